Background: an optimization exercise with open tools, aiming at small area and a short achievable clock period. Do not read the settings as production practice.
At most, simulation tests tie the RTL to the original design; equivalence was not proved.
Runs are listed by start time; runs that overlapped did not see each other's results, and the first one shown may already differ from the original design.
Some runs may be left out. An edit can pass the tests and still lose a function that they never use.
No functional check of the RTL was part of run 2.
Power figures rest on the tool's default switching activity, not on a simulated workload.

==> design/flow/design.v <==
module ALU #(parameter WIDTH=32)
(		 
output reg 	[WIDTH -1: 0] 	y,
input		[WIDTH -1: 0]	a, b,
input		[2: 0]	select
);
always @ (*)
begin
y= 32'h00000000;
case (select)
3'b000:	y = a + b;
3'b001:	y = a - b;
3'b010:	y = a & b;
3'b011:  y = a | b;
3'b100:	y = a + (~b);
3'b101:	y= 32'h00000000;
3'b110:	y = a ^ b;
3'b111:	y = a & (~b);
default:		y = 32'h00000000;
endcase
end
endmodule
module Mux4to1
#(
	parameter WIDTH = 32
)
(
	input [WIDTH-1:0] data_1, data_3, data_4,
	input [1:0]	selector,
	output [WIDTH-1:0] data_o
);
reg [WIDTH-1:0] data;
localparam [WIDTH-1:0] constant = 32'h1;
always @(*)
begin
case (selector)
	2'b00: begin
	data = data_1;
	end
	2'b01: begin
	data = constant;
	end
	2'b10: begin
	data = data_3;
	end
	2'b11: begin
	data = data_4;
	end
endcase
end
assign data_o = data; 
endmodule
module Reg_Direct(
    input clk, reset,
    input [31:0] data_in,
    output reg [31:0] data_out
);
    always @(posedge clk or negedge reset) 
	 begin 
        if (!reset)
            data_out <= 32'h0;
        else
            data_out <= data_in;
    end
endmodule
module Reg_Enable(
    input clk, reset, enable,
    input [31:0] data_in,
    output reg [31:0] data_out
);
    always @(posedge clk or negedge reset) begin 
        if (!reset)
            data_out <= 32'h0;
        else if (enable) 
				data_out <= data_in;
    end
endmodule
module Reg_Double(
    input clk, reset,
    input  [31:0] data_A_in, data_B_in,
    output [31:0] data_A_out, data_B_out
);
    Reg_Direct RA(.clk(clk), .reset(reset), .data_in(data_A_in), .data_out(data_A_out));
    Reg_Direct RB(.clk(clk), .reset(reset), .data_in(data_B_in), .data_out(data_B_out));
endmodule
module Wrap_Reg_Double(
    input clk, reset,
    input  [31:0] data_A_in, data_B_in,
    output [31:0] data_A_out, data_B_out
);
    Reg_Double RD(.clk(clk), .reset(reset), .data_A_in(data_A_in), .data_A_out(data_A_out), .data_B_in(data_B_in), .data_B_out(data_B_out));   
endmodule
module ff_d(d, clk, reset, enable, q);
input [31:0] d;
input clk, reset, enable;
output reg [31:0] q;
	always @ (posedge clk or negedge reset) begin
		if (!reset) begin
			q <= 0;
		end
		else begin
			if (enable) begin
				q <= d;
			end
		end
	end
endmodule 
module encoder(
input [4:0] a,                                  
input en,                                        
output [31:0] enc );                         
wire [3:0] w;                                 
decoder2x4 x1(w,a[4:3],en);      
decoder3x8 x2(enc[7:0], a[2:0],w[0]);   
decoder3x8 x3(enc[15:8], a[2:0],w[1]);
decoder3x8 x4(enc[23:16], a[2:0],w[2]);
decoder3x8 x5(enc[31:24], a[2:0],w[3]);
endmodule
module decoder2x4(
output reg [3:0] enc,
input [1:0] a,
input en);
always @(a,en)                
if(en)
case(a)
2'b00: enc=4'b0001;     
2'b01: enc=4'b0010;
2'b10: enc=4'b0100;
2'b11: enc=4'b1000;
default: enc=0;
endcase
else enc=0;               
endmodule
module decoder3x8(
output reg [7:0] enc,
input [2:0] a,
input en);
always @(a,en)
if(en)
case(a)                                   
0: enc =8'b00000001;            
1: enc =8'b00000010;            
2: enc =8'b00000100;
3: enc =8'b00001000;
4: enc =8'b00010000;
5: enc =8'b00100000;
6: enc =8'b01000000;
7: enc =8'b10000000;
default: enc=0;
endcase
else enc=0;         
endmodule
module mux_32(I0,I1,I2,I3,I4,I5,I6,I7,I8,I9,I10,I11,I12,I13,I14,I15,I16,I17,I18,I19,I20,I21,I22,I23,I24,
				 I25,I26,I27,I28,I29,I30,I31, Sel, Data);
input [31:0] I0,I1,I2,I3,I4,I5,I6,I7,I8,I9,I10,I11,I12,I13,I14,I15,I16,I17,I18,I19,I20,I21,I22,I23,I24,
				 I25,I26,I27,I28,I29,I30,I31;
input [4:0] Sel;
output [31:0] Data;
reg [31:0] Data_out;
always @(*) begin 
case(Sel)
5'b00000: Data_out = I0;
5'b00001: Data_out = I1;
5'b00010: Data_out = I2;
5'b00011: Data_out = I3;
5'b00100: Data_out = I4;
5'b00101: Data_out = I5;
5'b00110: Data_out = I6;
5'b00111: Data_out = I7;
5'b01000: Data_out = I8;
5'b01001: Data_out = I9;
5'b01010: Data_out = I10;
5'b01011: Data_out = I11;
5'b01100: Data_out = I12;
5'b01101: Data_out = I13;
5'b01110: Data_out = I14;
5'b01111: Data_out = I15;
5'b10000: Data_out = I16;
5'b10001: Data_out = I17;
5'b10010: Data_out = I18;
5'b10011: Data_out = I19;
5'b10100: Data_out = I20;
5'b10101: Data_out = I21;
5'b10110: Data_out = I22;
5'b10111: Data_out = I23;
5'b11000: Data_out = I24;
5'b11001: Data_out = I25;
5'b11010: Data_out = I26;
5'b11011: Data_out = I27;
5'b11100: Data_out = I28;
5'b11101: Data_out = I29;
5'b11110: Data_out = I30;
5'b11111: Data_out = I31;
endcase 
end 
assign Data = Data_out;
endmodule 
module Register_File #(parameter N = 32)(
	input 		clk,
	input 		reset,
	input 		Reg_Write_i,
	input [4:0] Write_Register_i,
	input [4:0] Read_Register_1_i,
	input [4:0] Read_Register_2_i,
	input [N-1:0] Write_Data_i,
	output [N-1:0] Read_Data_1_o,
	output [N-1:0] Read_Data_2_o
	);
	localparam enb = 1'b1;
	wire [N-1:0] enc;
	wire [N-1:0] q0, q1, q2, q3, q4, q5, q6, q7, q8, q9, q10, q11, q12, q13, q14, q15, q16, q17, q18, q19, q20, q21, q22, q23, 
				    q24, q25, q26, q27, q28, q29, q30, q31;
	encoder E0 (.a(Write_Register_i),.en(enb),.enc(enc));
	assign q0 = {N{1'b0}};
	ff_d  R1(.d(Write_Data_i), .clk(clk), .reset(reset), .enable(enc[1]&Reg_Write_i),  .q(q1));
	ff_d  R2(.d(Write_Data_i), .clk(clk), .reset(reset), .enable(enc[2]&Reg_Write_i),  .q(q2));
	ff_d  R3(.d(Write_Data_i), .clk(clk), .reset(reset), .enable(enc[3]&Reg_Write_i),  .q(q3));
	ff_d  R4(.d(Write_Data_i), .clk(clk), .reset(reset), .enable(enc[4]&Reg_Write_i),  .q(q4));
	ff_d  R5(.d(Write_Data_i), .clk(clk), .reset(reset), .enable(enc[5]&Reg_Write_i),  .q(q5));
	ff_d  R6(.d(Write_Data_i), .clk(clk), .reset(reset), .enable(enc[6]&Reg_Write_i),  .q(q6));
	ff_d  R7(.d(Write_Data_i), .clk(clk), .reset(reset), .enable(enc[7]&Reg_Write_i),  .q(q7));
	ff_d  R8(.d(Write_Data_i), .clk(clk), .reset(reset), .enable(enc[8]&Reg_Write_i),  .q(q8));
	ff_d  R9(.d(Write_Data_i), .clk(clk), .reset(reset), .enable(enc[9]&Reg_Write_i),  .q(q9));
	ff_d R10(.d(Write_Data_i), .clk(clk), .reset(reset), .enable(enc[10]&Reg_Write_i), .q(q10));
	ff_d R11(.d(Write_Data_i), .clk(clk), .reset(reset), .enable(enc[11]&Reg_Write_i), .q(q11));
	ff_d R12(.d(Write_Data_i), .clk(clk), .reset(reset), .enable(enc[12]&Reg_Write_i), .q(q12));
	ff_d R13(.d(Write_Data_i), .clk(clk), .reset(reset), .enable(enc[13]&Reg_Write_i), .q(q13));
	ff_d R14(.d(Write_Data_i), .clk(clk), .reset(reset), .enable(enc[14]&Reg_Write_i), .q(q14));
	ff_d R15(.d(Write_Data_i), .clk(clk), .reset(reset), .enable(enc[15]&Reg_Write_i), .q(q15));
	ff_d R16(.d(Write_Data_i), .clk(clk), .reset(reset), .enable(enc[16]&Reg_Write_i), .q(q16));
	ff_d R17(.d(Write_Data_i), .clk(clk), .reset(reset), .enable(enc[17]&Reg_Write_i), .q(q17));
	ff_d R18(.d(Write_Data_i), .clk(clk), .reset(reset), .enable(enc[18]&Reg_Write_i), .q(q18));
	ff_d R19(.d(Write_Data_i), .clk(clk), .reset(reset), .enable(enc[19]&Reg_Write_i), .q(q19));
	ff_d R20(.d(Write_Data_i), .clk(clk), .reset(reset), .enable(enc[20]&Reg_Write_i), .q(q20));
	ff_d R21(.d(Write_Data_i), .clk(clk), .reset(reset), .enable(enc[21]&Reg_Write_i), .q(q21));
	ff_d R22(.d(Write_Data_i), .clk(clk), .reset(reset), .enable(enc[22]&Reg_Write_i), .q(q22));
	ff_d R23(.d(Write_Data_i), .clk(clk), .reset(reset), .enable(enc[23]&Reg_Write_i), .q(q23));
	ff_d R24(.d(Write_Data_i), .clk(clk), .reset(reset), .enable(enc[24]&Reg_Write_i), .q(q24));
	ff_d R25(.d(Write_Data_i), .clk(clk), .reset(reset), .enable(enc[25]&Reg_Write_i), .q(q25));
	ff_d R26(.d(Write_Data_i), .clk(clk), .reset(reset), .enable(enc[26]&Reg_Write_i), .q(q26));
	ff_d R27(.d(Write_Data_i), .clk(clk), .reset(reset), .enable(enc[27]&Reg_Write_i), .q(q27));
	ff_d R28(.d(Write_Data_i), .clk(clk), .reset(reset), .enable(enc[28]&Reg_Write_i), .q(q28));
	ff_d R29(.d(Write_Data_i), .clk(clk), .reset(reset), .enable(enc[29]&Reg_Write_i), .q(q29));
	ff_d R30(.d(Write_Data_i), .clk(clk), .reset(reset), .enable(enc[30]&Reg_Write_i), .q(q30));
	ff_d R31(.d(Write_Data_i), .clk(clk), .reset(reset), .enable(enc[31]&Reg_Write_i), .q(q31));
	mux_32 RD1(.I0(q0), .I1(q1), .I2(q2), .I3(q3), .I4(q4), .I5(q5), .I6(q6), .I7(q7), .I8(q8), .I9(q9), .I10(q10), .I11(q11),
	           .I12(q12), .I13(q13), .I14(q14), .I15(q15), .I16(q16), .I17(q17), .I18(q18), .I19(q19), .I20(q20), .I21(q21),
		   .I22(q22), .I23(q23), .I24(q24), .I25(q25), .I26(q26), .I27(q27), .I28(q28), .I29(q29), .I30(q30), .I31(q31),
		        .Sel(Read_Register_1_i), .Data(Read_Data_1_o));
	mux_32 RD2(.I0(q0), .I1(q1), .I2(q2), .I3(q3), .I4(q4), .I5(q5), .I6(q6), .I7(q7), .I8(q8), .I9(q9), .I10(q10), .I11(q11),
	           .I12(q12), .I13(q13), .I14(q14), .I15(q15), .I16(q16), .I17(q17), .I18(q18), .I19(q19), .I20(q20), .I21(q21),
		   .I22(q22), .I23(q23), .I24(q24), .I25(q25), .I26(q26), .I27(q27), .I28(q28), .I29(q29), .I30(q30), .I31(q31),
		        .Sel(Read_Register_2_i),.Data(Read_Data_2_o));
endmodule
module Wrap_Register_File #(parameter N = 32)(
	input 		clk,
	input 		reset,
	input 		Reg_Write_i,
	input [4:0] Write_Register_i,
	input [4:0] Read_Register_1_i,
	input [4:0] Read_Register_2_i,
	input [N-1:0] Write_Data_i,
	output [N-1:0] Read_Data_1_o,
	output [N-1:0] Read_Data_2_o
	);
	Register_File #(.N(N)) RF (.clk(clk), .reset(reset), .Reg_Write_i(Reg_Write_i), .Write_Register_i(Write_Register_i), .Read_Register_1_i(Read_Register_1_i), .Read_Register_2_i(Read_Register_2_i), .Write_Data_i(Write_Data_i), .Read_Data_1_o(Read_Data_1_o), .Read_Data_2_o(Read_Data_2_o));
endmodule
module Sign_Extend
(
	input [15:0] SE_I,
	output wire [31:0] SE_O
);
assign	SE_O = {{16{SE_I[15]}},SE_I};
endmodule
module muxselect #(parameter WIDTH = 32)(
output [WIDTH-1:0] O,
input [WIDTH-1:0] S0, S1,
input I);
assign O=(I) ? S1:S0;
endmodule
module MIPS_Single_Cycle
#(	
	parameter DATA_WIDTH 	= 32
)
(
	input clk,
	input reset,
	input PCWrite, IorD, IRWrite, MemtoReg, RegWrite, ALUSrcA, CUS,
	input [1:0] ALUSrcB,
	input [3:0] ALUControl,
	input PCSrc,
	input  [31:0] mem_rdata,
	output [31:0] mem_addr,
	output [31:0] mem_wdata
	);
	wire [31:0] PCW_i, PCW_O, ALUOut, ADR, MS_O, RI_O, RD_O, WD3_W, RD1_W, RD2_W, 
	SignImm_W, A_W, B_W, SrcA_W, SrcB_W, ALUResult;
	wire [4:0] A1, A2, A3;
	Reg_Enable PCReg (.clk(clk), .reset(reset), .enable(PCWrite), .data_in(PCW_i), .data_out(PCW_O));
	muxselect #(.WIDTH(32)) IorDMux (.S0(PCW_O), .S1(ALUOut), .I(IorD), .O(ADR));
	assign mem_addr  = ADR;
	assign mem_wdata = B_W;
	assign MS_O      = mem_rdata;
	Reg_Enable InstrReg (.clk(clk), .reset(reset), .enable(IRWrite), .data_in(MS_O), .data_out(RI_O));
	Reg_Direct DataReg (.clk(clk), .reset(reset), .data_in(MS_O), .data_out(RD_O));
	assign A1 = RI_O[25:21];
	assign A2 = RI_O[20:16];
	muxselect #(.WIDTH(5)) RegDataMux (.S0(RI_O[20:16]), .S1(RI_O[15:11]), .I(CUS), .O(A3));
	muxselect #(.WIDTH(32)) MemtoRegDMux (.S0(RD_O), .S1(ALUOut), .I(MemtoReg), .O(WD3_W));
	Wrap_Register_File #(.N(DATA_WIDTH)) RF (.clk(clk), .reset(reset), .Reg_Write_i(RegWrite),.Write_Register_i(A3), .Read_Register_1_i(A1), .Read_Register_2_i(A2),	.Write_Data_i(WD3_W), .Read_Data_1_o(RD1_W), .Read_Data_2_o(RD2_W));
	Sign_Extend SE (.SE_I(RI_O [15:0]), .SE_O(SignImm_W));
	Wrap_Reg_Double RD (.clk(clk), .reset(reset), .data_A_in(RD1_W), .data_A_out(A_W), .data_B_in(RD2_W), .data_B_out(B_W));   
	muxselect #(.WIDTH(32)) ALUSrc_A (.S0(A_W), .S1(PCW_O), .I(ALUSrcA), .O(SrcA_W));
	Mux4to1 #(.WIDTH(DATA_WIDTH)) ALUSrc_B (.data_1(B_W), .data_3(SignImm_W), .data_4({SignImm_W[29:0], 2'b00}), .selector(ALUSrcB), .data_o(SrcB_W));
	ALU #(.WIDTH(DATA_WIDTH)) Alu (.a(SrcA_W), .b(SrcB_W), .select(ALUControl[2:0]), .y(ALUResult));
	Reg_Direct AluOut (.clk(clk), .reset(reset), .data_in(ALUResult), .data_out(ALUOut));
	muxselect #(.WIDTH(32)) ALUOUT (.S0(ALUResult), .S1(ALUOut), .I(PCSrc), .O(PCW_i));
endmodule
==> design/flow/run.sh <==
#!/bin/bash
# synth_recipe.tcl (not shown) runs the flow's synth.tcl, then flattens the netlist and writes it again
# the make line also repeats each setting of config.mk as NAME=value (left out here)
make -C /OpenROAD-flow-scripts/flow DESIGN_CONFIG=/design/flow/config.mk WORK_HOME=/design/flow/orfs CLKGATE_MAP_FILE= SYNTH_SCRIPT=/design/flow/synth_recipe.tcl finish
==> design/flow/config.mk <==
export PLATFORM = sky130hd
export DESIGN_NAME = MIPS_Single_Cycle
export DESIGN_NICKNAME = MIPS_Single_Cycle
export VERILOG_FILES = /design/flow/design.v
export SDC_FILE = /design/flow/constraint.sdc
export NUM_CORES = 4
export LEC_CHECK = 0
export CAP_MARGIN = 20
export CORE_MARGIN = 2
export CORE_UTILIZATION = 40
export SLEW_MARGIN = 20
==> design/flow/constraint.sdc <==
create_clock -name core_clock -period 5.0 [get_ports {clk}]
set_input_delay 1.0000 -clock core_clock [delete_from_list [all_inputs] [get_ports {clk}]]
set_output_delay 1.0000 -clock core_clock [all_outputs]
set_load 0.01 [all_outputs]
==> results of run 1 <==
==> cell families (layout without fill, tap and decap cells) <==
group	Yosys count	count (layout)	synth area share, %
fa+ha+maj	65	65	1.43
flops	1178	1178	51.5
buf+inv	620	843	4.10
compound gates	2321	2321	26.2
simple gates	1731	1731	13.1
xor+xnor	51	51	0.780
mux	155	155	2.88
other cells	0	16	0
==> critical path, delay by kind of cell <==
family | cells | cell delay [ns]
fa+ha+maj | 1 | 0.29
xor+xnor | 2 | 0.33
compound gates | 7 | 1.81
simple gates | 5 | 1.42
mux | 1 | 0.32
buf+inv | 2 | 0.23
==> worst max path at each step <==
stage	end	slack, ns	depth (start not counted)
final	PCReg.data_out[20]$_DFFE_PN0P_	0.25	18
after global routing	PCReg.data_out[20]$_DFFE_PN0P_	0.07	18
after CTS	PCReg.data_out[30]$_DFFE_PN0P_	0.02	22
after detailed placement	PCReg.data_out[29]$_DFFE_PN0P_	-1.16	19
after global placement	PCReg.data_out[29]$_DFFE_PN0P_	-1.12	20
after floorplan	PCReg.data_out[20]$_DFFE_PN0P_	0.03	17
==> through the flow <==
| stage | instances | total power, mW |
|---|---|---|
| floorplan | 6121 | 23.1 |
| global placement | 7986 | 28.4 |
| detailed placement | 7991 | 28.8 |
| CTS | 8218 | 38.6 |
| global route | 8234 | 41.1 |
| finish | 8250 | 39.4 |
==> cells in the mapped netlist, types with 20 or more instances <==
library cell	instances
inv_1	63
a22o_1	165
a222oi_1	65
or4_1	48
nand3_1	151
ha_1	64
dfrtp_1	1178
or3_1	30
buf_1	31
mux2i_1	78
nand2_1	312
a21o_1	20
a21oi_1	942
nand4_1	104
nor2_1	977
a22oi_1	594
a221oi_1	155
xnor2_1	36
clkbuf_1	521
mux2_2	73
nand2b_1	32
o21ai_0	269
==> power breakdown <==
part           internal, mW  switching [mW]
clock                  5.62            4.23
combinational          4.79            6.50
sequential             13.8            4.39
total                  24.2            15.1
==> metal layers <==
layer / vias up / global-route usage (%) / wire, um
met5: - / 0.628 / 285
met4: 21 / 23.6 / 23600
met3: 1623 / 18.7 / 49500
met2: 5293 / 54.7 / 117000
met1: 27557 / 48.4 / 102000
li1: 22798 / - / -
==> area by class of cell <==
class,instances,area [um2]
well taps,1890,2360
multi-input cells,4323,26500
repair buffers,553,5370
flip-flops and latches,1178,29500
diodes,16,40.0
clock buffers,159,3470
fillers,13208,73500
inverters,63,236
clock inverters,68,795
==> what timing repair did <==
item	in CTS	in global routing
pin swaps	2	16
endpoints found under the setup margin	18	20
buffers inserted	0	7
resized for setup	15	17
==> cells in the final DEF (no fill, tap or decap), drive strengths merged, types with 152 or more instances in the layout <==
master and n:
a21oi 942, a221oi 155, a22o 165, a22oi 597, buf 450, clkbuf 160
dfrtp 1178, nand2 312, nand3 152, nor2 978, o21ai 272
==> run summary, run 1 <==
crit-path cells dlymetal6s2s_1 > buf_6 > mux2_2 > a22o_1 > or2_4 > or4_4 > nor4_4 > nor2_1 > xnor2_1 > ha_1 > and3_4 > a221o_1 > a221oi_4 > o211ai_1 > a31oi_1 > xor2_1 > a21oi_2 > a221o_1; Pleak 28.8 nW; vias in the first global route 53423; Min-Delay Path Class in2async; reg2reg path depth 16; Post-DRT Antenna Nets 0; Critical Path Sink Type register; Residual DRC 0; 1st-pass router iterations 13; clock skew 0.0397 ns; Slew Viols, Final 0; Vias 57292; max cap viols 0; clk root buf clkbuf_16; die area 146000 um2; initial antenna violation count 19; synth top area cells dfrtp_1, a21oi_1, a22oi_1; total CTS buffers 121; headroom to the max-slew limit 9.31%; Critical Path AT 5.42 ns; Power per Cell Area 577 nW/um2; Area Growth Syn to Fin 19.2%; Worst-path clk slew 0.06 ns; Cell Rows 138; setup_tns 0 ns; die width 382 um; Worst R2R Setup Slack 0.30 ns; Main synth FF type dfrtp_1; critical path's slowest cell or4_4; crit path kind in2reg; Post-Syn Area 57300 um2; Startpoint Class input pin; worst vdd ir 316 uV; port buffer count 110; dpl hpwl 175000 um; Tmin final 4.75 ns; dpl cell area 63500 um2; Most Frequent Cell on Critical Path a221o_1; pin count of the biggest net entering global routing 131; EDFF count, synth 0; worst-margin pin slew 1.36 ns; Top Ports 112; fin worst setup slack 0.250 ns; pre-CTS WS -1.16 ns; Synth top area share 51.5%; Synth Register Bits 1178; synth unique cells 69; final WL 292000 um; ratio of cells with drive above 1 in the final layout 14.2%; first-pass GRT wire length 407000 um; Synthesis Warnings 8; final hold slack 0.289 ns; CTS H-tree depth 3; Nets 6353; CTS Sinks 1178; Syn Area/Cell 9.35 um2; Starting Density 40.4%; FFs w/ async S/R, synth 100%; total global routing overflow 0; design area 68200 um2; chip height 382 um; Seq/Total Area, Yosys 51.5%; DRT iter0 DRCs 10004; # hold bufs at CTS 0; Reg2Reg Capture Point PCReg.data_out[20]$_DFFE_PN0P_; Syn Inst Count 6121; Final Cycle Share 95.0%; Critical Path Start ALUSrcB[0]; Achievable Freq 0.211 GHz; TritonCTS clock tree yes; gr usage total 39.1%; RSZ-0062 raised after global routing no; # setup viols final 0; worst endpoint required time 5.67 ns; Final Core Density 48.1%; latest clock arrival within the worst-skew pair 0.80 ns; Fin. Hold Viols 0; wire length per cell 35.4 um; DR vias/cell 6.94; CTS Buffer Depth 3; Crit Path Max Fanout 5; Core Region 142000 um2; Final Wtd Congestion 0.990; CP max stage delay 0.54 ns; RR Startpoint InstrReg.data_out[6]$_DFFE_PN0P_; status timing/DRC/antenna clean; area leader, netlist dfrtp_1
==> run 2, diff against run 1 <==
--- a/design/flow/design.v
+++ b/design/flow/design.v
@@ -1,22 +1,82 @@
-module ALU #(parameter WIDTH=32)
-(		 
-output reg 	[WIDTH -1: 0] 	y,
-input		[WIDTH -1: 0]	a, b,
-input		[2: 0]	select
+module alu_opnd (
+	input  [31:0] A, PC, B, SE,
+	input         srca,
+	input  [1:0]  srcb,
+	input         binv,
+	output [31:0] sa,
+	output [31:0] bx
 );
-always @ (*)
-begin
-y= 32'h00000000;
-case (select)
-3'b000:	y = a + b;
-3'b001:	y = a - b;
-3'b010:	y = a & b;
-3'b011:  y = a | b;
-3'b100:	y = a + (~b);
-3'b101:	y= 32'h00000000;
-3'b110:	y = a ^ b;
-3'b111:	y = a & (~b);
-default:		y = 32'h00000000;
-endcase
-end
+	reg [31:0] sb;
+	always @(*) begin
+		case (srcb)
+			2'b00: sb = B;
+			2'b01: sb = 32'h1;
+			2'b10: sb = SE;
+			2'b11: sb = {SE[29:0], 2'b00};
+		endcase
+	end
+	assign sa = srca ? PC : A;
+	assign bx = sb ^ {32{binv}};
+endmodule
+module alu_xnor (
+	input  [31:0] a, b,
+	output [31:0] pn
+);
+	assign pn = ~(a ^ b);
+endmodule
+module alu_gen (
+	input  [31:0] a, b,
+	input         cin,
+	output [31:0] gn
+);
+	assign gn[31:1] = ~(a[31:1] & b[31:1]);
+	assign gn[0]    = ~((a[0] & b[0]) | ((a[0] | b[0]) & cin));
+endmodule
+module ks_n2p #(parameter D = 1) (
+	input  [31:0] gn, pn,
+	output [31:0] g, p
+);
+	genvar i;
+	generate
+		for (i = 0; i < 32; i = i + 1) begin : b
+			if (i >= D) begin : c
+				assign g[i] = ~(gn[i] & (pn[i] | gn[i-D]));
+			end else begin : t
+				assign g[i] = ~gn[i];
+			end
+			if (i >= 2*D) begin : pp
+				assign p[i] = ~(pn[i] | pn[i-D]);
+			end else begin : pz
+				assign p[i] = 1'b0;
+			end
+		end
+	endgenerate
+endmodule
+module ks_p2n #(parameter D = 2) (
+	input  [31:0] g, p,
+	output [31:0] gn, pn
+);
+	genvar i;
+	generate
+		for (i = 0; i < 32; i = i + 1) begin : b
+			if (i >= D) begin : c
+				assign gn[i] = ~(g[i] | (p[i] & g[i-D]));
+			end else begin : t
+				assign gn[i] = ~g[i];
+			end
+			if (i >= 2*D) begin : pp
+				assign pn[i] = ~(p[i] & p[i-D]);
+			end else begin : pz
+				assign pn[i] = 1'b1;
+			end
+		end
+	endgenerate
+endmodule
+module alu_tail (
+	input  [31:0] c,
+	input  [31:0] r0, r1, q0, q1,
+	output [31:0] r, q
+);
+	assign r = (r1 & c) | (r0 & ~c);
+	assign q = (q1 & c) | (q0 & ~c);
 endmodule
@@ -281,3 +341,3 @@
 module MIPS_Single_Cycle
-#(	
+#(
 	parameter DATA_WIDTH 	= 32
@@ -295,24 +355,97 @@
 	);
-	wire [31:0] PCW_i, PCW_O, ALUOut, ADR, MS_O, RI_O, RD_O, WD3_W, RD1_W, RD2_W, 
-	SignImm_W, A_W, B_W, SrcA_W, SrcB_W, ALUResult;
-	wire [4:0] A1, A2, A3;
-	Reg_Enable PCReg (.clk(clk), .reset(reset), .enable(PCWrite), .data_in(PCW_i), .data_out(PCW_O));
-	muxselect #(.WIDTH(32)) IorDMux (.S0(PCW_O), .S1(ALUOut), .I(IorD), .O(ADR));
-	assign mem_addr  = ADR;
-	assign mem_wdata = B_W;
-	assign MS_O      = mem_rdata;
-	Reg_Enable InstrReg (.clk(clk), .reset(reset), .enable(IRWrite), .data_in(MS_O), .data_out(RI_O));
-	Reg_Direct DataReg (.clk(clk), .reset(reset), .data_in(MS_O), .data_out(RD_O));
-	assign A1 = RI_O[25:21];
-	assign A2 = RI_O[20:16];
-	muxselect #(.WIDTH(5)) RegDataMux (.S0(RI_O[20:16]), .S1(RI_O[15:11]), .I(CUS), .O(A3));
-	muxselect #(.WIDTH(32)) MemtoRegDMux (.S0(RD_O), .S1(ALUOut), .I(MemtoReg), .O(WD3_W));
-	Wrap_Register_File #(.N(DATA_WIDTH)) RF (.clk(clk), .reset(reset), .Reg_Write_i(RegWrite),.Write_Register_i(A3), .Read_Register_1_i(A1), .Read_Register_2_i(A2),	.Write_Data_i(WD3_W), .Read_Data_1_o(RD1_W), .Read_Data_2_o(RD2_W));
-	Sign_Extend SE (.SE_I(RI_O [15:0]), .SE_O(SignImm_W));
-	Wrap_Reg_Double RD (.clk(clk), .reset(reset), .data_A_in(RD1_W), .data_A_out(A_W), .data_B_in(RD2_W), .data_B_out(B_W));   
-	muxselect #(.WIDTH(32)) ALUSrc_A (.S0(A_W), .S1(PCW_O), .I(ALUSrcA), .O(SrcA_W));
-	Mux4to1 #(.WIDTH(DATA_WIDTH)) ALUSrc_B (.data_1(B_W), .data_3(SignImm_W), .data_4({SignImm_W[29:0], 2'b00}), .selector(ALUSrcB), .data_o(SrcB_W));
-	ALU #(.WIDTH(DATA_WIDTH)) Alu (.a(SrcA_W), .b(SrcB_W), .select(ALUControl[2:0]), .y(ALUResult));
-	Reg_Direct AluOut (.clk(clk), .reset(reset), .data_in(ALUResult), .data_out(ALUOut));
-	muxselect #(.WIDTH(32)) ALUOUT (.S0(ALUResult), .S1(ALUOut), .I(PCSrc), .O(PCW_i));
+	reg [31:0] PC, IR, MDR, A, B, ALUOut;
+	reg [32*32-1:32] rf;
+	reg [31:1]      rf_valid;
+	wire [4:0]  ra1 = IR[25:21];
+	wire [4:0]  ra2 = IR[20:16];
+	wire [4:0]  wa  = CUS ? IR[15:11] : IR[20:16];
+	wire [31:0] wd  = MemtoReg ? ALUOut : MDR;
+	reg  [31:1] we, sel1, sel2;
+	wire [31:0] rd1, rd2;
+	integer i;
+	always @(*) begin
+		for (i = 1; i < 32; i = i + 1) begin
+			we[i]   = RegWrite & (wa == i);
+			sel1[i] = rf_valid[i] & (ra1 == i);
+			sel2[i] = rf_valid[i] & (ra2 == i);
+		end
+	end
+	rf_read u_rd1 (.q(rf), .sel(sel1), .d(rd1));
+	rf_read u_rd2 (.q(rf), .sel(sel2), .d(rd2));
+	reg [32*32-1:32] rf_next;
+	always @(*) begin
+		for (i = 1; i < 32; i = i + 1)
+			rf_next[i*32 +: 32] = (wd & {32{we[i]}}) | (rf[i*32 +: 32] & {32{~we[i]}});
+	end
+	always @(posedge clk)
+		rf <= rf_next;
+	always @(posedge clk or negedge reset) begin
+		if (!reset)
+			rf_valid <= 31'h0;
+		else
+			rf_valid <= rf_valid | we;
+	end
+	wire [31:0] SignImm = {{16{IR[15]}}, IR[15:0]};
+	wire [2:0]  op    = ALUControl[2:0];
+	wire        binv  = (op == 3'b001) | (op == 3'b100) | (op == 3'b111);
+	wire        cin   = (op == 3'b001);
+	wire        s_sum = (op == 3'b000) | (op == 3'b001) | (op == 3'b100);
+	wire        s_g   = (op == 3'b010) | (op == 3'b111) | (op == 3'b011);
+	wire        s_p   = (op == 3'b110) | (op == 3'b011);
+	wire [31:0] sa, bx, pn, gn;
+	alu_opnd u_opnd (.A(A), .PC(PC), .B(B), .SE(SignImm), .srca(ALUSrcA),
+	                 .srcb(ALUSrcB), .binv(binv), .sa(sa), .bx(bx));
+	alu_xnor u_xnor (.a(sa), .b(bx), .pn(pn));
+	alu_gen  u_gen  (.a(sa), .b(bx), .cin(cin), .gn(gn));
+	wire [31:0] g1, p1, g2n, p2n, g3, p3, g4n, p4n, g5, p5;
+	ks_n2p #(.D(1))  u_l1 (.gn(gn),  .pn(pn),  .g(g1),  .p(p1));
+	ks_p2n #(.D(2))  u_l2 (.g(g1),   .p(p1),   .gn(g2n), .pn(p2n));
+	ks_n2p #(.D(4))  u_l3 (.gn(g2n), .pn(p2n), .g(g3),  .p(p3));
+	ks_p2n #(.D(8))  u_l4 (.g(g3),   .p(p3),   .gn(g4n), .pn(p4n));
+	ks_n2p #(.D(16)) u_l5 (.gn(g4n), .pn(p4n), .g(g5),  .p(p5));
+	wire [31:0] carry = {g5[30:0], cin};
+	wire [31:0] p = ~pn;
+	wire [31:0] g = {~gn[31:1], sa[0] & bx[0]};
+	wire [31:0] r_lo = (g & {32{s_g}}) | (p & {32{s_p}});
+	wire [31:0] r_c0 = r_lo | (p & {32{s_sum}});
+	wire [31:0] r_c1 = r_lo | (pn & {32{s_sum}});
+	wire        pc_alu  = PCWrite & ~PCSrc;
+	wire        pc_out  = PCWrite & PCSrc;
+	wire [31:0] pc_hold = (ALUOut & {32{pc_out}}) | (PC & {32{~pc_out}});
+	wire [31:0] pc_c0   = (r_c0 & {32{pc_alu}}) | (pc_hold & {32{~pc_alu}});
+	wire [31:0] pc_c1   = (r_c1 & {32{pc_alu}}) | (pc_hold & {32{~pc_alu}});
+	wire [31:0] ALUResult, pc_next;
+	alu_tail u_tail (.c(carry), .r0(r_c0), .r1(r_c1), .q0(pc_c0), .q1(pc_c1),
+	                 .r(ALUResult), .q(pc_next));
+	always @(posedge clk or negedge reset) begin
+		if (!reset) begin
+			PC     <= 32'h0;
+			IR     <= 32'h0;
+			MDR    <= 32'h0;
+			A      <= 32'h0;
+			B      <= 32'h0;
+			ALUOut <= 32'h0;
+		end else begin
+			PC     <= pc_next;
+			if (IRWrite) IR <= mem_rdata;
+			MDR    <= mem_rdata;
+			A      <= rd1;
+			B      <= rd2;
+			ALUOut <= ALUResult;
+		end
+	end
+	assign mem_addr  = IorD ? ALUOut : PC;
+	assign mem_wdata = B;
+endmodule
+module rf_read (
+	input  [32*32-1:32] q,
+	input  [31:1]       sel,
+	output reg [31:0]   d
+);
+	integer i;
+	always @(*) begin
+		d = 32'h0;
+		for (i = 1; i < 32; i = i + 1)
+			d = d | (q[i*32 +: 32] & {32{sel[i]}});
+	end
 endmodule
--- a/design/flow/config.mk
+++ b/design/flow/config.mk
@@ -10,2 +10,4 @@
 export CORE_UTILIZATION = 40
+export SETUP_SLACK_MARGIN = 2.2
 export SLEW_MARGIN = 20
+export SYNTH_HIERARCHICAL = 1
==> run summary, run 2 <==
DR vias/cell 6.83; CTS Sinks 1209; Post-DRT Antenna Nets 0; worst-margin pin slew 0.997 ns; RR Startpoint IR[15]$_DFFE_PN0P_; Tmin final 3.06 ns; Most Frequent Cell on Critical Path buf_12; CTS H-tree depth 4; final WL 206000 um; 1st-pass router iterations 10; design area 65500 um2; Filler cells 11572; CP max stage delay 0.33 ns; chip height 372 um; gr usage total 29.0%; Achievable Freq 0.327 GHz; Reg2Reg Capture Point PC[26]$_DFF_PN0_; Worst-path clk slew 0.06 ns; wire length per cell 34.6 um; Starting Density 40.2%; Slew Viols, Final 0; Critical Path AT 3.69 ns; Fin. Hold Viols 0; max cap viols 0; RSZ-0062 raised after global routing yes; Syn Area/Cell 14.0 um2; die width 372 um; total CTS buffers 133; # setup viols final 0; Core Region 135000 um2; Power per Cell Area 453 nW/um2; latest clock arrival within the worst-skew pair 0.78 ns; Area Growth Syn to Fin 20.7%; dpl hpwl 124000 um; worst endpoint required time 5.64 ns; initial antenna violation count 19; Nets 4102; Final Wtd Congestion 0.933; crit path kind in2reg; total global routing overflow 0; fin worst setup slack 1.94 ns; Min-Delay Path Class in2async; Vias 40608; most frequent cells in the layout edfxtp_1, a22oi_1, dfrtp_1, nand3_1, buf_4; first-pass GRT wire length 284000 um; Crit Path Max Fanout 6; ratio of cells with drive above 1 in the final layout 26.2%; Syn Inst Count 3870; DRT iter0 DRCs 6406; Worst R2R Setup Slack 1.99 ns; status timing/DRC/antenna clean; worst vdd ir 359 uV; setup_tns 0 ns; Post-Syn Area 54300 um2; commonest non-fill, non-tap cell in the layout edfxtp_1; # hold bufs at CTS 0; reg2reg path depth 12; CP Buf/Inv Count 6; port buffer count 110; family with the most delay on the worst path buffers and inverters; critical path's slowest cell mux2_4; crit-path cells buf_12 > buf_12 > nand2b_4 > nand3_4 > o21ai_4 > buf_12 > buf_12 > buf_16 > xor2_4 > xnor2_4 > nor2_4 > buf_12 > nand2_4 > o21ai_4 > a21oi_4 > o21ai_4 > mux2_4; CTS Buffer Depth 3; Critical Path Sink Type register; dpl cell area 58700 um2; TritonCTS clock tree yes; clock skew 0.0336 ns; pre-CTS WS 0.651 ns; clk root buf clkbuf_16; Cell Rows 135; Startpoint Class input pin; Synthesis Warnings 9; pin count of the biggest net entering global routing 113; Final Core Density 48.5%; Top Ports 112; die area 139000 um2; vias in the first global route 38259; headroom to the max-slew limit 33.5%; Pleak 22.6 nW; Residual DRC 0; Final Cycle Share 61.2%
-- run 2: cell types whose count changed in the layout (fill, tap and decap cells not counted), moves of 64 or more --
cell,before,now
a22oi_1,594,763
a21oi_1,936,38
dfrtp_1,1178,198
buf_4,372,139
a221oi_1,154,3
a22o_1,165,64
ha_1,64,0
edfxtp_1,0,992
nand2_1,306,38
o21ai_0,268,4
nor2_1,889,19
-- run 2: layout make-up --
class / count / area, um2 / area share [%]
Tap cell: 1781 / 2230 / 3.40
Sequential cell: 1209 / 35200 / 53.8
Clock buffer: 174 / 3630 / 5.54
Inverter: 35 / 134 / 0.204
Clock inverter: 65 / 601 / 0.916
Antenna cell: 10 / 25.0 / 0.0382
Timing Repair Buffer: 317 / 3350 / 5.11
Multi-Input combinational cell: 2358 / 20300 / 31.0
-- run 2: metal layers --
metal	part of all wire [%]	global-route usage, %	up-vias
li1	-	-	16415
met1	39	39.6	20808
met2	43	42.9	2827
met3	13	9.09	544
met4	4.4	11.7	14
met5	0.048	0	-
-- run 2: timing repair --
action	in CTS	in global routing
endpoints found under the setup margin	1134	129
gates cloned	7	0
gates resized for setup	394	188
setup buffers	42	24
pin swaps	65	39
-- run 2: worst max path at each step --
| stage | from | end | slack, ns | cells past startpoint |
|---|---|---|---|---|
| after floorplan | ALUControl[1] | ALUOut[27]$_DFF_PN0_ | 1.57 | 15 |
| after global placement | ALUControl[0] | PC[26]$_DFF_PN0_ | 0.63 | 13 |
| after detailed placement | ALUControl[0] | PC[25]$_DFF_PN0_ | 0.65 | 13 |
| after CTS | ALUControl[1] | PC[28]$_DFF_PN0_ | 2.09 | 17 |
| after global routing | ALUSrcB[0] | PC[25]$_DFF_PN0_ | 1.93 | 13 |
| final | ALUControl[1] | PC[25]$_DFF_PN0_ | 1.94 | 17 |
-- run 2: per-stage QoR --
stage	power, mW	instances	hold slack [ns]
CTS	29.1	5915	0.324
global placement	18.8	5627	0.453
detailed placement	18.9	5627	0.457
finish	29.7	5949	0.321
floorplan	16.3	3870	0.439
global route	30.5	5939	0.357
-- run 2: power by group --
group,internal (mW),switching [mW]
logic,2.77,4.50
registers,12.2,0.569
clock network,5.55,4.14
==> run 3, diff against run 2 <==
--- a/design/flow/design.v
+++ b/design/flow/design.v
@@ -1 +1,17 @@
+module alu_ctl (
+	input  [2:0] op,
+	output       binv, cin, s_sum, s_g, s_p
+);
+	assign binv  = (op[0] & ~op[1]) | (op[2] & ~op[1]) | (op[2] & op[0]);
+	assign cin   = op[0] & ~op[2];
+	assign s_sum = (op == 3'b000) | (op == 3'b001) | (op == 3'b100);
+	assign s_g   = (op == 3'b010) | (op == 3'b111) | (op == 3'b011);
+	assign s_p   = (op == 3'b110) | (op == 3'b011);
+endmodule
+module alu_binv (
+	input  [2:0] op,
+	output       binv
+);
+	assign binv = (op[0] & ~op[1]) | (op[2] & ~op[1]) | (op[2] & op[0]);
+endmodule
 module alu_opnd (
@@ -4,3 +20,3 @@
 	input  [1:0]  srcb,
-	input         binv,
+	input  [31:0] binv,
 	output [31:0] sa,
@@ -18,3 +34,3 @@
 	assign sa = srca ? PC : A;
-	assign bx = sb ^ {32{binv}};
+	assign bx = sb ^ binv;
 endmodule
@@ -74,2 +90,21 @@
 endmodule
+module nand_vv (
+	input  [31:0] a, b,
+	output [31:0] y
+);
+	assign y = ~(a & b);
+endmodule
+module nand_vs (
+	input  [31:0] a,
+	input         s,
+	output [31:0] y
+);
+	assign y = ~(a & {32{s}});
+endmodule
+module inv_v (
+	input  [31:0] a,
+	output [31:0] y
+);
+	assign y = ~a;
+endmodule
 module alu_tail (
@@ -79,4 +114,10 @@
 );
-	assign r = (r1 & c) | (r0 & ~c);
-	assign q = (q1 & c) | (q0 & ~c);
+	wire [31:0] cn, r1n, r0n, q1n, q0n;
+	inv_v   u_cn (.a(c), .y(cn));
+	nand_vv u_r1 (.a(r1), .b(c),  .y(r1n));
+	nand_vv u_r0 (.a(r0), .b(cn), .y(r0n));
+	nand_vv u_r  (.a(r1n), .b(r0n), .y(r));
+	nand_vv u_q1 (.a(q1), .b(c),  .y(q1n));
+	nand_vv u_q0 (.a(q0), .b(cn), .y(q0n));
+	nand_vv u_q  (.a(q1n), .b(q0n), .y(q));
 endmodule
@@ -388,11 +429,16 @@
 	wire [31:0] SignImm = {{16{IR[15]}}, IR[15:0]};
-	wire [2:0]  op    = ALUControl[2:0];
-	wire        binv  = (op == 3'b001) | (op == 3'b100) | (op == 3'b111);
-	wire        cin   = (op == 3'b001);
-	wire        s_sum = (op == 3'b000) | (op == 3'b001) | (op == 3'b100);
-	wire        s_g   = (op == 3'b010) | (op == 3'b111) | (op == 3'b011);
-	wire        s_p   = (op == 3'b110) | (op == 3'b011);
+	wire [3:0] binv_q;
+	wire       binv, cin, s_sum, s_g, s_p;
+	alu_ctl u_ctl (.op(ALUControl[2:0]), .binv(binv), .cin(cin),
+	               .s_sum(s_sum), .s_g(s_g), .s_p(s_p));
+	genvar gq;
+	generate
+		for (gq = 0; gq < 4; gq = gq + 1) begin : bq
+			alu_binv u (.op(ALUControl[2:0]), .binv(binv_q[gq]));
+		end
+	endgenerate
+	wire [31:0] binv_v = {{8{binv_q[3]}}, {8{binv_q[2]}}, {8{binv_q[1]}}, {8{binv_q[0]}}};
 	wire [31:0] sa, bx, pn, gn;
 	alu_opnd u_opnd (.A(A), .PC(PC), .B(B), .SE(SignImm), .srca(ALUSrcA),
-	                 .srcb(ALUSrcB), .binv(binv), .sa(sa), .bx(bx));
+	                 .srcb(ALUSrcB), .binv(binv_v), .sa(sa), .bx(bx));
 	alu_xnor u_xnor (.a(sa), .b(bx), .pn(pn));
@@ -436,3 +482,7 @@
 	end
-	assign mem_addr  = IorD ? ALUOut : PC;
+	wire [31:0] addr_o, addr_p;
+	wire        iord_n = ~IorD;
+	nand_vs u_am_o (.a(ALUOut), .s(IorD),   .y(addr_o));
+	nand_vs u_am_p (.a(PC),     .s(iord_n), .y(addr_p));
+	nand_vv u_am   (.a(addr_o), .b(addr_p), .y(mem_addr));
 	assign mem_wdata = B;
@@ -442,9 +492,39 @@
 	input  [31:1]       sel,
-	output reg [31:0]   d
+	output [31:0]       d
 );
-	integer i;
+	wire [32*11-1:0] yn;
+	genvar k;
+	generate
+		for (k = 0; k < 10; k = k + 1) begin : grp
+			rd_grp3 u (.q0(q[(3*k+1)*32 +: 32]), .q1(q[(3*k+2)*32 +: 32]),
+			           .q2(q[(3*k+3)*32 +: 32]), .s0(sel[3*k+1]),
+			           .s1(sel[3*k+2]), .s2(sel[3*k+3]), .yn(yn[k*32 +: 32]));
+		end
+	endgenerate
+	rd_one u_31 (.q(q[31*32 +: 32]), .s(sel[31]), .yn(yn[10*32 +: 32]));
+	rd_or11 u_or (.yn(yn), .d(d));
+endmodule
+module rd_grp3 (
+	input  [31:0] q0, q1, q2,
+	input         s0, s1, s2,
+	output [31:0] yn
+);
+	assign yn = ~((q0 & {32{s0}}) | (q1 & {32{s1}}) | (q2 & {32{s2}}));
+endmodule
+module rd_one (
+	input  [31:0] q,
+	input         s,
+	output [31:0] yn
+);
+	assign yn = ~(q & {32{s}});
+endmodule
+module rd_or11 (
+	input  [32*11-1:0] yn,
+	output reg [31:0]  d
+);
+	integer k;
 	always @(*) begin
 		d = 32'h0;
-		for (i = 1; i < 32; i = i + 1)
-			d = d | (q[i*32 +: 32] & {32{sel[i]}});
+		for (k = 0; k < 11; k = k + 1)
+			d = d | ~yn[k*32 +: 32];
 	end
--- a/design/flow/config.mk
+++ b/design/flow/config.mk
@@ -10,3 +10,3 @@
 export CORE_UTILIZATION = 40
-export SETUP_SLACK_MARGIN = 2.2
+export SETUP_SLACK_MARGIN = 2.4
 export SLEW_MARGIN = 20
==> run summary, run 3 <==
Critical Path AT 1.85 ns; ratio of cells with drive above 1 in the final layout 27.7%; Power per Cell Area 455 nW/um2; port buffer count 110; vias in the first global route 39089; crit path kind in2out; RSZ-0062 raised after global routing yes; reg2reg path depth 6; headroom to the max-slew limit 18.7%; Post-DRT Antenna Nets 0; clock power share 29.6%; Critical Path Start IorD; status timing/DRC/antenna clean; CTS Sinks 1209; worst vdd ir 310 uV; Syn Area/Cell 14.0 um2; die area 137000 um2; final WL 214000 um; Final Cycle Share 57.1%; # setup viols final 0; Synthesis Warnings 9; worst-margin pin slew 1.22 ns; chip height 370 um; initial antenna violation count 12; Residual DRC 0; total CTS buffers 119; CTS Buffer Depth 3; RR Startpoint IR[18]$_DFFE_PN0P_; dpl cell area 56500 um2; Fin. Hold Viols 0; clk root buf clkbuf_16; dpl hpwl 117000 um; Area Growth Syn to Fin 23.6%; Critical Path Sink Type output pin; Net Sw Frac 33.3%; Crit Path Max Fanout 5; Syn Inst Count 3833; Min-Delay Path Class in2async; Filler cells 11189; Nets 4159; DRT iter0 DRCs 9705; combinational share of power 28.4%; design area 66300 um2; first-pass GRT wire length 278000 um; TritonCTS clock tree yes; latest clock arrival within the worst-skew pair 0.77 ns; Pleak 23.7 nW; P_sw 10.0 mW; setup_tns 0 ns; 1st-pass router iterations 14; Worst-path clk slew 0.07 ns; Startpoint Class input pin; Core Region 133000 um2; Vias 41866; Achievable Freq 0.350 GHz; Reg2Reg Capture Point B[3]$_DFF_PN0_; Worst Setup EP mem_addr[29]; CTS H-tree depth 3; Tmin final 2.85 ns; Slew Viols, Final 0; area of the multi-input gates 19400 um2; Starting Density 40.2%; sequential share of power 41.9%; gr usage total 28.2%; Top Ports 112; wire length per cell 35.8 um; commonest non-fill, non-tap cell in the layout edfxtp_1; DR vias/cell 6.99; most frequent cells in the layout edfxtp_1, a222oi_1, nand2_1, dfrtp_1, buf_4; max cap viols 0; Cell Rows 134; clock skew 0.0379 ns; total global routing overflow 0; P_int 20.1 mW; pin count of the biggest net entering global routing 109; die width 370 um; Worst R2R Setup Slack 2.20 ns; Final Wtd Congestion 0.922; worst endpoint required time 4.00 ns; sequential cell area 35300 um2; # hold bufs at CTS 0; Post-Syn Area 53600 um2
==> run 3: how the worst min path moves through the flow <==
stage | slack [ns] | cells past startpoint | to | from
floorplan | 0.44 | 2 | rf_valid[10]$_DFF_PN0_ | rf_valid[10]$_DFF_PN0_
global placement | 0.45 | 2 | rf_valid[22]$_DFF_PN0_ | rf_valid[22]$_DFF_PN0_
detailed placement | 0.46 | 2 | rf_valid[29]$_DFF_PN0_ | rf_valid[29]$_DFF_PN0_
CTS | 0.34 | 1 | ALUOut[0]$_DFF_PN0_ | reset
global route | 0.35 | 1 | ALUOut[0]$_DFF_PN0_ | reset
finish | 0.28 | 1 | ALUOut[0]$_DFF_PN0_ | reset
==> run 3: cell type report <==
type / instances / share of cell area (%)
Tap cell: 1768 / 3.34
Inverter: 102 / 0.591
Multi-Input combinational cell: 2261 / 29.3
Clock inverter: 67 / 0.963
Clock buffer: 157 / 4.80
Timing Repair Buffer: 418 / 7.80
Sequential cell: 1209 / 53.2
Antenna cell: 6 / 0.0227
==> run 3: per-stage QoR <==
| stage | instances | setup WS [ns] | util [%] | hold WS (ns) | total power, mW |
|---|---|---|---|---|---|
| after floorplan | 3833 | 2.03 | - | 0.442 | 16.3 |
| after global placement | 5554 | 0.859 | 42.4 | 0.454 | 18.7 |
| after detailed placement | 5554 | 0.805 | 42.4 | 0.463 | 18.8 |
| after CTS | 5851 | 2.14 | 47.0 | 0.341 | 28.4 |
| after global routing | 5982 | 2.12 | 49.7 | 0.349 | 31.0 |
| final | 5988 | 2.15 | 49.7 | 0.276 | 30.2 |
==> run 3: metal layers <==
metal	GRT usage, %	vias to the layer above	part of all wire, %
li1	-	16657	-
met4	14.9	2	6.8
met3	7.57	693	14
met1	35.7	20984	34
met5	0	-	0.0061
met2	44.4	3530	45
==> run 3: critical path, cell delays in order <==
cell and delay (ns):
buf_8 0.09, clkinvlp_4 0.09, buf_12 0.15, buf_12 0.14, buf_16 0.14, nand2_4 0.06, nand2_4 0.06, buf_6 0.12
==> run 3: what timing repair did <==
action | in CTS | in global routing
gates cloned | 12 | 29
resized for setup | 594 | 491
endpoints found under the setup margin | 1175 | 480
pin swaps | 112 | 273
setup buffers | 61 | 101
==> run 3: power by group through the flow <==
stage / clock network (mW) / registers (mW) / logic (mW)
floorplan: 0 / 12.5 / 3.78
global placement: 0 / 12.8 / 5.92
detailed placement: 0 / 12.8 / 6.00
CTS: 8.97 / 12.6 / 6.80
global route: 9.35 / 12.7 / 8.97
finish: 8.94 / 12.6 / 8.58
==> run 4, diff against run 3 <==
--- a/design/flow/config.mk
+++ b/design/flow/config.mk
@@ -10,2 +10,5 @@
 export CORE_UTILIZATION = 40
+export CTS_BUF_LIST = sky130_fd_sc_hd__clkbuf_16
+export CTS_CLUSTER_DIAMETER = 65
+export CTS_CLUSTER_SIZE = 28
 export SETUP_SLACK_MARGIN = 2.4
@@ -13 +16,2 @@
 export SYNTH_HIERARCHICAL = 1
+export TNS_END_PERCENT = 5
==> run summary, run 4 <==
Startpoint Class register; dpl hpwl 116000 um; critical path's slowest cell and3_2; Power per Cell Area 433 nW/um2; # setup viols final 0; max layer used met5; Final Cycle Share 59.9%; CTS Sinks 1209; commonest non-fill, non-tap cell in the layout edfxtp_1; Syn Inst Count 3833; wire length per cell 35.1 um; die area 137000 um2; placed cell count 5563; met3 wire length 26900 um; CP max stage delay 0.76 ns; max cap viols 0; Fin. Hold Viols 0; 1st-pass router iterations 13; Final Wtd Congestion 0.971; Final Core Density 46.9%; Critical Path Sink Type register; Post-Syn Area 53600 um2; Residual DRC 0; chip height 370 um; Area Growth Syn to Fin 16.6%; Finished Layout Cells 5843; port buffer count 110; DRT iter0 DRCs 8901; RSZ-0062 raised after global routing yes; gr usage total 27.0%; clk root buf clkbuf_16; worst endpoint required time 5.59 ns; CP Buf/Inv Count 2; Worst-path clk slew 0.09 ns; most frequent cells in the layout edfxtp_1, a222oi_1, nand2_1, dfrtp_1, o21ai_0; Min-Delay Path Class in2async; met2 WL 97200 um; status timing/DRC/antenna clean; fin worst setup slack 2.00 ns; family with the most delay on the worst path simple AND/OR/NAND/NOR gates; Vias 40419; total CTS buffers 77; worst vdd ir 280 uV; CTS Buffer Depth 3; DR vias/cell 6.92; Slew Viols, Final 0; ratio of cells with drive above 1 in the final layout 20.8%; clock skew 0.0635 ns; TritonCTS clock tree yes; Critical Path AT 3.58 ns; Synthesis Warnings 9; pre-CTS WS 0.653 ns; routed length on met1 69500 um; CTS H-tree depth 3; Pleak 22.2 nW; Top Ports 112; setup_tns 0 ns; die width 370 um; Cell Rows 134; first-pass GRT wire length 267000 um; Post-DRT Antenna Nets 0; latest clock arrival within the worst-skew pair 0.72 ns; Achievable Freq 0.334 GHz; final WL 205000 um; Core Region 133000 um2; Nets 4050; # hold bufs at CTS 0; Syn Area/Cell 14.0 um2; vias in the first global route 37572; crit-path cells buf_12 > buf_4 > nor3b_4 > and3_2 > a222oi_1 > nand4_1 > or3_1; worst-margin pin slew 1.14 ns; total global routing overflow 0; pin count of the biggest net entering global routing 100; Crit Path Max Fanout 16; Tmin final 3.00 ns; headroom to the max-slew limit 23.7%; final hold slack 0.304 ns; crit path kind reg2reg; Starting Density 40.2%; initial antenna violation count 12
run 4: layout make-up:
class	instances	area [um2]
Tap cell	1768	2210
Timing Repair Buffer	341	3800
Sequential cell	1209	35200
Antenna cell	11	27.5
Clock buffer	78	1950
Clock inverter	63	790
Inverter	102	387
Multi-Input combinational cell	2271	18100
Fill cell	11614	70800
run 4: metal layers:
layer	vias to the layer above	global-route usage [%]
met2	3136	44.5
met1	20319	34.0
met4	2	11.2
li1	16418	-
met3	544	6.81
met5	-	0
run 4: power breakdown:
part / internal, mW / leakage, nW / switching (mW) / total (mW)
Sequential: 12.1 / 11.5 / 0.535 / 12.6
Clock: 3.28 / 1.35 / 3.95 / 7.23
Combinational: 2.48 / 9.28 / 4.77 / 7.25
Total: 17.8 / 22.2 / 9.25 / 27.1
run 4: repair_timing:
action / 4_1_cts / 5_1_grt
cloned: 4 / 27
buffers inserted: 51 / 46
endpoints found under the hold margin: 0 / 0
endpoints found under the setup margin: 1198 / 1147
pin swaps: 95 / 103
resized for setup: 549 / 184
run 4: through the flow:
step	power (mW)	cell area (um2)
after detailed placement	18.6	56100
after floorplan	16.1	54100
after global placement	18.5	56100
final	27.1	62500
after global routing	27.9	62500
after CTS	26.7	61000
run 4: worst paths after layout:
path,end,depth (start not counted),start,slack [ns]
min in group core_clock,rf_valid[24]$_DFF_PN0_,2,rf_valid[24]$_DFF_PN0_,0.49
setup reg to reg,B[2]$_DFF_PN0_,7,IR[17]$_DFFE_PN0P_,2.00
setup / recovery,B[2]$_DFF_PN0_,7,IR[17]$_DFFE_PN0P_,2.00
hold reg to reg,rf_valid[24]$_DFF_PN0_,2,rf_valid[24]$_DFF_PN0_,0.49
hold / removal,PC[7]$_DFF_PN0_,1,reset,0.30
max in group asynchronous,IR[15]$_DFFE_PN0P_,2,reset,3.62
==> run 5, diff against run 4 <==
--- a/design/flow/design.v
+++ b/design/flow/design.v
@@ -14,3 +14,17 @@
 );
-	assign binv = (op[0] & ~op[1]) | (op[2] & ~op[1]) | (op[2] & op[0]);
+	wire [2:0] t;
+	nand3_stage u_t (.a({op[0], ~op[1], ~op[1]}), .b({op[2], op[0], op[2]}), .y(t));
+	nand3_1 u_b (.a(t), .y(binv));
+endmodule
+module nand3_stage (
+	input  [2:0] a, b,
+	output [2:0] y
+);
+	assign y = ~(a & b);
+endmodule
+module nand3_1 (
+	input  [2:0] a,
+	output       y
+);
+	assign y = ~&a;
 endmodule
@@ -483,5 +497,13 @@
 	wire [31:0] addr_o, addr_p;
-	wire        iord_n = ~IorD;
-	nand_vs u_am_o (.a(ALUOut), .s(IorD),   .y(addr_o));
-	nand_vs u_am_p (.a(PC),     .s(iord_n), .y(addr_p));
+	wire [3:0]  iord_n, iord_p;
+	inv_s u_in0 (.a(IorD), .y(iord_n[0]));
+	inv_s u_in1 (.a(IorD), .y(iord_n[1]));
+	inv_s u_in2 (.a(IorD), .y(iord_n[2]));
+	inv_s u_in3 (.a(IorD), .y(iord_n[3]));
+	inv_s u_ip0 (.a(iord_n[0]), .y(iord_p[0]));
+	inv_s u_ip1 (.a(iord_n[1]), .y(iord_p[1]));
+	inv_s u_ip2 (.a(iord_n[2]), .y(iord_p[2]));
+	inv_s u_ip3 (.a(iord_n[3]), .y(iord_p[3]));
+	nand_vv u_am_o (.a(ALUOut), .b({{8{iord_p[3]}}, {8{iord_p[2]}}, {8{iord_p[1]}}, {8{iord_p[0]}}}), .y(addr_o));
+	nand_vv u_am_p (.a(PC),     .b({{8{iord_n[3]}}, {8{iord_n[2]}}, {8{iord_n[1]}}, {8{iord_n[0]}}}), .y(addr_p));
 	nand_vv u_am   (.a(addr_o), .b(addr_p), .y(mem_addr));
@@ -522,10 +544,28 @@
 	input  [32*11-1:0] yn,
-	output reg [31:0]  d
+	output [31:0]      d
 );
-	integer k;
-	always @(*) begin
-		d = 32'h0;
-		for (k = 0; k < 11; k = k + 1)
-			d = d | ~yn[k*32 +: 32];
-	end
+	wire [31:0] o0, o1, o2, dn;
+	rd_nand4 u_o0 (.a(yn[0*32 +: 32]), .b(yn[1*32 +: 32]), .c(yn[2*32 +: 32]), .d(yn[3*32 +: 32]), .y(o0));
+	rd_nand4 u_o1 (.a(yn[4*32 +: 32]), .b(yn[5*32 +: 32]), .c(yn[6*32 +: 32]), .d(yn[7*32 +: 32]), .y(o1));
+	rd_nand4 u_o2 (.a(yn[8*32 +: 32]), .b(yn[9*32 +: 32]), .c(yn[10*32 +: 32]), .d(32'hffffffff), .y(o2));
+	rd_nor3  u_n  (.a(o0), .b(o1), .c(o2), .y(dn));
+	inv_v    u_i  (.a(dn), .y(d));
+endmodule
+module rd_nand4 (
+	input  [31:0] a, b, c, d,
+	output [31:0] y
+);
+	assign y = ~(a & b & c & d);
+endmodule
+module rd_nor3 (
+	input  [31:0] a, b, c,
+	output [31:0] y
+);
+	assign y = ~(a | b | c);
+endmodule
+module inv_s (
+	input  a,
+	output y
+);
+	assign y = ~a;
 endmodule
--- a/design/flow/config.mk
+++ b/design/flow/config.mk
@@ -13,3 +13,3 @@
 export CTS_CLUSTER_SIZE = 28
-export SETUP_SLACK_MARGIN = 2.4
+export SETUP_SLACK_MARGIN = 2.5
 export SLEW_MARGIN = 20
==> run summary, run 5 <==
status timing/DRC/antenna clean; Reg2Reg Capture Point A[13]$_DFF_PN0_; CP Buf/Inv Count 4; max cap viols 0; CTS Buffer Depth 3; first-pass GRT wire length 268000 um; TritonCTS clock tree yes; Vias 40653; Nets 4245; reg2reg path depth 9; Post-DRT Antenna Nets 0; CP max stage delay 0.52 ns; Final Cycle Share 56.0%; total CTS buffers 79; Filler cells 11420; Total Power 27.4 mW; # hold bufs at CTS 0; Fin. Hold Viols 0; 1st-pass router iterations 11; Syn Inst Count 3912; Pleak 22.7 nW; die area 138000 um2; family with the most delay on the worst path simple AND/OR/NAND/NOR gates; worst vdd ir 260 uV; DRT iter0 DRCs 8400; latest clock arrival within the worst-skew pair 0.72 ns; Core Region 135000 um2; most frequent cells in the layout edfxtp_1, a222oi_1, nand2_1, dfrtp_1, nand4_1; Worst-path clk slew 0.10 ns; clock skew 0.0396 ns; Power per Cell Area 424 nW/um2; crit path kind reg2reg; vias in the first global route 38303; pin count of the biggest net entering global routing 94; total global routing overflow 0; Critical Path AT 3.40 ns; Tmin final 2.80 ns; die width 372 um; CTS Sinks 1209; Final Wtd Congestion 0.963; wire length per cell 33.7 um; Starting Density 40.1%; Area Growth Syn to Fin 19.5%; Top Ports 112; headroom to the max-slew limit 23.6%; worst-margin pin slew 1.15 ns; Cell Rows 135; worst endpoint required time 5.60 ns; gr usage total 26.9%; Achievable Freq 0.357 GHz; final WL 204000 um; ratio of cells with drive above 1 in the final layout 24.0%; RR Startpoint IR[24]$_DFFE_PN0P_; port buffer count 110; Post-Syn Area 54200 um2; Worst R2R Setup Slack 2.20 ns; chip height 372 um; crit-path cells and2_4 > buf_4 > and3_4 > buf_12 > clkbuf_16 > a222oi_1 > nand4_1 > nor3_2 > inv_1; DR vias/cell 6.72; Synthesis Warnings 8; Worst Setup EP A[13]$_DFF_PN0_; clk root buf clkbuf_16; Min-Delay Path Class in2async; Crit Path Max Fanout 16; final hold slack 0.292 ns; cell depth of the worst setup path 9; critical path's slowest cell dfrtp_2; Critical Path Sink Type register; RSZ-0062 raised after global routing yes; dpl hpwl 119000 um; Residual DRC 0; CTS H-tree depth 3; initial antenna violation count 7; Slew Viols, Final 0; Startpoint Class register; # setup viols final 0; Critical Path Start IR[24]$_DFFE_PN0P_; setup_tns 0 ns; Syn Area/Cell 13.8 um2; commonest non-fill, non-tap cell in the layout edfxtp_1
[run 5: worst min path at each step]
stage	from	endpoint	slack [ns]
CTS	reset	IR[4]$_DFFE_PN0P_	0.33
global route	reset	PC[2]$_DFF_PN0_	0.34
floorplan	rf_valid[10]$_DFF_PN0_	rf_valid[10]$_DFF_PN0_	0.44
global placement	rf_valid[27]$_DFF_PN0_	rf_valid[27]$_DFF_PN0_	0.46
finish	reset	ALUOut[4]$_DFF_PN0_	0.29
detailed placement	rf_valid[3]$_DFF_PN0_	rf_valid[3]$_DFF_PN0_	0.46
[run 5: where the power goes]
part	internal [mW]	switching, mW	total, mW
combinational	2.51	4.87	7.38
sequential	12.0	0.466	12.5
clock	3.38	4.16	7.55
[run 5: area by class of cell]
type | count | area [um2] | area share, %
Antenna cell | 8 | 20.0 | 0.0309
Tap cell | 1781 | 2230 | 3.44
Inverter | 173 | 688 | 1.06
Multi-Input combinational cell | 2331 | 18900 | 29.2
Sequential cell | 1209 | 35200 | 54.5
Timing Repair Buffer | 403 | 4680 | 7.23
Clock buffer | 80 | 2000 | 3.09
Clock inverter | 66 | 943 | 1.46
[run 5: per-stage QoR]
stage	worst slack (ns)	cells	util [%]	area, um2
after floorplan	2.03	3974	-	54800
after global placement	0.500	5749	42.4	57200
after detailed placement	0.523	5749	42.4	57200
after CTS	2.23	5952	46.2	62400
after global routing	2.17	6049	47.9	64700
final	2.20	6051	47.9	64700
[run 5: routing by layer]
metal  track usage (%)  share of wire (%)  routed length [um]  up-vias
li1                  -                  -                   -    16779
met1              33.7                 35               71100    20552
met2              44.4                 48               97000     2805
met3              6.05                 12               24500      517
met4              12.2                5.6               11400        0
met5             0.769                  0                   0        -
[run 5: repair_timing]
| action | CTS | global route |
|---|---|---|
| endpoints found under the setup margin | 1185 | 959 |
| resized for setup | 578 | 278 |
| gates cloned | 4 | 28 |
| buffers inserted | 53 | 62 |
| pin swaps | 117 | 161 |
==> run 6, diff against run 5 <==
--- a/design/flow/design.v
+++ b/design/flow/design.v
@@ -33,2 +33,3 @@
 	input         srca,
+	input         a_ok,
 	input  [1:0]  srcb,
@@ -47,3 +48,5 @@
 	end
-	assign sa = srca ? PC : A;
+	wire   s_pc = srca;
+	wire   s_a  = ~srca & a_ok;
+	assign sa = (PC & {32{s_pc}}) | (A & {32{s_a}});
 	assign bx = sb ^ binv;
@@ -123,2 +126,15 @@
 endmodule
+module alu_pre (
+	input  [31:0] pn, g, ALUOut, PC,
+	input         s_g, s_p, s_sum, pc_alu, pc_out_l, pc_keep,
+	output [31:0] r_c0, r_c1, pc_c0, pc_c1
+);
+	wire [31:0] p       = ~pn;
+	wire [31:0] r_lo    = (g & {32{s_g}}) | (p & {32{s_p}});
+	assign      r_c0    = r_lo | (p & {32{s_sum}});
+	assign      r_c1    = r_lo | (pn & {32{s_sum}});
+	wire [31:0] pc_hold = (ALUOut & {32{pc_out_l}}) | (PC & {32{pc_keep}});
+	assign      pc_c0   = pc_alu ? r_c0 : pc_hold;
+	assign      pc_c1   = pc_alu ? r_c1 : pc_hold;
+endmodule
 module alu_tail (
@@ -411,2 +427,10 @@
 	reg [31:0] PC, IR, MDR, A, B, ALUOut;
+	reg live;
+	always @(posedge clk or negedge reset) begin
+		if (!reset)
+			live <= 1'b0;
+		else
+			live <= 1'b1;
+	end
+	wire live_n = ~live;
 	reg [32*32-1:32] rf;
@@ -416,4 +440,7 @@
 	wire [4:0]  wa  = CUS ? IR[15:11] : IR[20:16];
-	wire [31:0] wd  = MemtoReg ? ALUOut : MDR;
-	reg  [31:1] we, sel1, sel2;
+	wire        wd_o = MemtoReg & live;
+	wire        wd_m = ~MemtoReg & live;
+	wire [31:0] wd   = (ALUOut & {32{wd_o}}) | (MDR & {32{wd_m}});
+	reg  [31:1] we;
+	wire [31:1] sel1, sel2;
 	wire [31:0] rd1, rd2;
@@ -423,6 +450,6 @@
 			we[i]   = RegWrite & (wa == i);
-			sel1[i] = rf_valid[i] & (ra1 == i);
-			sel2[i] = rf_valid[i] & (ra2 == i);
 		end
 	end
+	rd_dec u_dec1 (.ra(ra1), .valid(rf_valid), .sel(sel1));
+	rd_dec u_dec2 (.ra(ra2), .valid(rf_valid), .sel(sel2));
 	rf_read u_rd1 (.q(rf), .sel(sel1), .d(rd1));
@@ -455,3 +482,3 @@
 	wire [31:0] sa, bx, pn, gn;
-	alu_opnd u_opnd (.A(A), .PC(PC), .B(B), .SE(SignImm), .srca(ALUSrcA),
+	alu_opnd u_opnd (.A(A), .PC(PC), .B(B), .SE(SignImm), .srca(ALUSrcA), .a_ok(live),
 	                 .srcb(ALUSrcB), .binv(binv_v), .sa(sa), .bx(bx));
@@ -466,12 +493,11 @@
 	wire [31:0] carry = {g5[30:0], cin};
-	wire [31:0] p = ~pn;
 	wire [31:0] g = {~gn[31:1], sa[0] & bx[0]};
-	wire [31:0] r_lo = (g & {32{s_g}}) | (p & {32{s_p}});
-	wire [31:0] r_c0 = r_lo | (p & {32{s_sum}});
-	wire [31:0] r_c1 = r_lo | (pn & {32{s_sum}});
-	wire        pc_alu  = PCWrite & ~PCSrc;
-	wire        pc_out  = PCWrite & PCSrc;
-	wire [31:0] pc_hold = (ALUOut & {32{pc_out}}) | (PC & {32{~pc_out}});
-	wire [31:0] pc_c0   = (r_c0 & {32{pc_alu}}) | (pc_hold & {32{~pc_alu}});
-	wire [31:0] pc_c1   = (r_c1 & {32{pc_alu}}) | (pc_hold & {32{~pc_alu}});
+	wire        pc_alu   = PCWrite & ~PCSrc;
+	wire        pc_out   = PCWrite & PCSrc;
+	wire        pc_out_l = pc_out & live;
+	wire [31:0] r_c0, r_c1, pc_c0, pc_c1;
+	alu_pre u_pre (.pn(pn), .g(g), .ALUOut(ALUOut), .PC(PC),
+	               .s_g(s_g), .s_p(s_p), .s_sum(s_sum), .pc_alu(pc_alu),
+	               .pc_out_l(pc_out_l), .pc_keep(~pc_out),
+	               .r_c0(r_c0), .r_c1(r_c1), .pc_c0(pc_c0), .pc_c1(pc_c1));
 	wire [31:0] ALUResult, pc_next;
@@ -483,6 +509,3 @@
 			IR     <= 32'h0;
-			MDR    <= 32'h0;
-			A      <= 32'h0;
 			B      <= 32'h0;
-			ALUOut <= 32'h0;
 		end else begin
@@ -490,8 +513,10 @@
 			if (IRWrite) IR <= mem_rdata;
-			MDR    <= mem_rdata;
-			A      <= rd1;
 			B      <= rd2;
-			ALUOut <= ALUResult;
 		end
 	end
+	always @(posedge clk) begin
+		MDR    <= mem_rdata;
+		A      <= rd1;
+		ALUOut <= ALUResult;
+	end
 	wire [31:0] addr_o, addr_p;
@@ -502,6 +527,6 @@
 	inv_s u_in3 (.a(IorD), .y(iord_n[3]));
-	inv_s u_ip0 (.a(iord_n[0]), .y(iord_p[0]));
-	inv_s u_ip1 (.a(iord_n[1]), .y(iord_p[1]));
-	inv_s u_ip2 (.a(iord_n[2]), .y(iord_p[2]));
-	inv_s u_ip3 (.a(iord_n[3]), .y(iord_p[3]));
+	nor_s u_ip0 (.a(iord_n[0]), .b(live_n), .y(iord_p[0]));
+	nor_s u_ip1 (.a(iord_n[1]), .b(live_n), .y(iord_p[1]));
+	nor_s u_ip2 (.a(iord_n[2]), .b(live_n), .y(iord_p[2]));
+	nor_s u_ip3 (.a(iord_n[3]), .b(live_n), .y(iord_p[3]));
 	nand_vv u_am_o (.a(ALUOut), .b({{8{iord_p[3]}}, {8{iord_p[2]}}, {8{iord_p[1]}}, {8{iord_p[0]}}}), .y(addr_o));
@@ -571 +596,44 @@
 endmodule
+module nor_s (
+	input  a, b,
+	output y
+);
+	assign y = ~(a | b);
+endmodule
+module rd_dec (
+	input  [4:0]  ra,
+	input  [31:1] valid,
+	output [31:1] sel
+);
+	wire [3:0] hi;
+	wire [7:0] lo;
+	predec2 u_hi (.a(ra[4:3]), .y(hi));
+	predec3 u_lo (.a(ra[2:0]), .y(lo));
+	wire [31:0] hi_x, lo_x;
+	genvar i;
+	generate
+		for (i = 0; i < 32; i = i + 1) begin : x
+			assign hi_x[i] = hi[i / 8];
+			assign lo_x[i] = lo[i % 8];
+		end
+	endgenerate
+	and3_v u_sel (.a(valid), .b(hi_x[31:1]), .c(lo_x[31:1]), .y(sel));
+endmodule
+module predec2 (
+	input  [1:0] a,
+	output [3:0] y
+);
+	assign y = 4'b0001 << a;
+endmodule
+module predec3 (
+	input  [2:0] a,
+	output [7:0] y
+);
+	assign y = 8'b00000001 << a;
+endmodule
+module and3_v (
+	input  [31:1] a, b, c,
+	output [31:1] y
+);
+	assign y = a & b & c;
+endmodule
--- a/design/flow/config.mk
+++ b/design/flow/config.mk
@@ -11,4 +11,4 @@
 export CTS_BUF_LIST = sky130_fd_sc_hd__clkbuf_16
-export CTS_CLUSTER_DIAMETER = 65
-export CTS_CLUSTER_SIZE = 28
+export CTS_CLUSTER_DIAMETER = 60
+export CTS_CLUSTER_SIZE = 24
 export SETUP_SLACK_MARGIN = 2.5
@@ -16,2 +16,2 @@
 export SYNTH_HIERARCHICAL = 1
-export TNS_END_PERCENT = 5
+export TNS_END_PERCENT = 30
==> run summary, run 6 <==
Worst-path clk slew 0.09 ns; worst-margin pin slew 1.10 ns; clk root buf clkbuf_16; clock skew 0.0433 ns; max cap viols 0; RSZ-0062 raised after global routing yes; TritonCTS clock tree yes; CTS H-tree depth 3; Critical Path Sink Type output pin; Total Power 27.5 mW; crit path kind in2out; Final Cycle Share 58.2%; wire length per cell 33.6 um; Worst R2R Setup Slack 2.21 ns; CTS Buffer Depth 3; dpl hpwl 117000 um; crit-path cells buf_12 > clkinvlp_4 > nor2_4 > buf_6 > buf_6 > nand2_2 > nand2_2 > buf_6; headroom to the max-slew limit 26.7%; Slew Viols, Final 0; Post-DRT Antenna Nets 0; Top Ports 112; Pleak 23.5 nW; DRT iter0 DRCs 8024; Power per Cell Area 416 nW/um2; Crit Path Max Fanout 5; status timing/DRC/antenna clean; Final Core Density 49.5%; total CTS buffers 95; total global routing overflow 0; pre-CTS WS 0.688 ns; reg2reg path depth 8; CP max stage delay 0.22 ns; critical path's slowest cell nor2_4; Synthesis Warnings 8; # hold bufs at CTS 0; Min-Delay Path Class in2async; worst vdd ir 254 uV; Startpoint Class input pin; Starting Density 40.3%; Fin. Hold Viols 0; commonest non-fill, non-tap cell in the layout edfxtp_1; 1st-pass router iterations 9; Post-Syn Area 53800 um2; Achievable Freq 0.344 GHz; Cell Rows 134; # setup viols final 0; Syn Area/Cell 13.8 um2; chip height 371 um; initial antenna violation count 5; worst endpoint required time 4.00 ns; Reg2Reg Capture Point A[8]$_DFF_P_; fin worst setup slack 2.09 ns; final WL 206000 um; Core Region 133000 um2; die area 137000 um2; vias in the first global route 39002; CTS Sinks 1210; DR vias/cell 6.73; Most Frequent Cell on Critical Path buf_6; die width 371 um; Syn Inst Count 3895; latest clock arrival within the worst-skew pair 0.73 ns; Area Growth Syn to Fin 23.0%; Final Wtd Congestion 0.955; port buffer count 110; pin count of the biggest net entering global routing 80; setup_tns 0 ns; ratio of cells with drive above 1 in the final layout 28.6%; Residual DRC 0; first-pass GRT wire length 271000 um; gr usage total 27.2%; Nets 4326; Critical Path AT 1.91 ns; Vias 41244; RR Startpoint IR[23]$_DFFE_PN0P_; most frequent cells in the layout edfxtp_1, a222oi_1, nand2_1, buf_4, nand4_1; Tmin final 2.91 ns
==> run 6: area by class of cell <==
type                    instances  area (um2)
inverters                     179         712
repair buffers                482        5650
flip-flops and latches       1210       34800
diodes                          2        5.00
clock inverters                83         982
clock buffers                  96        2400
fillers                     11280       67300
well taps                    1768        2210
multi-input cells            2310       19400
==> run 6: per-stage QoR <==
stage / hold slack (ns) / cells / cell area (um2)
6_report: 0.230 / 6130 / 66100
3_3_place_gp: 0.455 / 5722 / 56600
5_1_grt: 0.257 / 6128 / 66100
3_5_place_dp: 0.468 / 5725 / 56700
2_1_floorplan: 0.442 / 3957 / 54300
4_1_cts: 0.224 / 6015 / 63400
==> run 6: worst max-delay path by stage <==
stage | start | slack [ns] | endpoint
finish | IorD | 2.09 | mem_addr[12]
global placement | ALUControl[2] | 0.70 | PC[25]$_DFF_PN0_
CTS | IorD | 2.12 | mem_addr[30]
detailed placement | ALUControl[2] | 0.69 | PC[25]$_DFF_PN0_
global route | live$_DFF_PN0_ | 2.06 | mem_addr[30]
floorplan | CUS | 1.97 | register
==> run 6: timing repair <==
| item | in CTS | in global routing |
|---|---|---|
| resized for setup | 674 | 369 |
| buffers inserted | 100 | 84 |
| setup endpoints to repair | 1552 | 883 |
| pin swaps | 149 | 290 |
| cloned | 11 | 29 |
==> run 6: worst max-delay path: cells and delay by family <==
kind | cells | cell delay (ns)
and+or+nand+nor | 3 | 0.35
buffers and inverters | 5 | 0.55
==> run 6: report_power, final <==
part,total [mW],switching (mW),internal [mW]
Combinational,6.91,4.34,2.57
Clock,8.20,4.24,3.96
Sequential,12.4,0.627,11.7
Total,27.5,9.21,18.3
==> run 6: routing by layer <==
layer / routed length [um] / share of wire, % / vias to the layer above / track usage, %
met2: 96000 / 47 / 3039 / 45.1
met5: 33 / 0.016 / - / 0
li1: - / - / 16965 / -
met3: 24600 / 12 / 600 / 5.76
met4: 13300 / 6.5 / 2 / 12.9
met1: 71800 / 35 / 20638 / 33.9
==> run 7, diff against run 6 <==
--- a/design/flow/design.v
+++ b/design/flow/design.v
@@ -33,3 +33,3 @@
 	input         srca,
-	input         a_ok,
+	input         a_ok, pc_ok, se_ok,
 	input  [1:0]  srcb,
@@ -39,12 +39,9 @@
 );
-	reg [31:0] sb;
-	always @(*) begin
-		case (srcb)
-			2'b00: sb = B;
-			2'b01: sb = 32'h1;
-			2'b10: sb = SE;
-			2'b11: sb = {SE[29:0], 2'b00};
-		endcase
-	end
-	wire   s_pc = srca;
+	wire   s_b  = ~srcb[1] & ~srcb[0];
+	wire   s_1  = ~srcb[1] &  srcb[0];
+	wire   s_se =  srcb[1] & ~srcb[0] & se_ok;
+	wire   s_s2 =  srcb[1] &  srcb[0] & se_ok;
+	wire [31:0] sb = (B & {32{s_b}}) | {31'h0, s_1} | (SE & {32{s_se}}) |
+	                 ({SE[29:0], 2'b00} & {32{s_s2}});
+	wire   s_pc = srca & pc_ok;
 	wire   s_a  = ~srca & a_ok;
@@ -449,7 +446,7 @@
 		for (i = 1; i < 32; i = i + 1) begin
-			we[i]   = RegWrite & (wa == i);
+			we[i]   = RegWrite & live & (wa == i);
 		end
 	end
-	rd_dec u_dec1 (.ra(ra1), .valid(rf_valid), .sel(sel1));
-	rd_dec u_dec2 (.ra(ra2), .valid(rf_valid), .sel(sel2));
+	rd_dec u_dec1 (.ra(ra1), .en(live), .valid(rf_valid), .sel(sel1));
+	rd_dec u_dec2 (.ra(ra2), .en(live), .valid(rf_valid), .sel(sel2));
 	rf_read u_rd1 (.q(rf), .sel(sel1), .d(rd1));
@@ -482,3 +479,3 @@
 	wire [31:0] sa, bx, pn, gn;
-	alu_opnd u_opnd (.A(A), .PC(PC), .B(B), .SE(SignImm), .srca(ALUSrcA), .a_ok(live),
+	alu_opnd u_opnd (.A(A), .PC(PC), .B(B), .SE(SignImm), .srca(ALUSrcA), .a_ok(live), .pc_ok(live), .se_ok(live),
 	                 .srcb(ALUSrcB), .binv(binv_v), .sa(sa), .bx(bx));
@@ -500,3 +497,3 @@
 	               .s_g(s_g), .s_p(s_p), .s_sum(s_sum), .pc_alu(pc_alu),
-	               .pc_out_l(pc_out_l), .pc_keep(~pc_out),
+	               .pc_out_l(pc_out_l), .pc_keep(~pc_out & live),
 	               .r_c0(r_c0), .r_c1(r_c1), .pc_c0(pc_c0), .pc_c1(pc_c1));
@@ -506,11 +503,11 @@
 	always @(posedge clk or negedge reset) begin
-		if (!reset) begin
-			PC     <= 32'h0;
-			IR     <= 32'h0;
-			B      <= 32'h0;
-		end else begin
-			PC     <= pc_next;
-			if (IRWrite) IR <= mem_rdata;
-			B      <= rd2;
-		end
+		if (!reset)
+			B <= 32'h0;
+		else
+			B <= rd2;
+	end
+	wire [31:0] ir_next = IRWrite ? mem_rdata : (IR & {32{live}});
+	always @(posedge clk) begin
+		PC <= pc_next;
+		IR <= ir_next;
 	end
@@ -523,10 +520,11 @@
 	wire [3:0]  iord_n, iord_p;
-	inv_s u_in0 (.a(IorD), .y(iord_n[0]));
-	inv_s u_in1 (.a(IorD), .y(iord_n[1]));
-	inv_s u_in2 (.a(IorD), .y(iord_n[2]));
-	inv_s u_in3 (.a(IorD), .y(iord_n[3]));
-	nor_s u_ip0 (.a(iord_n[0]), .b(live_n), .y(iord_p[0]));
-	nor_s u_ip1 (.a(iord_n[1]), .b(live_n), .y(iord_p[1]));
-	nor_s u_ip2 (.a(iord_n[2]), .b(live_n), .y(iord_p[2]));
-	nor_s u_ip3 (.a(iord_n[3]), .b(live_n), .y(iord_p[3]));
+	nor_s u_in0 (.a(IorD), .b(live_n), .y(iord_n[0]));
+	nor_s u_in1 (.a(IorD), .b(live_n), .y(iord_n[1]));
+	nor_s u_in2 (.a(IorD), .b(live_n), .y(iord_n[2]));
+	nor_s u_in3 (.a(IorD), .b(live_n), .y(iord_n[3]));
+	wire  iord_l = ~IorD;
+	nor_s u_ip0 (.a(iord_l), .b(live_n), .y(iord_p[0]));
+	nor_s u_ip1 (.a(iord_l), .b(live_n), .y(iord_p[1]));
+	nor_s u_ip2 (.a(iord_l), .b(live_n), .y(iord_p[2]));
+	nor_s u_ip3 (.a(iord_l), .b(live_n), .y(iord_p[3]));
 	nand_vv u_am_o (.a(ALUOut), .b({{8{iord_p[3]}}, {8{iord_p[2]}}, {8{iord_p[1]}}, {8{iord_p[0]}}}), .y(addr_o));
@@ -604,2 +602,3 @@
 	input  [4:0]  ra,
+	input         en,
 	input  [31:1] valid,
@@ -609,3 +608,3 @@
 	wire [7:0] lo;
-	predec2 u_hi (.a(ra[4:3]), .y(hi));
+	predec2 u_hi (.a(ra[4:3]), .en(en), .y(hi));
 	predec3 u_lo (.a(ra[2:0]), .y(lo));
@@ -623,5 +622,6 @@
 	input  [1:0] a,
+	input        en,
 	output [3:0] y
 );
-	assign y = 4'b0001 << a;
+	assign y = {3'b000, en} << a;
 endmodule
--- a/design/flow/config.mk
+++ b/design/flow/config.mk
@@ -11,4 +11,4 @@
 export CTS_BUF_LIST = sky130_fd_sc_hd__clkbuf_16
-export CTS_CLUSTER_DIAMETER = 60
-export CTS_CLUSTER_SIZE = 24
+export CTS_CLUSTER_DIAMETER = 65
+export CTS_CLUSTER_SIZE = 28
 export SETUP_SLACK_MARGIN = 2.5
@@ -16,2 +16,2 @@
 export SYNTH_HIERARCHICAL = 1
-export TNS_END_PERCENT = 30
+export TNS_END_PERCENT = 5
==> run summary, run 7 <==
status timing/DRC/antenna clean; gr usage total 27.6%; RR Startpoint live$_DFF_PN0_; worst vdd ir 236 uV; Pleak 23.0 nW; crit path kind reg2reg; Critical Path Start live$_DFF_PN0_; Crit Path Max Fanout 16; DR vias/cell 6.75; CTS Buffer Depth 3; clock skew 0.0421 ns; Residual DRC 0; Critical Path Sink Type register; Most Frequent Cell on Critical Path buf_12; CTS H-tree depth 3; Nets 4247; vias in the first global route 39103; first-pass GRT wire length 275000 um; # setup viols final 0; die area 137000 um2; Synthesis Warnings 7; Post-Syn Area 53800 um2; Slew Viols, Final 0; Tmin final 3.17 ns; Top Ports 112; DRT iter0 DRCs 8242; crit-path cells buf_12 > buf_12 > buf_12 > buf_4 > and3b_2 > and3_4 > buf_4 > clkbuf_16 > a222oi_1 > nand4_1 > nor3_2 > inv_1; max cap viols 0; Area Growth Syn to Fin 20.1%; Power per Cell Area 368 nW/um2; initial antenna violation count 2; family with the most delay on the worst path simple AND/OR/NAND/NOR gates; CTS Sinks 1210; CP Buf/Inv Count 7; worst endpoint required time 5.58 ns; total CTS buffers 81; chip height 371 um; Total Power 23.8 mW; most frequent cells in the layout edfxtp_1, a222oi_1, nand2_1, nand4_1, buf_4; ratio of cells with drive above 1 in the final layout 25.3%; design area 64600 um2; 1st-pass router iterations 13; Final Wtd Congestion 0.963; pin count of the biggest net entering global routing 70; Cell Rows 134; Post-DRT Antenna Nets 0; worst-margin pin slew 1.11 ns; setup_tns 0 ns; latest clock arrival within the worst-skew pair 0.71 ns; final WL 202000 um; Final Core Density 48.4%; dpl hpwl 118000 um; Startpoint Class register; Min-Delay Path Class in2async; Core Region 133000 um2; Final Cycle Share 63.4%; # hold bufs at CTS 0; critical path's slowest cell dfrtp_2; headroom to the max-slew limit 25.9%; TritonCTS clock tree yes; commonest non-fill, non-tap cell in the layout edfxtp_1; Syn Inst Count 3903; Achievable Freq 0.315 GHz; RSZ-0062 raised after global routing yes; clk root buf clkbuf_16; Vias 40765; Syn Area/Cell 13.8 um2; antenna diode count 0; port buffer count 110; Critical Path AT 3.75 ns; total global routing overflow 0; CP max stage delay 0.43 ns; dpl cell area 56800 um2; Starting Density 40.3%; die width 371 um; Fin. Hold Viols 0; Worst-path clk slew 0.10 ns; wire length per cell 33.4 um
-- run 7: what timing repair did --
action / 4_1_cts / 5_1_grt
gates resized for setup: 698 / 160
setup endpoints to repair: 1412 / 1205
buffers inserted: 85 / 37
cloned: 6 / 15
pin swaps: 167 / 129
-- run 7: metrics by stage --
step                setup WS (ns)  hold WS [ns]  std cells
floorplan                    1.94         0.442       3965
CTS                          2.04         0.249       5983
global route                 1.86         0.275       6035
detailed placement          0.474         0.470       5741
global placement            0.526         0.456       5741
finish                       1.83         0.259       6035
-- run 7: per-layer routing --
metal	global-route usage (%)	share of wire (%)	vias to the layer above
li1	-	-	16846
met1	34.2	35	20257
met2	44.6	47	3126
met3	6.57	13	532
met4	14.5	5.3	4
met5	0	0.013	-
-- run 7: layout make-up --
type | instances | area, um2
fillers | 11438 | 68900
multi-input cells | 2299 | 19400
inverters | 192 | 739
clock buffers | 83 | 2080
flip-flops and latches | 1210 | 34500
repair buffers | 414 | 4610
clock inverters | 68 | 1020
well taps | 1768 | 2210
repair inverters | 1 | 11.3
-- run 7: worst paths after layout --
check,end,slack (ns),cells past startpoint
min reg2reg,rf_valid[7]$_DFF_PN0_,0.49,2
max reg2reg,B[13]$_DFF_PN0_,1.83,12
min in group core_clock,rf_valid[7]$_DFF_PN0_,0.49,2
max,B[13]$_DFF_PN0_,1.83,12
max in group asynchronous,rf_valid[1]$_DFF_PN0_,3.78,2
min,B[3]$_DFF_PN0_,0.26,1
-- run 7: report_power, final --
part | switching (mW) | internal, mW
sequential | 0.417 | 11.4
combinational | 2.57 | 1.52
clock | 4.21 | 3.61
total | 7.19 | 16.6
==> run 8, diff against run 7 <==
--- a/design/flow/design.v
+++ b/design/flow/design.v
@@ -33,3 +33,2 @@
 	input         srca,
-	input         a_ok, pc_ok, se_ok,
 	input  [1:0]  srcb,
@@ -39,11 +38,12 @@
 );
-	wire   s_b  = ~srcb[1] & ~srcb[0];
-	wire   s_1  = ~srcb[1] &  srcb[0];
-	wire   s_se =  srcb[1] & ~srcb[0] & se_ok;
-	wire   s_s2 =  srcb[1] &  srcb[0] & se_ok;
-	wire [31:0] sb = (B & {32{s_b}}) | {31'h0, s_1} | (SE & {32{s_se}}) |
-	                 ({SE[29:0], 2'b00} & {32{s_s2}});
-	wire   s_pc = srca & pc_ok;
-	wire   s_a  = ~srca & a_ok;
-	assign sa = (PC & {32{s_pc}}) | (A & {32{s_a}});
+	reg [31:0] sb;
+	always @(*) begin
+		case (srcb)
+			2'b00: sb = B;
+			2'b01: sb = 32'h1;
+			2'b10: sb = SE;
+			2'b11: sb = {SE[29:0], 2'b00};
+		endcase
+	end
+	assign sa = srca ? PC : A;
 	assign bx = sb ^ binv;
@@ -424,10 +424,2 @@
 	reg [31:0] PC, IR, MDR, A, B, ALUOut;
-	reg live;
-	always @(posedge clk or negedge reset) begin
-		if (!reset)
-			live <= 1'b0;
-		else
-			live <= 1'b1;
-	end
-	wire live_n = ~live;
 	reg [32*32-1:32] rf;
@@ -437,5 +429,3 @@
 	wire [4:0]  wa  = CUS ? IR[15:11] : IR[20:16];
-	wire        wd_o = MemtoReg & live;
-	wire        wd_m = ~MemtoReg & live;
-	wire [31:0] wd   = (ALUOut & {32{wd_o}}) | (MDR & {32{wd_m}});
+	wire [31:0] wd  = MemtoReg ? ALUOut : MDR;
 	reg  [31:1] we;
@@ -446,7 +436,7 @@
 		for (i = 1; i < 32; i = i + 1) begin
-			we[i]   = RegWrite & live & (wa == i);
+			we[i]   = RegWrite & (wa == i);
 		end
 	end
-	rd_dec u_dec1 (.ra(ra1), .en(live), .valid(rf_valid), .sel(sel1));
-	rd_dec u_dec2 (.ra(ra2), .en(live), .valid(rf_valid), .sel(sel2));
+	rd_dec u_dec1 (.ra(ra1), .valid(rf_valid), .sel(sel1));
+	rd_dec u_dec2 (.ra(ra2), .valid(rf_valid), .sel(sel2));
 	rf_read u_rd1 (.q(rf), .sel(sel1), .d(rd1));
@@ -479,3 +469,3 @@
 	wire [31:0] sa, bx, pn, gn;
-	alu_opnd u_opnd (.A(A), .PC(PC), .B(B), .SE(SignImm), .srca(ALUSrcA), .a_ok(live), .pc_ok(live), .se_ok(live),
+	alu_opnd u_opnd (.A(A), .PC(PC), .B(B), .SE(SignImm), .srca(ALUSrcA),
 	                 .srcb(ALUSrcB), .binv(binv_v), .sa(sa), .bx(bx));
@@ -491,5 +481,4 @@
 	wire [31:0] g = {~gn[31:1], sa[0] & bx[0]};
-	wire        pc_alu   = PCWrite & ~PCSrc;
-	wire        pc_out   = PCWrite & PCSrc;
-	wire        pc_out_l = pc_out & live;
+	wire        pc_alu = PCWrite & ~PCSrc;
+	wire        pc_out = PCWrite & PCSrc;
 	wire [31:0] r_c0, r_c1, pc_c0, pc_c1;
@@ -497,3 +486,3 @@
 	               .s_g(s_g), .s_p(s_p), .s_sum(s_sum), .pc_alu(pc_alu),
-	               .pc_out_l(pc_out_l), .pc_keep(~pc_out & live),
+	               .pc_out_l(pc_out), .pc_keep(~pc_out),
 	               .r_c0(r_c0), .r_c1(r_c1), .pc_c0(pc_c0), .pc_c1(pc_c1));
@@ -503,16 +492,17 @@
 	always @(posedge clk or negedge reset) begin
-		if (!reset)
-			B <= 32'h0;
-		else
-			B <= rd2;
-	end
-	wire [31:0] ir_next = IRWrite ? mem_rdata : (IR & {32{live}});
-	always @(posedge clk) begin
-		PC <= pc_next;
-		IR <= ir_next;
-	end
-	always @(posedge clk) begin
-		MDR    <= mem_rdata;
-		A      <= rd1;
-		ALUOut <= ALUResult;
+		if (!reset) begin
+			PC     <= 32'h0;
+			IR     <= 32'h0;
+			MDR    <= 32'h0;
+			A      <= 32'h0;
+			B      <= 32'h0;
+			ALUOut <= 32'h0;
+		end else begin
+			PC     <= pc_next;
+			if (IRWrite) IR <= mem_rdata;
+			MDR    <= mem_rdata;
+			A      <= rd1;
+			B      <= rd2;
+			ALUOut <= ALUResult;
+		end
 	end
@@ -520,11 +510,10 @@
 	wire [3:0]  iord_n, iord_p;
-	nor_s u_in0 (.a(IorD), .b(live_n), .y(iord_n[0]));
-	nor_s u_in1 (.a(IorD), .b(live_n), .y(iord_n[1]));
-	nor_s u_in2 (.a(IorD), .b(live_n), .y(iord_n[2]));
-	nor_s u_in3 (.a(IorD), .b(live_n), .y(iord_n[3]));
-	wire  iord_l = ~IorD;
-	nor_s u_ip0 (.a(iord_l), .b(live_n), .y(iord_p[0]));
-	nor_s u_ip1 (.a(iord_l), .b(live_n), .y(iord_p[1]));
-	nor_s u_ip2 (.a(iord_l), .b(live_n), .y(iord_p[2]));
-	nor_s u_ip3 (.a(iord_l), .b(live_n), .y(iord_p[3]));
+	inv_s u_in0 (.a(IorD), .y(iord_n[0]));
+	inv_s u_in1 (.a(IorD), .y(iord_n[1]));
+	inv_s u_in2 (.a(IorD), .y(iord_n[2]));
+	inv_s u_in3 (.a(IorD), .y(iord_n[3]));
+	inv_s u_ip0 (.a(iord_n[0]), .y(iord_p[0]));
+	inv_s u_ip1 (.a(iord_n[1]), .y(iord_p[1]));
+	inv_s u_ip2 (.a(iord_n[2]), .y(iord_p[2]));
+	inv_s u_ip3 (.a(iord_n[3]), .y(iord_p[3]));
 	nand_vv u_am_o (.a(ALUOut), .b({{8{iord_p[3]}}, {8{iord_p[2]}}, {8{iord_p[1]}}, {8{iord_p[0]}}}), .y(addr_o));
@@ -594,11 +583,4 @@
 endmodule
-module nor_s (
-	input  a, b,
-	output y
-);
-	assign y = ~(a | b);
-endmodule
 module rd_dec (
 	input  [4:0]  ra,
-	input         en,
 	input  [31:1] valid,
@@ -608,3 +590,3 @@
 	wire [7:0] lo;
-	predec2 u_hi (.a(ra[4:3]), .en(en), .y(hi));
+	predec2 u_hi (.a(ra[4:3]), .y(hi));
 	predec3 u_lo (.a(ra[2:0]), .y(lo));
@@ -622,6 +604,5 @@
 	input  [1:0] a,
-	input        en,
 	output [3:0] y
 );
-	assign y = {3'b000, en} << a;
+	assign y = 4'b0001 << a;
 endmodule
==> run summary, run 8 <==
status timing/DRC/antenna clean; cell depth of the worst setup path 1; Starting Density 40.2%; die width 372 um; port buffer count 110; critical path's slowest cell clkdlybuf4s50_1; TritonCTS clock tree yes; Vias 39931; CTS Buffer Depth 3; crit path kind reg2out; dpl hpwl 117000 um; crit-path cells clkdlybuf4s50_1; routed length on met1 68100 um; Power per Cell Area 431 nW/um2; Total Power 27.2 mW; met3 wire length 24100 um; worst endpoint required time 4.00 ns; headroom to the max-slew limit 31.4%; worst vdd ir 224 uV; Area Growth Syn to Fin 16.6%; Slew Viols, Final 0; design area 63200 um2; Post-DRT Antenna Nets 0; Final Cycle Share 56.1%; Post-Syn Area 54200 um2; Synthesis Warnings 8; latest clock arrival within the worst-skew pair 0.72 ns; RSZ-0062 raised after global routing yes; Startpoint Class register; final WL 197000 um; clock skew 0.0411 ns; Filler cells 11606; gr usage total 26.6%; reg2reg path depth 8; Core Region 135000 um2; CTS Sinks 1209; clk root buf clkbuf_16; placed cell count 5693; pin count of the biggest net entering global routing 92; Nets 4146; CP max stage delay 0.60 ns; ratio of cells with drive above 1 in the final layout 22.8%; commonest non-fill, non-tap cell in the layout edfxtp_1; total global routing overflow 0; Worst R2R Setup Slack 2.20 ns; max cap viols 0; Cell Rows 135; # hold bufs at CTS 0; Syn Inst Count 3852; family with the most delay on the worst path buffers and inverters; Min-Delay Path Class in2async; RR Startpoint IR[22]$_DFFE_PN0P_; vias in the first global route 38063; worst-margin pin slew 1.03 ns; Finished Layout Cells 5946; die area 139000 um2; setup_tns 0 ns; Crit Path Max Fanout 2; fin worst setup slack 2.19 ns; Pleak 22.2 nW; Achievable Freq 0.356 GHz; Tmin final 2.81 ns; # setup viols final 0; Reg2Reg Capture Point A[29]$_DFF_PN0_; Syn Area/Cell 14.1 um2; Worst-path clk slew 0.10 ns; DR vias/cell 6.72; CTS H-tree depth 3; Residual DRC 0; Final Wtd Congestion 0.929; Fin. Hold Viols 0; Critical Path Sink Type output pin; CP Buf/Inv Count 1; first-pass GRT wire length 266000 um; met2 WL 92600 um; 1st-pass router iterations 14; max layer used met5; chip height 372 um; pre-CTS WS 0.525 ns; dpl cell area 57000 um2; wire length per cell 33.1 um; DRT iter0 DRCs 7687; initial antenna violation count 3; total CTS buffers 81; most frequent cells in the layout edfxtp_1, a222oi_1, nand2_1, dfrtp_1, nand4_1; Critical Path AT 1.81 ns; Top Ports 112
## run 8: layout make-up
type	instances	area (um2)	area share, %
Antenna cell	1	2.50	0.00396
Clock buffer	85	2130	3.37
Clock inverter	64	915	1.45
Inverter	183	718	1.14
Multi-Input combinational cell	2272	18100	28.7
Sequential cell	1209	35200	55.8
Tap cell	1781	2230	3.53
Timing Repair Buffer	351	3830	6.06
## run 8: through the flow
stage / hold slack (ns) / util, %
final: 0.302 / 46.8
after floorplan: 0.442 / -
after global placement: 0.467 / 42.2
after detailed placement: 0.480 / 42.2
after global routing: 0.365 / 46.8
after CTS: 0.317 / 46.0
## run 8: repair_timing
action / in CTS / in global routing
buffers inserted: 58 / 23
pin swaps: 104 / 161
gates cloned: 4 / 17
endpoints found under the setup margin: 1209 / 1009
resized for setup: 535 / 149
## run 8: worst max-delay path by stage
| stage | start | endpoint | slack [ns] |
|---|---|---|---|
| finish | B[23]$_DFF_PN0_ | mem_wdata[23] | 2.19 |
| global route | CUS | register | 2.17 |
| CTS | IR[22]$_DFFE_PN0P_ | A[1]$_DFF_PN0_ | 2.14 |
| detailed placement | ALUControl[2] | PC[11]$_DFF_PN0_ | 0.52 |
| global placement | ALUControl[2] | PC[11]$_DFF_PN0_ | 0.61 |
| floorplan | CUS | register | 1.96 |
## run 8: layer usage
| metal | vias to the layer above | global-route usage [%] |
|---|---|---|
| met5 | - | 0 |
| met4 | 2 | 13.8 |
| met3 | 606 | 6.69 |
| met2 | 2942 | 43.7 |
| met1 | 19848 | 32.5 |
| li1 | 16533 | - |
## run 8: report_power, final
group	leakage (nW)	switching [mW]	total [mW]	internal [mW]
Combinational	9.24	4.49	6.79	2.31
Clock	1.48	4.11	7.74	3.62
Sequential	11.5	0.616	12.7	12.1
Total	22.2	9.21	27.2	18.0
==> run 9, diff against run 8 <==
==> design/flow/design.v: back to that of run 5 <==
--- a/design/flow/config.mk
+++ b/design/flow/config.mk
@@ -13,2 +13,3 @@
 export CTS_CLUSTER_SIZE = 28
+export PLACE_DENSITY = 0.7
 export SETUP_SLACK_MARGIN = 2.5
==> run summary, run 9 <==
status timing/DRC/antenna clean; Critical Path AT 1.82 ns; family with the most delay on the worst path buffers and inverters; met1 Track Usage GR 31.3%; Pleak 22.3 nW; crit path kind in2out; crit-path cells buf_16 > clkinvlp_4 > clkinvlp_4 > buf_6 > nand2_2 > nand2_2 > buf_6; Syn Area/Cell 13.8 um2; port buffer count 110; TritonCTS clock tree yes; Slew Viols, Final 0; Min-Delay Path Class in2async; final hold slack 0.335 ns; headroom to the max-slew limit 23.0%; Post-DRT Antenna Nets 0; Starting Density 40.1%; clk root buf clkbuf_16; # setup viols final 0; Crit Path Max Fanout 4; Core Region 135000 um2; die area 138000 um2; Achievable Freq 0.354 GHz; Final Wtd Congestion 0.964; Worst-path clk slew 0.09 ns; Residual DRC 0; ratio of cells with drive above 1 in the final layout 22.1%; Critical Path Sink Type output pin; RSZ-0062 raised after global routing yes; 1st-pass router iterations 13; worst endpoint required time 4.00 ns; Cell Rows 135; Area Growth Syn to Fin 17.3%; final WL 192000 um; Tmin final 2.82 ns; Power per Cell Area 418 nW/um2; CTS H-tree depth 3; Nets 4211; first-pass GRT wire length 262000 um; total global routing overflow 0; vias in the first global route 39168; CP Buf/Inv Count 5; placed cell count 5752; DRT iter0 DRCs 9496; initial antenna violation count 4; Fin. Hold Viols 0; latest clock arrival within the worst-skew pair 0.71 ns; gr usage total 25.9%; wire length per cell 32.0 um; met3 usage 6.67%; commonest non-fill, non-tap cell in the layout edfxtp_1; Top Ports 112; chip height 372 um; Syn Inst Count 3912; setup_tns 0 ns; CTS Sinks 1209; die width 372 um; total CTS buffers 73; Synthesis Warnings 8; max cap viols 0; clock skew 0.0510 ns; most frequent cells in the layout edfxtp_1, a222oi_1, nand2_1, dfrtp_1, nand4_1; Finished Layout Cells 6000; most used routing layer in global routing met2; critical path's slowest cell buf_6; dpl hpwl 115000 um; Startpoint Class input pin; Final Cycle Share 56.5%; pin count of the biggest net entering global routing 104; worst-margin pin slew 1.15 ns; DR vias/cell 6.81; CP max stage delay 0.17 ns; worst vdd ir 307 uV; # hold bufs at CTS 0; Post-Syn Area 54200 um2; met2 usage 42.2%; CTS Buffer Depth 3; Vias 40831
## run 9: changes by cell type in the layout (fill, tap and decap cells not counted), sizes merged, moves of 28 or more
cell,change
o21ai,+128
a31oi,-64
a221oi,-32
o21bai,-51
nand2,-63
and3,+28
nand2b,+64
o211a,+32
## run 9: power breakdown
group	switching [mW]	internal [mW]	total, mW
sequential	0.476	12.0	12.5
clock	3.86	3.17	7.03
combinational	4.65	2.39	7.04
## run 9: cell type report
class	instances	area, um2
tap	1781	2230
clock buffer	77	1930
timing repair buffer	372	4150
inverter	173	696
clock inverter	49	702
multi-input combinational	2334	18500
fill	11391	71500
antenna	5	12.5
sequential	1209	35200
## run 9: timing repair
item,CTS,global route
endpoints found under the setup margin,1162,1176
pin swaps,114,99
gates resized for setup,625,166
cloned,3,17
buffers inserted,65,32
## run 9: metal layers
metal,vias to the layer above,share of wire [%]
met4,0,6.0
met5,-,0
met3,586,14
met2,3465,47
li1,16662,-
met1,20118,33
## run 9: worst register-to-register path: stages (launching register included)
cell	delay (ns)
dfrtp_2	0.50
and2_1	0.30
and4b_1	0.27
buf_12	0.19
a222oi_1	0.46
nand4_1	0.49
nor3_4	0.41
inv_1	0.10
## run 9: path summary, 6_finish.rpt
check | startpoint | end | slack [ns] | cells past startpoint
max in group asynchronous | reset | IR[22]$_DFFE_PN0P_ | 3.56 | 2
setup reg to reg | IR[25]$_DFFE_PN0P_ | A[2]$_DFF_PN0_ | 2.19 | 7
hold reg to reg | rf_valid[26]$_DFF_PN0_ | rf_valid[26]$_DFF_PN0_ | 0.49 | 2
setup / recovery | IorD | mem_addr[17] | 2.18 | 7
hold / removal | reset | PC[4]$_DFF_PN0_ | 0.34 | 1
min in group core_clock | rf_valid[26]$_DFF_PN0_ | rf_valid[26]$_DFF_PN0_ | 0.49 | 2
## run 9: per-stage QoR
stage,instance area [um2],power (mW),setup WS (ns),utilization [%]
floorplan,54800,16.0,2.03,-
global placement,57200,18.1,0.691,42.4
detailed placement,57200,18.3,0.691,42.4
CTS,62300,26.2,2.20,46.2
global route,63500,27.4,2.17,47.1
finish,63500,26.6,2.18,47.1
==> run 10, diff against run 9 <==
--- a/design/flow/design.v
+++ b/design/flow/design.v
@@ -123,2 +123,15 @@
 endmodule
+module alu_pre (
+	input  [31:0] pn, g, ALUOut, PC,
+	input         s_g, s_p, s_sum, pc_alu, pc_out_l, pc_keep,
+	output [31:0] r_c0, r_c1, pc_c0, pc_c1
+);
+	wire [31:0] p       = ~pn;
+	wire [31:0] r_lo    = (g & {32{s_g}}) | (p & {32{s_p}});
+	assign      r_c0    = r_lo | (p & {32{s_sum}});
+	assign      r_c1    = r_lo | (pn & {32{s_sum}});
+	wire [31:0] pc_hold = (ALUOut & {32{pc_out_l}}) | (PC & {32{pc_keep}});
+	assign      pc_c0   = pc_alu ? r_c0 : pc_hold;
+	assign      pc_c1   = pc_alu ? r_c1 : pc_hold;
+endmodule
 module alu_tail (
@@ -415,14 +428,20 @@
 	wire [4:0]  ra2 = IR[20:16];
-	wire [4:0]  wa  = CUS ? IR[15:11] : IR[20:16];
 	wire [31:0] wd  = MemtoReg ? ALUOut : MDR;
-	reg  [31:1] we, sel1, sel2;
+	wire [31:1] we;
+	wire [31:1] sel1, sel2;
 	wire [31:0] rd1, rd2;
 	integer i;
-	always @(*) begin
-		for (i = 1; i < 32; i = i + 1) begin
-			we[i]   = RegWrite & (wa == i);
-			sel1[i] = rf_valid[i] & (ra1 == i);
-			sel2[i] = rf_valid[i] & (ra2 == i);
-		end
-	end
+	wire [3:0] h1, h2, ha;
+	wire [7:0] l1, l2, la;
+	predec2 u_pd_h1 (.a(ra1[4:3]), .y(h1));
+	predec3 u_pd_l1 (.a(ra1[2:0]), .y(l1));
+	predec2 u_pd_h2 (.a(ra2[4:3]), .y(h2));
+	predec3 u_pd_l2 (.a(ra2[2:0]), .y(l2));
+	predec2 u_pd_ha (.a(IR[15:14]), .y(ha));
+	predec3 u_pd_la (.a(IR[13:11]), .y(la));
+	wire       wr_a = RegWrite & CUS;
+	wire       wr_b = RegWrite & ~CUS;
+	wr_dec u_wdec (.ha(ha & {4{wr_a}}), .la(la), .hb(h2 & {4{wr_b}}), .lb(l2), .we(we));
+	rd_dec u_dec1 (.hi(h1), .lo(l1), .valid(rf_valid), .sel(sel1));
+	rd_dec u_dec2 (.hi(h2), .lo(l2), .valid(rf_valid), .sel(sel2));
 	rf_read u_rd1 (.q(rf), .sel(sel1), .d(rd1));
@@ -466,12 +485,10 @@
 	wire [31:0] carry = {g5[30:0], cin};
-	wire [31:0] p = ~pn;
 	wire [31:0] g = {~gn[31:1], sa[0] & bx[0]};
-	wire [31:0] r_lo = (g & {32{s_g}}) | (p & {32{s_p}});
-	wire [31:0] r_c0 = r_lo | (p & {32{s_sum}});
-	wire [31:0] r_c1 = r_lo | (pn & {32{s_sum}});
-	wire        pc_alu  = PCWrite & ~PCSrc;
-	wire        pc_out  = PCWrite & PCSrc;
-	wire [31:0] pc_hold = (ALUOut & {32{pc_out}}) | (PC & {32{~pc_out}});
-	wire [31:0] pc_c0   = (r_c0 & {32{pc_alu}}) | (pc_hold & {32{~pc_alu}});
-	wire [31:0] pc_c1   = (r_c1 & {32{pc_alu}}) | (pc_hold & {32{~pc_alu}});
+	wire        pc_alu = PCWrite & ~PCSrc;
+	wire        pc_out = PCWrite & PCSrc;
+	wire [31:0] r_c0, r_c1, pc_c0, pc_c1;
+	alu_pre u_pre (.pn(pn), .g(g), .ALUOut(ALUOut), .PC(PC),
+	               .s_g(s_g), .s_p(s_p), .s_sum(s_sum), .pc_alu(pc_alu),
+	               .pc_out_l(pc_out), .pc_keep(~pc_out),
+	               .r_c0(r_c0), .r_c1(r_c1), .pc_c0(pc_c0), .pc_c1(pc_c1));
 	wire [31:0] ALUResult, pc_next;
@@ -571 +588,52 @@
 endmodule
+module rd_dec (
+	input  [3:0]  hi,
+	input  [7:0]  lo,
+	input  [31:1] valid,
+	output [31:1] sel
+);
+	wire [31:0] hi_x, lo_x;
+	genvar i;
+	generate
+		for (i = 0; i < 32; i = i + 1) begin : x
+			assign hi_x[i] = hi[i / 8];
+			assign lo_x[i] = lo[i % 8];
+		end
+	endgenerate
+	and3_v u_sel (.a(valid), .b(hi_x[31:1]), .c(lo_x[31:1]), .y(sel));
+endmodule
+module predec2 (
+	input  [1:0] a,
+	output [3:0] y
+);
+	assign y = 4'b0001 << a;
+endmodule
+module predec3 (
+	input  [2:0] a,
+	output [7:0] y
+);
+	assign y = 8'b00000001 << a;
+endmodule
+module and3_v (
+	input  [31:1] a, b, c,
+	output [31:1] y
+);
+	assign y = a & b & c;
+endmodule
+module wr_dec (
+	input  [3:0]  ha, hb,
+	input  [7:0]  la, lb,
+	output [31:1] we
+);
+	wire [31:0] ha_x, la_x, hb_x, lb_x;
+	genvar i;
+	generate
+		for (i = 0; i < 32; i = i + 1) begin : x
+			assign ha_x[i] = ha[i / 8];
+			assign la_x[i] = la[i % 8];
+			assign hb_x[i] = hb[i / 8];
+			assign lb_x[i] = lb[i % 8];
+		end
+	endgenerate
+	assign we = (ha_x[31:1] & la_x[31:1]) | (hb_x[31:1] & lb_x[31:1]);
+endmodule
==> run summary, run 10 <==
Power per Cell Area 419 nW/um2; die area 139000 um2; total global routing overflow 0; latest clock arrival within the worst-skew pair 0.68 ns; chip height 373 um; Fin. Hold Viols 0; Critical Path Sink Type register; clock skew 0.0479 ns; Critical Path AT 3.20 ns; worst vdd ir 278 uV; vias in the first global route 39168; Post-Syn Area 54400 um2; Core Region 135000 um2; # setup viols final 0; crit-path cells clkdlybuf4s50_1 > and3_1 > a22o_4 > buf_4; pin count of the biggest net entering global routing 93; Vias 41093; setup_tns 0 ns; final WL 196000 um; ratio of cells with drive above 1 in the final layout 24.4%; CTS H-tree depth 3; wire length per cell 33.2 um; crit path kind in2reg; # hold bufs at CTS 0; Syn Inst Count 3831; Achievable Freq 0.355 GHz; Final Wtd Congestion 0.966; Syn Area/Cell 14.2 um2; Filler cells 11402; Cell Rows 135; TritonCTS clock tree yes; CTS Sinks 1209; Min-Delay Path Class in2async; DR vias/cell 6.95; commonest non-fill, non-tap cell in the layout edfxtp_1; clk root buf clkbuf_16; dpl hpwl 113000 um; pre-CTS WS 0.626 ns; Final Cycle Share 56.3%; RSZ-0062 raised after global routing yes; Nets 4133; status timing/DRC/antenna clean; total CTS buffers 68; Synthesis Warnings 8; Slew Viols, Final 0; DRT iter0 DRCs 9636; Crit Path Max Fanout 25; CP max stage delay 0.65 ns; first-pass GRT wire length 266000 um; worst-margin pin slew 1.06 ns; Area Growth Syn to Fin 16.5%; Tmin final 2.81 ns; fin worst setup slack 2.19 ns; Worst R2R Setup Slack 2.19 ns; Worst-path clk slew 0.10 ns; Pleak 22.6 nW; port buffer count 110; Post-DRT Antenna Nets 0; Starting Density 40.2%; Startpoint Class input pin; critical path's slowest cell clkdlybuf4s50_1; 1st-pass router iterations 11; gr usage total 25.9%; dpl cell area 56900 um2; most frequent cells in the layout edfxtp_1, a222oi_1, nand2_1, dfrtp_1, nand4_1; Residual DRC 0; worst endpoint required time 5.39 ns; headroom to the max-slew limit 29.4%; initial antenna violation count 1; Top Ports 112; design area 63400 um2; max cap viols 0; CTS Buffer Depth 3; die width 373 um
[run 10: cell type report]
class                           instances  area (um2)  share of cell area (%)
Timing Repair Buffer                  371        4140                    6.54
Antenna cell                            4        10.0                  0.0158
Multi-Input combinational cell       2263       18700                    29.5
Inverter                              172         691                    1.09
Tap cell                             1781        2230                    3.52
Clock buffer                           69        1730                    2.73
Clock inverter                         45         598                   0.944
Sequential cell                      1209       35200                    55.6
[run 10: worst max-delay path, delay by kind of cell]
kind | cells | cell delay (ns)
simple gates | 1 | 0.58
buf+inv | 2 | 0.98
compound gates | 1 | 0.62
[run 10: metrics by stage]
stage	utilization [%]	power [mW]	instances	hold WS, ns
4_1_cts	45.6	25.9	5847	0.355
3_3_place_gp	42.1	18.4	5649	0.456
5_1_grt	46.9	27.3	5910	0.390
2_1_floorplan	-	16.3	3893	0.444
6_report	46.9	26.5	5914	0.338
3_5_place_dp	42.1	18.5	5649	0.462
[run 10: timing repair]
action                                  4_1_cts  5_1_grt
endpoints found under the setup margin     1145      754
cloned                                        9       20
buffers inserted                             75       42
hold endpoints to repair                      0        0
gates resized for setup                     563      219
pin swaps                                   117      151
[run 10: final timing paths]
path                                       startpoint                     to  cells past startpoint
worst max-delay path                         RegWrite               register                      4
worst min-delay path                            reset        PC[5]$_DFF_PN0_                      1
worst max register to register     IR[12]$_DFFE_PN0P_               register                      3
worst min register to register  rf_valid[5]$_DFF_PN0_  rf_valid[5]$_DFF_PN0_                      1
max in group asynchronous                       reset     IR[22]$_DFFE_PN0P_                      2
min in group core_clock         rf_valid[5]$_DFF_PN0_  rf_valid[5]$_DFF_PN0_                      1
[run 10: metal layers]
metal  routed length, um  vias to the layer above  GRT usage, %
li1                    -                    16468             -
met1               63600                    20178          31.7
met2               89800                     3705          41.4
met3               30400                      740          8.07
met4               12600                        2          13.2
met5                  13                        -             0
[run 10: where the power goes]
part           switching (mW)  total, mW  internal, mW  leakage [nW]
clock network            3.69       6.59          2.89          1.14
registers               0.671       12.8          12.1          11.5
logic                    4.61       7.15          2.54          9.98
total                    8.97       26.5          17.6          22.6
==> run 11, diff against run 10 <==
--- a/design/flow/config.mk
+++ b/design/flow/config.mk
@@ -14,3 +14,3 @@
 export PLACE_DENSITY = 0.7
-export SETUP_SLACK_MARGIN = 2.5
+export SETUP_SLACK_MARGIN = 2.65
 export SLEW_MARGIN = 20
==> run summary, run 11 <==
status timing/DRC/antenna clean; fin worst setup slack 1.87 ns; RR Startpoint IR[11]$_DFFE_PN0P_; pre-CTS WS 0.660 ns; Final Wtd Congestion 0.953; met3 usage 8.18%; Power per Cell Area 415 nW/um2; dpl hpwl 113000 um; CTS Buffer Depth 3; Min-Delay Path Class in2async; Nets 4133; combinational share of power 26.2%; headroom to the max-slew limit 16.5%; DRT iter0 DRCs 10363; latest clock arrival within the worst-skew pair 0.68 ns; CTS Sinks 1209; initial antenna violation count 5; port buffer count 110; clk root buf clkbuf_16; met1 Track Usage GR 31.4%; total global routing overflow 0; Core Region 135000 um2; worst-margin pin slew 1.25 ns; Syn Inst Count 3831; worst endpoint required time 5.39 ns; Startpoint Class register; setup_tns 0 ns; clock power share 24.8%; Area Growth Syn to Fin 15.8%; total CTS buffers 67; die width 373 um; max cap viols 0; Starting Density 40.2%; TritonCTS clock tree yes; first-pass GRT wire length 268000 um; die area 139000 um2; Critical Path AT 3.52 ns; Worst R2R Setup Slack 1.87 ns; RSZ-0062 raised after global routing yes; Slew Viols, Final 0; Net Sw Frac 33.7%; commonest non-fill, non-tap cell in the layout edfxtp_1; Fin. Hold Viols 0; gr usage total 26.1%; Tmin final 3.13 ns; sequential cell area 35200 um2; final WL 199000 um; Worst-path clk slew 0.10 ns; crit path kind reg2reg; P_sw 8.81 mW; vias in the first global route 39549; chip height 373 um; Residual DRC 0; worst vdd ir 251 uV; Achievable Freq 0.320 GHz; wire length per cell 33.6 um; sequential share of power 49.0%; ratio of cells with drive above 1 in the final layout 24.4%; 1st-pass router iterations 12; Pleak 22.5 nW; Synthesis Warnings 8; Critical Path Sink Type register; DR vias/cell 7.00; most used routing layer in global routing met2; Cell Rows 135; Final Cycle Share 62.6%; Vias 41403; Post-DRT Antenna Nets 0; CTS H-tree depth 3; Crit Path Max Fanout 28; Top Ports 112; Post-Syn Area 54400 um2; reg2reg path depth 4; met2 usage 41.7%; Syn Area/Cell 14.2 um2; pin count of the biggest net entering global routing 104; P_int 17.3 mW; area of the multi-input gates 18400 um2; Filler cells 11488; most frequent cells in the layout edfxtp_1, a222oi_1, nand2_1, dfrtp_1, nand4_1; clock skew 0.0353 ns; # setup viols final 0
## run 11: cell count changes in the layout (fill, tap and decap cells not counted), sizes merged, moves of 2 or more
cell / previous run / this run
bufbuf: 0 / 3
clkinvlp: 1 / 7
clkinv: 11 / 15
a22o: 32 / 36
clkbuf: 86 / 79
buf: 286 / 284
diode: 4 / 1
inv: 202 / 196
## run 11: per-stage QoR
stage                     total power [mW]  hold WS (ns)  cell area (um2)  utilization, %  cells
after floorplan                       16.3         0.444            54900               -   3893
after global placement                18.4         0.456            56900            42.1   5648
after detailed placement              18.5         0.463            56900            42.1   5648
after CTS                             25.7         0.404            61700            45.7   5856
after global routing                  26.9         0.461            63000            46.6   5912
final                                 26.1         0.372            63000            46.6   5913
## run 11: repair_timing
action | in CTS | in global routing
hold buffers | 0 | 0
resized for setup | 547 | 165
endpoints found under the setup margin | 1135 | 1179
cloned | 10 | 20
pin swaps | 115 | 61
setup buffers | 83 | 36
## run 11: cell type report
cell class                 count  share of cell area, %
antenna                        1                0.00397
clock buffer                  67                   2.66
clock inverter                48                  0.980
inverter                     172                   1.09
multi-input combinational   2267                   29.3
sequential                  1209                   56.0
tap                         1781                   3.54
timing repair buffer         368                   6.51
## run 11: critical path, cell delays in order (launching register included)
cell	delay, ns
dfrtp_2	0.55
buf_4	0.27
nor3b_1	0.65
a22o_2	1.00
buf_4	0.33
## run 11: how the worst max path moves through the flow
stage                       start               end  slack (ns)  depth (start not counted)
3_3_place_gp        ALUControl[2]  PC[30]$_DFF_PN0_        0.71                         13
3_5_place_dp        ALUControl[2]  PC[28]$_DFF_PN0_        0.66                         13
5_1_grt        IR[11]$_DFFE_PN0P_          register        1.94                          4
6_report       IR[11]$_DFFE_PN0P_          register        1.87                          4
4_1_cts                      IorD      mem_addr[16]        2.07                          8
2_1_floorplan          ALUSrcB[1]  PC[18]$_DFF_PN0_        2.12                         14
## run 11: per-layer routing
metal | up-vias | routed length [um]
li1 | 16445 | -
met1 | 20446 | 64500
met2 | 3817 | 90500
met3 | 689 | 31100
met4 | 6 | 12400
met5 | - | 41
## run 11: power by group through the flow
stage / Sequential (mW) / Combinational, mW / Clock (mW)
finish: 12.8 / 6.85 / 6.47
global route: 12.9 / 7.21 / 6.79
CTS: 12.8 / 6.46 / 6.46
detailed placement: 13.0 / 5.56 / 0
global placement: 12.9 / 5.43 / 0
floorplan: 12.7 / 3.66 / 0
==> run 12, diff against run 11 <==
--- a/design/flow/design.v
+++ b/design/flow/design.v
@@ -33,2 +33,3 @@
 	input         srca,
+	input         a_ok,
 	input  [1:0]  srcb,
@@ -47,3 +48,4 @@
 	end
-	assign sa = srca ? PC : A;
+	wire   s_a = ~srca & a_ok;
+	assign sa = (PC & {32{srca}}) | (A & {32{s_a}});
 	assign bx = sb ^ binv;
@@ -424,2 +426,10 @@
 	reg [31:0] PC, IR, MDR, A, B, ALUOut;
+	reg live;
+	always @(posedge clk or negedge reset) begin
+		if (!reset)
+			live <= 1'b0;
+		else
+			live <= 1'b1;
+	end
+	wire live_n = ~live;
 	reg [32*32-1:32] rf;
@@ -428,3 +438,5 @@
 	wire [4:0]  ra2 = IR[20:16];
-	wire [31:0] wd  = MemtoReg ? ALUOut : MDR;
+	wire        wd_o = MemtoReg & live;
+	wire        wd_m = ~MemtoReg & live;
+	wire [31:0] wd   = (ALUOut & {32{wd_o}}) | (MDR & {32{wd_m}});
 	wire [31:1] we;
@@ -474,3 +486,3 @@
 	wire [31:0] sa, bx, pn, gn;
-	alu_opnd u_opnd (.A(A), .PC(PC), .B(B), .SE(SignImm), .srca(ALUSrcA),
+	alu_opnd u_opnd (.A(A), .PC(PC), .B(B), .SE(SignImm), .srca(ALUSrcA), .a_ok(live),
 	                 .srcb(ALUSrcB), .binv(binv_v), .sa(sa), .bx(bx));
@@ -491,3 +503,3 @@
 	               .s_g(s_g), .s_p(s_p), .s_sum(s_sum), .pc_alu(pc_alu),
-	               .pc_out_l(pc_out), .pc_keep(~pc_out),
+	               .pc_out_l(pc_out & live), .pc_keep(~pc_out),
 	               .r_c0(r_c0), .r_c1(r_c1), .pc_c0(pc_c0), .pc_c1(pc_c1));
@@ -500,6 +512,3 @@
 			IR     <= 32'h0;
-			MDR    <= 32'h0;
-			A      <= 32'h0;
 			B      <= 32'h0;
-			ALUOut <= 32'h0;
 		end else begin
@@ -507,8 +516,10 @@
 			if (IRWrite) IR <= mem_rdata;
-			MDR    <= mem_rdata;
-			A      <= rd1;
 			B      <= rd2;
-			ALUOut <= ALUResult;
 		end
 	end
+	always @(posedge clk) begin
+		MDR    <= mem_rdata;
+		A      <= rd1;
+		ALUOut <= ALUResult;
+	end
 	wire [31:0] addr_o, addr_p;
@@ -519,6 +530,6 @@
 	inv_s u_in3 (.a(IorD), .y(iord_n[3]));
-	inv_s u_ip0 (.a(iord_n[0]), .y(iord_p[0]));
-	inv_s u_ip1 (.a(iord_n[1]), .y(iord_p[1]));
-	inv_s u_ip2 (.a(iord_n[2]), .y(iord_p[2]));
-	inv_s u_ip3 (.a(iord_n[3]), .y(iord_p[3]));
+	nor_s u_ip0 (.a(iord_n[0]), .b(live_n), .y(iord_p[0]));
+	nor_s u_ip1 (.a(iord_n[1]), .b(live_n), .y(iord_p[1]));
+	nor_s u_ip2 (.a(iord_n[2]), .b(live_n), .y(iord_p[2]));
+	nor_s u_ip3 (.a(iord_n[3]), .b(live_n), .y(iord_p[3]));
 	nand_vv u_am_o (.a(ALUOut), .b({{8{iord_p[3]}}, {8{iord_p[2]}}, {8{iord_p[1]}}, {8{iord_p[0]}}}), .y(addr_o));
@@ -639 +650,7 @@
 endmodule
+module nor_s (
+	input  a, b,
+	output y
+);
+	assign y = ~(a | b);
+endmodule
--- a/design/flow/config.mk
+++ b/design/flow/config.mk
@@ -14,3 +14,3 @@
 export PLACE_DENSITY = 0.7
-export SETUP_SLACK_MARGIN = 2.65
+export SETUP_SLACK_MARGIN = 2.5
 export SLEW_MARGIN = 20
==> run summary, run 12 <==
CTS H-tree depth 3; clock skew 0.0476 ns; Filler cells 11567; die width 371 um; Area Growth Syn to Fin 13.8%; DRT iter0 DRCs 8313; headroom to the max-slew limit 22.4%; Pleak 21.7 nW; Post-Syn Area 53800 um2; Nets 4090; TritonCTS clock tree yes; Min-Delay Path Class in2async; clock power share 27.5%; dpl hpwl 112000 um; Syn Area/Cell 13.9 um2; total global routing overflow 0; CTS Buffer Depth 3; Final Wtd Congestion 1.02; Post-DRT Antenna Nets 0; Top Ports 112; worst vdd ir 241 uV; final hold slack 0.299 ns; wire length per cell 32.0 um; CP max stage delay 0.51 ns; Core Region 133000 um2; Worst-path clk slew 0.09 ns; combinational share of power 23.5%; Reg2Reg Capture Point B[11]$_DFF_PN0_; # hold bufs at CTS 0; initial antenna violation count 0; Critical Path Sink Type register; latest clock arrival within the worst-skew pair 0.70 ns; P_sw 8.34 mW; worst-margin pin slew 1.16 ns; Worst R2R Setup Slack 2.04 ns; commonest non-fill, non-tap cell in the layout edfxtp_1; DR vias/cell 6.94; sequential share of power 49.1%; pin count of the biggest net entering global routing 65; met2 WL 85900 um; fin worst setup slack 2.04 ns; sequential cell area 34800 um2; Startpoint Class register; # setup viols final 0; Power per Cell Area 413 nW/um2; critical path's slowest cell dfrtp_1; Residual DRC 0; status timing/DRC/antenna clean; clk root buf clkbuf_16; first-pass GRT wire length 263000 um; reg2reg path depth 7; Starting Density 40.3%; Slew Viols, Final 0; area of the multi-input gates 18400 um2; max cap viols 0; final WL 187000 um; Crit Path Max Fanout 32; met3 wire length 28300 um; RR Startpoint IR[17]$_DFFE_PN0P_; chip height 371 um; Achievable Freq 0.338 GHz; crit-path cells and3b_2 > and3_1 > buf_4 > a222oi_1 > nand4_1 > nor3_2 > inv_1; setup_tns 0 ns; Syn Inst Count 3875; routed length on met1 62000 um; CTS Sinks 1210; Vias 40675; P_int 17.0 mW; gr usage total 26.1%; total CTS buffers 72; pre-CTS WS 0.699 ns; Cell Rows 134; max layer used met5; ratio of cells with drive above 1 in the final layout 21.5%; Tmin final 2.96 ns; Critical Path AT 3.52 ns; crit path kind reg2reg; Final Cycle Share 59.1%; 1st-pass router iterations 15; vias in the first global route 39494; most frequent cells in the layout edfxtp_1, a222oi_1, nand2_1, nand4_1, inv_1; port buffer count 110; worst endpoint required time 5.57 ns; RSZ-0062 raised after global routing yes; Net Sw Frac 32.9%; Fin. Hold Viols 0; die area 138000 um2; Synthesis Warnings 8
run 12: timing repair:
| action | in CTS | in global routing |
|---|---|---|
| endpoints found under the setup margin | 1289 | 1078 |
| cloned | 4 | 1 |
| pin swaps | 83 | 19 |
| setup buffers | 52 | 0 |
| resized for setup | 482 | 27 |
run 12: worst max-delay path, delay by kind of cell, from the launching register on:
family | cells | cell delay, ns
compound gates | 1 | 0.49
buf+inv | 2 | 0.39
flops | 1 | 0.51
simple gates | 4 | 1.41
run 12: final cells by class:
type | count | area share, %
repair inverters | 1 | 0.0143
flip-flops and latches | 1210 | 56.8
clock buffers | 74 | 3.02
clock inverters | 54 | 1.27
multi-input cells | 2300 | 30.0
inverters | 169 | 1.07
repair buffers | 288 | 4.28
diodes | 1 | 0.00408
well taps | 1768 | 3.61
run 12: how the worst max path moves through the flow:
| stage | slack, ns | startpoint | cells after the start | to |
|---|---|---|---|---|
| global route | 2.05 | ALUControl[1] | 14 | PC[18]$_DFF_PN0_ |
| floorplan | 2.16 | ALUSrcB[1] | 14 | PC[18]$_DFF_PN0_ |
| global placement | 0.73 | ALUControl[2] | 13 | PC[26]$_DFF_PN0_ |
| CTS | 2.11 | live$_DFF_PN0_ | 7 | mem_addr[4] |
| detailed placement | 0.70 | ALUControl[2] | 13 | PC[26]$_DFF_PN0_ |
| finish | 2.04 | IR[17]$_DFFE_PN0P_ | 7 | B[11]$_DFF_PN0_ |
run 12: power groups by stage:
stage	Sequential [mW]	Combinational, mW	Clock (mW)
after floorplan	12.4	3.16	0
after global placement	12.6	4.76	0
after detailed placement	12.6	4.86	0
after CTS	12.4	5.61	6.99
after global routing	12.5	6.23	7.29
final	12.4	5.94	6.96
run 12: per-stage QoR:
stage | std cells | area (um2) | power, mW | util [%]
after global routing | 5864 | 61300 | 26.0 | 45.9
after floorplan | 3937 | 54300 | 15.5 | -
after detailed placement | 5679 | 56500 | 17.5 | 42.3
after CTS | 5863 | 61000 | 25.0 | 45.7
after global placement | 5679 | 56400 | 17.3 | 42.3
final | 5865 | 61300 | 25.3 | 45.9
run 12: per-layer routing:
metal | vias to the layer above | track usage, %
met2 | 3588 | 41.6
met3 | 704 | 7.96
li1 | 16429 | -
met5 | - | 0.734
met1 | 19952 | 31.4
met4 | 2 | 15.0
==> run 13, diff against run 12 <==
==> design/flow/design.v: back to that of run 8 <==
==> run summary, run 13 <==
status timing/DRC/antenna clean; wire length per cell 32.2 um; met1 Track Usage GR 32.0%; dpl hpwl 116000 um; RR Startpoint IR[23]$_DFFE_PN0P_; CTS Buffer Depth 3; Area Growth Syn to Fin 16.6%; headroom to the max-slew limit 29.0%; Critical Path AT 1.96 ns; Final Cycle Share 59.2%; sequential cell area 35200 um2; port buffer count 110; Tmin final 2.96 ns; Min-Delay Path Class in2async; Residual DRC 0; clock skew 0.0663 ns; placed cell count 5689; Syn Inst Count 3852; Critical Path Sink Type output pin; Top Ports 112; DRT iter0 DRCs 8961; DR vias/cell 6.82; CP Buf/Inv Count 6; worst endpoint required time 4.00 ns; Final Wtd Congestion 0.940; initial antenna violation count 4; Slew Viols, Final 0; 1st-pass router iterations 17; reg2reg path depth 9; Nets 4160; gr usage total 25.7%; ratio of cells with drive above 1 in the final layout 23.7%; chip height 372 um; pin count of the biggest net entering global routing 105; first-pass GRT wire length 261000 um; met2 usage 42.1%; Finished Layout Cells 5945; Worst R2R Setup Slack 2.23 ns; most frequent cells in the layout edfxtp_1, a222oi_1, nand2_1, dfrtp_1, nand4_1; Crit Path Max Fanout 4; Final Core Density 46.9%; die width 372 um; CTS Sinks 1209; TritonCTS clock tree yes; total global routing overflow 0; CP max stage delay 0.18 ns; setup_tns 0 ns; crit path kind in2out; Filler cells 11472; Synthesis Warnings 8; Post-Syn Area 54200 um2; Fin. Hold Viols 0; # setup viols final 0; final WL 192000 um; met3 usage 5.69%; die area 139000 um2; family with the most delay on the worst path buffers and inverters; critical path's slowest cell clkinvlp_4; crit-path cells buf_12 > clkinvlp_4 > clkinvlp_4 > buf_6 > buf_12 > nand2_4 > nand2_4 > buf_6; vias in the first global route 38719; # hold bufs at CTS 0; most used routing layer in global routing met2; Starting Density 40.2%; area of the multi-input gates 18500 um2; Pleak 22.2 nW; Post-DRT Antenna Nets 0; Vias 40574; clk root buf clkbuf_16; worst vdd ir 264 uV; Worst-path clk slew 0.10 ns; max cap viols 0; CTS H-tree depth 3; Reg2Reg Capture Point A[28]$_DFF_PN0_; Cell Rows 135; worst-margin pin slew 1.07 ns; Syn Area/Cell 14.1 um2; commonest non-fill, non-tap cell in the layout edfxtp_1; Achievable Freq 0.338 GHz; RSZ-0062 raised after global routing yes; Core Region 135000 um2; total CTS buffers 68; Startpoint Class input pin; latest clock arrival within the worst-skew pair 0.71 ns; Power per Cell Area 413 nW/um2
-- run 13: report_power, final --
group          switching [mW]  total (mW)  internal (mW)
registers               0.615        12.7           12.1
logic                    4.54        6.90           2.36
clock network            3.66        6.55           2.88
total                    8.82        26.1           17.3
-- run 13: repair_timing --
| action | 4_1_cts | 5_1_grt |
|---|---|---|
| setup endpoints to repair | 1213 | 1171 |
| cloned | 6 | 19 |
| pin swaps | 122 | 84 |
| gates resized for setup | 615 | 158 |
| buffers inserted | 59 | 50 |
-- run 13: how the worst max path moves through the flow --
stage | start | end | slack [ns] | cells after the start
after global placement | ALUControl[1] | PC[28]$_DFF_PN0_ | 0.60 | 14
final | IorD | mem_addr[16] | 2.04 | 8
after global routing | IorD | mem_addr[17] | 2.03 | 7
after floorplan | CUS | register | 1.96 | 5
after CTS | IorD | mem_addr[23] | 2.06 | 8
after detailed placement | ALUControl[1] | PC[28]$_DFF_PN0_ | 0.53 | 13
-- run 13: area by class of cell --
cell class,instances,area share (%)
flip-flops and latches,1209,55.7
multi-input cells,2271,29.2
repair buffers,379,6.66
well taps,1781,3.52
clock buffers,72,2.85
inverters,183,1.13
clock inverters,47,0.880
diodes,3,0.0119
-- run 13: metal layers --
layer / share of wire [%] / vias up
met2: 47 / 3258
met3: 13 / 603
met5: 0.0057 / -
met4: 6.2 / 2
li1: - / 16506
met1: 34 / 20205
-- run 13: through the flow --
stage | total power, mW | cell area, um2 | hold slack [ns] | worst slack, ns
after global placement | 18.2 | 57000 | 0.466 | 0.597
after detailed placement | 18.4 | 57000 | 0.476 | 0.532
after CTS | 25.8 | 61900 | 0.411 | 2.06
final | 26.1 | 63200 | 0.370 | 2.04
after floorplan | 16.1 | 54700 | 0.442 | 1.96
after global routing | 27.0 | 63200 | 0.427 | 2.03
==> run 14, diff against run 13 <==
==> design/flow/design.v: back to that of run 5 <==
--- a/design/flow/config.mk
+++ b/design/flow/config.mk
@@ -13,3 +13,3 @@
 export CTS_CLUSTER_SIZE = 28
-export PLACE_DENSITY = 0.7
+export PLACE_DENSITY = 0.75
 export SETUP_SLACK_MARGIN = 2.5
==> run summary, run 14 <==
dpl hpwl 114000 um; Syn Area/Cell 13.8 um2; status timing/DRC/antenna clean; port buffer count 110; worst endpoint required time 4.00 ns; die width 372 um; Slew Viols, Final 0; total global routing overflow 0; Post-DRT Antenna Nets 0; Fin. Hold Viols 0; Achievable Freq 0.347 GHz; 1st-pass router iterations 13; Vias 41466; Critical Path AT 1.88 ns; DR vias/cell 6.95; clk root buf clkbuf_16; Residual DRC 0; final WL 193000 um; # setup viols final 0; CTS H-tree depth 2; Post-Syn Area 54200 um2; CTS Sinks 1209; Pleak 22.0 nW; Nets 4188; Power per Cell Area 407 nW/um2; sequential cell area 35200 um2; area of the multi-input gates 18900 um2; ratio of cells with drive above 1 in the final layout 22.0%; Starting Density 40.1%; dpl cell area 57000 um2; die area 138000 um2; Final Wtd Congestion 1.00; CTS Buffer Depth 3; clock skew 0.0392 ns; commonest non-fill, non-tap cell in the layout edfxtp_1; first-pass GRT wire length 261000 um; Crit Path Max Fanout 8; Worst-path clk slew 0.09 ns; total CTS buffers 61; chip height 372 um; Final Core Density 46.7%; initial antenna violation count 5; Synthesis Warnings 8; Total Power 25.7 mW; latest clock arrival within the worst-skew pair 0.74 ns; wire length per cell 32.4 um; pin count of the biggest net entering global routing 100; crit path kind in2out; design area 63000 um2; gr usage total 25.6%; Top Ports 112; RSZ-0062 raised after global routing yes; Startpoint Class input pin; headroom to the max-slew limit 23.1%; max cap viols 0; Min-Delay Path Class in2async; Tmin final 2.88 ns; setup_tns 0 ns; Core Region 135000 um2; Filler cells 11356; Syn Inst Count 3912; Final Cycle Share 57.6%; vias in the first global route 39650; DRT iter0 DRCs 9993; Area Growth Syn to Fin 16.3%; worst vdd ir 334 uV; Cell Rows 135; worst-margin pin slew 1.15 ns; Critical Path Sink Type output pin; TritonCTS clock tree yes; most frequent cells in the layout edfxtp_1, a222oi_1, nand2_1, dfrtp_1, nand4_1
## run 14: final cells by class
cell class	instances	area share, %
clock inverters	43	0.830
flip-flops and latches	1209	55.9
inverters	173	1.10
multi-input cells	2334	30.0
diodes	2	0.00794
repair buffers	361	6.19
well taps	1781	3.54
clock buffers	61	2.42
## run 14: what timing repair did
item                       4_1_cts  5_1_grt
cloned                           5       18
pin swaps                      109      186
resized for setup              572      234
buffers inserted                57       48
hold buffers                     0        0
setup endpoints to repair     1204     1128
## run 14: where the power goes
group / switching [mW] / internal, mW / total (mW)
logic: 4.77 / 2.40 / 7.17
registers: 0.490 / 12.0 / 12.5
clock network: 3.57 / 2.41 / 5.98
## run 14: critical path, stage by stage
cell        delay, ns
buf_12           0.12
clkinvlp_4       0.09
clkinvlp_4       0.22
buf_6            0.21
nand2_4          0.06
nand2_4          0.06
buf_6            0.12
## run 14: through the flow
step | hold slack (ns) | cells | worst slack, ns
6_report | 0.242 | 5964 | 2.12
3_5_place_dp | 0.469 | 5730 | 0.563
3_3_place_gp | 0.460 | 5730 | 0.609
4_1_cts | 0.254 | 5896 | 2.13
2_1_floorplan | 0.442 | 3974 | 2.03
5_1_grt | 0.291 | 5964 | 2.08
## run 14: path summary, 6_finish.rpt
check	start	to	slack, ns	depth (start not counted)
max in group asynchronous	reset	B[12]$_DFF_PN0_	3.59	2
hold / removal	reset	PC[6]$_DFF_PN0_	0.24	1
hold reg to reg	rf_valid[2]$_DFF_PN0_	rf_valid[2]$_DFF_PN0_	0.50	2
setup / recovery	IorD	mem_addr[7]	2.12	7
min in group core_clock	rf_valid[2]$_DFF_PN0_	rf_valid[2]$_DFF_PN0_	0.50	2
setup reg to reg	IR[24]$_DFFE_PN0P_	A[2]$_DFF_PN0_	2.21	8
## run 14: layer usage
layer	share of wire, %	global-route usage, %	wire [um]
met2	46	41.8	89400
met4	6.6	13.5	12800
met5	0.0062	0	12
met3	15	6.78	29600
met1	32	30.9	61500
==> run 15, diff against run 14 <==
==> design/flow/design.v: back to that of run 12 <==
==> run summary, run 15 <==
Vias 41538; Area Growth Syn to Fin 14.9%; final WL 193000 um; Post-DRT Antenna Nets 0; status timing/DRC/antenna clean; Top Ports 112; Pleak 21.9 nW; DRT iter0 DRCs 10358; CTS H-tree depth 2; Nets 4134; critical path's slowest cell a22o_2; initial antenna violation count 3; total CTS buffers 61; RSZ-0062 raised after global routing yes; first-pass GRT wire length 256000 um; family with the most delay on the worst path compound AO/OA/AOI/OAI gates; Post-Syn Area 53800 um2; pre-CTS WS 0.712 ns; Syn Inst Count 3875; Power per Cell Area 394 nW/um2; Final Cycle Share 61.7%; dpl cell area 56500 um2; Starting Density 40.3%; Min-Delay Path Class in2async; TritonCTS clock tree yes; clk root buf clkbuf_16; latest clock arrival within the worst-skew pair 0.73 ns; Syn Area/Cell 13.9 um2; dpl hpwl 111000 um; headroom to the max-slew limit 14.9%; Achievable Freq 0.324 GHz; Synthesis Warnings 8; Cell Rows 134; Worst-path clk slew 0.10 ns; design area 61800 um2; Final Wtd Congestion 0.979; ratio of cells with drive above 1 in the final layout 22.1%; Core Region 133000 um2; Startpoint Class register; Tmin final 3.09 ns; port buffer count 110; die width 371 um; commonest non-fill, non-tap cell in the layout edfxtp_1; CTS Buffer Depth 3; clock skew 0.0410 ns; CP Buf/Inv Count 0; # setup viols final 0; wire length per cell 32.7 um; Critical Path AT 3.41 ns; total global routing overflow 0; Crit Path Max Fanout 33; crit path kind reg2reg; CP max stage delay 1.08 ns; die area 138000 um2; worst vdd ir 398 uV; vias in the first global route 38907; Residual DRC 0; final hold slack 0.321 ns; pin count of the biggest net entering global routing 123; Filler cells 11273; DR vias/cell 7.04; placed cell count 5677; Slew Viols, Final 0; worst endpoint required time 5.32 ns; Final Core Density 46.3%; Total Power 24.4 mW; crit-path cells nor3b_2 > a22o_2; fin worst setup slack 1.91 ns; gr usage total 25.2%; CTS Sinks 1210; max cap viols 0; most frequent cells in the layout edfxtp_1, a222oi_1, nand2_1, nand4_1, inv_1; 1st-pass router iterations 14; setup_tns 0 ns; chip height 371 um; Fin. Hold Viols 0; Critical Path Sink Type register; Finished Layout Cells 5898; worst-margin pin slew 1.28 ns
## run 15: final timing paths
check                                           start                     to  slack, ns  depth (start not counted)
worst max register to register     IR[12]$_DFFE_PN0P_               register       1.91                          2
worst min register to register  rf_valid[7]$_DFF_PN0_  rf_valid[7]$_DFF_PN0_       0.49                          1
min in group core_clock         rf_valid[7]$_DFF_PN0_  rf_valid[7]$_DFF_PN0_       0.49                          1
worst max-delay path               IR[12]$_DFFE_PN0P_               register       1.91                          2
max in group asynchronous                       reset     IR[16]$_DFFE_PN0P_       3.86                          2
worst min-delay path                            reset        PC[7]$_DFF_PN0_       0.32                          2
## run 15: repair_timing
action | 4_1_cts | 5_1_grt
endpoints found under the setup margin | 1291 | 1136
cloned | 5 | 20
endpoints found under the hold margin | 0 | 0
hold buffers | 0 | 0
pin swaps | 76 | 81
buffers inserted | 37 | 51
gates resized for setup | 449 | 184
## run 15: power breakdown
part	internal, mW	leakage [nW]	total (mW)	switching (mW)
logic	2.10	9.59	5.87	3.77
clock network	2.53	1.03	6.05	3.52
registers	11.8	11.2	12.5	0.658
## run 15: worst register-to-register path, delay by kind of cell (launching register included)
kind | cells | cell delay (ns)
AND/OR/NAND/NOR | 1 | 0.97
AO/OA/AOI/OAI | 1 | 1.08
flip-flops | 1 | 0.62
## run 15: cell type report
cell class | instances | area, um2 | area share [%]
well taps | 1768 | 2210 | 3.58
inverters | 169 | 653 | 1.06
clock buffers | 62 | 1550 | 2.51
flip-flops and latches | 1210 | 34800 | 56.3
repair buffers | 340 | 3680 | 5.95
clock inverters | 42 | 522 | 0.844
repair inverters | 1 | 8.76 | 0.0142
multi-input cells | 2303 | 18400 | 29.8
diodes | 3 | 7.51 | 0.0121
## run 15: routing by layer
metal / vias up / routed length [um] / GRT usage, %
li1: 16491 / - / -
met1: 20063 / 59700 / 30.4
met2: 4158 / 86800 / 39.6
met3: 822 / 33000 / 8.74
met4: 4 / 13600 / 13.4
met5: - / 25 / 0
==> run 16, diff against run 15 <==
==> design/flow/design.v: back to that of run 5 <==
--- a/design/flow/config.mk
+++ b/design/flow/config.mk
@@ -13,3 +13,3 @@
 export CTS_CLUSTER_SIZE = 28
-export PLACE_DENSITY = 0.75
+export PLACE_DENSITY = 0.65
 export SETUP_SLACK_MARGIN = 2.5
==> run summary, run 16 <==
Pleak 22.5 nW; Synthesis Warnings 8; Min-Delay Path Class in2async; Fin. Hold Viols 0; most frequent cells in the layout edfxtp_1, a222oi_1, nand2_1, dfrtp_1, nand4_1; Area Growth Syn to Fin 18.0%; Critical Path AT 1.89 ns; Net Sw Frac 33.8%; crit path kind in2out; initial antenna violation count 5; # setup viols final 0; dpl hpwl 114000 um; critical path's slowest cell clkinvlp_4; Worst-path clk slew 0.09 ns; P_sw 8.89 mW; setup_tns 0 ns; 1st-pass router iterations 11; CTS H-tree depth 3; clock skew 0.0430 ns; CP max stage delay 0.19 ns; worst-margin pin slew 1.17 ns; latest clock arrival within the worst-skew pair 0.70 ns; total global routing overflow 0; first-pass GRT wire length 266000 um; wire length per cell 33.0 um; port buffer count 110; final hold slack 0.125 ns; Worst R2R Setup Slack 2.26 ns; Tmin final 2.89 ns; worst vdd ir 273 uV; Core Region 135000 um2; final WL 199000 um; CTS Buffer Depth 3; status timing/DRC/antenna clean; ratio of cells with drive above 1 in the final layout 21.8%; Final Cycle Share 57.9%; CTS Sinks 1209; sequential share of power 47.4%; pin count of the biggest net entering global routing 109; crit-path cells buf_12 > clkinv_4 > buf_6 > clkinvlp_4 > buf_6 > nand2_2 > nand2_2 > buf_6; clock power share 26.5%; Vias 40956; Startpoint Class input pin; die area 138000 um2; max cap viols 0; # hold bufs at CTS 0; Critical Path Sink Type output pin; chip height 372 um; RSZ-0062 raised after global routing yes; Cell Rows 135; Post-Syn Area 54200 um2; commonest non-fill, non-tap cell in the layout edfxtp_1; gr usage total 26.4%; Final Wtd Congestion 1.02; total CTS buffers 72; P_int 17.4 mW; DRT iter0 DRCs 8859; worst endpoint required time 4.00 ns; clk root buf clkbuf_16; Nets 4233; headroom to the max-slew limit 21.8%; Top Ports 112; TritonCTS clock tree yes; Slew Viols, Final 0; Most Frequent Cell on Critical Path buf_6; Power per Cell Area 412 nW/um2; Post-DRT Antenna Nets 0; combinational share of power 26.1%; Syn Inst Count 3912; Starting Density 40.1%; Syn Area/Cell 13.8 um2; Crit Path Max Fanout 8; Achievable Freq 0.346 GHz; Residual DRC 0; die width 372 um; vias in the first global route 38974; DR vias/cell 6.79
run 16: critical path: cells and delay by family:
kind	cells	cell delay [ns]
buffers and inverters	6	0.76
and+or+nand+nor	2	0.13
run 16: timing repair:
item	CTS	global route
buffers inserted	68	54
gates resized for setup	508	243
cloned	4	32
hold endpoints to repair	0	0
pin swaps	99	136
setup endpoints to repair	1198	1169
run 16: final timing paths:
kind / start / endpoint / cells past startpoint
max in group asynchronous: reset / IR[21]$_DFFE_PN0P_ / 2
worst min register to register: rf_valid[7]$_DFF_PN0_ / rf_valid[7]$_DFF_PN0_ / 2
worst min-delay path: reset / PC[25]$_DFF_PN0_ / 1
worst max-delay path: IorD / mem_addr[7] / 8
worst max register to register: IR[24]$_DFFE_PN0P_ / A[16]$_DFF_PN0_ / 8
min in group core_clock: rf_valid[7]$_DFF_PN0_ / rf_valid[7]$_DFF_PN0_ / 2
run 16: metal layers:
metal  vias up  share of wire (%)  GRT usage (%)
li1      16741                  -              -
met1     20381                 34           32.6
met2      3262                 46           43.3
met3       570                 13           6.39
met4         2                6.0           13.1
met5         -             0.0065              0
run 16: final cells by class:
cell class | count | area (um2)
multi-input combinational | 2336 | 18500
tap | 1781 | 2230
sequential | 1209 | 35200
inverter | 173 | 674
timing repair buffer | 393 | 4630
clock inverter | 55 | 741
fill | 11413 | 71100
antenna | 8 | 20.0
clock buffer | 75 | 1880
run 16: power groups by stage:
stage | Combinational (mW) | Clock, mW | Sequential (mW)
2_1_floorplan | 3.51 | 0 | 12.5
3_3_place_gp | 5.46 | 0 | 12.7
3_5_place_dp | 5.55 | 0 | 12.7
4_1_cts | 6.46 | 7.01 | 12.5
5_1_grt | 7.28 | 7.36 | 12.5
6_report | 6.88 | 6.97 | 12.5
run 16: through the flow:
stage          power, mW  utilization [%]  cell area [um2]  cells  setup WS, ns
5_1_grt             27.2             47.3            63900   6025          2.07
4_1_cts             25.9             45.9            61900   5936          2.11
6_report            26.3             47.3            63900   6030          2.11
2_1_floorplan       16.0                -            54800   3974          2.03
3_3_place_gp        18.1             42.3            57100   5734         0.667
3_5_place_dp        18.2             42.3            57100   5734         0.662
==> run 17, diff against run 16 <==
==> design/flow/design.v: back to that of run 8 <==
==> run summary, run 17 <==
Post-DRT Antenna Nets 0; Final Cycle Share 59.5%; CTS H-tree depth 3; CTS Sinks 1209; TritonCTS clock tree yes; Min-Delay Path Class in2async; 1st-pass router iterations 13; setup_tns 0 ns; Fin. Hold Viols 0; die width 372 um; Core Region 135000 um2; Vias 40061; worst-margin pin slew 1.05 ns; Top Ports 112; vias in the first global route 38843; Residual DRC 0; Pleak 22.0 nW; Starting Density 40.2%; headroom to the max-slew limit 29.6%; Syn Inst Count 3852; total global routing overflow 0; clk root buf clkbuf_16; # hold bufs at CTS 0; worst vdd ir 264 uV; first-pass GRT wire length 265000 um; dpl hpwl 115000 um; DRT iter0 DRCs 8038; Power per Cell Area 421 nW/um2; design area 62600 um2; status timing/DRC/antenna clean; Tmin final 2.97 ns; wire length per cell 32.1 um; Final Core Density 46.4%; final WL 190000 um; latest clock arrival within the worst-skew pair 0.69 ns; Slew Viols, Final 0; CTS Buffer Depth 3; Area Growth Syn to Fin 15.5%; Achievable Freq 0.336 GHz; most frequent cells in the layout edfxtp_1, a222oi_1, nand2_1, dfrtp_1, nand4_1; clock skew 0.0622 ns; Post-Syn Area 54200 um2; gr usage total 26.2%; initial antenna violation count 3; Synthesis Warnings 8; Worst-path clk slew 0.10 ns; dpl cell area 56900 um2; pin count of the biggest net entering global routing 96; total CTS buffers 70; Cell Rows 135; Critical Path Sink Type register; commonest non-fill, non-tap cell in the layout edfxtp_1; DR vias/cell 6.77; # setup viols final 0; max cap viols 0; chip height 372 um; crit path kind reg2reg; Nets 4134; worst endpoint required time 5.62 ns; Critical Path AT 3.59 ns; Startpoint Class register; die area 139000 um2; fin worst setup slack 2.03 ns; final hold slack 0.362 ns; Crit Path Max Fanout 32; ratio of cells with drive above 1 in the final layout 22.7%; Syn Area/Cell 14.1 um2; Final Wtd Congestion 0.965; pre-CTS WS 0.508 ns; port buffer count 110; RSZ-0062 raised after global routing yes
-- run 17: per-stage QoR --
step | instances | total power [mW]
after floorplan | 3914 | 16.1
after global placement | 5683 | 18.3
after detailed placement | 5683 | 18.4
after CTS | 5891 | 26.1
after global routing | 5919 | 27.3
final | 5920 | 26.4
-- run 17: worst paths after layout --
check / from / endpoint / slack, ns / depth (start not counted)
min reg2reg: rf_valid[25]$_DFF_PN0_ / rf_valid[25]$_DFF_PN0_ / 0.50 / 1
max: IR[23]$_DFFE_PN0P_ / A[13]$_DFF_PN0_ / 2.03 / 7
max reg2reg: IR[23]$_DFFE_PN0P_ / A[13]$_DFF_PN0_ / 2.03 / 7
min: reset / IR[3]$_DFFE_PN0P_ / 0.36 / 1
max in group asynchronous: reset / IR[20]$_DFFE_PN0P_ / 3.57 / 2
min in group core_clock: rf_valid[25]$_DFF_PN0_ / rf_valid[25]$_DFF_PN0_ / 0.50 / 1
-- run 17: cell type report --
cell class,count,area (um2)
Timing Repair Buffer,352,3620
Fill cell,11691,72400
Inverter,183,716
Sequential cell,1209,35200
Tap cell,1781,2230
Multi-Input combinational cell,2270,18300
Antenna cell,2,5.00
Clock buffer,70,1750
Clock inverter,53,731
-- run 17: layer usage --
metal | global-route usage (%) | part of all wire, % | vias to the layer above | wire, um
li1 | - | - | 16464 | -
met5 | 0 | 0.0037 | - | 7
met3 | 5.48 | 12 | 537 | 23600
met2 | 43.3 | 47 | 3002 | 90100
met1 | 32.6 | 35 | 20056 | 66300
met4 | 13.4 | 5.3 | 2 | 10000
-- run 17: critical path, stage by stage (launching register included) --
cell,delay (ns)
dfrtp_1,0.56
nor3b_1,0.70
and3_1,0.30
buf_4,0.51
a222oi_1,0.23
nand4_1,0.42
nor3_2,0.12
inv_1,0.07
-- run 17: report_power, final --
part | internal (mW) | switching [mW] | leakage [nW]
combinational | 2.37 | 4.56 | 9.33
clock | 2.97 | 3.79 | 1.20
sequential | 12.1 | 0.613 | 11.5
total | 17.4 | 8.96 | 22.0
-- run 17: timing repair --
item | CTS | global route
cloned | 8 | 7
resized for setup | 595 | 68
setup buffers | 77 | 20
pin swaps | 127 | 26
endpoints found under the setup margin | 1198 | 1180

[separate check: timing with driven ports]
The results above use ideal ports. As a check the final layouts listed here were re-extracted and re-timed, cells and wires unchanged. Step 1, drivers: a clkbuf_16 drives clk and a buf_2 each remaining input, both assumed. Step 2 also shifts input and output timing later by t, the mid clock arrival at the registers, as if the neighbouring blocks saw the same clock. Three values: no drivers, after step 1, after step 2; two values: the first two.
run	shift t [ns]	setup slack, ns	worst hold slack (ns)	worst setup path after step 2	cell pins on the clock port's net
run 1	0.871	0.250 / 0.302 / -0.556	0.289 / 0.277 / 0.513	input to register	1
run 2	0.842	1.942 / 1.910 / 1.121	0.321 / 0.297 / 0.475	input to register	1
run 3	0.833	2.146 / 2.092 / 1.432	0.276 / 0.246 / 0.492	input to register	1
run 4	0.772	2.005 / 2.005 / 1.519	0.304 / 0.266 / 0.486	input to register	1
run 5	0.782	2.202 / 2.145 / 1.363	0.292 / 0.267 / 0.480	input to register	1
run 6	0.792	2.090 / 2.026 / 1.471	0.230 / 0.184 / 0.495	input to register	1
run 7	0.769	1.830 / 1.830 / 1.386	0.259 / 0.228 / 0.490	input to register	1
run 8	0.778	2.193 / 2.107 / 1.350	0.302 / 0.268 / 0.497	input to register	1
run 9	0.766	2.176 / 2.070 / 1.304	0.335 / 0.300 / 0.489	input to register	1
run 10	0.748	2.186 / 2.097 / 1.349	0.338 / 0.304 / 0.490	input to register	1
run 11	0.742	1.872 / 1.851 / 1.108	0.372 / 0.346 / 0.489	input to register	1
run 12	0.758	2.043 / 2.043 / 1.309	0.299 / 0.256 / 0.489	input to register	1
run 13	0.747	2.042 / 1.992 / 1.273	0.370 / 0.345 / 0.506	input to register	1
run 14	0.795	2.121 / 2.072 / 1.296	0.242 / 0.215 / 0.504	input to register	1
run 15	0.787	1.914 / 1.898 / 1.111	0.321 / 0.279 / 0.490	input to register	1
run 16	0.758	2.106 / 2.057 / 1.346	0.125 / 0.097 / 0.498	input to register	1
run 17	0.730	2.027 / 2.003 / 1.315	0.362 / 0.341 / 0.499	input to register	1
With both steps, setup timing fails in run 1, where it was met with ideal ports. For run 9, which loses most, drivers alone change the setup slack by -0.106 ns; drivers and shift together by -0.872 ns.
